This is an optimization exercise on Yosys and OpenROAD, whose aim is small area and a short achievable clock period, not a production implementation.
At most, simulation tests tie the RTL to the original design; equivalence was not proved.
Order is by start time. A run may have started before the one above it ended, and the first run may already hold edits.
Some runs may be left out. An edit can pass the tests and still lose a function that they never use.
Function not checked in runs 26 and 27: the RTL went through the layout flow alone.

[design/flow/config.mk]
export PLATFORM = sky130hd
export DESIGN_NAME = APB_top
export DESIGN_NICKNAME = APB_top
export VERILOG_FILES = /design/flow/design.v
export SDC_FILE = /design/flow/constraint.sdc
export NUM_CORES = 4
export LEC_CHECK = 0
export CAP_MARGIN = 20
export CORE_MARGIN = 2
export CORE_UTILIZATION = 40
export PLACE_DENSITY = 0.6
export SLEW_MARGIN = 20
[design/flow/constraint.sdc]
create_clock -name core_clock -period 5.0 [get_ports {PCLK}]
set_input_delay 1.0000 -clock core_clock [delete_from_list [all_inputs] [get_ports {PCLK}]]
set_output_delay 1.0000 -clock core_clock [all_outputs]
set_load 0.01 [all_outputs]
[design/flow/design.v]
module APB_master(input Transfer,               
                  input Wr_Rd,                  
                  input [4:0] Address,          
                  input [31:0] write_data,      
                  output reg [31:0] read_data,  
                  input PCLK,                   
                  input PRESETn,                
                  input PREADY,                 
                  input [31:0] PRDATA,          
                  input PSLVERR,                
                  output [4:0] PADDR,           
                  output PSELx,                 
                  output PENABLE,               
                  output PWRITE,                
                  output [31:0] PWDATA);        
    parameter IDLE = 2'b00, SETUP = 2'b01, ACCESS = 2'b10;
    (* fsm_encoding = "none" *) reg [1:0] ps;
    reg [1:0] ns;
    reg [4:0]  paddr_q;
    reg        pwrite_q;
    reg [31:0] pwdata_q;
    wire setup_open = PRESETn && Transfer && (ps == SETUP);
    always @(posedge PCLK) begin
        if (!PRESETn)
            ps <= IDLE;
        else
            ps <= ns;
    end
    always @(*) begin
        if (!PRESETn  || !Transfer)
            ns = IDLE;
        else
        begin
            case (ps)
                IDLE:    ns = SETUP;
                SETUP:   ns = PSLVERR ? IDLE : ACCESS;
                ACCESS:  ns = PSLVERR ? IDLE : (PREADY ? SETUP : ACCESS);
                default: ns = IDLE;
            endcase
        end
    end
    assign PSELx   = (ps == SETUP) || (ps == ACCESS);
    assign PENABLE = (ps == ACCESS);
    always @(posedge PCLK) begin
        if (setup_open) begin
            paddr_q  <= Address;
            pwrite_q <= Wr_Rd;
            if (Wr_Rd)
                pwdata_q <= write_data;
        end
    end
    assign PADDR  = setup_open ? Address : paddr_q;
    assign PWRITE = setup_open ? Wr_Rd   : pwrite_q;
    assign PWDATA = (setup_open && Wr_Rd) ? write_data : pwdata_q;
    always @(posedge PCLK) begin
        if (PRESETn && PSELx && PENABLE && PREADY && !PSLVERR && !PWRITE)
            read_data <= PRDATA;
    end
endmodule
module APB_slave(input PCLK,                
                 input PRESETn,             
                 input [4:0] PADDR,         
                 input PSELx,               
                 input PENABLE,             
                 input PWRITE,              
                 input [31:0]PWDATA,        
                 output PREADY,             
                 output [31:0] PRDATA,      
                 output PSLVERR);           
    reg [31:0] mem [0:31];  
    assign PREADY  = PRESETn && PSELx && PENABLE;
    assign PSLVERR = 1'b0;
    always @(posedge PCLK) begin
        if (PRESETn && PSELx && PENABLE && PWRITE)
            mem[PADDR] <= PWDATA;
    end
    assign PRDATA = mem[PADDR];
endmodule
module APB_top(input PCLK,
               input PRESETn,
               input Transfer,
               input Wr_Rd,
               input [4:0] Address,
               input [31:0] write_data,
               output [31:0] read_data);
    wire [4:0] PADDR;
    wire [31:0] PWDATA,PRDATA;
    wire PSELx,PENABLE,PWRITE,PREADY,PSLVERR;
    APB_master Design_master(Transfer,Wr_Rd,Address,write_data,read_data,PCLK,PRESETn,PREADY,PRDATA,PSLVERR,PADDR,PSELx,PENABLE,PWRITE,PWDATA);
    APB_slave Design_slave(PCLK,PRESETn,PADDR,PSELx,PENABLE,PWRITE,PWDATA,PREADY,PRDATA,PSLVERR);
endmodule
[design/flow/run.sh]
#!/bin/bash
# synth_recipe.tcl (not shown) runs the flow's synth.tcl, then flattens the netlist and writes it again
# the make line also repeats each setting of config.mk as NAME=value (left out here)
make -C /OpenROAD-flow-scripts/flow DESIGN_CONFIG=/design/flow/config.mk WORK_HOME=/design/flow/orfs CLKGATE_MAP_FILE= SYNTH_SCRIPT=/design/flow/synth_recipe.tcl finish
==> results.sh, run 1 <==
export IMPL_crit_type="input pin to register"
export IMPL_synth_area_per_cell_um2=17.8
export IMPL_path_max_fanout=30
export IMPL_cts_clk_slew_worst_paths_ns=0.06
export IMPL_area_growth_pct=16.4
export IMPL_drv_cap=0
export IMPL_synth_compound_area_share_pct=5.00
export IMPL_grt_max_degree=158
export IMPL_final_nets=2537
export IMPL_port_buffers=72
export IMPL_drive_gt1_share_pct=19.0
export IMPL_cts_tree="yes"
export IMPL_rsz0062_at_grt="false"
export IMPL_grt_pass1_vias=22600
export IMPL_core_area_um2=103000
export IMPL_ant_nets=0
export IMPL_max_freq_mhz=259
export IMPL_dp_hpwl_mm=60.9
export IMPL_finalHoldViolations=0
export IMPL_wirelength_mm=109
export IMPL_ys_ff_latch=1096
export IMPL_crit_required_ns=5.39
export IMPL_end_kind="register"
export IMPL_cts_sinks=1096
export IMPL_ctsResizeCount=0
export IMPL_firstDrtPassIters=6
export IMPL_status="timing/DRC/antenna clean"
export IMPL_drt_iter0_drc=2558
export IMPL_dieHeight_um=327
export IMPL_antenna_found_initial=1
export IMPL_cts_buffers=109
export IMPL_fin_crit_sh_pct=77.2
export IMPL_synth_seq_area_share_pct=78.8
export IMPL_syn_area_um2=41700
export IMPL_wire_per_inst_um=27.4
export IMPL_skew_ns=0.0329
export IMPL_cts_setup_buffers=0
export IMPL_cts_root_buffer="clkbuf_16"
export IMPL_synthXorXnorAreaFrac_pct=0
export IMPL_avgViaCountPerCell=5.66
export IMPL_synth_top_family_by_area="multiplexers"
export IMPL_yosysWarnings=2
export IMPL_drc=0
export IMPL_post_route_min_period_ns=3.86
export IMPL_ioPinCount=73
export IMPL_synthSimpleGateAreaFrac_pct=5.82
export IMPL_worstSkewPairLatency_ns=0.70
export IMPL_grt_pass1_wl_mm=158
export IMPL_setup_violations=0
export IMPL_yosys_area_share_adder_pct=0
export IMPL_die_area_um2=107000
export IMPL_vias=22500
export IMPL_synthMuxAreaShare_pct=8.73
export IMPL_grt_overflow_total=0
export IMPL_synth_cell_types=24
export IMPL_arrival_ns=4.25
export IMPL_htreeDepth=3
export IMPL_tightestPinTransition_ns=1.09
export IMPL_min_path_type="register to register"
export IMPL_gp_congestion=0.810
export IMPL_die_width_um=327
export IMPL_start_util_pct=40.3
export IMPL_cts_hold_buf=0
export IMPL_slew_limit_headroom_pct=27.0
export IMPL_postSynthCellCount=2338
export IMPL_row_count=118
export IMPL_track_usage_pct=20.5
export IMPL_tns_ns=0
export IMPL_cts_buffer_depth=3
export IMPL_cp_start_kind="input pin"
export IMPL_final_max_slew_viol_count=0
export IMPL_syn_nets=2379
cells in the final DEF (no fill, tap or decap), types with 5 or more instances in the layout:
cell type | Yosys | final
clkbuf_1 | 46 | 23
nand3_1 | 121 | 117
clkbuf_16 | 0 | 110
a22oi_1 | 115 | 115
dfxtp_1 | 8 | 8
clkdlybuf4s50_1 | 0 | 72
nor3_2 | 0 | 5
bufinv_16 | 0 | 12
mux4_2 | 141 | 141
buf_4 | 12 | 82
nor2_4 | 0 | 32
clkinvlp_4 | 0 | 5
edfxtp_1 | 1088 | 1088
nand4_1 | 32 | 32
nor2b_1 | 6 | 6
clkinv_2 | 0 | 23
and2_1 | 8 | 8
clkinv_1 | 0 | 22
mux2_2 | 33 | 32
nand2_1 | 356 | 355
buf_12 | 0 | 27
a21oi_1 | 241 | 241
critical path, stage by stage:
cell             delay, ns
clkdlybuf4s50_1       0.58
nand4b_4              0.35
mux2i_4               0.56
buf_12                0.24
buf_12                0.23
mux4_2                0.53
a22oi_1               0.52
nand4_1               0.17
path summary, 6_finish.rpt:
| path | start | slack (ns) | to | depth (start not counted) |
|---|---|---|---|---|
| setup / recovery | PRESETn | 1.14 | Design_master.read_data[3]$_DFFE_PP_ | 8 |
| hold / removal | Design_master.pwrite_q$_DFF_P_ | 0.48 | Design_master.pwrite_q$_DFF_P_ | 2 |
| setup reg to reg | Design_master.ps[0]$_SDFF_PP0_ | 1.61 | Design_master.read_data[3]$_DFFE_PP_ | 7 |
| hold reg to reg | Design_master.pwrite_q$_DFF_P_ | 0.48 | Design_master.pwrite_q$_DFF_P_ | 2 |
sequential cells by signal, indices dropped and copies added (netlist names):
| name | cells |
|---|---|
| Design_master.paddr_q | 5 |
| Design_master.ps | 2 |
| Design_master.pwdata_q | 32 |
| Design_master.pwrite_q | 1 |
| Design_slave.mem | 1024 |
| Design_master.read_data | 32 |
per-layer routing:
metal / share of wire [%] / vias up / GRT usage, % / routed length (um)
li1: - / 9572 / - / -
met1: 40 / 11800 / 27.8 / 44000
met2: 48 / 919 / 32.5 / 52100
met3: 8.0 / 194 / 4.31 / 8670
met4: 3.5 / 4 / 7.74 / 3860
met5: 0.091 / - / 0.577 / 99
synth_stat cells (all sizes together):
master | n | area (um^2)
nand4b | 2 | 32.5
dfxtp | 8 | 160
nor2 | 34 | 128
a22oi | 115 | 863
a31oi | 2 | 12.5
nand4 | 32 | 200
mux4 | 141 | 3180
nand3 | 121 | 606
and2 | 8 | 50.1
nand2 | 356 | 1340
buf | 88 | 482
nor2b | 6 | 37.5
mux2 | 33 | 372
inv | 6 | 22.5
edfxtp | 1088 | 32700
clkbuf | 46 | 173
mux2i | 4 | 90.1
nor3 | 7 | 35.0
a21oi | 241 | 1210
cell families (layout without fill, tap and decap cells):
kind of cell | count (synthesis) | in the layout
flops | 1096 | 1096
simple gates | 566 | 566
mux | 178 | 178
other cells | 0 | 1
buf+inv | 140 | 388
compound gates | 358 | 358
final cells by class:
type | count | area, um^2
Antenna cell | 1 | 2.50
Clock buffer | 133 | 2840
Clock inverter | 68 | 723
Fill cell | 8741 | 54900
Inverter | 6 | 27.5
Multi-Input combinational cell | 1102 | 8450
Sequential cell | 1096 | 32800
Tap cell | 1380 | 1730
Timing Repair Buffer | 181 | 1880
per-stage QoR:
stage               worst slack [ns]  instances  util (%)  area (um^2)  hold slack, ns
floorplan                      0.866       2338         -        41700           0.436
global placement               0.511       3765      43.5        44900           0.460
detailed placement             0.430       3765      43.5        44900           0.483
CTS                             1.15       3966      46.9        48500           0.490
global route                   0.968       3966      46.9        48500           0.515
finish                          1.14       3967      46.9        48500           0.482
Power of run 1 is not shown: the default activity estimate is doubtful for this run.
==> run 2: changes to the inputs <==
==> design/flow/design.v (replaced) <==
module APB_master(input             PCLK,
                  input             PRESETn,
                  input             Transfer,
                  input             Wr_Rd,
                  input      [4:0]  Address,
                  input      [31:0] write_data,
                  output reg [31:0] read_data,
                  input      [31:0] PRDATA,    
                  output reg [31:0] PSEL_ROW,  
                  output reg [31:0] PWDATA,
                  output            PWEN,      
                  output            PACCESS);
    reg st_setup, st_access;
    reg pwrite_q;
    wire go = PRESETn & Transfer;
    always @(posedge PCLK) begin
        st_setup  <= go & ~st_setup;
        st_access <= go & st_setup;
    end
    always @(posedge PCLK) begin
        PSEL_ROW <= 32'd1 << Address;
        pwrite_q <= Wr_Rd;
        PWDATA   <= write_data;
    end
    assign PACCESS = st_access;
    assign PWEN    = PRESETn & st_access & pwrite_q;
    always @(posedge PCLK) begin
        if (PRESETn & st_access & ~pwrite_q)
            read_data <= PRDATA;
    end
endmodule
module APB_slave(input         PCLK,
                 input  [31:0] PSEL_ROW,
                 input  [31:0] PWDATA,
                 input         PWEN,
                 output [31:0] PRDATA);
    reg [31:0] mem [0:31];
    integer i;
    always @(posedge PCLK) begin
        for (i = 0; i < 32; i = i + 1)
            if (PWEN & PSEL_ROW[i])
                mem[i] <= PWDATA;
    end
    reg [31:0] rd;
    always @(*) begin
        rd = 32'd0;
        for (i = 0; i < 32; i = i + 1)
            rd = rd | (mem[i] & {32{PSEL_ROW[i]}});
    end
    assign PRDATA = rd;
endmodule
module APB_top(input PCLK,
               input PRESETn,
               input Transfer,
               input Wr_Rd,
               input [4:0] Address,
               input [31:0] write_data,
               output [31:0] read_data);
    wire [31:0] PSEL_ROW, PWDATA, PRDATA;
    wire        PWEN, PACCESS;
    APB_master Design_master(.PCLK(PCLK), .PRESETn(PRESETn), .Transfer(Transfer),
                             .Wr_Rd(Wr_Rd), .Address(Address), .write_data(write_data),
                             .read_data(read_data), .PRDATA(PRDATA), .PSEL_ROW(PSEL_ROW),
                             .PWDATA(PWDATA), .PWEN(PWEN), .PACCESS(PACCESS));
    APB_slave Design_slave(.PCLK(PCLK), .PSEL_ROW(PSEL_ROW), .PWDATA(PWDATA),
                           .PWEN(PWEN), .PRDATA(PRDATA));
endmodule
==> results.sh, run 2 <==
export IMPL_status="timing/DRC/antenna clean"
export IMPL_ys_ff_latch=1123
export IMPL_grt_max_degree=34
export IMPL_cts_tree="yes"
export IMPL_track_usage_pct=22.2
export IMPL_yosys_area_share_adder_pct=0
export IMPL_ctsResizeCount=0
export IMPL_final_max_slew_viol_count=0
export IMPL_grt_pass1_vias=19500
export IMPL_synth_top_area_share_pct=80.6
export IMPL_synth_area_per_cell_um2=19.6
export IMPL_dp_hpwl_mm=72.3
export IMPL_syn_nets=2053
export IMPL_ioPinCount=73
export IMPL_syn_area_um2=39300
export IMPL_row_count=115
export IMPL_nFillCells=8140
export IMPL_crit_chain="clkdlybuf4s50_1, and3_2, and2_2"
export IMPL_drv_cap=0
export IMPL_rsz0062_at_grt="false"
export IMPL_dieHeight_um=318
export IMPL_synth_top_family_by_area="compound AO/OA/AOI/OAI gates"
export IMPL_crit_type="input pin to register"
export IMPL_cts_buffers=110
export IMPL_cts_buffer_depth=3
export IMPL_start_util_pct=40.1
export IMPL_firstDrtPassIters=6
export IMPL_cts_sinks=1123
export IMPL_synthXorXnorAreaFrac_pct=0
export IMPL_slowest_stage="and3_2"
export IMPL_grtUsageMet1_pct=31.9
export IMPL_final_common_cell="edfxtp_1"
export IMPL_core_area_um2=98000
export IMPL_regArea_um2=33100
export IMPL_max_freq_mhz=326
export IMPL_fin_crit_sh_pct=61.3
export IMPL_setup_violations=0
export IMPL_postSynthCellCount=2012
export IMPL_vias=21100
export IMPL_tns_ns=0
export IMPL_area_growth_pct=12.9
export IMPL_yosys_top_cells_area="edfxtp_1 81%, a22oi_1 9.8%, dfxtp_1 3.4%"
export IMPL_crit_required_ns=5.28
export IMPL_wirelength_mm=115
export IMPL_synth_flop_cell="edfxtp_1"
export IMPL_port_buffers=72
export IMPL_grt_pass1_wl_mm=155
export IMPL_final_nets=2104
export IMPL_gp_congestion=0.922
export IMPL_grt_overflow_total=0
export IMPL_path_max_fanout=32
export IMPL_synthMuxAreaShare_pct=0
export IMPL_synthSimpleGateAreaFrac_pct=3.74
export IMPL_synth_top_cell_by_area="edfxtp_1"
export IMPL_slew_limit_headroom_pct=23.1
export IMPL_tightestPinTransition_ns=1.15
export IMPL_synth_cell_types=21
export IMPL_path_buf_inv=1
export IMPL_end_kind="register"
export IMPL_worstSkewPairLatency_ns=0.69
export IMPL_cpPeakStageDelay_ns=0.89
export IMPL_grt_busiest_layer="met2"
export IMPL_drt_iter0_drc=3288
export IMPL_cts_clk_slew_worst_paths_ns=0.06
export IMPL_drc=0
export IMPL_min_path_type="register to register"
export IMPL_yosysWarnings=3
export IMPL_wire_per_inst_um=33.2
export IMPL_drive_gt1_share_pct=12.2
export IMPL_synth_seq_area_share_pct=84.0
export IMPL_rrSetupSlack_ns=2.42
export IMPL_cts_root_buffer="clkbuf_16"
export IMPL_synth_most_common_cell="edfxtp_1"
export IMPL_path_delay_family="simple AND/OR/NAND/NOR gates"
export IMPL_synth_common_cells="1,056 x edfxtp_1, 512 x a22oi_1, 128 x nand4_1"
export IMPL_synth_edf_count=1056
export IMPL_post_route_min_period_ns=3.06
export IMPL_cts_setup_buffers=0
export IMPL_die_width_um=318
export IMPL_grtUsageMet3_pct=4.71
export IMPL_holdWs_ns=0.405
export IMPL_die_area_um2=101000
export IMPL_cts_hold_buf=0
export IMPL_mostFrequentLayoutCells="1,056 x edfxtp_1, 512 x a22oi_1, 128 x nand4_1, 115 x clkbuf_16, 72 x clkdlybuf4s50_1"
export IMPL_antenna_found_initial=15
export IMPL_skew_ns=0.0403
export IMPL_htreeDepth=3
export IMPL_async_flop_share_pct=0
export IMPL_synth_compound_area_share_pct=9.77
export IMPL_ant_nets=0
export IMPL_finalHoldViolations=0
export IMPL_avgViaCountPerCell=6.11
export IMPL_largest_register_ffs=1024
export IMPL_cp_start_kind="input pin"
export IMPL_grtUsageMet2_pct=33.2
export IMPL_regMostFlops="Design_slave.mem"
export IMPL_arrival_ns=3.34
export IMPL_multiInputGateArea_um2=5360
run 2: cell types whose count changed after synthesis, moves of 32 or more:
cell and change:
buf_6 +50, nand3_1 -120, a22oi_1 +397, or4_1 +32, a21oi_1 -241, nand4_1 +96, mux4_2 -141, buf_2 -36
mux2_2 -33, nand2_1 -352, edfxtp_1 -32, dfxtp_1 +59
run 2: worst paths after layout:
check | start | to | cells after the start
worst min register to register | Design_master.st_setup$_DFF_P_ | Design_master.st_setup$_DFF_P_ | 1
worst max register to register | Design_master.PSEL_ROW[21]$_SDFF_PN0_ | Design_master.read_data[24]$_DFFE_PP_ | 3
worst min-delay path | Design_master.st_setup$_DFF_P_ | Design_master.st_setup$_DFF_P_ | 1
worst max-delay path | PRESETn | Design_slave.mem[6][31]$_DFFE_PP_ | 3
run 2: per-layer routing:
metal	share of wire (%)	wire length, um
met4	4.1	4720
met5	0.039	45
met2	45	51500
met1	40	45500
met3	11	12900
run 2: stage by stage:
stage | setup slack (ns) | instance area (um^2) | utilization, % | instances
6_report | 1.94 | 44400 | 45.3 | 3449
5_1_grt | 1.93 | 44400 | 45.3 | 3445
2_1_floorplan | 2.17 | 39300 | - | 2012
4_1_cts | 2.00 | 44400 | 45.3 | 3445
3_3_place_gp | 1.29 | 40800 | 41.7 | 3238
3_5_place_dp | 1.29 | 40800 | 41.7 | 3238
run 2: logic make-up after synthesis:
logic type,count (synthesis)
AND/OR/NAND/NOR,243
flip-flops,1123
buffers and inverters,134
AO/OA/AOI/OAI,512
run 2: layout make-up:
cell class	count	area share (%)
repair buffers	73	1.64
multi-input cells	755	12.1
well taps	1287	3.62
clock inverters	55	1.04
diodes	4	0.0225
flip-flops and latches	1123	74.6
clock buffers	152	7.02
Power of run 2 is not shown: the default activity estimate is doubtful for this run.
==> run 3: changes to the inputs <==
--- a/design/flow/config.mk
+++ b/design/flow/config.mk
@@ -10,3 +10,4 @@
 export CORE_UTILIZATION = 40
 export PLACE_DENSITY = 0.6
+export SETUP_SLACK_MARGIN = 3.0
 export SLEW_MARGIN = 20
==> results.sh, run 3 <==
export IMPL_synth_seq_area_share_pct=84.0
export IMPL_dp_hpwl_mm=68.8
export IMPL_wirelength_mm=123
export IMPL_setup_worst_path_end="read_data[26]"
export IMPL_synth_most_common_cell="edfxtp_1"
export IMPL_tightestPinTransition_ns=1.07
export IMPL_r2r_cells=5
export IMPL_postSynthCellCount=2012
export IMPL_syn_area_um2=39300
export IMPL_nFillCells=7969
export IMPL_path_delay_family="flip-flops"
export IMPL_worstSkewPairLatency_ns=0.70
export IMPL_fin_util_pct=47.0
export IMPL_cpPeakStageDelay_ns=0.52
export IMPL_cts_hold_buf=0
export IMPL_finalHoldViolations=0
export IMPL_path_max_fanout=1
export IMPL_mostFrequentLayoutCells="1,056 x edfxtp_1, 420 x a22oi_1, 128 x nand4_1, 112 x clkbuf_16, 92 x a22oi_2"
export IMPL_largest_register_ffs=1024
export IMPL_synth_area_per_cell_um2=19.6
export IMPL_drc=0
export IMPL_crit_chain="buf_2"
export IMPL_syn_nets=2053
export IMPL_cp_depth=1
export IMPL_regMostFlops="Design_slave.mem"
export IMPL_arrival_ns=1.42
export IMPL_post_route_min_period_ns=2.42
export IMPL_path_buf_inv=1
export IMPL_r2r_start="Design_master.PSEL_ROW[3]$_SDFF_PP0_"
export IMPL_end_kind="output pin"
export IMPL_fin_crit_sh_pct=48.4
export IMPL_final_nets=2199
export IMPL_die_area_um2=101000
export IMPL_whs_path_depth=1
export IMPL_drv_cap=0
export IMPL_yosysWarnings=3
export IMPL_cts_buffers=111
export IMPL_slowest_stage="edfxtp_1"
export IMPL_ioPinCount=73
export IMPL_synth_edf_count=1056
export IMPL_drt_iter0_drc=3337
export IMPL_drive_gt1_share_pct=21.7
export IMPL_htreeDepth=3
export IMPL_row_count=115
export IMPL_holdWs_ns=0.406
export IMPL_start_util_pct=40.1
export IMPL_crit_required_ns=4.00
export IMPL_r2r_end="Design_master.read_data[15]$_DFFE_PP_"
export IMPL_final_common_cell="edfxtp_1"
export IMPL_setup_violations=0
export IMPL_firstDrtPassIters=5
export IMPL_status="timing/DRC/antenna clean"
export IMPL_crit_type="register to output pin"
export IMPL_cts_root_buffer="clkbuf_16"
export IMPL_min_path_type="register to register"
export IMPL_dieHeight_um=318
export IMPL_avgViaCountPerCell=6.06
export IMPL_area_growth_pct=17.1
export IMPL_skew_ns=0.0293
export IMPL_synth_common_cells="1,056 x edfxtp_1, 512 x a22oi_1, 128 x nand4_1"
export IMPL_rrSetupSlack_ns=2.88
export IMPL_rsz0062_at_grt="true"
export IMPL_slew_limit_headroom_pct=28.6
export IMPL_max_freq_mhz=414
export IMPL_synth_flop_cell="edfxtp_1"
export IMPL_grt_pass1_wl_mm=156
export IMPL_cts_sinks=1123
export IMPL_ys_ff_latch=1123
export IMPL_wire_per_inst_um=34.6
export IMPL_synth_top_area_share_pct=80.6
export IMPL_track_usage_pct=22.5
export IMPL_vias=21500
export IMPL_die_width_um=318
export IMPL_tns_ns=0
export IMPL_antenna_found_initial=17
export IMPL_grt_pass1_vias=20000
export IMPL_cts_buffer_depth=3
export IMPL_yosys_top_cells_area="edfxtp_1 81%, a22oi_1 9.8%, dfxtp_1 3.4%"
export IMPL_port_buffers=72
export IMPL_cp_start_kind="register"
export IMPL_crit_path_start="Design_master.read_data[26]$_DFFE_PP_"
export IMPL_grt_overflow_total=0
export IMPL_synth_cell_types=21
export IMPL_ant_nets=0
export IMPL_final_max_slew_viol_count=0
export IMPL_cts_clk_slew_worst_paths_ns=0.06
export IMPL_synth_top_cell_by_area="edfxtp_1"
export IMPL_grt_max_degree=35
export IMPL_cts_tree="yes"
export IMPL_gp_congestion=0.878
export IMPL_core_area_um2=98000
export IMPL_async_flop_share_pct=0
## run 3: cell count changes in the layout (fill, tap and decap cells not counted), moves of 8 or more
cell and delta:
buf_8 +8, buf_2 +24, dfxtp_4 +31, and2_4 +44, buf_4 +28, a22oi_1 -92, a22oi_2 +92, clkdlybuf4s50_1 -33
dfxtp_2 -29, buf_6 +17, buf_12 +20, and2_2 -22, diode_2 +9
## run 3: repair_timing
item                                     CTS  global route
endpoints found under the setup margin  1120           185
pin swaps                                 24            59
gates cloned                              18             7
setup buffers                              6            64
resized for setup                        257            69
endpoints found under the hold margin      0             0
## run 3: how the worst min path moves through the flow
stage	startpoint	to
after CTS	Design_master.st_setup$_DFF_P_	Design_master.st_setup$_DFF_P_
after floorplan	Design_master.st_setup$_DFF_P_	Design_master.st_setup$_DFF_P_
after detailed placement	Design_master.st_setup$_DFF_P_	Design_master.st_setup$_DFF_P_
after global placement	Design_master.st_setup$_DFF_P_	Design_master.st_setup$_DFF_P_
final	Design_master.st_setup$_DFF_P_	Design_master.st_setup$_DFF_P_
after global routing	Design_master.st_setup$_DFF_P_	Design_master.st_setup$_DFF_P_
## run 3: cells by family after synthesis
kind of cell | after synthesis | share of synthesized area (%)
buffers and inverters | 134 | 2.47
flip-flops | 1123 | 84.0
AO/OA/AOI/OAI | 512 | 9.77
AND/OR/NAND/NOR | 243 | 3.74
## run 3: layout make-up
cell class                      instances  area [um^2]  area share, %
Clock inverter                         70          599           1.30
Tap cell                             1287         1610           3.50
Multi-Input combinational cell        780         6110           13.3
Antenna cell                           13         32.5         0.0706
Timing Repair Buffer                  142         1560           3.39
Sequential cell                      1123        33200           72.1
Clock buffer                          138         2930           6.36
## run 3: stage by stage
step	area (um^2)	std cells	worst slack (ns)
2_1_floorplan	39400	2012	2.74
6_report	46100	3553	2.58
4_1_cts	44900	3469	2.53
3_3_place_gp	40800	3237	1.60
5_1_grt	46000	3540	2.54
3_5_place_dp	40800	3237	1.55
## run 3: metal layers
layer  track usage, %  share of wire (%)  vias to the layer above
met3             3.80                 10                      187
met4             6.67                3.2                        6
li1                 -                  -                     8809
met5                0              0.033                        -
met1             30.4                 38                    11300
met2             37.5                 48                     1259
## run 3: worst register-to-register path, stage by stage, from the launching register on
cell and delay [ns]:
dfxtp_4 0.37, buf_4 0.15, buf_16 0.16, a22oi_1 0.38, nand4_1 0.24, or4_1 0.57
Power of run 3 is not shown: the default activity estimate is doubtful for this run.
==> run 4: changes to the inputs <==
--- a/design/flow/config.mk
+++ b/design/flow/config.mk
@@ -10,4 +10,4 @@
 export CORE_UTILIZATION = 40
 export PLACE_DENSITY = 0.6
-export SETUP_SLACK_MARGIN = 3.0
+export SETUP_SLACK_MARGIN = 2.6
 export SLEW_MARGIN = 20
==> results.sh, run 4 <==
export IMPL_slew_limit_headroom_pct=32.1
export IMPL_die_area_um2=101000
export IMPL_yosys_top_cells_area="edfxtp_1 81%, a22oi_1 9.8%, dfxtp_1 3.4%"
export IMPL_synth_flop_cell="edfxtp_1"
export IMPL_grt_busiest_layer="met2"
export IMPL_gp_congestion=0.923
export IMPL_syn_nets=2053
export IMPL_r2r_cells=3
export IMPL_cts_buffer_depth=3
export IMPL_track_usage_pct=21.1
export IMPL_row_count=115
export IMPL_end_kind="register"
export IMPL_cts_sinks=1123
export IMPL_vias=20500
export IMPL_whs_path_depth=1
export IMPL_synth_common_cells="1,056 x edfxtp_1, 512 x a22oi_1, 128 x nand4_1"
export IMPL_regArea_um2=33100
export IMPL_setup_worst_path_end="Design_slave.mem[23][27]$_DFFE_PP_"
export IMPL_ioPinCount=73
export IMPL_setup_violations=0
export IMPL_crit_type="input pin to register"
export IMPL_cts_buffers=108
export IMPL_grtUsageMet3_pct=2.88
export IMPL_cts_hold_buf=0
export IMPL_fin_crit_sh_pct=50.7
export IMPL_max_freq_mhz=395
export IMPL_ys_ff_latch=1123
export IMPL_synth_top_area_share_pct=80.6
export IMPL_start_util_pct=40.1
export IMPL_rsz0062_at_grt="true"
export IMPL_grt_overflow_total=0
export IMPL_nFillCells=8133
export IMPL_area_growth_pct=13.2
export IMPL_status="timing/DRC/antenna clean"
export IMPL_skew_ns=0.0399
export IMPL_die_width_um=318
export IMPL_firstDrtPassIters=5
export IMPL_synth_most_common_cell="edfxtp_1"
export IMPL_synth_area_per_cell_um2=19.6
export IMPL_drc=0
export IMPL_antenna_found_initial=10
export IMPL_wirelength_mm=108
export IMPL_worstSkewPairLatency_ns=0.70
export IMPL_synth_edf_count=1056
export IMPL_min_path_type="register to register"
export IMPL_arrival_ns=2.84
export IMPL_cts_setup_buffers=0
export IMPL_r2r_start="Design_master.PSEL_ROW[0]$_SDFF_PP0_"
export IMPL_r2r_end="Design_master.read_data[6]$_DFFE_PP_"
export IMPL_avgViaCountPerCell=5.95
export IMPL_core_area_um2=98000
export IMPL_grt_max_degree=34
export IMPL_cts_clk_slew_worst_paths_ns=0.06
export IMPL_cts_tree="yes"
export IMPL_drv_cap=0
export IMPL_post_route_min_period_ns=2.53
export IMPL_dieHeight_um=318
export IMPL_final_common_cell="edfxtp_1"
export IMPL_htreeDepth=3
export IMPL_drt_iter0_drc=2618
export IMPL_wire_per_inst_um=31.3
export IMPL_grt_pass1_vias=19700
export IMPL_synth_top_cell_by_area="edfxtp_1"
export IMPL_mostFrequentLayoutCells="1,056 x edfxtp_1, 505 x a22oi_1, 128 x nand4_1, 110 x clkbuf_16, 64 x dfxtp_2"
export IMPL_ant_nets=0
export IMPL_grt_pass1_wl_mm=149
export IMPL_grtUsageMet1_pct=29.4
export IMPL_synth_seq_area_share_pct=84.0
export IMPL_grtUsageMet2_pct=34.2
export IMPL_tightestPinTransition_ns=1.02
export IMPL_drive_gt1_share_pct=13.5
export IMPL_placed_cells=3239
export IMPL_crit_required_ns=5.31
export IMPL_port_buffers=72
export IMPL_path_max_fanout=32
export IMPL_syn_area_um2=39300
export IMPL_cts_root_buffer="clkbuf_16"
export IMPL_largest_register_ffs=1024
export IMPL_dp_hpwl_mm=67.0
export IMPL_yosysWarnings=3
export IMPL_final_max_slew_viol_count=0
export IMPL_synth_cell_types=21
export IMPL_rrSetupSlack_ns=2.55
export IMPL_final_cell_count_no_fill=3452
export IMPL_tns_ns=0
export IMPL_cp_start_kind="input pin"
export IMPL_multiInputGateArea_um2=5440
export IMPL_postSynthCellCount=2012
export IMPL_finalHoldViolations=0
export IMPL_crit_path_start="PRESETn"
export IMPL_async_flop_share_pct=0
export IMPL_final_nets=2103
export IMPL_regMostFlops="Design_slave.mem"
==> run 4: cell types whose count changed in the layout (fill, tap and decap cells not counted), sizes merged, moves of 2 or more <==
cell and delta:
and3 -2, and2 -22, clkinv -12, inv -3
buf -91, bufinv +3, clkdlybuf4s15 +7, clkinvlp +7
dlygate4sd2 +14
==> run 4: area by class of cell <==
type,instances,area share [%]
flip-flops and latches,1123,74.4
repair buffers,74,1.52
multi-input cells,755,12.2
clock buffers,136,6.58
well taps,1287,3.62
clock inverters,65,1.61
diodes,12,0.0674
==> run 4: critical path, cell delays in order <==
cell and delay (ns):
clkdlybuf4s50_1 0.58, and3_1 0.21, buf_4 0.44, and2_4 0.56
==> run 4: logic make-up after synthesis <==
group | Yosys count | synth area share [%]
AOI/OAI and AO/OA | 512 | 9.77
and+or+nand+nor | 243 | 3.74
DFF | 1123 | 84.0
buffers and inverters | 134 | 2.47
==> run 4: worst min-delay path by stage <==
stage                                        start                              to
finish              Design_master.st_setup$_DFF_P_  Design_master.st_setup$_DFF_P_
global route        Design_master.st_setup$_DFF_P_  Design_master.st_setup$_DFF_P_
CTS                 Design_master.st_setup$_DFF_P_  Design_master.st_setup$_DFF_P_
detailed placement  Design_master.st_setup$_DFF_P_  Design_master.st_setup$_DFF_P_
global placement    Design_master.st_setup$_DFF_P_  Design_master.st_setup$_DFF_P_
floorplan           Design_master.st_setup$_DFF_P_  Design_master.st_setup$_DFF_P_
==> run 4: per-layer routing <==
| layer | up-vias | wire length (um) |
|---|---|---|
| met5 | - | 0 |
| met4 | 0 | 3890 |
| met3 | 178 | 8450 |
| met2 | 1029 | 51800 |
| met1 | 10800 | 44000 |
| li1 | 8580 | - |
==> run 4: stage by stage <==
stage          util, %  instance area, um^2  setup WS (ns)  hold WS (ns)
2_1_floorplan        -                39400           2.60         0.383
3_3_place_gp      41.7                40800           1.63         0.402
3_5_place_dp      41.7                40800           1.60         0.397
4_1_cts           45.4                44400           2.32         0.405
5_1_grt           45.4                44500           2.45         0.445
6_report          45.4                44500           2.47         0.407
==> run 4: what timing repair did <==
item,in CTS,in global routing
endpoints found under the setup margin,1060,1032
pin swaps,1,0
gates resized for setup,72,38
Power of run 4 is not shown: the default activity estimate is doubtful for this run.
==> run 5: changes to the inputs <==
--- a/design/flow/design.v
+++ b/design/flow/design.v
@@ -10,5 +10,6 @@
                   output reg [31:0] PWDATA,
                   output            PWEN,      
-                  output            PACCESS);
+                  output            PACCESS,
+                  output            PREAD);    
     reg st_setup, st_access;
     reg pwrite_q;
@@ -24,9 +25,9 @@
     end
     assign PACCESS = st_access;
+    assign PREAD   = st_access & ~pwrite_q;
     assign PWEN    = PRESETn & st_access & pwrite_q;
-    always @(posedge PCLK) begin
-        if (PRESETn & st_access & ~pwrite_q)
-            read_data <= PRDATA;
-    end
+    wire rd_hold = ~(PRESETn & st_access & ~pwrite_q);
+    always @(posedge PCLK)
+        read_data <= ({32{PRESETn}} & PRDATA) | ({32{rd_hold}} & read_data);
 endmodule
 module APB_slave(input         PCLK,
@@ -34,4 +35,5 @@
                  input  [31:0] PWDATA,
                  input         PWEN,
+                 input         PREAD,
                  output [31:0] PRDATA);
     reg [31:0] mem [0:31];
@@ -46,5 +48,5 @@
         rd = 32'd0;
         for (i = 0; i < 32; i = i + 1)
-            rd = rd | (mem[i] & {32{PSEL_ROW[i]}});
+            rd = rd | (mem[i] & {32{PSEL_ROW[i] & PREAD}});
     end
     assign PRDATA = rd;
@@ -58,10 +60,11 @@
                output [31:0] read_data);
     wire [31:0] PSEL_ROW, PWDATA, PRDATA;
-    wire        PWEN, PACCESS;
+    wire        PWEN, PACCESS, PREAD;
     APB_master Design_master(.PCLK(PCLK), .PRESETn(PRESETn), .Transfer(Transfer),
                              .Wr_Rd(Wr_Rd), .Address(Address), .write_data(write_data),
                              .read_data(read_data), .PRDATA(PRDATA), .PSEL_ROW(PSEL_ROW),
-                             .PWDATA(PWDATA), .PWEN(PWEN), .PACCESS(PACCESS));
+                             .PWDATA(PWDATA), .PWEN(PWEN), .PACCESS(PACCESS),
+                             .PREAD(PREAD));
     APB_slave Design_slave(.PCLK(PCLK), .PSEL_ROW(PSEL_ROW), .PWDATA(PWDATA),
-                           .PWEN(PWEN), .PRDATA(PRDATA));
+                           .PWEN(PWEN), .PREAD(PREAD), .PRDATA(PRDATA));
 endmodule
--- a/design/flow/config.mk
+++ b/design/flow/config.mk
@@ -10,4 +10,4 @@
 export CORE_UTILIZATION = 40
 export PLACE_DENSITY = 0.6
-export SETUP_SLACK_MARGIN = 2.6
+export SETUP_SLACK_MARGIN = 3.0
 export SLEW_MARGIN = 20
==> results.sh, run 5 <==
export IMPL_tightestPinTransition_ns=1.00
export IMPL_rsz0062_at_grt="true"
export IMPL_drt_iter0_drc=3339
export IMPL_grt_pass1_wl_mm=152
export IMPL_max_freq_mhz=466
export IMPL_grt_max_degree=45
export IMPL_ys_ff_latch=1123
export IMPL_fin_crit_sh_pct=42.9
export IMPL_htreeDepth=3
export IMPL_setup_violations=0
export IMPL_row_count=115
export IMPL_arrival_ns=1.15
export IMPL_cts_root_buffer="clkbuf_16"
export IMPL_drv_cap=0
export IMPL_wirelength_mm=112
export IMPL_avgViaCountPerCell=5.98
export IMPL_grt_overflow_total=0
export IMPL_cts_buffer_depth=3
export IMPL_end_kind="output pin"
export IMPL_skew_ns=0.0202
export IMPL_synth_common_cells="1,024 x edfxtp_1, 512 x a22oi_1, 128 x nand4_1"
export IMPL_slowest_stage="dfxtp_4"
export IMPL_vias=21500
export IMPL_grt_pass1_vias=20000
export IMPL_async_flop_share_pct=0
export IMPL_die_width_um=318
export IMPL_track_usage_pct=21.2
export IMPL_wire_per_inst_um=31.2
export IMPL_syn_area_um2=39300
export IMPL_crit_type="register to output pin"
export IMPL_syn_nets=2122
export IMPL_firstDrtPassIters=5
export IMPL_tns_ns=0
export IMPL_cts_sinks=1123
export IMPL_ioPinCount=73
export IMPL_final_common_cell="edfxtp_1"
export IMPL_regMostFlops="Design_slave.mem"
export IMPL_crit_chain="buf_6"
export IMPL_synth_top_cell_by_area="edfxtp_1"
export IMPL_path_max_fanout=2
export IMPL_largest_register_ffs=1024
export IMPL_core_area_um2=97800
export IMPL_drc=0
export IMPL_start_util_pct=40.2
export IMPL_synth_seq_area_share_pct=83.2
export IMPL_synth_flop_cell="edfxtp_1"
export IMPL_finalHoldViolations=0
export IMPL_port_buffers=72
export IMPL_worstSkewPairLatency_ns=0.66
export IMPL_dp_hpwl_mm=66.1
export IMPL_drive_gt1_share_pct=19.6
export IMPL_cts_hold_buf=0
export IMPL_min_path_type="register to register"
export IMPL_ant_nets=0
export IMPL_status="timing/DRC/antenna clean"
export IMPL_synth_top_area_share_pct=78.2
export IMPL_post_route_min_period_ns=2.15
export IMPL_path_delay_family="flip-flops"
export IMPL_cts_buffers=108
export IMPL_die_area_um2=101000
export IMPL_cpPeakStageDelay_ns=0.36
export IMPL_final_max_slew_viol_count=0
export IMPL_synth_most_common_cell="edfxtp_1"
export IMPL_synth_area_per_cell_um2=18.9
export IMPL_yosysWarnings=3
export IMPL_synth_cell_types=23
export IMPL_cts_tree="yes"
export IMPL_mostFrequentLayoutCells="1,024 x edfxtp_1, 475 x a22oi_1, 128 x nand4_1, 117 x clkbuf_16, 57 x dfxtp_2"
export IMPL_crit_required_ns=4.00
export IMPL_dieHeight_um=318
export IMPL_final_nets=2248
export IMPL_area_growth_pct=16.5
export IMPL_slew_limit_headroom_pct=33.4
export IMPL_gp_congestion=0.876
export IMPL_antenna_found_initial=3
export IMPL_cts_clk_slew_worst_paths_ns=0.06
export IMPL_yosys_top_cells_area="edfxtp_1 78%, a22oi_1 9.8%, dfxtp_1 5.0%"
export IMPL_cp_start_kind="register"
export IMPL_synth_edf_count=1024
export IMPL_postSynthCellCount=2081
export IMPL_path_buf_inv=1
-- run 5: cell count changes after synthesis, sizes merged --
cell    before   now
o21ai        0    32
edfxtp    1056  1024
nor4         0    32
or4         32     0
nand3b       3     4
buf         87   116
clkbuf      47    24
nand2        4    35
dfxtp       67    99
nor2        35    34
-- run 5: per-stage QoR --
step           setup WS (ns)  util, %  instances  hold slack, ns  area (um^2)
3_5_place_dp            1.57     41.9       3333           0.398        41000
2_1_floorplan           2.94        -       2081           0.383        39400
4_1_cts                 2.75     46.2       3556           0.406        45200
6_report                2.85     46.8       3588           0.401        45800
3_3_place_gp            1.68     41.9       3333           0.402        41000
5_1_grt                 2.84     46.8       3587           0.427        45800
-- run 5: metal layers --
layer,track usage (%),part of all wire (%)
met4,6.83,3.1
met3,4.57,11
met2,31.3,45
met1,31.5,42
met5,0,0.0089
-- run 5: cells by family (layout without fill, tap and decap cells) --
group	Yosys count	after routing	synth area share (%)
simple gates	274	301	3.94
other cells	0	2	0
flops	1123	1123	83.2
compound gates	544	544	10.2
buf+inv	140	331	2.64
-- run 5: layout make-up --
class                      count  area (um^2)
antenna                        2         5.00
clock buffer                 155         3140
clock inverter                47          453
fill                        8115        52000
multi-input combinational    845         6300
sequential                  1123        32900
tap                         1287         1610
timing repair buffer         129         1410
-- run 5: worst paths after layout --
kind,start,to,slack [ns],cells after the start
hold / removal,Design_master.st_setup$_DFF_P_,Design_master.st_setup$_DFF_P_,0.40,1
setup / recovery,Design_master.read_data[1]$_DFF_P_,read_data[1],2.85,1
hold reg to reg,Design_master.st_setup$_DFF_P_,Design_master.st_setup$_DFF_P_,0.40,1
setup reg to reg,Design_master.PSEL_ROW[3]$_SDFF_PP0_,Design_master.read_data[20]$_DFF_P_,2.98,5
-- run 5: timing repair --
action,in CTS,in global routing
buffers inserted,7,14
pin swaps,51,32
cloned,14,16
setup endpoints to repair,1088,406
gates resized for setup,278,78
Power of run 5 is not shown: the default activity estimate is doubtful for this run.
==> run 6: changes to the inputs <==
--- a/design/flow/config.mk
+++ b/design/flow/config.mk
@@ -8,6 +8,6 @@
 export CAP_MARGIN = 20
 export CORE_MARGIN = 2
-export CORE_UTILIZATION = 40
-export PLACE_DENSITY = 0.6
+export CORE_UTILIZATION = 65
+export PLACE_DENSITY = 0.75
 export SETUP_SLACK_MARGIN = 3.0
 export SLEW_MARGIN = 20
==> results.sh, run 6 <==
export IMPL_r2r_end="Design_master.read_data[23]$_DFF_P_"
export IMPL_cp_start_kind="register"
export IMPL_crit_type="register to output pin"
export IMPL_rrSetupSlack_ns=2.91
export IMPL_tns_ns=0
export IMPL_finalHoldViolations=0
export IMPL_synth_cell_types=23
export IMPL_cts_root_buffer="clkbuf_16"
export IMPL_slowest_stage="dfxtp_4"
export IMPL_cts_buffer_depth=3
export IMPL_yosys_top_cells_area="edfxtp_1 78%, a22oi_1 9.8%, dfxtp_1 5.0%"
export IMPL_antenna_found_initial=2
export IMPL_largest_register_ffs=1024
export IMPL_ioPinCount=73
export IMPL_setup_worst_path_end="read_data[1]"
export IMPL_track_usage_pct=33.5
export IMPL_final_max_slew_viol_count=0
export IMPL_firstDrtPassIters=6
export IMPL_max_freq_mhz=463
export IMPL_drc=0
export IMPL_cp_depth=1
export IMPL_port_buffers=72
export IMPL_synth_top_area_share_pct=78.2
export IMPL_avgViaCountPerCell=7.20
export IMPL_cts_clk_slew_worst_paths_ns=0.06
export IMPL_htreeDepth=3
export IMPL_wire_per_inst_um=34.2
export IMPL_slew_limit_headroom_pct=35.8
export IMPL_yosysWarnings=3
export IMPL_r2r_start="Design_master.PSEL_ROW[9]$_SDFF_PP0_"
export IMPL_insertedDiodeCount=0
export IMPL_area_growth_pct=15.2
export IMPL_grtUsageMet2_pct=48.2
export IMPL_start_util_pct=65.4
export IMPL_drive_gt1_share_pct=19.3
export IMPL_min_path_type="register to register"
export IMPL_tightestPinTransition_ns=0.962
export IMPL_final_common_cell="edfxtp_1"
export IMPL_syn_area_um2=39300
export IMPL_status="timing/DRC/antenna clean"
export IMPL_async_flop_share_pct=0
export IMPL_grt_pass1_wl_mm=146
export IMPL_arrival_ns=1.16
export IMPL_grt_pass1_vias=20700
export IMPL_synth_seq_area_share_pct=83.2
export IMPL_ys_ff_latch=1123
export IMPL_skew_ns=0.0211
export IMPL_cpPeakStageDelay_ns=0.39
export IMPL_drv_cap=0
export IMPL_row_count=90
export IMPL_rsz0062_at_grt="true"
export IMPL_die_area_um2=62500
export IMPL_cts_tree="yes"
export IMPL_syn_nets=2122
export IMPL_synth_edf_count=1024
export IMPL_core_area_um2=60100
export IMPL_whs_path_depth=1
export IMPL_mostFrequentLayoutCells="1,024 x edfxtp_1, 485 x a22oi_1, 128 x nand4_1, 119 x clkbuf_16, 59 x and2_4"
export IMPL_worstSkewPairLatency_ns=0.67
export IMPL_dieHeight_um=250
export IMPL_postSynthCellCount=2081
export IMPL_grtUsageMet1_pct=50.9
export IMPL_grt_max_degree=65
export IMPL_drt_iter0_drc=4332
export IMPL_synth_most_common_cell="edfxtp_1"
export IMPL_wirelength_mm=106
export IMPL_r2r_cells=6
export IMPL_end_kind="output pin"
export IMPL_vias=22300
export IMPL_grt_busiest_layer="met1"
export IMPL_post_route_min_period_ns=2.16
export IMPL_cts_buffers=105
export IMPL_crit_required_ns=4.00
export IMPL_dp_hpwl_mm=61.2
export IMPL_fin_crit_sh_pct=43.2
export IMPL_cts_sinks=1123
export IMPL_path_max_fanout=2
export IMPL_ant_nets=0
export IMPL_gp_congestion=0.917
export IMPL_die_width_um=250
export IMPL_path_buf_inv=1
export IMPL_crit_chain="buf_6"
export IMPL_synth_area_per_cell_um2=18.9
export IMPL_crit_path_start="Design_master.read_data[1]$_DFF_P_"
export IMPL_path_delay_family="flip-flops"
export IMPL_final_nets=2271
export IMPL_cts_hold_buf=0
export IMPL_regMostFlops="Design_slave.mem"
export IMPL_synth_flop_cell="edfxtp_1"
export IMPL_synth_common_cells="1,024 x edfxtp_1, 512 x a22oi_1, 128 x nand4_1"
export IMPL_grt_overflow_total=0
export IMPL_synth_top_cell_by_area="edfxtp_1"
export IMPL_setup_violations=0
export IMPL_grtUsageMet3_pct=8.72
run 6: cell count changes in the layout (fill, tap and decap cells not counted), sizes merged:
cell / change
buf: +16
clkbuf: -14
and2: +11
clkinv: +7
bufinv: +3
clkinvlp: -3
diode: -2
inv: +2
run 6: worst min path at each step:
stage / startpoint / endpoint / slack [ns]
5_1_grt: Design_master.st_setup$_DFF_P_ / Design_master.st_setup$_DFF_P_ / 0.47
4_1_cts: Design_master.st_setup$_DFF_P_ / Design_master.st_setup$_DFF_P_ / 0.44
6_report: Design_master.st_setup$_DFF_P_ / Design_master.st_setup$_DFF_P_ / 0.44
3_3_place_gp: Design_master.st_setup$_DFF_P_ / Design_master.st_setup$_DFF_P_ / 0.39
2_1_floorplan: Design_master.st_setup$_DFF_P_ / Design_master.st_setup$_DFF_P_ / 0.38
3_5_place_dp: Design_master.st_setup$_DFF_P_ / Design_master.st_setup$_DFF_P_ / 0.43
run 6: layer usage:
| metal | wire length [um] | vias up |
|---|---|---|
| met5 | 27 | - |
| met4 | 3540 | 4 |
| met3 | 16800 | 203 |
| met2 | 47300 | 1929 |
| met1 | 38600 | 11200 |
| li1 | - | 8989 |
run 6: through the flow:
| step | setup WS, ns | hold WS [ns] | cells | cell area (um^2) | utilization (%) |
|---|---|---|---|---|---|
| 2_1_floorplan | 2.94 | 0.383 | 2081 | 39400 | - |
| 3_3_place_gp | 1.79 | 0.391 | 2841 | 40400 | 67.2 |
| 3_5_place_dp | 1.72 | 0.430 | 2841 | 40400 | 67.2 |
| 4_1_cts | 2.66 | 0.438 | 3083 | 44800 | 74.5 |
| 5_1_grt | 2.84 | 0.466 | 3103 | 45300 | 75.3 |
| 6_report | 2.84 | 0.440 | 3103 | 45300 | 75.3 |
run 6: timing repair:
item | CTS | global route
gates resized for setup | 260 | 77
endpoints found under the hold margin | 0 | 0
pin swaps | 30 | 27
buffers inserted | 12 | 10
endpoints found under the setup margin | 1088 | 254
gates cloned | 32 | 10
run 6: cells by family (layout without fill, tap and decap cells):
family | count (synthesis) | count (layout) | synth area share (%)
compound gates | 544 | 544 | 10.2
buf+inv | 140 | 342 | 2.64
flops | 1123 | 1123 | 83.2
simple gates | 274 | 312 | 3.94
run 6: layout make-up:
cell class	count	area, um^2
Sequential cell	1123	32800
Fill cell	3220	14800
Multi-Input combinational cell	856	6310
Clock buffer	142	3050
Timing Repair Buffer	144	1540
Tap cell	782	978
Clock inverter	56	576
Power of run 6 is not shown: the default activity estimate is doubtful for this run.
==> run 7: changes to the inputs <==
--- a/design/flow/config.mk
+++ b/design/flow/config.mk
@@ -8,6 +8,8 @@
 export CAP_MARGIN = 20
 export CORE_MARGIN = 2
-export CORE_UTILIZATION = 65
-export PLACE_DENSITY = 0.75
-export SETUP_SLACK_MARGIN = 3.0
+export CORE_UTILIZATION = 40
+export CTS_CLUSTER_DIAMETER = 100
+export CTS_CLUSTER_SIZE = 30
+export PLACE_DENSITY = 0.6
+export SETUP_SLACK_MARGIN = 3.3
 export SLEW_MARGIN = 20
==> results.sh, run 7 <==
export IMPL_synth_cell_types=23
export IMPL_syn_nets=2122
export IMPL_hp_start="Design_master.st_setup$_DFF_P_"
export IMPL_fin_util_pct=46.9
export IMPL_r2r_end="Design_master.read_data[10]$_DFF_P_"
export IMPL_drv_cap=0
export IMPL_path_max_fanout=8
export IMPL_cts_tree="yes"
export IMPL_slew_limit_headroom_pct=19.1
export IMPL_final_nets=2319
export IMPL_synth_most_common_cell="edfxtp_1"
export IMPL_status="timing/DRC/antenna clean"
export IMPL_gp_congestion=0.890
export IMPL_tightestPinTransition_ns=1.21
export IMPL_mostFrequentLayoutCells="1,024 x edfxtp_1, 346 x a22oi_1, 166 x a22oi_2, 128 x nand4_1, 86 x and2_4"
export IMPL_regMostFlops="Design_slave.mem"
export IMPL_dieHeight_um=318
export IMPL_arrival_ns=2.73
export IMPL_port_buffers=72
export IMPL_final_max_slew_viol_count=0
export IMPL_grt_pass1_vias=20800
export IMPL_cts_buffer_depth=3
export IMPL_rrSetupSlack_ns=2.77
export IMPL_area_growth_pct=16.7
export IMPL_path_delay_family="simple AND/OR/NAND/NOR gates"
export IMPL_wirelength_mm=129
export IMPL_dpl_instance_area_um2=40900
export IMPL_crit_type="register to register"
export IMPL_skew_ns=0.0240
export IMPL_yosysWarnings=3
export IMPL_synth_top_cell_by_area="edfxtp_1"
export IMPL_synth_flop_cell="edfxtp_1"
export IMPL_stdcell_area_um2=45900
export IMPL_crit_required_ns=5.51
export IMPL_cp_depth=7
export IMPL_grt_overflow_total=0
export IMPL_vias=22700
export IMPL_synth_edf_count=1024
export IMPL_die_width_um=318
export IMPL_start_util_pct=40.2
export IMPL_end_kind="register"
export IMPL_postSynthCellCount=2081
export IMPL_cts_hold_buf=0
export IMPL_tns_ns=0
export IMPL_fin_crit_sh_pct=44.5
export IMPL_synth_seq_area_share_pct=83.2
export IMPL_crit_chain="buf_12, buf_8, buf_4, a22oi_2, nand4_1, nor4_4, o21ai_1"
export IMPL_synth_area_per_cell_um2=18.9
export IMPL_wire_per_inst_um=35.9
export IMPL_drt_iter0_drc=4079
export IMPL_synth_common_cells="1,024 x edfxtp_1, 512 x a22oi_1, 128 x nand4_1"
export IMPL_row_count=115
export IMPL_htreeDepth=2
export IMPL_worstSkewPairLatency_ns=0.64
export IMPL_async_flop_share_pct=0
export IMPL_yosys_top_cells_area="edfxtp_1 78%, a22oi_1 9.8%, dfxtp_1 5.0%"
export IMPL_dp_hpwl_mm=72.1
export IMPL_die_area_um2=101000
export IMPL_cts_sinks=1123
export IMPL_ant_nets=0
export IMPL_cts_clk_slew_worst_paths_ns=0.11
export IMPL_ioPinCount=73
export IMPL_grt_pass1_wl_mm=168
export IMPL_cpPeakStageDelay_ns=0.56
export IMPL_path_buf_inv=3
export IMPL_synth_top_area_share_pct=78.2
export IMPL_ys_ff_latch=1123
export IMPL_largest_register_ffs=1024
export IMPL_setup_violations=0
export IMPL_cp_start_kind="register"
export IMPL_min_path_type="register to register"
export IMPL_grt_max_degree=65
export IMPL_drc=0
export IMPL_post_route_min_period_ns=2.23
export IMPL_max_freq_mhz=449
export IMPL_drive_gt1_share_pct=27.2
export IMPL_cts_root_buffer="clkbuf_16"
export IMPL_finalHoldViolations=0
export IMPL_avgViaCountPerCell=6.31
export IMPL_crit_path_start="Design_master.PSEL_ROW[14]$_SDFF_PP0_"
export IMPL_whs_path_depth=1
export IMPL_syn_area_um2=39300
export IMPL_rsz0062_at_grt="true"
export IMPL_r2r_cells=7
export IMPL_hold_path_endpoint="Design_master.st_setup$_DFF_P_"
export IMPL_cts_buffers=44
export IMPL_final_common_cell="edfxtp_1"
export IMPL_slowest_stage="nand4_1"
export IMPL_track_usage_pct=24.1
export IMPL_firstDrtPassIters=5
export IMPL_antenna_found_initial=10
export IMPL_r2r_start="Design_master.PSEL_ROW[14]$_SDFF_PP0_"
export IMPL_core_area_um2=97800
[run 7: changes by cell type in the layout (fill, tap and decap cells not counted), moves of 27 or more]
| cell | before | now |
|---|---|---|
| a22oi_1 | 485 | 346 |
| a22oi_2 | 27 | 166 |
| clkbuf_16 | 119 | 52 |
| buf_4 | 46 | 81 |
| dfxtp_1 | 43 | 9 |
| and2_4 | 59 | 86 |
[run 7: how the worst max path moves through the flow]
stage,end
2_1_floorplan,Design_slave.mem[21][0]$_DFFE_PP_
3_3_place_gp,Design_slave.mem[11][12]$_DFFE_PP_
3_5_place_dp,Design_slave.mem[18][20]$_DFFE_PP_
4_1_cts,read_data[1]
5_1_grt,Design_master.read_data[4]$_DFF_P_
6_report,Design_master.read_data[10]$_DFF_P_
[run 7: layer usage]
layer  track usage, %  wire length [um]  vias to the layer above  share of wire (%)
met2             38.6             60100                     1586                 46
met5                0                88                        -              0.068
met3             5.11             15200                      247                 12
met1             32.5             47700                    11800                 37
li1                 -                 -                     9060                  -
met4             8.94              6310                       12                4.9
[run 7: metrics by stage]
step | cells | setup slack (ns) | hold slack, ns
floorplan | 2081 | 2.96 | 0.383
global placement | 3318 | 1.91 | 0.394
detailed placement | 3318 | 1.88 | 0.420
CTS | 3524 | 2.66 | 0.436
global route | 3599 | 2.80 | 0.462
finish | 3603 | 2.77 | 0.429
[run 7: kinds of logic (layout without fill, tap and decap cells)]
logic type | count (synthesis) | count (layout) | share of synthesized area (%)
simple gates | 274 | 334 | 3.94
other cells | 0 | 4 | 0
buf+inv | 140 | 311 | 2.64
compound gates | 544 | 544 | 10.2
flops | 1123 | 1123 | 83.2
[run 7: final cells by class]
class	count	area [um^2]
Tap cell	1287	1610
Clock buffer	74	1230
Sequential cell	1123	32900
Fill cell	8009	51900
Timing Repair Buffer	231	2730
Antenna cell	4	10.0
Clock inverter	6	82.6
Multi-Input combinational cell	878	7330
[run 7: timing repair]
action,in CTS,in global routing
gates cloned,41,36
pin swaps,150,91
buffers inserted,85,39
resized for setup,522,63
endpoints found under the setup margin,1090,513
Power of run 7 is not shown: the default activity estimate is doubtful for this run.
==> run 8: changes to the inputs <==
--- a/design/flow/config.mk
+++ b/design/flow/config.mk
@@ -9,6 +9,4 @@
 export CORE_MARGIN = 2
 export CORE_UTILIZATION = 40
-export CTS_CLUSTER_DIAMETER = 100
-export CTS_CLUSTER_SIZE = 30
 export PLACE_DENSITY = 0.6
 export SETUP_SLACK_MARGIN = 3.3
==> results.sh, run 8 <==
export IMPL_cts_buffer_depth=3
export IMPL_htreeDepth=3
export IMPL_dpl_instance_area_um2=40900
export IMPL_crit_type="register to register"
export IMPL_finalHoldViolations=0
export IMPL_arrival_ns=2.75
export IMPL_syn_nets=2122
export IMPL_synth_common_cells="1,024 x edfxtp_1, 512 x a22oi_1, 128 x nand4_1"
export IMPL_antenna_found_initial=5
export IMPL_dieHeight_um=318
export IMPL_final_max_slew_viol_count=0
export IMPL_die_width_um=318
export IMPL_tns_ns=0
export IMPL_synth_cell_types=23
export IMPL_status="timing/DRC/antenna clean"
export IMPL_grtUsageMet2_pct=39.4
export IMPL_grt_pass1_vias=21700
export IMPL_vias=22900
export IMPL_gp_congestion=0.890
export IMPL_grt_pass1_wl_mm=173
export IMPL_post_route_min_period_ns=2.20
export IMPL_cts_buffers=111
export IMPL_cts_hold_buf=0
export IMPL_yosysWarnings=3
export IMPL_tightestPinTransition_ns=1.19
export IMPL_synth_flop_cell="edfxtp_1"
export IMPL_grt_overflow_total=0
export IMPL_fin_crit_sh_pct=44.1
export IMPL_drv_cap=0
export IMPL_grt_busiest_layer="met2"
export IMPL_final_common_cell="edfxtp_1"
export IMPL_path_max_fanout=7
export IMPL_cts_sinks=1123
export IMPL_die_area_um2=101000
export IMPL_ant_nets=0
export IMPL_core_area_um2=97800
export IMPL_ys_ff_latch=1123
export IMPL_setup_violations=0
export IMPL_track_usage_pct=24.7
export IMPL_dp_hpwl_mm=72.1
export IMPL_cts_tree="yes"
export IMPL_grtUsageMet3_pct=5.78
export IMPL_grt_max_degree=65
export IMPL_wirelength_mm=128
export IMPL_firstDrtPassIters=5
export IMPL_largest_register_ffs=1024
export IMPL_wire_per_inst_um=34.5
export IMPL_cp_start_kind="register"
export IMPL_syn_area_um2=39300
export IMPL_slew_limit_headroom_pct=20.6
export IMPL_drive_gt1_share_pct=29.6
export IMPL_synth_edf_count=1024
export IMPL_regArea_um2=32900
export IMPL_dp_slack_ns=1.88
export IMPL_async_flop_share_pct=0
export IMPL_end_kind="register"
export IMPL_start_util_pct=40.2
export IMPL_yosys_top_cells_area="edfxtp_1 78%, a22oi_1 9.8%, dfxtp_1 5.0%"
export IMPL_crit_required_ns=5.55
export IMPL_area_growth_pct=22.0
export IMPL_nFillCells=7829
export IMPL_drt_iter0_drc=3615
export IMPL_synth_top_area_share_pct=78.2
export IMPL_grtUsageMet1_pct=32.8
export IMPL_final_nets=2354
export IMPL_synth_top_cell_by_area="edfxtp_1"
export IMPL_stdcell_area_um2=48000
export IMPL_synth_area_per_cell_um2=18.9
export IMPL_synth_most_common_cell="edfxtp_1"
export IMPL_worstSkewPairLatency_ns=0.69
export IMPL_drc=0
export IMPL_mostFrequentLayoutCells="1,024 x edfxtp_1, 337 x a22oi_1, 175 x a22oi_2, 128 x nand4_1, 114 x clkbuf_16"
export IMPL_setup_slack_ns=2.80
export IMPL_synth_seq_area_share_pct=83.2
export IMPL_fin_util_pct=49.0
export IMPL_cts_root_buffer="clkbuf_16"
export IMPL_avgViaCountPerCell=6.18
export IMPL_ioPinCount=73
export IMPL_multiInputGateArea_um2=7160
export IMPL_min_path_type="register to register"
export IMPL_row_count=115
export IMPL_regMostFlops="Design_slave.mem"
export IMPL_cts_clk_slew_worst_paths_ns=0.06
export IMPL_max_freq_mhz=454
export IMPL_skew_ns=0.0337
export IMPL_port_buffers=72
export IMPL_postSynthCellCount=2081
export IMPL_rsz0062_at_grt="true"
[run 8: cell counts after synthesis]
No cell type changed its count.
[run 8: routing by layer]
layer / up-vias / wire, um
met5: - / 40
met4: 6 / 6130
met3: 307 / 14700
met2: 1546 / 59800
met1: 11800 / 47200
li1: 9191 / -
[run 8: area by class of cell]
class                           instances  share of cell area, %
Clock inverter                         70                   1.39
Tap cell                             1287                   3.36
Sequential cell                      1123                   68.6
Clock buffer                          140                   6.23
Multi-Input combinational cell        854                   14.9
Antenna cell                            4                 0.0209
Timing Repair Buffer                  223                   5.46
[run 8: final timing paths]
path,start,to,slack (ns),cells after the start
setup / recovery,Design_master.PSEL_ROW[14]$_SDFF_PP0_,Design_master.read_data[10]$_DFF_P_,2.80,6
hold / removal,Design_master.st_setup$_DFF_P_,Design_master.st_setup$_DFF_P_,0.42,1
setup reg to reg,Design_master.PSEL_ROW[14]$_SDFF_PP0_,Design_master.read_data[10]$_DFF_P_,2.80,6
hold reg to reg,Design_master.st_setup$_DFF_P_,Design_master.st_setup$_DFF_P_,0.42,1
[run 8: worst max-delay path: stages, from the launching register on]
cell     delay (ns)
dfxtp_4        0.37
buf_12         0.15
buf_12         0.14
a22oi_2        0.30
nand4_1        0.61
nor4_4         0.40
o21ai_1        0.09
[run 8: metrics by stage]
step                hold slack [ns]  instances
floorplan                     0.383       2081
global placement              0.394       3318
CTS                           0.428       3649
global route                  0.453       3697
detailed placement            0.420       3318
finish                        0.421       3701
[run 8: logic make-up after synthesis]
logic type	after synthesis	share of synthesized area [%]
AO/OA/AOI/OAI	544	10.2
flip-flops	1123	83.2
buffers and inverters	140	2.64
AND/OR/NAND/NOR	274	3.94
[run 8: repair_timing]
item / in CTS / in global routing
resized for setup: 522 / 55
endpoints found under the setup margin: 1089 / 163
buffers inserted: 80 / 44
pin swaps: 158 / 76
cloned: 41 / 4
Power of run 8 is not shown: the default activity estimate is doubtful for this run.
==> run 9: changes to the inputs <==
--- a/design/flow/config.mk
+++ b/design/flow/config.mk
@@ -9,5 +9,6 @@
 export CORE_MARGIN = 2
 export CORE_UTILIZATION = 40
+export CTS_BUF_LIST = sky130_fd_sc_hd__clkbuf_8
 export PLACE_DENSITY = 0.6
-export SETUP_SLACK_MARGIN = 3.3
+export SETUP_SLACK_MARGIN = 3.0
 export SLEW_MARGIN = 20
==> results.sh, run 9 <==
export IMPL_status="timing/DRC/antenna clean"
export IMPL_yosysWarnings=3
export IMPL_setup_violations=0
export IMPL_synth_seq_area_share_pct=83.2
export IMPL_syn_nets=2122
export IMPL_cpPeakStageDelay_ns=0.36
export IMPL_post_route_min_period_ns=2.30
export IMPL_final_nets=2350
export IMPL_cts_tree="yes"
export IMPL_cts_sinks=1123
export IMPL_dp_slack_ns=1.57
export IMPL_cts_root_buffer="clkbuf_8"
export IMPL_ioPinCount=73
export IMPL_yosys_top_cells_area="edfxtp_1 78%, a22oi_1 9.8%, dfxtp_1 5.0%"
export IMPL_ys_ff_latch=1123
export IMPL_antenna_found_initial=2
export IMPL_path_delay_family="flip-flops"
export IMPL_slowest_stage="dfxtp_4"
export IMPL_cp_start_kind="register"
export IMPL_postSynthCellCount=2081
export IMPL_grt_max_degree=45
export IMPL_path_max_fanout=2
export IMPL_start_util_pct=40.2
export IMPL_arrival_ns=1.30
export IMPL_drc=0
export IMPL_track_usage_pct=21.9
export IMPL_synth_cell_types=23
export IMPL_crit_required_ns=4.00
export IMPL_ant_nets=0
export IMPL_synth_area_per_cell_um2=18.9
export IMPL_die_area_um2=101000
export IMPL_cts_buffer_depth=3
export IMPL_synth_top_area_share_pct=78.2
export IMPL_avgViaCountPerCell=5.94
export IMPL_nFillCells=8216
export IMPL_row_count=115
export IMPL_grt_overflow_total=0
export IMPL_port_buffers=72
export IMPL_vias=22200
export IMPL_syn_area_um2=39300
export IMPL_cts_buffers=175
export IMPL_crit_chain="buf_6"
export IMPL_final_common_cell="edfxtp_1"
export IMPL_worstSkewPairLatency_ns=0.83
export IMPL_slew_limit_headroom_pct=31.7
export IMPL_min_path_type="register to register"
export IMPL_max_freq_mhz=434
export IMPL_fin_crit_sh_pct=46.0
export IMPL_grt_pass1_wl_mm=155
export IMPL_synth_flop_cell="edfxtp_1"
export IMPL_drv_cap=0
export IMPL_largest_register_ffs=1024
export IMPL_async_flop_share_pct=0
export IMPL_wirelength_mm=115
export IMPL_dp_hpwl_mm=66.1
export IMPL_synth_edf_count=1024
export IMPL_core_area_um2=97800
export IMPL_setup_slack_ns=2.70
export IMPL_drt_iter0_drc=3182
export IMPL_cts_clk_slew_worst_paths_ns=0.06
export IMPL_firstDrtPassIters=7
export IMPL_rsz0062_at_grt="true"
export IMPL_synth_most_common_cell="edfxtp_1"
export IMPL_end_kind="output pin"
export IMPL_regMostFlops="Design_slave.mem"
export IMPL_final_max_slew_viol_count=0
export IMPL_finalHoldViolations=0
export IMPL_htreeDepth=4
export IMPL_wire_per_inst_um=30.9
export IMPL_drive_gt1_share_pct=22.2
export IMPL_area_growth_pct=16.7
export IMPL_mostFrequentLayoutCells="1,024 x edfxtp_1, 479 x a22oi_1, 192 x clkbuf_8, 128 x nand4_1, 75 x inv_1"
export IMPL_grt_pass1_vias=20800
export IMPL_tns_ns=0
export IMPL_synth_top_cell_by_area="edfxtp_1"
export IMPL_skew_ns=0.0323
export IMPL_synth_common_cells="1,024 x edfxtp_1, 512 x a22oi_1, 128 x nand4_1"
export IMPL_dieHeight_um=318
export IMPL_die_width_um=318
export IMPL_path_buf_inv=1
export IMPL_gp_congestion=0.876
export IMPL_crit_type="register to output pin"
export IMPL_tightestPinTransition_ns=1.02
run 9: cell counts after synthesis:
No cell type changed its count.
run 9: area by class of cell:
type	count	area (um^2)	area share, %
timing repair buffer	146	1650	3.59
tap	1287	1610	3.51
antenna	2	5.00	0.0109
clock inverter	120	654	1.43
clock buffer	191	2630	5.73
sequential	1123	32900	71.7
multi-input combinational	863	6460	14.1
run 9: timing repair:
action                     in CTS  in global routing
hold buffers                    0                  0
buffers inserted                9                 27
gates resized for setup       308                 67
cloned                         31                 19
pin swaps                      56                 44
setup endpoints to repair    1088                549
run 9: through the flow:
stage	utilization [%]	instances	hold slack, ns	area [um^2]
after global routing	46.9	3731	0.427	45900
after global placement	41.9	3333	0.402	41000
after detailed placement	41.9	3333	0.398	41000
after floorplan	-	2081	0.383	39400
after CTS	46.1	3684	0.406	45100
final	46.9	3732	0.400	45900
run 9: logic make-up (layout without fill, tap and decap cells):
kind of cell | Yosys count | in the layout | share of synthesized area, %
other | 0 | 2 | 0
buffers and inverters | 140 | 457 | 2.64
AND/OR/NAND/NOR | 274 | 319 | 3.94
flip-flops | 1123 | 1123 | 83.2
AO/OA/AOI/OAI | 544 | 544 | 10.2
run 9: metal layers:
| metal | vias up | global-route usage, % | part of all wire [%] |
|---|---|---|---|
| met4 | 2 | 7.40 | 2.7 |
| li1 | 9189 | - | - |
| met5 | - | 0 | 0.011 |
| met2 | 1301 | 32.1 | 45 |
| met1 | 11500 | 31.7 | 41 |
| met3 | 165 | 5.76 | 11 |
run 9: final timing paths:
check,startpoint,endpoint,slack [ns],depth (start not counted)
worst max-delay path,Design_master.read_data[1]$_DFF_P_,read_data[1],2.70,1
worst min register to register,Design_master.st_setup$_DFF_P_,Design_master.st_setup$_DFF_P_,0.40,1
worst min-delay path,Design_master.st_setup$_DFF_P_,Design_master.st_setup$_DFF_P_,0.40,1
worst max register to register,Design_master.PSEL_ROW[8]$_SDFF_PP0_,Design_master.read_data[3]$_DFF_P_,2.96,5
Power of run 9 is not shown: the default activity estimate is doubtful for this run.
==> run 10: changes to the inputs <==
--- a/design/flow/config.mk
+++ b/design/flow/config.mk
@@ -9,5 +9,5 @@
 export CORE_MARGIN = 2
 export CORE_UTILIZATION = 40
-export CTS_BUF_LIST = sky130_fd_sc_hd__clkbuf_8
+export CTS_BUF_LIST = sky130_fd_sc_hd__clkbuf_4
 export PLACE_DENSITY = 0.6
 export SETUP_SLACK_MARGIN = 3.0
==> results.sh, run 10 <==
export IMPL_status="timing/DRC/antenna clean"
export IMPL_die_width_um=318
export IMPL_drive_gt1_share_pct=29.4
export IMPL_wire_per_inst_um=29.7
export IMPL_regMostFlops="Design_slave.mem"
export IMPL_slew_limit_headroom_pct=31.0
export IMPL_rrSetupSlack_ns=2.94
export IMPL_syn_nets=2122
export IMPL_finalHoldViolations=0
export IMPL_grt_max_degree=45
export IMPL_synth_top_family_by_area="compound AO/OA/AOI/OAI gates"
export IMPL_largest_register_ffs=1024
export IMPL_yosys_area_share_adder_pct=0
export IMPL_worstSkewPairLatency_ns=1.17
export IMPL_yosys_top_cells_area="edfxtp_1 78%, a22oi_1 9.8%, dfxtp_1 5.0%"
export IMPL_ys_ff_latch=1123
export IMPL_skew_ns=0.0988
export IMPL_avgViaCountPerCell=5.87
export IMPL_synthXorXnorAreaFrac_pct=0
export IMPL_cts_sinks=1123
export IMPL_drc=0
export IMPL_path_delay_family="flip-flops"
export IMPL_grt_overflow_total=0
export IMPL_track_usage_pct=21.4
export IMPL_r2r_start="Design_master.pwrite_q$_DFF_P_"
export IMPL_max_freq_mhz=381
export IMPL_cts_buffers=297
export IMPL_whs_path_depth=1
export IMPL_mostFrequentLayoutCells="1,024 x edfxtp_1, 468 x a22oi_1, 446 x clkbuf_4, 128 x nand4_1, 56 x dfxtp_2"
export IMPL_end_kind="output pin"
export IMPL_grt_pass1_vias=21700
export IMPL_dieHeight_um=318
export IMPL_dp_slack_ns=1.57
export IMPL_yosysWarnings=3
export IMPL_crit_chain="buf_6"
export IMPL_cts_root_buffer="clkbuf_4"
export IMPL_final_common_cell="edfxtp_1"
export IMPL_path_buf_inv=1
export IMPL_cp_start_kind="register"
export IMPL_crit_type="register to output pin"
export IMPL_highest_signal_layer="met4"
export IMPL_synth_seq_area_share_pct=83.2
export IMPL_cts_tree="yes"
export IMPL_fin_crit_sh_pct=52.5
export IMPL_crit_required_ns=4.00
export IMPL_r2r_end="Design_slave.mem[15][26]$_DFFE_PP_"
export IMPL_synth_top_cell_by_area="edfxtp_1"
export IMPL_area_growth_pct=16.7
export IMPL_synthMuxAreaShare_pct=0
export IMPL_synth_area_per_cell_um2=18.9
export IMPL_hold_path_endpoint="Design_master.PWDATA[1]$_DFF_P_"
export IMPL_synth_cell_types=23
export IMPL_firstDrtPassIters=6
export IMPL_port_buffers=72
export IMPL_tns_ns=0
export IMPL_ioPinCount=73
export IMPL_cpPeakStageDelay_ns=0.36
export IMPL_synth_edf_count=1024
export IMPL_final_nets=2444
export IMPL_row_count=115
export IMPL_antenna_found_initial=4
export IMPL_slowest_stage="dfxtp_4"
export IMPL_met1_length_mm=47.7
export IMPL_synthSimpleGateAreaFrac_pct=3.94
export IMPL_synth_most_common_cell="edfxtp_1"
export IMPL_setup_violations=0
export IMPL_arrival_ns=1.63
export IMPL_gp_congestion=0.876
export IMPL_synth_flop_cell="edfxtp_1"
export IMPL_grt_pass1_wl_mm=153
export IMPL_rsz0062_at_grt="true"
export IMPL_met2WireLength_mm=52.4
export IMPL_setup_slack_ns=2.37
export IMPL_async_flop_share_pct=0
export IMPL_synth_top_area_share_pct=78.2
export IMPL_synth_compound_area_share_pct=10.2
export IMPL_dp_hpwl_mm=66.1
export IMPL_cts_clk_slew_worst_paths_ns=0.07
export IMPL_final_max_slew_viol_count=0
export IMPL_holdWs_ns=0.270
export IMPL_wirelength_mm=116
export IMPL_tightestPinTransition_ns=1.04
export IMPL_vias=22900
export IMPL_drt_iter0_drc=3082
export IMPL_core_area_um2=97800
export IMPL_cts_buffer_depth=4
export IMPL_syn_area_um2=39300
export IMPL_ant_nets=0
export IMPL_cts_hold_buf=0
export IMPL_hp_start="write_data[1]"
export IMPL_r2r_cells=2
export IMPL_die_area_um2=101000
export IMPL_path_max_fanout=2
export IMPL_htreeDepth=5
export IMPL_wl_met3_mm=12.4
export IMPL_start_util_pct=40.2
export IMPL_post_route_min_period_ns=2.63
export IMPL_postSynthCellCount=2081
export IMPL_synth_common_cells="1,024 x edfxtp_1, 512 x a22oi_1, 128 x nand4_1"
export IMPL_min_path_type="input pin to register"
export IMPL_drv_cap=0
run 10: cell counts after synthesis:
Identical to the previous run, type by type.
run 10: metal layers:
layer / vias up / global-route usage [%]
met3: 175 / 5.57
met1: 11700 / 31.1
met5: - / 0
met2: 1422 / 30.8
li1: 9549 / -
met4: 0 / 7.98
run 10: cell families (layout without fill, tap and decap cells):
kind of cell,after synthesis,after routing
other,0,8
flip-flops,1123,1123
buffers and inverters,140,632
AND/OR/NAND/NOR,274,306
AO/OA/AOI/OAI,544,544
run 10: final cells by class:
class / count / area, um^2
sequential: 1123 / 32900
antenna: 8 / 20.0
tap: 1287 / 1610
multi-input combinational: 850 / 6380
clock inverter: 55 / 270
fill: 8343 / 52000
clock buffer: 446 / 3350
timing repair buffer: 131 / 1380
run 10: how the worst max path moves through the flow:
stage | startpoint | end | slack [ns] | cells past startpoint
floorplan | PRESETn | Design_slave.mem[30][0]$_DFFE_PP_ | 2.94 | 2
global placement | PRESETn | Design_slave.mem[31][1]$_DFFE_PP_ | 1.68 | 3
detailed placement | PRESETn | Design_slave.mem[31][18]$_DFFE_PP_ | 1.57 | 3
CTS | Design_master.read_data[21]$_DFF_P_ | read_data[21] | 2.28 | 1
global route | Design_master.read_data[21]$_DFF_P_ | read_data[21] | 2.27 | 1
finish | Design_master.read_data[21]$_DFF_P_ | read_data[21] | 2.37 | 1
run 10: repair_timing:
item / in CTS / in global routing
pin swaps: 51 / 68
gates cloned: 1 / 34
setup endpoints to repair: 167 / 688
setup buffers: 11 / 12
gates resized for setup: 280 / 77
run 10: worst reg2reg max path: stages (launching register included):
cell and delay, ns:
dfxtp_1 0.59, and3_4 0.56, and2_2 0.55
run 10: metrics by stage:
| step | instances | utilization (%) | cell area (um^2) |
|---|---|---|---|
| finish | 3900 | 46.9 | 45900 |
| global route | 3898 | 46.9 | 45900 |
| CTS | 3846 | 46.2 | 45200 |
| detailed placement | 3333 | 41.9 | 41000 |
| global placement | 3333 | 41.9 | 41000 |
| floorplan | 2081 | - | 39400 |
Power of run 10 is not shown: the default activity estimate is doubtful for this run.
==> run 11: changes to the inputs <==
--- a/design/flow/config.mk
+++ b/design/flow/config.mk
@@ -8,7 +8,8 @@
 export CAP_MARGIN = 20
 export CORE_MARGIN = 2
-export CORE_UTILIZATION = 40
-export CTS_BUF_LIST = sky130_fd_sc_hd__clkbuf_4
-export PLACE_DENSITY = 0.6
-export SETUP_SLACK_MARGIN = 3.0
+export CORE_UTILIZATION = 65
+export CTS_CLUSTER_DIAMETER = 100
+export CTS_CLUSTER_SIZE = 25
+export PLACE_DENSITY = 0.75
+export SETUP_SLACK_MARGIN = 2.9
 export SLEW_MARGIN = 20
==> results.sh, run 11 <==
export IMPL_status="timing/DRC/antenna clean"
export IMPL_core_area_um2=60100
export IMPL_grt_overflow_total=0
export IMPL_synth_cell_types=23
export IMPL_drive_gt1_share_pct=16.9
export IMPL_synth_most_common_cell="edfxtp_1"
export IMPL_final_max_slew_viol_count=0
export IMPL_synth_seq_area_share_pct=83.2
export IMPL_cts_clk_slew_worst_paths_ns=0.10
export IMPL_nFillCells=3486
export IMPL_regMostFlops="Design_slave.mem"
export IMPL_crit_type="register to register"
export IMPL_crit_path_start="Design_master.PSEL_ROW[11]$_SDFF_PP0_"
export IMPL_cts_buffers=50
export IMPL_vias=22500
export IMPL_fin_crit_sh_pct=44.3
export IMPL_path_max_fanout=35
export IMPL_htreeDepth=2
export IMPL_finalHoldViolations=0
export IMPL_antenna_found_initial=7
export IMPL_arrival_ns=2.73
export IMPL_hold_path_endpoint="Design_master.st_setup$_DFF_P_"
export IMPL_slew_limit_headroom_pct=30.0
export IMPL_rsz0062_at_grt="true"
export IMPL_yosysWarnings=3
export IMPL_yosys_top_cells_area="edfxtp_1 78%, a22oi_1 9.8%, dfxtp_1 5.0%"
export IMPL_ys_ff_latch=1123
export IMPL_row_count=90
export IMPL_ant_nets=0
export IMPL_holdWs_ns=0.427
export IMPL_final_common_cell="edfxtp_1"
export IMPL_mostFrequentLayoutCells="1,024 x edfxtp_1, 491 x a22oi_1, 128 x nand4_1, 97 x and2_4, 60 x clkbuf_16"
export IMPL_synth_area_per_cell_um2=18.9
export IMPL_grt_max_degree=41
export IMPL_cts_sinks=1123
export IMPL_cpPeakStageDelay_ns=0.51
export IMPL_wire_per_inst_um=36.7
export IMPL_synth_flop_cell="edfxtp_1"
export IMPL_crit_chain="buf_4, a22oi_1, nand4_1, nor4_1, o21ai_1"
export IMPL_postSynthCellCount=2081
export IMPL_firstDrtPassIters=6
export IMPL_start_util_pct=65.4
export IMPL_dieHeight_um=250
export IMPL_path_delay_family="simple AND/OR/NAND/NOR gates"
export IMPL_r2r_start="Design_master.PSEL_ROW[11]$_SDFF_PP0_"
export IMPL_crit_required_ns=5.52
export IMPL_dp_slack_ns=1.67
export IMPL_ioPinCount=73
export IMPL_dp_hpwl_mm=62.7
export IMPL_cp_depth=5
export IMPL_post_route_min_period_ns=2.21
export IMPL_async_flop_share_pct=0
export IMPL_max_freq_mhz=452
export IMPL_largest_register_ffs=1024
export IMPL_cts_tree="yes"
export IMPL_gp_congestion=0.915
export IMPL_grt_pass1_vias=19900
export IMPL_avgViaCountPerCell=7.36
export IMPL_drc=0
export IMPL_final_nets=2264
export IMPL_skew_ns=0.0195
export IMPL_tightestPinTransition_ns=1.05
export IMPL_cts_hold_buf=0
export IMPL_path_buf_inv=1
export IMPL_worstSkewPairLatency_ns=0.65
export IMPL_port_buffers=72
export IMPL_end_kind="register"
export IMPL_die_area_um2=62500
export IMPL_setup_slack_ns=2.79
export IMPL_final_cell_count_no_fill=3054
export IMPL_cts_buffer_depth=3
export IMPL_cp_start_kind="register"
export IMPL_die_width_um=250
export IMPL_slowest_stage="nor4_1"
export IMPL_synth_top_area_share_pct=78.2
export IMPL_hp_start="Design_master.st_setup$_DFF_P_"
export IMPL_area_growth_pct=11.0
export IMPL_grt_pass1_wl_mm=148
export IMPL_track_usage_pct=34.2
export IMPL_r2r_cells=5
export IMPL_syn_nets=2122
export IMPL_wirelength_mm=112
export IMPL_synth_edf_count=1024
export IMPL_setup_violations=0
export IMPL_syn_area_um2=39300
export IMPL_synth_top_cell_by_area="edfxtp_1"
export IMPL_drv_cap=0
export IMPL_r2r_end="Design_master.read_data[3]$_DFF_P_"
export IMPL_tns_ns=0
export IMPL_cts_root_buffer="clkbuf_16"
export IMPL_synth_common_cells="1,024 x edfxtp_1, 512 x a22oi_1, 128 x nand4_1"
export IMPL_min_path_type="register to register"
export IMPL_drt_iter0_drc=4234
export IMPL_whs_path_depth=1
export IMPL_rrSetupSlack_ns=2.79
export IMPL_placed_cells=2833
## run 11: timing repair
action                      CTS  global route
resized for setup           248            97
pin swaps                    23            26
buffers inserted             17            13
gates cloned                 44            45
setup endpoints to repair  1088          1076
## run 11: final cells by class
type / count / area [um^2] / area share, %
Multi-Input combinational cell: 896 / 6550 / 15.0
Antenna cell: 7 / 17.5 / 0.0401
Tap cell: 782 / 978 / 2.24
Sequential cell: 1123 / 32800 / 75.2
Timing Repair Buffer: 152 / 1790 / 4.11
Clock buffer: 94 / 1490 / 3.41
## run 11: routing by layer
| layer | global-route usage, % | routed length [um] | vias up |
|---|---|---|---|
| li1 | - | - | 8980 |
| met1 | 48.5 | 37900 | 11200 |
| met2 | 50.9 | 50800 | 2046 |
| met3 | 9.41 | 17600 | 282 |
| met4 | 14.7 | 5830 | 8 |
| met5 | 0 | 55 | - |
## run 11: kinds of logic after synthesis
group	after synthesis	synth area share (%)
flip-flops	1123	83.2
AO/OA/AOI/OAI	544	10.2
AND/OR/NAND/NOR	274	3.94
buffers and inverters	140	2.64
## run 11: through the flow
stage / utilization, % / instance area [um^2]
finish: 72.6 / 43700
global route: 72.6 / 43600
CTS: 71.0 / 42700
detailed placement: 67.2 / 40400
global placement: 67.2 / 40400
floorplan: - / 39400
## run 11: worst reg2reg max path, cell delays in order, from the launching register on
cell and delay (ns):
dfxtp_1 0.31, buf_4 0.25, a22oi_1 0.51, nand4_1 0.40, nor4_1 0.51, o21ai_1 0.10
## run 11: worst max path at each step
stage / to / slack, ns
after floorplan: Design_slave.mem[0][0]$_DFFE_PP_ / 2.79
after global placement: Design_slave.mem[30][31]$_DFFE_PP_ / 1.69
after detailed placement: Design_slave.mem[30][0]$_DFFE_PP_ / 1.67
after CTS: Design_master.read_data[9]$_DFF_P_ / 2.58
after global routing: Design_master.read_data[8]$_DFF_P_ / 2.84
final: Design_master.read_data[3]$_DFF_P_ / 2.79
Power of run 11 is not shown: the default activity estimate is doubtful for this run.
==> run 12: changes to the inputs <==
--- a/design/flow/config.mk
+++ b/design/flow/config.mk
@@ -8,8 +8,8 @@
 export CAP_MARGIN = 20
 export CORE_MARGIN = 2
-export CORE_UTILIZATION = 65
+export CORE_UTILIZATION = 40
 export CTS_CLUSTER_DIAMETER = 100
 export CTS_CLUSTER_SIZE = 25
-export PLACE_DENSITY = 0.75
+export PLACE_DENSITY = 0.6
 export SETUP_SLACK_MARGIN = 2.9
 export SLEW_MARGIN = 20
==> results.sh, run 12 <==
export IMPL_cts_clk_slew_worst_paths_ns=0.10
export IMPL_crit_chain="buf_6"
export IMPL_crit_required_ns=4.00
export IMPL_yosysWarnings=3
export IMPL_async_flop_share_pct=0
export IMPL_die_width_um=318
export IMPL_drv_cap=0
export IMPL_drt_iter0_drc=3138
export IMPL_antenna_found_initial=9
export IMPL_drc=0
export IMPL_cts_buffers=51
export IMPL_final_cell_count_no_fill=3484
export IMPL_core_area_um2=97800
export IMPL_grt_pass1_wl_mm=155
export IMPL_cts_tree="yes"
export IMPL_r2r_cells=5
export IMPL_final_nets=2191
export IMPL_rsz0062_at_grt="true"
export IMPL_worstSkewPairLatency_ns=0.66
export IMPL_grtUsageMet2_pct=37.5
export IMPL_cts_buffer_depth=3
export IMPL_slew_limit_headroom_pct=26.5
export IMPL_wire_per_inst_um=33.2
export IMPL_tightestPinTransition_ns=1.10
export IMPL_synth_top_area_share_pct=78.2
export IMPL_start_util_pct=40.2
export IMPL_vias=21100
export IMPL_dp_hpwl_mm=68.0
export IMPL_die_area_um2=101000
export IMPL_arrival_ns=1.25
export IMPL_cts_hold_buf=0
export IMPL_yosys_top_cells_area="edfxtp_1 78%, a22oi_1 9.8%, dfxtp_1 5.0%"
export IMPL_skew_ns=0.0256
export IMPL_firstDrtPassIters=5
export IMPL_synth_area_per_cell_um2=18.9
export IMPL_synth_common_cells="1,024 x edfxtp_1, 512 x a22oi_1, 128 x nand4_1"
export IMPL_ioPinCount=73
export IMPL_grt_max_degree=65
export IMPL_cts_root_buffer="clkbuf_16"
export IMPL_wirelength_mm=116
export IMPL_ant_nets=0
export IMPL_grtUsageMet1_pct=28.0
export IMPL_area_growth_pct=11.0
export IMPL_fin_crit_sh_pct=45.0
export IMPL_htreeDepth=2
export IMPL_synth_cell_types=23
export IMPL_grtUsageMet3_pct=3.86
export IMPL_finalHoldViolations=0
export IMPL_crit_path_start="Design_master.read_data[4]$_DFF_P_"
export IMPL_end_kind="output pin"
export IMPL_tns_ns=0
export IMPL_port_buffers=72
export IMPL_synth_flop_cell="edfxtp_1"
export IMPL_post_route_min_period_ns=2.25
export IMPL_cts_sinks=1123
export IMPL_mostFrequentLayoutCells="1,024 x edfxtp_1, 482 x a22oi_1, 128 x nand4_1, 72 x and2_4, 71 x dfxtp_2"
export IMPL_final_common_cell="edfxtp_1"
export IMPL_drive_gt1_share_pct=16.1
export IMPL_whs_path_depth=1
export IMPL_max_freq_mhz=444
export IMPL_synth_most_common_cell="edfxtp_1"
export IMPL_syn_nets=2122
export IMPL_nFillCells=8340
export IMPL_grt_busiest_layer="met2"
export IMPL_largest_register_ffs=1024
export IMPL_avgViaCountPerCell=6.07
export IMPL_r2r_start="Design_master.PSEL_ROW[30]$_SDFF_PN0_"
export IMPL_gp_congestion=0.892
export IMPL_fin_util_pct=44.6
export IMPL_postSynthCellCount=2081
export IMPL_crit_type="register to output pin"
export IMPL_synth_seq_area_share_pct=83.2
export IMPL_min_path_type="register to register"
export IMPL_rrSetupSlack_ns=2.84
export IMPL_cp_start_kind="register"
export IMPL_placed_cells=3314
export IMPL_row_count=115
export IMPL_hp_start="Design_master.st_setup$_DFF_P_"
export IMPL_slowest_stage="dfxtp_4"
export IMPL_ys_ff_latch=1123
export IMPL_cp_depth=1
export IMPL_dp_slack_ns=1.74
export IMPL_grt_pass1_vias=19700
export IMPL_dieHeight_um=318
export IMPL_track_usage_pct=21.9
export IMPL_regMostFlops="Design_slave.mem"
export IMPL_path_buf_inv=1
export IMPL_cpPeakStageDelay_ns=0.46
export IMPL_syn_area_um2=39300
export IMPL_grt_overflow_total=0
export IMPL_final_max_slew_viol_count=0
export IMPL_synth_top_cell_by_area="edfxtp_1"
export IMPL_path_delay_family="flip-flops"
export IMPL_setup_violations=0
export IMPL_setup_slack_ns=2.75
export IMPL_path_max_fanout=2
export IMPL_status="timing/DRC/antenna clean"
export IMPL_synth_edf_count=1024
## run 12: cell counts after synthesis
Identical to the previous run, type by type.
## run 12: cell families after synthesis
group	after synthesis	synth area share (%)
flops	1123	83.2
buf+inv	140	2.64
simple gates	274	3.94
compound gates	544	10.2
## run 12: layer usage
| layer | part of all wire (%) | vias to the layer above |
|---|---|---|
| li1 | - | 8790 |
| met1 | 37 | 11000 |
| met2 | 50 | 1162 |
| met3 | 8.7 | 196 |
| met4 | 4.1 | 6 |
| met5 | 0.037 | - |
## run 12: area by class of cell
cell class                      instances  area (um^2)  share of cell area, %
Clock buffer                           91         1480                   3.39
Antenna cell                            5         12.5                 0.0287
Sequential cell                      1123        32900                   75.3
Clock inverter                          4         32.5                 0.0745
Timing Repair Buffer                  106         1220                   2.79
Multi-Input combinational cell        868         6420                   14.7
Tap cell                             1287         1610                   3.69
## run 12: timing repair
action	in CTS	in global routing
endpoints found under the setup margin	1080	565
hold endpoints to repair	0	0
cloned	34	22
buffers inserted	6	8
resized for setup	293	46
pin swaps	37	22
## run 12: through the flow
step	hold slack [ns]	instance area [um^2]
2_1_floorplan	0.383	39400
3_3_place_gp	0.390	40900
3_5_place_dp	0.398	40900
4_1_cts	0.411	43200
5_1_grt	0.428	43600
6_report	0.410	43700
## run 12: final timing paths
check | to
hold / removal | Design_master.st_setup$_DFF_P_
setup / recovery | read_data[4]
hold reg to reg | Design_master.st_setup$_DFF_P_
setup reg to reg | Design_master.read_data[16]$_DFF_P_
Power of run 12 is not shown: the default activity estimate is doubtful for this run.
==> run 13: changes to the inputs <==
--- a/design/flow/config.mk
+++ b/design/flow/config.mk
@@ -8,8 +8,8 @@
 export CAP_MARGIN = 20
 export CORE_MARGIN = 2
-export CORE_UTILIZATION = 40
+export CORE_UTILIZATION = 50
 export CTS_CLUSTER_DIAMETER = 100
 export CTS_CLUSTER_SIZE = 25
-export PLACE_DENSITY = 0.6
+export PLACE_DENSITY = 0.65
 export SETUP_SLACK_MARGIN = 2.9
 export SLEW_MARGIN = 20
==> results.sh, run 13 <==
export IMPL_status="timing/DRC/antenna clean"
export IMPL_drt_iter0_drc=3981
export IMPL_synth_top_area_share_pct=78.2
export IMPL_drv_cap=0
export IMPL_skew_ns=0.0137
export IMPL_tightestPinTransition_ns=0.958
export IMPL_cts_tree="yes"
export IMPL_cts_buffer_depth=3
export IMPL_min_path_type="register to register"
export IMPL_cts_root_buffer="clkbuf_16"
export IMPL_synth_top_cell_by_area="edfxtp_1"
export IMPL_cts_hold_buf=0
export IMPL_rsz0062_at_grt="true"
export IMPL_crit_type="register to register"
export IMPL_post_route_min_period_ns=2.20
export IMPL_crit_required_ns=5.49
export IMPL_yosysWarnings=3
export IMPL_die_width_um=284
export IMPL_drc=0
export IMPL_start_util_pct=50.7
export IMPL_mostFrequentLayoutCells="1,024 x edfxtp_1, 490 x a22oi_1, 128 x nand4_1, 104 x and2_4, 56 x clkbuf_16"
export IMPL_htreeDepth=2
export IMPL_end_kind="register"
export IMPL_synth_common_cells="1,024 x edfxtp_1, 512 x a22oi_1, 128 x nand4_1"
export IMPL_wire_per_inst_um=33.6
export IMPL_slew_limit_headroom_pct=36.1
export IMPL_placed_cells=3074
export IMPL_grt_overflow_total=0
export IMPL_cp_start_kind="register"
export IMPL_wirelength_mm=111
export IMPL_holdWs_ns=0.423
export IMPL_synth_most_common_cell="edfxtp_1"
export IMPL_cts_sinks=1123
export IMPL_final_cell_count_no_fill=3298
export IMPL_firstDrtPassIters=6
export IMPL_die_area_um2=80900
export IMPL_synth_area_per_cell_um2=18.9
export IMPL_synth_flop_cell="edfxtp_1"
export IMPL_finalHoldViolations=0
export IMPL_arrival_ns=2.69
export IMPL_dp_hpwl_mm=61.2
export IMPL_synth_seq_area_share_pct=83.2
export IMPL_cts_buffers=50
export IMPL_syn_nets=2122
export IMPL_setup_slack_ns=2.80
export IMPL_cts_clk_slew_worst_paths_ns=0.10
export IMPL_ant_nets=0
export IMPL_ys_ff_latch=1123
export IMPL_synth_edf_count=1024
export IMPL_r2r_end="Design_master.read_data[6]$_DFF_P_"
export IMPL_synth_cell_types=23
export IMPL_path_max_fanout=36
export IMPL_hp_start="Design_master.st_setup$_DFF_P_"
export IMPL_drive_gt1_share_pct=17.5
export IMPL_final_max_slew_viol_count=0
export IMPL_port_buffers=72
export IMPL_final_common_cell="edfxtp_1"
export IMPL_whs_path_depth=1
export IMPL_antenna_found_initial=5
export IMPL_area_growth_pct=12.3
export IMPL_max_freq_mhz=455
export IMPL_tns_ns=0
export IMPL_postSynthCellCount=2081
export IMPL_hold_path_endpoint="Design_master.st_setup$_DFF_P_"
export IMPL_final_nets=2255
export IMPL_setup_violations=0
export IMPL_regMostFlops="Design_slave.mem"
export IMPL_gp_congestion=0.878
export IMPL_crit_path_start="Design_master.PSEL_ROW[25]$_SDFF_PN0_"
export IMPL_ioPinCount=73
export IMPL_syn_area_um2=39300
export IMPL_row_count=102
export IMPL_r2r_start="Design_master.PSEL_ROW[25]$_SDFF_PN0_"
export IMPL_grt_pass1_wl_mm=149
export IMPL_grt_pass1_vias=19900
export IMPL_largest_register_ffs=1024
export IMPL_core_area_um2=77600
export IMPL_grt_max_degree=65
export IMPL_fin_crit_sh_pct=44.0
export IMPL_avgViaCountPerCell=6.54
export IMPL_dieHeight_um=284
export IMPL_worstSkewPairLatency_ns=0.64
export IMPL_yosys_top_cells_area="edfxtp_1 78%, a22oi_1 9.8%, dfxtp_1 5.0%"
export IMPL_async_flop_share_pct=0
export IMPL_rrSetupSlack_ns=2.80
export IMPL_track_usage_pct=26.4
export IMPL_vias=21600
export IMPL_r2r_cells=4
export IMPL_dp_slack_ns=1.67
-- run 13: stage by stage --
stage	cell area [um^2]	util (%)
after global routing	44100	56.9
after floorplan	39400	-
after detailed placement	40600	52.3
after CTS	43700	56.4
after global placement	40600	52.3
final	44100	56.9
-- run 13: what timing repair did --
| action | 4_1_cts | 5_1_grt |
|---|---|---|
| endpoints found under the setup margin | 1081 | 786 |
| pin swaps | 26 | 26 |
| buffers inserted | 35 | 7 |
| resized for setup | 308 | 52 |
| cloned | 81 | 5 |
-- run 13: cell type report --
cell class                      instances  area [um^2]
Antenna cell                            2         5.00
Clock buffer                           94         1490
Fill cell                            5807        33400
Multi-Input combinational cell        897         6680
Sequential cell                      1123        32900
Tap cell                             1040         1300
Timing Repair Buffer                  142         1780
-- run 13: per-layer routing --
metal	share of wire, %	GRT usage [%]	vias up	wire [um]
met5	0.017	0	-	19
met2	45	39.5	1426	49600
met4	3.6	8.67	4	4000
li1	-	-	8955	-
met3	14	6.79	164	15200
met1	38	38.2	11000	41900
-- run 13: worst max path at each step --
stage	endpoint
2_1_floorplan	Design_slave.mem[0][0]$_DFFE_PP_
3_3_place_gp	Design_slave.mem[30][21]$_DFFE_PP_
3_5_place_dp	Design_slave.mem[30][21]$_DFFE_PP_
4_1_cts	Design_master.read_data[25]$_DFF_P_
5_1_grt	Design_master.read_data[4]$_DFF_P_
6_report	Design_master.read_data[6]$_DFF_P_
-- run 13: cell families after synthesis --
group                  synth area share [%]
buffers and inverters                  2.64
and+or+nand+nor                        3.94
DFF                                    83.2
AOI/OAI and AO/OA                      10.2
-- run 13: critical path, stage by stage, from the launching register on --
cell     delay [ns]
dfxtp_2        0.56
a22oi_1        0.26
nand4_1        0.62
nor4_2         0.51
o21ai_1        0.09
Power of run 13 is not shown: the default activity estimate is doubtful for this run.
==> run 14: changes to the inputs <==
--- a/design/flow/config.mk
+++ b/design/flow/config.mk
@@ -8,8 +8,8 @@
 export CAP_MARGIN = 20
 export CORE_MARGIN = 2
-export CORE_UTILIZATION = 50
+export CORE_UTILIZATION = 40
 export CTS_CLUSTER_DIAMETER = 100
 export CTS_CLUSTER_SIZE = 25
-export PLACE_DENSITY = 0.65
-export SETUP_SLACK_MARGIN = 2.9
+export PLACE_DENSITY = 0.6
+export SETUP_SLACK_MARGIN = 3.0
 export SLEW_MARGIN = 20
==> results.sh, run 14 <==
export IMPL_crit_type="register to output pin"
export IMPL_synth_top_cell_by_area="edfxtp_1"
export IMPL_rsz0062_at_grt="true"
export IMPL_skew_ns=0.0268
export IMPL_htreeDepth=2
export IMPL_end_kind="output pin"
export IMPL_start_util_pct=40.2
export IMPL_final_nets=2220
export IMPL_final_max_slew_viol_count=0
export IMPL_slew_limit_headroom_pct=31.9
export IMPL_cp_start_kind="register"
export IMPL_die_width_um=318
export IMPL_dp_hpwl_mm=66.1
export IMPL_crit_chain="buf_6"
export IMPL_path_buf_inv=1
export IMPL_cts_root_buffer="clkbuf_16"
export IMPL_drv_cap=0
export IMPL_firstDrtPassIters=5
export IMPL_ant_nets=0
export IMPL_cts_tree="yes"
export IMPL_syn_nets=2122
export IMPL_cpPeakStageDelay_ns=0.38
export IMPL_path_max_fanout=2
export IMPL_slowest_stage="dfxtp_4"
export IMPL_drc=0
export IMPL_dieHeight_um=318
export IMPL_synth_flop_cell="edfxtp_1"
export IMPL_syn_area_um2=39300
export IMPL_rrSetupSlack_ns=2.90
export IMPL_post_route_min_period_ns=2.15
export IMPL_crit_required_ns=4.00
export IMPL_postSynthCellCount=2081
export IMPL_r2r_cells=6
export IMPL_wire_per_inst_um=32.1
export IMPL_mostFrequentLayoutCells="1,024 x edfxtp_1, 478 x a22oi_1, 128 x nand4_1, 58 x and2_4"
export IMPL_grt_pass1_vias=19700
export IMPL_crit_path_start="Design_master.read_data[1]$_DFF_P_"
export IMPL_min_path_type="register to register"
export IMPL_yosysWarnings=3
export IMPL_status="timing/DRC/antenna clean"
export IMPL_regMostFlops="Design_slave.mem"
export IMPL_path_delay_family="flip-flops"
export IMPL_fin_crit_sh_pct=42.9
export IMPL_port_buffers=72
export IMPL_worstSkewPairLatency_ns=0.65
export IMPL_row_count=115
export IMPL_async_flop_share_pct=0
export IMPL_r2r_end="Design_master.read_data[8]$_DFF_P_"
export IMPL_synth_cell_types=23
export IMPL_cts_buffers=50
export IMPL_synth_area_per_cell_um2=18.9
export IMPL_synth_edf_count=1024
export IMPL_nFillCells=8313
export IMPL_gp_congestion=0.876
export IMPL_max_freq_mhz=466
export IMPL_vias=21400
export IMPL_track_usage_pct=21.5
export IMPL_cts_clk_slew_worst_paths_ns=0.10
export IMPL_yosys_top_cells_area="edfxtp_1 78%, a22oi_1 9.8%, dfxtp_1 5.0%"
export IMPL_ioPinCount=73
export IMPL_grt_pass1_wl_mm=153
export IMPL_core_area_um2=97800
export IMPL_antenna_found_initial=1
export IMPL_r2r_start="Design_master.PSEL_ROW[8]$_SDFF_PP0_"
export IMPL_cp_depth=1
export IMPL_largest_register_ffs=1024
export IMPL_avgViaCountPerCell=6.09
export IMPL_grt_overflow_total=0
export IMPL_synth_top_area_share_pct=78.2
export IMPL_drive_gt1_share_pct=17.0
export IMPL_area_growth_pct=12.0
export IMPL_ys_ff_latch=1123
export IMPL_tns_ns=0
export IMPL_setup_worst_path_end="read_data[1]"
export IMPL_drt_iter0_drc=3305
export IMPL_die_area_um2=101000
export IMPL_synth_seq_area_share_pct=83.2
export IMPL_synth_most_common_cell="edfxtp_1"
export IMPL_arrival_ns=1.15
export IMPL_tightestPinTransition_ns=1.02
export IMPL_wirelength_mm=113
export IMPL_cts_sinks=1123
export IMPL_finalHoldViolations=0
export IMPL_final_common_cell="edfxtp_1"
export IMPL_synth_common_cells="1,024 x edfxtp_1, 512 x a22oi_1, 128 x nand4_1"
export IMPL_setup_violations=0
export IMPL_cts_buffer_depth=3
export IMPL_grt_max_degree=45
[run 14: worst min-delay path by stage]
stage | startpoint | to | slack, ns | cells after the start
final | Design_master.st_setup$_DFF_P_ | Design_master.st_setup$_DFF_P_ | 0.41 | 1
after floorplan | Design_master.st_setup$_DFF_P_ | Design_master.st_setup$_DFF_P_ | 0.38 | 1
after global placement | Design_master.st_setup$_DFF_P_ | Design_master.st_setup$_DFF_P_ | 0.40 | 1
after CTS | Design_master.st_setup$_DFF_P_ | Design_master.st_setup$_DFF_P_ | 0.41 | 1
after global routing | Design_master.st_setup$_DFF_P_ | Design_master.st_setup$_DFF_P_ | 0.43 | 1
after detailed placement | Design_master.st_setup$_DFF_P_ | Design_master.st_setup$_DFF_P_ | 0.40 | 1
[run 14: cell type report]
class / instances / area [um^2] / area share (%)
Sequential cell: 1123 / 32900 / 74.7
Multi-Input combinational cell: 853 / 6380 / 14.5
Timing Repair Buffer: 151 / 1670 / 3.80
Tap cell: 1287 / 1610 / 3.66
Clock buffer: 92 / 1480 / 3.37
Antenna cell: 2 / 5.00 / 0.0114
[run 14: metrics by stage]
step                instances  hold slack, ns  utilization (%)  setup slack (ns)  instance area [um^2]
finish                   3508           0.409             45.0              2.85                 44000
global route             3506           0.433             45.0              2.83                 44000
floorplan                2081           0.383                -              2.94                 39400
global placement         3333           0.402             41.9              1.68                 41000
detailed placement       3333           0.398             41.9              1.57                 41000
CTS                      3477           0.411             44.4              2.84                 43500
[run 14: layer usage]
| metal | routed length, um | global-route usage (%) | share of wire (%) |
|---|---|---|---|
| met2 | 50500 | 32.2 | 45 |
| met4 | 3450 | 5.97 | 3.1 |
| met3 | 11200 | 3.53 | 9.9 |
| met5 | 0 | 0 | 0 |
| met1 | 47500 | 32.4 | 42 |
[run 14: cells by family after synthesis]
kind of cell,Yosys count,synth area share (%)
AND/OR/NAND/NOR,274,3.94
flip-flops,1123,83.2
AO/OA/AOI/OAI,544,10.2
buffers and inverters,140,2.64
[run 14: timing repair]
action | 4_1_cts | 5_1_grt
resized for setup | 320 | 50
hold endpoints to repair | 0 | 0
hold buffers | 0 | 0
pin swaps | 66 | 35
setup endpoints to repair | 1088 | 60
gates cloned | 35 | 4
setup buffers | 17 | 25
Power of run 14 is not shown: the default activity estimate is doubtful for this run.
==> run 15: changes to the inputs <==
--- a/design/flow/config.mk
+++ b/design/flow/config.mk
@@ -11,5 +11,5 @@
 export CTS_CLUSTER_DIAMETER = 100
 export CTS_CLUSTER_SIZE = 25
-export PLACE_DENSITY = 0.6
+export PLACE_DENSITY = 0.7
 export SETUP_SLACK_MARGIN = 3.0
 export SLEW_MARGIN = 20
==> results.sh, run 15 <==
export IMPL_status="timing/DRC/antenna clean"
export IMPL_die_area_um2=101000
export IMPL_yosysWarnings=3
export IMPL_skew_ns=0.0251
export IMPL_htreeDepth=2
export IMPL_drv_cap=0
export IMPL_synth_common_cells="1,024 x edfxtp_1, 512 x a22oi_1, 128 x nand4_1"
export IMPL_vias=21200
export IMPL_cts_clk_slew_worst_paths_ns=0.10
export IMPL_cp_start_kind="register"
export IMPL_row_count=115
export IMPL_regArea_um2=32800
export IMPL_slew_limit_headroom_pct=34.8
export IMPL_syn_nets=2122
export IMPL_drive_gt1_share_pct=14.6
export IMPL_setup_violations=0
export IMPL_firstDrtPassIters=6
export IMPL_post_route_min_period_ns=2.16
export IMPL_wire_per_inst_um=30.0
export IMPL_area_growth_pct=10.6
export IMPL_synth_top_area_share_pct=78.2
export IMPL_yosys_top_cells_area="edfxtp_1 78%, a22oi_1 9.8%, dfxtp_1 5.0%"
export IMPL_synth_edf_count=1024
export IMPL_dieHeight_um=318
export IMPL_ioPinCount=73
export IMPL_r2r_start="Design_master.PSEL_ROW[17]$_SDFF_PN0_"
export IMPL_fin_crit_sh_pct=43.3
export IMPL_core_area_um2=97800
export IMPL_ys_ff_latch=1123
export IMPL_regMostFlops="Design_slave.mem"
export IMPL_rsz0062_at_grt="true"
export IMPL_path_max_fanout=2
export IMPL_finalHoldViolations=0
export IMPL_cts_root_buffer="clkbuf_16"
export IMPL_nFillCells=8150
export IMPL_grt_pass1_vias=19500
export IMPL_avgViaCountPerCell=6.09
export IMPL_synth_most_common_cell="edfxtp_1"
export IMPL_synth_area_per_cell_um2=18.9
export IMPL_grt_overflow_total=0
export IMPL_cts_buffers=51
export IMPL_worstSkewPairLatency_ns=0.65
export IMPL_crit_type="register to output pin"
export IMPL_start_util_pct=40.2
export IMPL_final_common_cell="edfxtp_1"
export IMPL_wirelength_mm=104
export IMPL_cts_sinks=1123
export IMPL_grt_max_degree=65
export IMPL_syn_area_um2=39300
export IMPL_slowest_stage="dfxtp_4"
export IMPL_ant_nets=0
export IMPL_multiInputGateArea_um2=6350
export IMPL_antenna_found_initial=2
export IMPL_holdWs_ns=0.418
export IMPL_mostFrequentLayoutCells="1,024 x edfxtp_1, 484 x a22oi_1, 128 x nand4_1, 64 x and2_4, 52 x clkbuf_16"
export IMPL_path_delay_family="flip-flops"
export IMPL_track_usage_pct=20.1
export IMPL_min_path_type="register to register"
export IMPL_synth_flop_cell="edfxtp_1"
export IMPL_cpPeakStageDelay_ns=0.40
export IMPL_largest_register_ffs=1024
export IMPL_grt_pass1_wl_mm=146
export IMPL_tns_ns=0
export IMPL_port_buffers=72
export IMPL_crit_required_ns=4.00
export IMPL_synth_seq_area_share_pct=83.2
export IMPL_cts_buffer_depth=3
export IMPL_arrival_ns=1.16
export IMPL_synth_cell_types=23
export IMPL_tightestPinTransition_ns=0.979
export IMPL_crit_path_start="Design_master.read_data[5]$_DFF_P_"
export IMPL_final_nets=2182
export IMPL_max_freq_mhz=462
export IMPL_crit_chain="buf_6"
export IMPL_drt_iter0_drc=3693
export IMPL_path_buf_inv=1
export IMPL_drc=0
export IMPL_end_kind="output pin"
export IMPL_die_width_um=318
export IMPL_hp_start="Design_master.st_setup$_DFF_P_"
export IMPL_synth_top_cell_by_area="edfxtp_1"
export IMPL_gp_congestion=0.911
export IMPL_final_max_slew_viol_count=0
export IMPL_async_flop_share_pct=0
export IMPL_postSynthCellCount=2081
export IMPL_cts_tree="yes"
export IMPL_dp_hpwl_mm=63.6
## run 15: cell counts after synthesis
No cell type changed its count.
## run 15: metal layers
metal / GRT usage, % / wire length (um) / share of wire [%] / vias up
met4: 6.78 / 4060 / 3.9 / 2
met3: 3.94 / 13100 / 13 / 171
met2: 30.4 / 46500 / 45 / 1546
met5: 0 / 15 / 0.014 / -
li1: - / - / - / 8763
met1: 29.4 / 40700 / 39 / 10700
## run 15: logic make-up (layout without fill, tap and decap cells)
| logic type | Yosys count | after routing | synth area share (%) |
|---|---|---|---|
| buffers and inverters | 140 | 208 | 2.64 |
| flip-flops | 1123 | 1123 | 83.2 |
| AO/OA/AOI/OAI | 544 | 544 | 10.2 |
| other | 0 | 3 | 0 |
| AND/OR/NAND/NOR | 274 | 309 | 3.94 |
## run 15: area by class of cell
class | count | area share, %
diodes | 3 | 0.0173
clock buffers | 91 | 3.33
clock inverters | 5 | 0.144
multi-input cells | 853 | 14.6
flip-flops and latches | 1123 | 75.5
well taps | 1287 | 3.70
repair buffers | 112 | 2.70
## run 15: what timing repair did
action | in CTS | in global routing
gates cloned | 34 | 1
gates resized for setup | 300 | 51
hold buffers | 0 | 0
buffers inserted | 4 | 0
pin swaps | 50 | 21
endpoints found under the setup margin | 1088 | 121
## run 15: worst paths after layout
| kind | endpoint | slack (ns) | cells past startpoint |
|---|---|---|---|
| setup reg to reg | Design_master.read_data[14]$_DFF_P_ | 2.97 | 5 |
| hold reg to reg | Design_master.st_setup$_DFF_P_ | 0.42 | 1 |
| hold / removal | Design_master.st_setup$_DFF_P_ | 0.42 | 1 |
| setup / recovery | read_data[5] | 2.84 | 1 |
## run 15: per-stage QoR
| stage | cell area [um^2] | utilization (%) | instances | worst slack [ns] |
|---|---|---|---|---|
| detailed placement | 41000 | 41.9 | 3336 | 1.70 |
| CTS | 43300 | 44.3 | 3470 | 2.66 |
| floorplan | 39400 | - | 2081 | 2.94 |
| global placement | 41000 | 41.9 | 3336 | 1.74 |
| finish | 43500 | 44.5 | 3474 | 2.84 |
| global route | 43500 | 44.5 | 3472 | 2.82 |
Power of run 15 is not shown: the default activity estimate is doubtful for this run.
==> run 16: changes to the inputs <==
--- a/design/flow/design.v
+++ b/design/flow/design.v
@@ -10,5 +10,4 @@
                   output reg [31:0] PWDATA,
                   output            PWEN,      
-                  output            PACCESS,
                   output            PREAD);    
     reg st_setup, st_access;
@@ -20,11 +19,10 @@
     end
     always @(posedge PCLK) begin
-        PSEL_ROW <= 32'd1 << Address;
+        PSEL_ROW <= (go & st_setup) ? (32'd1 << Address) : 32'd0;
         pwrite_q <= Wr_Rd;
         PWDATA   <= write_data;
     end
-    assign PACCESS = st_access;
-    assign PREAD   = st_access & ~pwrite_q;
-    assign PWEN    = PRESETn & st_access & pwrite_q;
+    assign PREAD   = ~pwrite_q;
+    assign PWEN    = PRESETn & pwrite_q;
     wire rd_hold = ~(PRESETn & st_access & ~pwrite_q);
     always @(posedge PCLK)
@@ -60,9 +58,9 @@
                output [31:0] read_data);
     wire [31:0] PSEL_ROW, PWDATA, PRDATA;
-    wire        PWEN, PACCESS, PREAD;
+    wire        PWEN, PREAD;
     APB_master Design_master(.PCLK(PCLK), .PRESETn(PRESETn), .Transfer(Transfer),
                              .Wr_Rd(Wr_Rd), .Address(Address), .write_data(write_data),
                              .read_data(read_data), .PRDATA(PRDATA), .PSEL_ROW(PSEL_ROW),
-                             .PWDATA(PWDATA), .PWEN(PWEN), .PACCESS(PACCESS),
+                             .PWDATA(PWDATA), .PWEN(PWEN),
                              .PREAD(PREAD));
     APB_slave Design_slave(.PCLK(PCLK), .PSEL_ROW(PSEL_ROW), .PWDATA(PWDATA),
==> results.sh, run 16 <==
export IMPL_cts_clk_slew_worst_paths_ns=0.10
export IMPL_die_area_um2=101000
export IMPL_area_growth_pct=9.66
export IMPL_postSynthCellCount=2088
export IMPL_regMostFlops="Design_slave.mem"
export IMPL_track_usage_pct=19.9
export IMPL_cts_buffer_depth=3
export IMPL_synth_cell_types=24
export IMPL_setup_violations=0
export IMPL_row_count=115
export IMPL_rrSetupSlack_ns=2.98
export IMPL_worstSkewPairLatency_ns=0.64
export IMPL_vias=21100
export IMPL_multiInputGateArea_um2=6100
export IMPL_arrival_ns=1.18
export IMPL_drive_gt1_share_pct=13.0
export IMPL_fin_util_pct=44.0
export IMPL_hp_start="Design_master.st_setup$_DFF_P_"
export IMPL_slew_limit_headroom_pct=31.3
export IMPL_finalHoldViolations=0
export IMPL_ant_nets=0
export IMPL_path_delay_family="flip-flops"
export IMPL_cp_start_kind="register"
export IMPL_wirelength_mm=103
export IMPL_slowest_stage="dfxtp_4"
export IMPL_final_common_cell="edfxtp_1"
export IMPL_port_buffers=72
export IMPL_synth_common_cells="1,024 x edfxtp_1, 512 x a22oi_1, 128 x nand4_1"
export IMPL_synth_top_cell_by_area="edfxtp_1"
export IMPL_dp_hpwl_mm=66.1
export IMPL_crit_required_ns=4.00
export IMPL_cts_sinks=1123
export IMPL_min_path_type="register to register"
export IMPL_tightestPinTransition_ns=1.03
export IMPL_synth_top_area_share_pct=78.2
export IMPL_ioPinCount=73
export IMPL_start_util_pct=40.2
export IMPL_drt_iter0_drc=3028
export IMPL_avgViaCountPerCell=6.10
export IMPL_syn_nets=2129
export IMPL_fin_crit_sh_pct=43.5
export IMPL_grt_max_degree=35
export IMPL_status="timing/DRC/antenna clean"
export IMPL_synth_flop_cell="edfxtp_1"
export IMPL_synth_edf_count=1024
export IMPL_drv_cap=0
export IMPL_firstDrtPassIters=6
export IMPL_yosysWarnings=3
export IMPL_r2r_end="Design_master.read_data[4]$_DFF_P_"
export IMPL_htreeDepth=2
export IMPL_cts_buffers=50
export IMPL_grt_pass1_vias=19300
export IMPL_grt_overflow_total=0
export IMPL_async_flop_share_pct=0
export IMPL_regArea_um2=32900
export IMPL_synth_area_per_cell_um2=18.8
export IMPL_core_area_um2=98000
export IMPL_die_width_um=318
export IMPL_holdWs_ns=0.418
export IMPL_final_max_slew_viol_count=0
export IMPL_dieHeight_um=318
export IMPL_crit_type="register to output pin"
export IMPL_final_nets=2169
export IMPL_rsz0062_at_grt="true"
export IMPL_end_kind="output pin"
export IMPL_path_buf_inv=1
export IMPL_drc=0
export IMPL_synth_most_common_cell="edfxtp_1"
export IMPL_grt_pass1_wl_mm=145
export IMPL_antenna_found_initial=3
export IMPL_tns_ns=0
export IMPL_ys_ff_latch=1123
export IMPL_stdcell_area_um2=43100
export IMPL_path_max_fanout=2
export IMPL_skew_ns=0.0352
export IMPL_yosys_top_cells_area="edfxtp_1 78%, a22oi_1 9.8%, dfxtp_1 5.0%"
export IMPL_mostFrequentLayoutCells="1,024 x edfxtp_1, 487 x a22oi_1, 128 x nand4_1, 51 x clkbuf_16, 45 x buf_4"
export IMPL_cts_hold_buf=0
export IMPL_nFillCells=8131
export IMPL_hold_path_endpoint="Design_master.st_setup$_DFF_P_"
export IMPL_cts_root_buffer="clkbuf_16"
export IMPL_post_route_min_period_ns=2.18
export IMPL_cts_tree="yes"
export IMPL_crit_chain="buf_6"
export IMPL_wire_per_inst_um=29.7
export IMPL_synth_seq_area_share_pct=83.2
export IMPL_dpl_instance_area_um2=41100
export IMPL_max_freq_mhz=459
export IMPL_syn_area_um2=39300
export IMPL_whs_path_depth=1
export IMPL_cpPeakStageDelay_ns=0.42
export IMPL_r2r_cells=5
export IMPL_largest_register_ffs=1024
export IMPL_gp_congestion=0.888
export IMPL_r2r_start="Design_master.PSEL_ROW[17]$_SDFF_PN0_"
==> run 16: cell types whose count changed in the layout (fill, tap and decap cells not counted), sizes merged, moves of 2 or more <==
| cell | change |
|---|---|
| clkinv | -3 |
| buf | +8 |
| and3 | +41 |
| nor2b | +2 |
| and2 | -64 |
| or3b | -2 |
| nand3b | -3 |
| nand2 | +5 |
==> run 16: worst register-to-register path, delay by kind of cell, from the launching register on <==
kind / cells / cell delay [ns]
buffers and inverters: 1 / 0.24
AO/OA/AOI/OAI: 2 / 0.38
flip-flops: 1 / 0.32
AND/OR/NAND/NOR: 2 / 0.97
==> run 16: worst max path at each step <==
| stage | depth (start not counted) | slack (ns) | end | startpoint |
|---|---|---|---|---|
| after global placement | 2 | 1.73 | Design_slave.mem[30][12]$_DFFE_PP_ | PRESETn |
| after floorplan | 2 | 3.08 | Design_slave.mem[15][0]$_DFFE_PP_ | PRESETn |
| after CTS | 1 | 2.82 | read_data[17] | Design_master.read_data[17]$_DFF_P_ |
| after global routing | 1 | 2.79 | read_data[11] | Design_master.read_data[11]$_DFF_P_ |
| after detailed placement | 2 | 1.70 | Design_slave.mem[30][13]$_DFFE_PP_ | PRESETn |
| final | 1 | 2.82 | read_data[17] | Design_master.read_data[17]$_DFF_P_ |
==> run 16: cells by family (layout without fill, tap and decap cells) <==
family,after synthesis,in the layout,share of synthesized area (%)
simple gates,278,290,3.95
other cells,0,3,0
buf+inv,143,212,2.68
compound gates,544,544,10.2
flops,1123,1123,83.2
==> run 16: layer usage <==
metal  vias up  share of wire, %  global-route usage, %  routed length (um)
li1       8758                 -                      -                   -
met1     10900                40                   29.7               41400
met2      1356                45                   29.4               45800
met3       125                12                   3.66               11900
met4         0               3.6                   6.49                3710
met5         -                 0                      0                   0
==> run 16: layout make-up <==
cell class / count / area share, %
clock inverter: 2 / 0.0290
tap: 1287 / 3.73
clock buffer: 91 / 3.31
antenna: 3 / 0.0174
sequential: 1123 / 76.2
multi-input combinational: 834 / 14.1
timing repair buffer: 119 / 2.59
==> run 16: per-stage QoR <==
step | std cells | worst slack, ns
final | 3459 | 2.82
after global routing | 3456 | 2.79
after CTS | 3455 | 2.82
after detailed placement | 3343 | 1.70
after global placement | 3343 | 1.73
after floorplan | 2088 | 3.08
==> run 16: what timing repair did <==
item                                    4_1_cts  5_1_grt
endpoints found under the setup margin     1121       82
pin swaps                                    25       21
gates cloned                                 12        0
setup buffers                                 7        1
resized for setup                           265       32
Power of run 16 is not shown: the default activity estimate is doubtful for this run.
==> run 17: changes to the inputs <==
--- a/design/flow/config.mk
+++ b/design/flow/config.mk
@@ -11,5 +11,5 @@
 export CTS_CLUSTER_DIAMETER = 100
 export CTS_CLUSTER_SIZE = 25
-export PLACE_DENSITY = 0.7
+export PLACE_DENSITY = 0.6
 export SETUP_SLACK_MARGIN = 3.0
 export SLEW_MARGIN = 20
==> results.sh, run 17 <==
export IMPL_dieHeight_um=318
export IMPL_crit_type="register to output pin"
export IMPL_htreeDepth=2
export IMPL_slew_limit_headroom_pct=35.2
export IMPL_status="timing/DRC/antenna clean"
export IMPL_final_cell_count_no_fill=3428
export IMPL_synth_most_common_cell="edfxtp_1"
export IMPL_synth_cell_types=24
export IMPL_synth_seq_area_share_pct=83.2
export IMPL_fin_crit_sh_pct=43.7
export IMPL_track_usage_pct=20.9
export IMPL_placed_cells=3311
export IMPL_syn_nets=2129
export IMPL_cts_root_buffer="clkbuf_16"
export IMPL_cp_start_kind="register"
export IMPL_drv_cap=0
export IMPL_arrival_ns=1.18
export IMPL_cts_tree="yes"
export IMPL_core_area_um2=98000
export IMPL_min_path_type="register to register"
export IMPL_postSynthCellCount=2088
export IMPL_path_buf_inv=1
export IMPL_yosys_top_cells_area="edfxtp_1 78%, a22oi_1 9.8%, dfxtp_1 5.0%"
export IMPL_grt_pass1_vias=19600
export IMPL_cts_buffers=50
export IMPL_post_route_min_period_ns=2.18
export IMPL_final_nets=2140
export IMPL_syn_area_um2=39300
export IMPL_gp_congestion=0.903
export IMPL_firstDrtPassIters=5
export IMPL_ys_ff_latch=1123
export IMPL_r2r_end="Design_master.read_data[28]$_DFF_P_"
export IMPL_start_util_pct=40.2
export IMPL_rsz0062_at_grt="true"
export IMPL_holdWs_ns=0.428
export IMPL_synth_flop_cell="edfxtp_1"
export IMPL_antenna_found_initial=0
export IMPL_whs_path_depth=1
export IMPL_max_freq_mhz=458
export IMPL_skew_ns=0.0330
export IMPL_rrSetupSlack_ns=2.95
export IMPL_synth_top_area_share_pct=78.2
export IMPL_setup_violations=0
export IMPL_crit_chain="buf_6"
export IMPL_drt_iter0_drc=3305
export IMPL_synth_area_per_cell_um2=18.8
export IMPL_mostFrequentLayoutCells="1,024 x edfxtp_1, 481 x a22oi_1, 128 x nand4_1, 56 x dfxtp_2, 50 x clkbuf_16"
export IMPL_dp_hpwl_mm=68.4
export IMPL_slowest_stage="dfxtp_4"
export IMPL_regMostFlops="Design_slave.mem"
export IMPL_cpPeakStageDelay_ns=0.41
export IMPL_wire_per_inst_um=31.6
export IMPL_row_count=115
export IMPL_yosysWarnings=3
export IMPL_vias=20800
export IMPL_drive_gt1_share_pct=13.5
export IMPL_die_area_um2=101000
export IMPL_path_max_fanout=2
export IMPL_grt_overflow_total=0
export IMPL_port_buffers=72
export IMPL_final_max_slew_viol_count=0
export IMPL_drc=0
export IMPL_final_common_cell="edfxtp_1"
export IMPL_grt_max_degree=52
export IMPL_largest_register_ffs=1024
export IMPL_crit_required_ns=4.00
export IMPL_tns_ns=0
export IMPL_ioPinCount=73
export IMPL_area_growth_pct=9.24
export IMPL_hold_path_endpoint="Design_master.st_setup$_DFF_P_"
export IMPL_r2r_cells=4
export IMPL_synth_common_cells="1,024 x edfxtp_1, 512 x a22oi_1, 128 x nand4_1"
export IMPL_worstSkewPairLatency_ns=0.66
export IMPL_synth_top_cell_by_area="edfxtp_1"
export IMPL_die_width_um=318
export IMPL_wirelength_mm=108
export IMPL_avgViaCountPerCell=6.07
export IMPL_grt_pass1_wl_mm=150
export IMPL_cts_buffer_depth=3
export IMPL_ant_nets=0
export IMPL_async_flop_share_pct=0
export IMPL_finalHoldViolations=0
export IMPL_end_kind="output pin"
export IMPL_cts_sinks=1123
export IMPL_hp_start="Design_master.st_setup$_DFF_P_"
export IMPL_tightestPinTransition_ns=0.972
export IMPL_path_delay_family="flip-flops"
export IMPL_cts_clk_slew_worst_paths_ns=0.10
export IMPL_r2r_start="Design_master.PSEL_ROW[9]$_SDFF_PP0_"
export IMPL_synth_edf_count=1024
[run 17: cell count changes in the layout (fill, tap and decap cells not counted), moves of 2 or more]
| cell | delta |
|---|---|
| nor4_4 | -2 |
| buf_6 | -2 |
| nor4_1 | +2 |
| buf_4 | -32 |
| dfxtp_2 | +17 |
| dfxtp_4 | +13 |
| a22oi_1 | -6 |
| dfxtp_1 | -30 |
| and3_2 | +6 |
| a22oi_2 | +6 |
[run 17: per-stage QoR]
step	setup slack (ns)	instance area, um^2	utilization, %
after floorplan	3.08	39500	-
after global placement	1.64	40900	41.7
after detailed placement	1.60	40900	41.7
after CTS	2.79	42800	43.7
after global routing	2.78	43000	43.9
final	2.82	43000	43.9
[run 17: logic make-up (layout without fill, tap and decap cells)]
group / after synthesis / in the layout / synth area share [%]
flops: 1123 / 1123 / 83.2
simple gates: 278 / 295 / 3.95
other cells: 0 / 2 / 0
buf+inv: 143 / 177 / 2.68
compound gates: 544 / 544 / 10.2
[run 17: metal layers]
| metal | vias up | track usage, % | wire length [um] |
|---|---|---|---|
| li1 | 8714 | - | - |
| met1 | 11000 | 31.9 | 47300 |
| met2 | 993 | 30.8 | 47800 |
| met3 | 106 | 3.86 | 10000 |
| met4 | 0 | 5.49 | 3200 |
| met5 | - | 0 | 0 |
[run 17: worst max-delay path by stage]
stage,start,end,cells past startpoint
final,Design_master.read_data[21]$_DFF_P_,read_data[21],1
after global routing,Design_master.read_data[0]$_DFF_P_,read_data[0],1
after CTS,Design_master.read_data[0]$_DFF_P_,read_data[0],1
after detailed placement,PRESETn,Design_master.read_data[1]$_DFF_P_,5
after global placement,PRESETn,Design_master.read_data[0]$_DFF_P_,5
after floorplan,PRESETn,Design_slave.mem[15][0]$_DFFE_PP_,2
[run 17: what timing repair did]
| action | 4_1_cts | 5_1_grt |
|---|---|---|
| hold buffers | 0 | 0 |
| pin swaps | 20 | 19 |
| setup endpoints to repair | 1120 | 53 |
| gates cloned | 17 | 0 |
| gates resized for setup | 275 | 32 |
| buffers inserted | 6 | 0 |
[run 17: cell type report]
cell class	count	area [um^2]
repair buffers	85	856
clock inverters	3	33.8
flip-flops and latches	1123	32900
fillers	8324	55000
diodes	2	5.00
well taps	1287	1610
clock buffers	89	1400
multi-input cells	839	6130
Power of run 17 is not shown: the default activity estimate is doubtful for this run.
==> run 18: changes to the inputs <==
--- a/design/flow/config.mk
+++ b/design/flow/config.mk
@@ -8,8 +8,8 @@
 export CAP_MARGIN = 20
 export CORE_MARGIN = 2
-export CORE_UTILIZATION = 40
+export CORE_UTILIZATION = 50
 export CTS_CLUSTER_DIAMETER = 100
 export CTS_CLUSTER_SIZE = 25
-export PLACE_DENSITY = 0.6
+export PLACE_DENSITY = 0.65
 export SETUP_SLACK_MARGIN = 3.0
 export SLEW_MARGIN = 20
==> results.sh, run 18 <==
export IMPL_slowest_stage="dfxtp_4"
export IMPL_synth_top_area_share_pct=78.2
export IMPL_synth_top_cell_by_area="edfxtp_1"
export IMPL_drv_cap=0
export IMPL_final_max_slew_viol_count=0
export IMPL_syn_nets=2129
export IMPL_r2r_cells=5
export IMPL_cts_buffer_depth=3
export IMPL_cts_clk_slew_worst_paths_ns=0.10
export IMPL_rrSetupSlack_ns=2.98
export IMPL_met1_length_mm=41.8
export IMPL_synth_common_cells="1,024 x edfxtp_1, 512 x a22oi_1, 128 x nand4_1"
export IMPL_tns_ns=0
export IMPL_ys_ff_latch=1123
export IMPL_r2r_end="Design_master.read_data[5]$_DFF_P_"
export IMPL_crit_chain="buf_6"
export IMPL_rsz0062_at_grt="true"
export IMPL_r2r_start="Design_master.PSEL_ROW[13]$_SDFF_PP0_"
export IMPL_crit_path_start="Design_master.read_data[12]$_DFF_P_"
export IMPL_firstDrtPassIters=7
export IMPL_track_usage_pct=26.6
export IMPL_cts_sinks=1123
export IMPL_final_nets=2244
export IMPL_die_area_um2=80900
export IMPL_fin_crit_sh_pct=43.2
export IMPL_synth_edf_count=1024
export IMPL_min_path_type="register to register"
export IMPL_drc=0
export IMPL_cts_tree="yes"
export IMPL_setup_slack_ns=2.84
export IMPL_yosysWarnings=3
export IMPL_crit_required_ns=4.00
export IMPL_slew_limit_headroom_pct=34.6
export IMPL_wire_per_inst_um=33.4
export IMPL_synth_cell_types=24
export IMPL_die_width_um=285
export IMPL_largest_register_ffs=1024
export IMPL_path_max_fanout=2
export IMPL_status="timing/DRC/antenna clean"
export IMPL_vias=21700
export IMPL_finalHoldViolations=0
export IMPL_ant_nets=0
export IMPL_yosys_top_cells_area="edfxtp_1 78%, a22oi_1 9.8%, dfxtp_1 5.0%"
export IMPL_cp_start_kind="register"
export IMPL_area_growth_pct=12.2
export IMPL_start_util_pct=50.6
export IMPL_synth_flop_cell="edfxtp_1"
export IMPL_wl_met3_mm=11.9
export IMPL_worstSkewPairLatency_ns=0.64
export IMPL_nFillCells=5747
export IMPL_grt_pass1_vias=20400
export IMPL_grt_max_degree=67
export IMPL_async_flop_share_pct=0
export IMPL_syn_area_um2=39300
export IMPL_wirelength_mm=110
export IMPL_port_buffers=72
export IMPL_final_common_cell="edfxtp_1"
export IMPL_ioPinCount=73
export IMPL_htreeDepth=2
export IMPL_cp_depth=1
export IMPL_synth_most_common_cell="edfxtp_1"
export IMPL_post_route_min_period_ns=2.16
export IMPL_row_count=102
export IMPL_dp_hpwl_mm=62.4
export IMPL_synth_seq_area_share_pct=83.2
export IMPL_skew_ns=0.0272
export IMPL_arrival_ns=1.16
export IMPL_path_delay_family="flip-flops"
export IMPL_highest_signal_layer="met5"
export IMPL_dieHeight_um=285
export IMPL_max_freq_mhz=463
export IMPL_synth_area_per_cell_um2=18.8
export IMPL_path_buf_inv=1
export IMPL_crit_type="register to output pin"
export IMPL_mostFrequentLayoutCells="1,024 x edfxtp_1, 497 x a22oi_1, 128 x nand4_1, 64 x and3_4, 54 x clkbuf_16"
export IMPL_gp_congestion=0.908
export IMPL_setup_worst_path_end="read_data[12]"
export IMPL_cpPeakStageDelay_ns=0.41
export IMPL_drt_iter0_drc=3357
export IMPL_setup_violations=0
export IMPL_fin_util_pct=56.8
export IMPL_drive_gt1_share_pct=15.9
export IMPL_end_kind="output pin"
export IMPL_avgViaCountPerCell=6.59
export IMPL_regMostFlops="Design_slave.mem"
export IMPL_grt_overflow_total=0
export IMPL_postSynthCellCount=2088
export IMPL_cts_hold_buf=0
export IMPL_grt_pass1_wl_mm=153
export IMPL_tightestPinTransition_ns=0.980
export IMPL_cts_buffers=51
export IMPL_cts_root_buffer="clkbuf_16"
export IMPL_met2WireLength_mm=51.5
export IMPL_dp_slack_ns=1.80
export IMPL_core_area_um2=77700
export IMPL_antenna_found_initial=6
-- run 18: cell types whose count changed in the layout (fill, tap and decap cells not counted), sizes merged --
cell and delta:
inv -1, bufbuf +1, clkdlybuf4s15 +1, buf +86, and3 +15, clkbuf +4
diode +2
-- run 18: worst min path at each step --
stage                                    from                        endpoint  slack, ns  cells past startpoint
2_1_floorplan  Design_master.st_setup$_DFF_P_  Design_master.st_setup$_DFF_P_       0.38                      1
3_3_place_gp   Design_master.st_setup$_DFF_P_  Design_master.st_setup$_DFF_P_       0.40                      1
3_5_place_dp   Design_master.st_setup$_DFF_P_  Design_master.st_setup$_DFF_P_       0.40                      1
4_1_cts        Design_master.st_setup$_DFF_P_  Design_master.st_setup$_DFF_P_       0.41                      1
5_1_grt        Design_master.st_setup$_DFF_P_  Design_master.st_setup$_DFF_P_       0.44                      1
6_report       Design_master.st_setup$_DFF_P_  Design_master.st_setup$_DFF_P_       0.41                      1
-- run 18: timing repair --
action,4_1_cts,5_1_grt
buffers inserted,47,8
pin swaps,58,30
gates resized for setup,292,58
gates cloned,33,1
endpoints found under the setup margin,1113,56
-- run 18: through the flow --
step | instance area (um^2) | cells | hold slack, ns
3_3_place_gp | 40800 | 3101 | 0.395
2_1_floorplan | 39500 | 2088 | 0.383
3_5_place_dp | 40800 | 3101 | 0.402
5_1_grt | 44100 | 3285 | 0.437
4_1_cts | 43800 | 3276 | 0.414
6_report | 44100 | 3289 | 0.413
-- run 18: area by class of cell --
type | instances | area [um^2] | area share [%]
Multi-Input combinational cell | 854 | 6340 | 14.4
Clock inverter | 2 | 32.5 | 0.0737
Timing Repair Buffer | 173 | 2090 | 4.75
Sequential cell | 1123 | 32900 | 74.5
Clock buffer | 93 | 1480 | 3.34
Antenna cell | 4 | 10.0 | 0.0227
Tap cell | 1040 | 1300 | 2.95
-- run 18: kinds of logic after synthesis --
| kind of cell | Yosys count | share of synthesized area [%] |
|---|---|---|
| AOI/OAI and AO/OA | 544 | 10.2 |
| DFF | 1123 | 83.2 |
| buffers and inverters | 143 | 2.68 |
| and+or+nand+nor | 278 | 3.95 |
-- run 18: metal layers --
metal | vias up | global-route usage, %
met2 | 1319 | 41.5
li1 | 8944 | -
met1 | 11200 | 37.4
met3 | 178 | 5.51
met5 | - | 0
met4 | 4 | 9.79
Power of run 18 is not shown: the default activity estimate is doubtful for this run.
==> run 19: changes to the inputs <==
--- a/design/flow/config.mk
+++ b/design/flow/config.mk
@@ -8,8 +8,8 @@
 export CAP_MARGIN = 20
 export CORE_MARGIN = 2
-export CORE_UTILIZATION = 50
+export CORE_UTILIZATION = 40
 export CTS_CLUSTER_DIAMETER = 100
 export CTS_CLUSTER_SIZE = 25
-export PLACE_DENSITY = 0.65
-export SETUP_SLACK_MARGIN = 3.0
+export PLACE_DENSITY = 0.6
+export SETUP_SLACK_MARGIN = 3.1
 export SLEW_MARGIN = 20
==> results.sh, run 19 <==
export IMPL_status="timing/DRC/antenna clean"
export IMPL_firstDrtPassIters=6
export IMPL_wire_per_inst_um=31.9
export IMPL_r2r_cells=6
export IMPL_synth_common_cells="1,024 x edfxtp_1, 512 x a22oi_1, 128 x nand4_1"
export IMPL_ioPinCount=73
export IMPL_r2r_start="Design_master.PSEL_ROW[22]$_SDFF_PN0_"
export IMPL_final_nets=2191
export IMPL_max_freq_mhz=459
export IMPL_cp_depth=1
export IMPL_final_common_cell="edfxtp_1"
export IMPL_slew_limit_headroom_pct=32.5
export IMPL_synth_flop_cell="edfxtp_1"
export IMPL_start_util_pct=40.2
export IMPL_port_buffers=72
export IMPL_syn_nets=2129
export IMPL_track_usage_pct=20.7
export IMPL_grt_overflow_total=0
export IMPL_multiInputGateArea_um2=6680
export IMPL_arrival_ns=1.18
export IMPL_synth_edf_count=1024
export IMPL_drc=0
export IMPL_regArea_um2=32900
export IMPL_min_path_type="register to register"
export IMPL_gp_congestion=0.887
export IMPL_grt_pass1_wl_mm=148
export IMPL_cts_tree="yes"
export IMPL_ant_nets=0
export IMPL_post_route_min_period_ns=2.18
export IMPL_tightestPinTransition_ns=1.01
export IMPL_die_width_um=318
export IMPL_wirelength_mm=111
export IMPL_cts_root_buffer="clkbuf_16"
export IMPL_r2r_end="Design_master.read_data[23]$_DFF_P_"
export IMPL_drv_cap=0
export IMPL_path_delay_family="flip-flops"
export IMPL_antenna_found_initial=0
export IMPL_row_count=115
export IMPL_worstSkewPairLatency_ns=0.66
export IMPL_finalHoldViolations=0
export IMPL_hold_path_endpoint="Design_master.st_setup$_DFF_P_"
export IMPL_die_area_um2=101000
export IMPL_regMostFlops="Design_slave.mem"
export IMPL_skew_ns=0.0471
export IMPL_whs_path_depth=1
export IMPL_rsz0062_at_grt="true"
export IMPL_synth_area_per_cell_um2=18.8
export IMPL_cts_hold_buf=0
export IMPL_slowest_stage="dfxtp_4"
export IMPL_dieHeight_um=318
export IMPL_cts_buffers=51
export IMPL_synth_top_cell_by_area="edfxtp_1"
export IMPL_rrSetupSlack_ns=3.00
export IMPL_grt_pass1_vias=19500
export IMPL_crit_required_ns=4.00
export IMPL_largest_register_ffs=1024
export IMPL_vias=21400
export IMPL_path_max_fanout=2
export IMPL_core_area_um2=98000
export IMPL_grt_max_degree=35
export IMPL_avgViaCountPerCell=6.16
export IMPL_drive_gt1_share_pct=18.8
export IMPL_postSynthCellCount=2088
export IMPL_drt_iter0_drc=3210
export IMPL_mostFrequentLayoutCells="1,024 x edfxtp_1, 416 x a22oi_1, 128 x nand4_1, 96 x a22oi_2, 55 x clkbuf_16"
export IMPL_cpPeakStageDelay_ns=0.41
export IMPL_yosys_top_cells_area="edfxtp_1 78%, a22oi_1 9.8%, dfxtp_1 5.0%"
export IMPL_cts_clk_slew_worst_paths_ns=0.10
export IMPL_dp_hpwl_mm=67.4
export IMPL_yosysWarnings=3
export IMPL_area_growth_pct=12.6
export IMPL_synth_cell_types=24
export IMPL_ys_ff_latch=1123
export IMPL_cp_start_kind="register"
export IMPL_fin_crit_sh_pct=43.6
export IMPL_synth_seq_area_share_pct=83.2
export IMPL_crit_type="register to output pin"
export IMPL_final_max_slew_viol_count=0
export IMPL_synth_top_area_share_pct=78.2
export IMPL_setup_violations=0
export IMPL_async_flop_share_pct=0
export IMPL_htreeDepth=2
export IMPL_cts_buffer_depth=3
export IMPL_synth_most_common_cell="edfxtp_1"
export IMPL_cts_sinks=1123
export IMPL_path_buf_inv=1
export IMPL_hp_start="Design_master.st_setup$_DFF_P_"
export IMPL_tns_ns=0
export IMPL_crit_chain="buf_6"
export IMPL_insertedDiodeCount=0
export IMPL_end_kind="output pin"
export IMPL_nFillCells=8181
export IMPL_syn_area_um2=39300
-- run 19: cell type report --
type                       instances  area share (%)
tap                             1287            3.64
sequential                      1123            74.3
multi-input combinational        840            15.1
clock buffer                      90            3.31
timing repair buffer             134            3.56
clock inverter                     4           0.116
-- run 19: kinds of logic after synthesis --
kind of cell	Yosys count	share of synthesized area (%)
AOI/OAI and AO/OA	544	10.2
buffers and inverters	143	2.68
DFF	1123	83.2
and+or+nand+nor	278	3.95
-- run 19: what timing repair did --
action                      CTS  global route
pin swaps                    95            59
cloned                        4            20
setup buffers                20             9
setup endpoints to repair  1120           850
resized for setup           376            72
-- run 19: stage by stage --
stage / setup WS, ns / util, % / cells / cell area [um^2] / hold WS [ns]
floorplan: 3.10 / - / 2088 / 39500 / 0.383
finish: 2.82 / 45.2 / 3478 / 44300 / 0.419
detailed placement: 1.55 / 41.9 / 3331 / 41000 / 0.405
CTS: 2.80 / 44.6 / 3449 / 43700 / 0.418
global placement: 1.61 / 41.9 / 3331 / 41000 / 0.398
global route: 2.78 / 45.2 / 3478 / 44300 / 0.425
-- run 19: routing by layer --
layer  part of all wire (%)  global-route usage (%)
met1                     43                    31.4
met2                     46                    31.4
met4                    2.4                    4.97
met3                    9.0                    3.02
met5                      0                       0
-- run 19: worst max path at each step --
stage	from	end	slack (ns)
final	Design_master.read_data[16]$_DFF_P_	read_data[16]	2.82
after detailed placement	PRESETn	Design_slave.mem[9][13]$_DFFE_PP_	1.55
after global placement	PRESETn	Design_slave.mem[9][12]$_DFFE_PP_	1.61
after floorplan	PRESETn	Design_slave.mem[16][0]$_DFFE_PP_	3.10
after global routing	Design_master.read_data[21]$_DFF_P_	read_data[21]	2.78
after CTS	Design_master.read_data[25]$_DFF_P_	read_data[25]	2.80
Power of run 19 is not shown: the default activity estimate is doubtful for this run.
==> run 20: changes to the inputs <==
--- a/design/flow/config.mk
+++ b/design/flow/config.mk
@@ -8,8 +8,8 @@
 export CAP_MARGIN = 20
 export CORE_MARGIN = 2
-export CORE_UTILIZATION = 40
+export CORE_UTILIZATION = 45
 export CTS_CLUSTER_DIAMETER = 100
 export CTS_CLUSTER_SIZE = 25
 export PLACE_DENSITY = 0.6
-export SETUP_SLACK_MARGIN = 3.1
+export SETUP_SLACK_MARGIN = 3.0
 export SLEW_MARGIN = 20
==> results.sh, run 20 <==
export IMPL_skew_ns=0.0323
export IMPL_drt_iter0_drc=2563
export IMPL_max_freq_mhz=459
export IMPL_port_buffers=72
export IMPL_path_buf_inv=1
export IMPL_fin_util_pct=49.8
export IMPL_final_nets=2177
export IMPL_finalHoldViolations=0
export IMPL_largest_register_ffs=1024
export IMPL_wire_per_inst_um=33.3
export IMPL_slew_limit_headroom_pct=32.0
export IMPL_slowest_stage="dfxtp_4"
export IMPL_yosysWarnings=3
export IMPL_grt_pass1_vias=19900
export IMPL_crit_chain="buf_6"
export IMPL_path_max_fanout=2
export IMPL_cts_clk_slew_worst_paths_ns=0.10
export IMPL_synth_most_common_cell="edfxtp_1"
export IMPL_mostFrequentLayoutCells="1,024 x edfxtp_1, 494 x a22oi_1, 128 x nand4_1, 52 x clkbuf_16, 49 x and3_4"
export IMPL_crit_required_ns=4.00
export IMPL_postSynthCellCount=2088
export IMPL_cpPeakStageDelay_ns=0.41
export IMPL_arrival_ns=1.18
export IMPL_dieHeight_um=300
export IMPL_setup_violations=0
export IMPL_die_area_um2=89800
export IMPL_cp_start_kind="register"
export IMPL_cts_sinks=1123
export IMPL_cts_buffers=51
export IMPL_avgViaCountPerCell=6.28
export IMPL_synth_area_per_cell_um2=18.8
export IMPL_grt_max_degree=51
export IMPL_area_growth_pct=9.79
export IMPL_row_count=108
export IMPL_syn_area_um2=39300
export IMPL_syn_nets=2129
export IMPL_synth_top_area_share_pct=78.2
export IMPL_synth_common_cells="1,024 x edfxtp_1, 512 x a22oi_1, 128 x nand4_1"
export IMPL_die_width_um=300
export IMPL_final_common_cell="edfxtp_1"
export IMPL_cts_buffer_depth=3
export IMPL_async_flop_share_pct=0
export IMPL_post_route_min_period_ns=2.18
export IMPL_wirelength_mm=111
export IMPL_crit_type="register to output pin"
export IMPL_grt_pass1_wl_mm=153
export IMPL_tns_ns=0
export IMPL_firstDrtPassIters=7
export IMPL_grt_overflow_total=0
export IMPL_yosys_top_cells_area="edfxtp_1 78%, a22oi_1 9.8%, dfxtp_1 5.0%"
export IMPL_rsz0062_at_grt="true"
export IMPL_min_path_type="register to register"
export IMPL_synth_seq_area_share_pct=83.2
export IMPL_htreeDepth=2
export IMPL_vias=20900
export IMPL_ioPinCount=73
export IMPL_ant_nets=0
export IMPL_drive_gt1_share_pct=13.3
export IMPL_final_max_slew_viol_count=0
export IMPL_synth_top_cell_by_area="edfxtp_1"
export IMPL_dp_hpwl_mm=65.4
export IMPL_start_util_pct=45.4
export IMPL_end_kind="output pin"
export IMPL_cts_root_buffer="clkbuf_16"
export IMPL_drc=0
export IMPL_ys_ff_latch=1123
export IMPL_synth_edf_count=1024
export IMPL_worstSkewPairLatency_ns=0.67
export IMPL_tightestPinTransition_ns=1.02
export IMPL_status="timing/DRC/antenna clean"
export IMPL_synth_flop_cell="edfxtp_1"
export IMPL_path_delay_family="flip-flops"
export IMPL_gp_congestion=0.856
export IMPL_drv_cap=0
export IMPL_core_area_um2=86800
export IMPL_synth_cell_types=24
export IMPL_fin_crit_sh_pct=43.6
export IMPL_track_usage_pct=24.1
export IMPL_regMostFlops="Design_slave.mem"
export IMPL_antenna_found_initial=5
export IMPL_cts_tree="yes"
export IMPL_nFillCells=7087
-- run 20: cell count changes in the layout (fill, tap and decap cells not counted), sizes merged --
cell / before / now
buf: 92 / 78
and3: 51 / 54
clkbuf: 93 / 91
diode: 0 / 2
inv: 3 / 4
-- run 20: cell type report --
type	instances	area, um^2	share of cell area (%)
diodes	2	5.00	0.0116
clock buffers	91	1460	3.37
clock inverters	5	53.8	0.125
multi-input cells	843	6150	14.2
flip-flops and latches	1123	32900	76.2
well taps	1155	1450	3.35
repair buffers	117	1180	2.73
-- run 20: path summary, 6_finish.rpt --
path	slack (ns)	endpoint	cells past startpoint	start
max	2.82	read_data[10]	1	Design_master.read_data[10]$_DFF_P_
min reg2reg	0.42	Design_master.st_setup$_DFF_P_	1	Design_master.st_setup$_DFF_P_
max reg2reg	2.97	Design_master.read_data[13]$_DFF_P_	4	Design_master.PSEL_ROW[11]$_SDFF_PP0_
min	0.42	Design_master.st_setup$_DFF_P_	1	Design_master.st_setup$_DFF_P_
-- run 20: layer usage --
metal | part of all wire, % | up-vias | global-route usage, % | routed length [um]
met3 | 7.8 | 161 | 4.39 | 8600
met1 | 40 | 11100 | 32.6 | 44200
met2 | 49 | 919 | 40.2 | 54600
li1 | - | 8788 | - | -
met5 | 0.035 | - | 0 | 39
met4 | 3.3 | 6 | 7.08 | 3610
-- run 20: logic make-up (layout without fill, tap and decap cells) --
kind of cell	count (synthesis)	count (layout)	synth area share [%]
AO/OA/AOI/OAI	544	544	10.2
buffers and inverters	143	213	2.68
flip-flops	1123	1123	83.2
other	0	2	0
AND/OR/NAND/NOR	278	299	3.95
-- run 20: through the flow --
stage	setup WS [ns]	std cells	hold slack, ns	cell area, um^2
2_1_floorplan	3.08	2088	0.383	39500
3_3_place_gp	1.34	3205	0.397	40900
3_5_place_dp	1.29	3205	0.404	40900
4_1_cts	2.80	3321	0.417	43000
5_1_grt	2.80	3334	0.449	43200
6_report	2.82	3336	0.420	43200
-- run 20: repair_timing --
action / CTS / global route
resized for setup: 276 / 25
setup endpoints to repair: 1120 / 474
gates cloned: 16 / 5
hold buffers: 0 / 0
setup buffers: 4 / 8
pin swaps: 22 / 31
Power of run 20 is not shown: the default activity estimate is doubtful for this run.
==> run 21: changes to the inputs <==
--- a/design/flow/config.mk
+++ b/design/flow/config.mk
@@ -8,7 +8,7 @@
 export CAP_MARGIN = 20
 export CORE_MARGIN = 2
-export CORE_UTILIZATION = 45
-export CTS_CLUSTER_DIAMETER = 100
-export CTS_CLUSTER_SIZE = 25
+export CORE_UTILIZATION = 40
+export CTS_CLUSTER_DIAMETER = 120
+export CTS_CLUSTER_SIZE = 30
 export PLACE_DENSITY = 0.6
 export SETUP_SLACK_MARGIN = 3.0
==> results.sh, run 21 <==
export IMPL_status="timing/DRC/antenna clean"
export IMPL_vias=20900
export IMPL_syn_area_um2=39300
export IMPL_yosysWarnings=3
export IMPL_cpPeakStageDelay_ns=0.41
export IMPL_cts_root_buffer="clkbuf_16"
export IMPL_final_common_cell="edfxtp_1"
export IMPL_postSynthCellCount=2088
export IMPL_cts_buffer_depth=3
export IMPL_synth_most_common_cell="edfxtp_1"
export IMPL_rsz0062_at_grt="true"
export IMPL_grt_pass1_vias=19400
export IMPL_area_growth_pct=8.86
export IMPL_gp_congestion=0.903
export IMPL_tightestPinTransition_ns=0.996
export IMPL_avgViaCountPerCell=6.12
export IMPL_track_usage_pct=20.9
export IMPL_synth_common_cells="1,024 x edfxtp_1, 512 x a22oi_1, 128 x nand4_1"
export IMPL_finalHoldViolations=0
export IMPL_max_freq_mhz=463
export IMPL_regMostFlops="Design_slave.mem"
export IMPL_setup_violations=0
export IMPL_wirelength_mm=109
export IMPL_mostFrequentLayoutCells="1,024 x edfxtp_1, 488 x a22oi_1, 128 x nand4_1, 55 x dfxtp_2, 45 x clkbuf_16"
export IMPL_synth_top_cell_by_area="edfxtp_1"
export IMPL_synth_seq_area_share_pct=83.2
export IMPL_die_area_um2=101000
export IMPL_grt_max_degree=51
export IMPL_slowest_stage="dfxtp_4"
export IMPL_syn_nets=2129
export IMPL_start_util_pct=40.2
export IMPL_crit_type="register to output pin"
export IMPL_synth_cell_types=24
export IMPL_yosys_top_cells_area="edfxtp_1 78%, a22oi_1 9.8%, dfxtp_1 5.0%"
export IMPL_crit_chain="buf_6"
export IMPL_antenna_found_initial=0
export IMPL_skew_ns=0.0305
export IMPL_cts_sinks=1123
export IMPL_htreeDepth=2
export IMPL_drive_gt1_share_pct=12.9
export IMPL_cts_clk_slew_worst_paths_ns=0.12
export IMPL_ys_ff_latch=1123
export IMPL_drv_cap=0
export IMPL_dp_hpwl_mm=68.4
export IMPL_drc=0
export IMPL_worstSkewPairLatency_ns=0.63
export IMPL_tns_ns=0
export IMPL_path_buf_inv=1
export IMPL_grt_overflow_total=0
export IMPL_arrival_ns=1.16
export IMPL_largest_register_ffs=1024
export IMPL_slew_limit_headroom_pct=33.6
export IMPL_die_width_um=318
export IMPL_path_delay_family="flip-flops"
export IMPL_ant_nets=0
export IMPL_cts_tree="yes"
export IMPL_path_max_fanout=2
export IMPL_end_kind="output pin"
export IMPL_ioPinCount=73
export IMPL_post_route_min_period_ns=2.16
export IMPL_crit_required_ns=4.00
export IMPL_final_max_slew_viol_count=0
export IMPL_row_count=115
export IMPL_cts_buffers=43
export IMPL_final_nets=2134
export IMPL_synth_area_per_cell_um2=18.8
export IMPL_synth_top_area_share_pct=78.2
export IMPL_cts_hold_buf=0
export IMPL_min_path_type="register to register"
export IMPL_synth_flop_cell="edfxtp_1"
export IMPL_firstDrtPassIters=7
export IMPL_dieHeight_um=318
export IMPL_synth_edf_count=1024
export IMPL_cp_start_kind="register"
export IMPL_async_flop_share_pct=0
export IMPL_fin_crit_sh_pct=43.2
export IMPL_wire_per_inst_um=31.9
export IMPL_core_area_um2=98000
export IMPL_grt_pass1_wl_mm=150
export IMPL_drt_iter0_drc=3511
export IMPL_port_buffers=72
[run 21: cell counts after synthesis]
No cell type changed its count.
[run 21: area by class of cell]
| cell class | instances | area (um^2) |
|---|---|---|
| flip-flops and latches | 1123 | 32900 |
| repair buffers | 86 | 903 |
| multi-input cells | 839 | 6090 |
| well taps | 1287 | 1610 |
| clock inverters | 1 | 16.3 |
| clock buffers | 77 | 1250 |
| diodes | 6 | 15.0 |
| fillers | 8321 | 55200 |
[run 21: per-layer routing]
layer | vias to the layer above | global-route usage [%] | share of wire, %
met5 | - | 0 | 0
met4 | 0 | 3.99 | 2.9
met3 | 94 | 3.41 | 9.6
met2 | 1058 | 31.4 | 44
met1 | 11100 | 32.3 | 43
li1 | 8691 | - | -
[run 21: final timing paths]
path,startpoint,to,slack (ns),cells past startpoint
hold reg to reg,Design_master.st_setup$_DFF_P_,Design_master.st_setup$_DFF_P_,0.44,1
hold / removal,Design_master.st_setup$_DFF_P_,Design_master.st_setup$_DFF_P_,0.44,1
setup / recovery,Design_master.read_data[0]$_DFF_P_,read_data[0],2.84,1
setup reg to reg,Design_master.PSEL_ROW[3]$_SDFF_PP0_,Design_master.read_data[8]$_DFF_P_,2.92,4
[run 21: worst reg2reg max path, delay by kind of cell (launching register included)]
| family | cells | cell delay (ns) |
|---|---|---|
| AND/OR/NAND/NOR | 2 | 0.77 |
| AO/OA/AOI/OAI | 2 | 0.63 |
| flip-flops | 1 | 0.56 |
[run 21: logic make-up (layout without fill, tap and decap cells)]
kind of cell	Yosys count	after routing	synth area share [%]
AO/OA/AOI/OAI	544	544	10.2
buffers and inverters	143	164	2.68
flip-flops	1123	1123	83.2
other	0	6	0
AND/OR/NAND/NOR	278	295	3.95
[run 21: timing repair]
action | 4_1_cts | 5_1_grt
endpoints found under the setup margin | 1120 | 87
resized for setup | 275 | 26
cloned | 16 | 1
setup buffers | 5 | 2
pin swaps | 14 | 17
[run 21: through the flow]
step	area [um^2]	hold WS [ns]	util (%)	worst slack (ns)	cells
6_report	42800	0.440	43.7	2.84	3419
5_1_grt	42800	0.440	43.7	2.81	3413
4_1_cts	42600	0.420	43.5	2.83	3410
3_5_place_dp	40900	0.404	41.7	1.60	3311
3_3_place_gp	40900	0.399	41.7	1.64	3311
2_1_floorplan	39500	0.383	-	3.08	2088
Power of run 21 is not shown: the default activity estimate is doubtful for this run.
==> run 22: changes to the inputs <==
--- a/design/flow/config.mk
+++ b/design/flow/config.mk
@@ -11,5 +11,5 @@
 export CTS_CLUSTER_DIAMETER = 120
 export CTS_CLUSTER_SIZE = 30
-export PLACE_DENSITY = 0.6
+export PLACE_DENSITY = 0.65
 export SETUP_SLACK_MARGIN = 3.0
 export SLEW_MARGIN = 20
==> results.sh, run 22 <==
export IMPL_crit_required_ns=4.00
export IMPL_regArea_um2=32900
export IMPL_synth_edf_count=1024
export IMPL_ant_nets=0
export IMPL_fin_crit_sh_pct=43.6
export IMPL_synth_cell_types=24
export IMPL_regMostFlops="Design_slave.mem"
export IMPL_mostFrequentLayoutCells="1,024 x edfxtp_1, 454 x a22oi_1, 128 x nand4_1, 58 x a22oi_2, 53 x dfxtp_2"
export IMPL_tns_ns=0
export IMPL_ys_ff_latch=1123
export IMPL_area_growth_pct=10.9
export IMPL_cts_sinks=1123
export IMPL_row_count=115
export IMPL_synth_flop_cell="edfxtp_1"
export IMPL_setup_violations=0
export IMPL_synth_most_common_cell="edfxtp_1"
export IMPL_end_kind="output pin"
export IMPL_post_route_min_period_ns=2.18
export IMPL_track_usage_pct=21.4
export IMPL_slew_limit_headroom_pct=29.9
export IMPL_grt_pass1_wl_mm=153
export IMPL_yosys_top_cells_area="edfxtp_1 78%, a22oi_1 9.8%, dfxtp_1 5.0%"
export IMPL_synth_top_cell_by_area="edfxtp_1"
export IMPL_drive_gt1_share_pct=16.3
export IMPL_dpl_instance_area_um2=41100
export IMPL_final_common_cell="edfxtp_1"
export IMPL_yosysWarnings=3
export IMPL_multiInputGateArea_um2=6410
export IMPL_synth_top_area_share_pct=78.2
export IMPL_avgViaCountPerCell=6.18
export IMPL_antenna_found_initial=3
export IMPL_path_buf_inv=1
export IMPL_syn_area_um2=39300
export IMPL_slowest_stage="dfxtp_4"
export IMPL_grt_pass1_vias=19700
export IMPL_wire_per_inst_um=32.2
export IMPL_cts_buffer_depth=3
export IMPL_ioPinCount=73
export IMPL_dieHeight_um=318
export IMPL_die_area_um2=101000
export IMPL_yosys_area_share_adder_pct=0
export IMPL_cts_hold_buf=0
export IMPL_grt_overflow_total=0
export IMPL_firstDrtPassIters=6
export IMPL_synthXorXnorAreaFrac_pct=0
export IMPL_status="timing/DRC/antenna clean"
export IMPL_die_width_um=318
export IMPL_rsz0062_at_grt="true"
export IMPL_cts_clk_slew_worst_paths_ns=0.11
export IMPL_final_nets=2184
export IMPL_skew_ns=0.0199
export IMPL_tightestPinTransition_ns=1.05
export IMPL_nFillCells=8178
export IMPL_cts_buffers=43
export IMPL_gp_congestion=0.914
export IMPL_arrival_ns=1.18
export IMPL_syn_nets=2129
export IMPL_wirelength_mm=112
export IMPL_largest_register_ffs=1024
export IMPL_synth_area_per_cell_um2=18.8
export IMPL_vias=21400
export IMPL_crit_type="register to output pin"
export IMPL_min_path_type="register to register"
export IMPL_finalHoldViolations=0
export IMPL_synth_seq_area_share_pct=83.2
export IMPL_drv_cap=0
export IMPL_cp_start_kind="register"
export IMPL_final_max_slew_viol_count=0
export IMPL_synth_compound_area_share_pct=10.2
export IMPL_cpPeakStageDelay_ns=0.43
export IMPL_worstSkewPairLatency_ns=0.63
export IMPL_synth_top_family_by_area="compound AO/OA/AOI/OAI gates"
export IMPL_crit_chain="buf_6"
export IMPL_synth_common_cells="1,024 x edfxtp_1, 512 x a22oi_1, 128 x nand4_1"
export IMPL_port_buffers=72
export IMPL_drc=0
export IMPL_synthSimpleGateAreaFrac_pct=3.95
export IMPL_dp_hpwl_mm=69.5
export IMPL_drt_iter0_drc=3707
export IMPL_core_area_um2=98000
export IMPL_synthMuxAreaShare_pct=0
export IMPL_cts_root_buffer="clkbuf_16"
export IMPL_path_max_fanout=2
export IMPL_async_flop_share_pct=0
export IMPL_cts_tree="yes"
export IMPL_postSynthCellCount=2088
export IMPL_start_util_pct=40.2
export IMPL_stdcell_area_um2=43600
export IMPL_max_freq_mhz=459
export IMPL_htreeDepth=2
export IMPL_path_delay_family="flip-flops"
export IMPL_grt_max_degree=53
## run 22: cell counts after synthesis
Identical to the previous run, type by type.
## run 22: worst reg2reg max path, cell delays in order (launching register included)
cell	delay, ns
dfxtp_4	0.40
buf_12	0.14
buf_4	0.15
a22oi_2	0.19
nand4_1	0.57
nor4_4	0.48
o21ai_1	0.08
## run 22: cells by family after synthesis
family,after synthesis
simple gates,278
flops,1123
buf+inv,143
compound gates,544
## run 22: layer usage
layer	track usage, %	share of wire [%]
met1	30.9	39
met2	32.9	46
met3	4.22	11
met4	6.35	3.2
met5	0	0.015
## run 22: repair_timing
item,CTS,global route
buffers inserted,9,15
pin swaps,44,42
cloned,20,2
gates resized for setup,334,56
endpoints found under the setup margin,1120,59
## run 22: worst paths after layout
path / endpoint / cells past startpoint / start / slack (ns)
min reg2reg: Design_master.st_setup$_DFF_P_ / 1 / Design_master.st_setup$_DFF_P_ / 0.43
max: read_data[11] / 1 / Design_master.read_data[11]$_DFF_P_ / 2.82
min: Design_master.st_setup$_DFF_P_ / 1 / Design_master.st_setup$_DFF_P_ / 0.43
max reg2reg: Design_master.read_data[9]$_DFF_P_ / 6 / Design_master.PSEL_ROW[10]$_SDFF_PP0_ / 2.86
## run 22: final cells by class
cell class / instances / share of cell area, %
diodes: 3 / 0.0172
repair buffers: 135 / 3.29
clock inverters: 1 / 0.0459
clock buffers: 77 / 2.86
well taps: 1287 / 3.69
multi-input cells: 840 / 14.7
flip-flops and latches: 1123 / 75.4
## run 22: stage by stage
stage / utilization [%] / instances / setup WS [ns] / hold WS [ns]
3_3_place_gp: 41.9 / 3339 / 1.66 / 0.396
6_report: 44.5 / 3466 / 2.82 / 0.427
3_5_place_dp: 41.9 / 3339 / 1.60 / 0.408
2_1_floorplan: - / 2088 / 3.08 / 0.383
4_1_cts: 44.1 / 3446 / 2.81 / 0.424
5_1_grt: 44.5 / 3463 / 2.80 / 0.449
Power of run 22 is not shown: the default activity estimate is doubtful for this run.
==> run 23: changes to the inputs <==
--- a/design/flow/config.mk
+++ b/design/flow/config.mk
@@ -8,8 +8,8 @@
 export CAP_MARGIN = 20
 export CORE_MARGIN = 2
-export CORE_UTILIZATION = 40
-export CTS_CLUSTER_DIAMETER = 120
-export CTS_CLUSTER_SIZE = 30
-export PLACE_DENSITY = 0.65
+export CORE_UTILIZATION = 35
+export CTS_CLUSTER_DIAMETER = 100
+export CTS_CLUSTER_SIZE = 25
+export PLACE_DENSITY = 0.6
 export SETUP_SLACK_MARGIN = 3.0
 export SLEW_MARGIN = 20
==> results.sh, run 23 <==
export IMPL_setup_violations=0
export IMPL_synth_seq_area_share_pct=83.2
export IMPL_cts_clk_slew_worst_paths_ns=0.10
export IMPL_start_util_pct=35.1
export IMPL_regMostFlops="Design_slave.mem"
export IMPL_worstSkewPairLatency_ns=0.65
export IMPL_slew_limit_headroom_pct=24.2
export IMPL_wirelength_mm=117
export IMPL_cts_root_buffer="clkbuf_16"
export IMPL_final_nets=2137
export IMPL_synth_common_cells="1,024 x edfxtp_1, 512 x a22oi_1, 128 x nand4_1"
export IMPL_cts_sinks=1123
export IMPL_dp_hpwl_mm=72.9
export IMPL_syn_area_um2=39300
export IMPL_row_count=123
export IMPL_tns_ns=0
export IMPL_yosys_top_cells_area="edfxtp_1 78%, a22oi_1 9.8%, dfxtp_1 5.0%"
export IMPL_crit_chain="buf_6"
export IMPL_postSynthCellCount=2088
export IMPL_area_growth_pct=10.6
export IMPL_path_buf_inv=1
export IMPL_synth_most_common_cell="edfxtp_1"
export IMPL_fin_crit_sh_pct=43.5
export IMPL_antenna_found_initial=4
export IMPL_wire_per_inst_um=32.0
export IMPL_firstDrtPassIters=5
export IMPL_cts_tree="yes"
export IMPL_syn_nets=2129
export IMPL_drv_cap=0
export IMPL_avgViaCountPerCell=5.85
export IMPL_async_flop_share_pct=0
export IMPL_synth_area_per_cell_um2=18.8
export IMPL_end_kind="output pin"
export IMPL_cpPeakStageDelay_ns=0.41
export IMPL_stdcell_area_um2=43500
export IMPL_min_path_type="register to register"
export IMPL_setup_worst_path_end="read_data[21]"
export IMPL_synth_top_area_share_pct=78.2
export IMPL_arrival_ns=1.17
export IMPL_rrSetupSlack_ns=2.94
export IMPL_r2r_start="Design_master.PSEL_ROW[16]$_SDFF_PN0_"
export IMPL_path_max_fanout=2
export IMPL_synth_flop_cell="edfxtp_1"
export IMPL_grt_max_degree=38
export IMPL_synth_edf_count=1024
export IMPL_die_width_um=339
export IMPL_ioPinCount=73
export IMPL_status="timing/DRC/antenna clean"
export IMPL_port_buffers=72
export IMPL_cp_start_kind="register"
export IMPL_ys_ff_latch=1123
export IMPL_track_usage_pct=19.2
export IMPL_holdWs_ns=0.417
export IMPL_crit_type="register to output pin"
export IMPL_path_delay_family="flip-flops"
export IMPL_slowest_stage="dfxtp_4"
export IMPL_mostFrequentLayoutCells="1,024 x edfxtp_1, 465 x a22oi_1, 128 x nand4_1, 60 x dfxtp_2, 56 x clkbuf_16"
export IMPL_ant_nets=0
export IMPL_r2r_cells=4
export IMPL_grt_overflow_total=0
export IMPL_r2r_end="Design_master.read_data[12]$_DFF_P_"
export IMPL_grt_pass1_wl_mm=156
export IMPL_final_max_slew_viol_count=0
export IMPL_dieHeight_um=339
export IMPL_largest_register_ffs=1024
export IMPL_drt_iter0_drc=3522
export IMPL_cts_buffer_depth=3
export IMPL_core_area_um2=112000
export IMPL_final_common_cell="edfxtp_1"
export IMPL_drive_gt1_share_pct=14.5
export IMPL_skew_ns=0.0319
export IMPL_gp_congestion=0.917
export IMPL_cp_depth=1
export IMPL_vias=21300
export IMPL_finalHoldViolations=0
export IMPL_yosysWarnings=3
export IMPL_crit_path_start="Design_master.read_data[21]$_DFF_P_"
export IMPL_grt_pass1_vias=19500
export IMPL_crit_required_ns=4.00
export IMPL_tightestPinTransition_ns=1.14
export IMPL_rsz0062_at_grt="true"
export IMPL_synth_top_cell_by_area="edfxtp_1"
export IMPL_post_route_min_period_ns=2.17
export IMPL_dpl_instance_area_um2=41200
export IMPL_synth_cell_types=24
export IMPL_htreeDepth=2
export IMPL_max_freq_mhz=460
export IMPL_cts_buffers=51
export IMPL_die_area_um2=115000
export IMPL_drc=0
run 23: cell counts after synthesis:
Identical to the previous run, type by type.
run 23: how the worst min path moves through the flow:
stage,depth (start not counted),end,slack [ns],start
final,1,Design_master.st_setup$_DFF_P_,0.42,Design_master.st_setup$_DFF_P_
after global routing,1,Design_master.st_setup$_DFF_P_,0.43,Design_master.st_setup$_DFF_P_
after CTS,1,Design_master.st_setup$_DFF_P_,0.41,Design_master.st_setup$_DFF_P_
after detailed placement,1,Design_master.st_setup$_DFF_P_,0.40,Design_master.st_setup$_DFF_P_
after global placement,1,Design_master.st_setup$_DFF_P_,0.39,Design_master.st_setup$_DFF_P_
after floorplan,1,Design_master.st_setup$_DFF_P_,0.38,Design_master.st_setup$_DFF_P_
run 23: logic make-up after synthesis:
group                  share of synthesized area [%]
and+or+nand+nor                                 3.95
DFF                                             83.2
AOI/OAI and AO/OA                               10.2
buffers and inverters                           2.68
run 23: area by class of cell:
cell class | instances | area [um^2]
Timing Repair Buffer | 88 | 972
Tap cell | 1500 | 1880
Fill cell | 10100 | 68500
Clock inverter | 3 | 37.5
Antenna cell | 3 | 7.51
Sequential cell | 1123 | 32900
Clock buffer | 92 | 1470
Multi-Input combinational cell | 832 | 6200
run 23: repair_timing:
item / 4_1_cts / 5_1_grt
setup buffers: 3 / 8
hold buffers: 0 / 0
resized for setup: 293 / 41
endpoints found under the setup margin: 1120 / 683
gates cloned: 3 / 7
pin swaps: 30 / 20
run 23: through the flow:
stage / setup WS (ns) / instances / util (%)
2_1_floorplan: 3.08 / 2088 / -
3_3_place_gp: 1.75 / 3522 / 36.7
3_5_place_dp: 1.71 / 3522 / 36.7
4_1_cts: 2.80 / 3623 / 38.5
5_1_grt: 2.79 / 3638 / 38.8
6_report: 2.83 / 3641 / 38.8
run 23: per-layer routing:
metal	share of wire [%]	track usage (%)	vias up
li1	-	-	8685
met1	40	27.0	11200
met2	45	29.3	1232
met3	11	4.20	159
met4	4.1	7.37	6
met5	0.029	0	-
Power of run 23 is not shown: the default activity estimate is doubtful for this run.
==> run 24: changes to the inputs <==
--- a/design/flow/config.mk
+++ b/design/flow/config.mk
@@ -8,8 +8,9 @@
 export CAP_MARGIN = 20
 export CORE_MARGIN = 2
-export CORE_UTILIZATION = 35
-export CTS_CLUSTER_DIAMETER = 100
-export CTS_CLUSTER_SIZE = 25
+export CORE_UTILIZATION = 40
+export CTS_CLUSTER_DIAMETER = 120
+export CTS_CLUSTER_SIZE = 30
 export PLACE_DENSITY = 0.6
 export SETUP_SLACK_MARGIN = 3.0
 export SLEW_MARGIN = 20
+export TNS_END_PERCENT = 10
==> results.sh, run 24 <==
export IMPL_status="timing/DRC/antenna clean"
export IMPL_synth_edf_count=1024
export IMPL_async_flop_share_pct=0
export IMPL_yosys_top_cells_area="edfxtp_1 78%, a22oi_1 9.8%, dfxtp_1 5.0%"
export IMPL_tightestPinTransition_ns=1.21
export IMPL_drv_cap=0
export IMPL_synth_top_cell_by_area="edfxtp_1"
export IMPL_rsz0062_at_grt="true"
export IMPL_avgViaCountPerCell=6.29
export IMPL_area_growth_pct=8.60
export IMPL_dp_hpwl_mm=78.3
export IMPL_firstDrtPassIters=6
export IMPL_synth_area_per_cell_um2=18.8
export IMPL_synth_common_cells="1,024 x edfxtp_1, 512 x a22oi_1, 128 x nand4_1"
export IMPL_port_buffers=72
export IMPL_grt_pass1_wl_mm=166
export IMPL_ioPinCount=73
export IMPL_final_common_cell="edfxtp_1"
export IMPL_final_nets=2128
export IMPL_post_route_min_period_ns=2.20
export IMPL_die_area_um2=101000
export IMPL_arrival_ns=1.20
export IMPL_cts_tree="yes"
export IMPL_cpPeakStageDelay_ns=0.43
export IMPL_slew_limit_headroom_pct=19.6
export IMPL_syn_nets=2129
export IMPL_mostFrequentLayoutCells="1,024 x edfxtp_1, 468 x a22oi_1, 128 x nand4_1, 45 x dfxtp_2"
export IMPL_track_usage_pct=23.9
export IMPL_path_max_fanout=2
export IMPL_wire_per_inst_um=36.2
export IMPL_start_util_pct=40.2
export IMPL_crit_required_ns=4.00
export IMPL_regMostFlops="Design_slave.mem"
export IMPL_synth_cell_types=24
export IMPL_htreeDepth=2
export IMPL_postSynthCellCount=2088
export IMPL_grt_overflow_total=0
export IMPL_cts_clk_slew_worst_paths_ns=0.11
export IMPL_crit_chain="buf_6"
export IMPL_finalHoldViolations=0
export IMPL_drive_gt1_share_pct=13.1
export IMPL_core_area_um2=98000
export IMPL_cp_start_kind="register"
export IMPL_ys_ff_latch=1123
export IMPL_die_width_um=318
export IMPL_vias=21500
export IMPL_cts_hold_buf=0
export IMPL_drt_iter0_drc=3970
export IMPL_synth_seq_area_share_pct=83.2
export IMPL_row_count=115
export IMPL_antenna_found_initial=12
export IMPL_ant_nets=0
export IMPL_wirelength_mm=124
export IMPL_synth_most_common_cell="edfxtp_1"
export IMPL_setup_violations=0
export IMPL_largest_register_ffs=1024
export IMPL_holdWs_ns=0.413
export IMPL_fin_crit_sh_pct=43.9
export IMPL_grt_pass1_vias=19700
export IMPL_yosysWarnings=3
export IMPL_min_path_type="register to register"
export IMPL_cts_root_buffer="clkbuf_16"
export IMPL_crit_type="register to output pin"
export IMPL_worstSkewPairLatency_ns=0.65
export IMPL_cts_buffers=43
export IMPL_gp_congestion=0.931
export IMPL_dieHeight_um=318
export IMPL_drc=0
export IMPL_cts_buffer_depth=3
export IMPL_synth_flop_cell="edfxtp_1"
export IMPL_cts_sinks=1123
export IMPL_grt_max_degree=37
export IMPL_path_buf_inv=1
export IMPL_slowest_stage="dfxtp_4"
export IMPL_tns_ns=0
export IMPL_path_delay_family="flip-flops"
export IMPL_max_freq_mhz=455
export IMPL_end_kind="output pin"
export IMPL_syn_area_um2=39300
export IMPL_skew_ns=0.0268
export IMPL_final_max_slew_viol_count=0
export IMPL_synth_top_area_share_pct=78.2
-- run 24: cell counts after synthesis --
Identical to the previous run, type by type.
-- run 24: cell type report --
cell class / instances / area, um^2
sequential: 1123 / 32900
clock inverter: 4 / 45.0
fill: 8343 / 55300
clock buffer: 75 / 1220
antenna: 6 / 15.0
tap: 1287 / 1610
multi-input combinational: 822 / 5930
timing repair buffer: 97 / 962
-- run 24: per-stage QoR --
| step | instances | instance area [um^2] | util [%] | worst slack, ns |
|---|---|---|---|---|
| 2_1_floorplan | 2088 | 39400 | - | 2.78 |
| 3_3_place_gp | 3326 | 40900 | 41.7 | 1.92 |
| 3_5_place_dp | 3326 | 40900 | 41.7 | 1.87 |
| 4_1_cts | 3408 | 42500 | 43.4 | 2.78 |
| 5_1_grt | 3408 | 42700 | 43.6 | 2.78 |
| 6_report | 3414 | 42700 | 43.6 | 2.80 |
-- run 24: timing repair --
action / in CTS / in global routing
buffers inserted: 3 / 0
setup endpoints to repair: 1101 / 637
gates cloned: 0 / 0
pin swaps: 7 / 19
gates resized for setup: 264 / 52
-- run 24: cell families after synthesis --
logic type / synth area share, %
DFF: 83.2
AOI/OAI and AO/OA: 10.2
and+or+nand+nor: 3.95
buffers and inverters: 2.68
-- run 24: path summary, 6_finish.rpt --
check | from | endpoint | slack [ns] | cells past startpoint
worst min register to register | Design_master.st_setup$_DFF_P_ | Design_master.st_setup$_DFF_P_ | 0.41 | 1
worst max-delay path | Design_master.read_data[30]$_DFF_P_ | read_data[30] | 2.80 | 1
worst max register to register | Design_master.PSEL_ROW[20]$_SDFF_PN0_ | Design_master.read_data[16]$_DFF_P_ | 2.89 | 4
worst min-delay path | Design_master.st_setup$_DFF_P_ | Design_master.st_setup$_DFF_P_ | 0.41 | 1
-- run 24: metal layers --
metal  track usage [%]  wire [um]  part of all wire (%)
met1              32.5      46800                    38
met2              39.0      58700                    47
met3              4.25      12900                    10
met4              8.50       5270                   4.3
met5                 0         22                 0.018
Power of run 24 is not shown: the default activity estimate is doubtful for this run.
==> run 25: changes to the inputs <==
--- a/design/flow/config.mk
+++ b/design/flow/config.mk
@@ -11,6 +11,6 @@
 export CTS_CLUSTER_DIAMETER = 120
 export CTS_CLUSTER_SIZE = 30
+export GPL_TIMING_DRIVEN = 0
 export PLACE_DENSITY = 0.6
 export SETUP_SLACK_MARGIN = 3.0
 export SLEW_MARGIN = 20
-export TNS_END_PERCENT = 10
==> results.sh, run 25 <==
export IMPL_area_growth_pct=17.3
export IMPL_max_freq_mhz=463
export IMPL_tns_ns=0
export IMPL_path_delay_family="flip-flops"
export IMPL_synth_top_area_share_pct=78.2
export IMPL_grtUsageMet3_pct=4.55
export IMPL_min_path_type="register to register"
export IMPL_worstSkewPairLatency_ns=0.65
export IMPL_row_count=115
export IMPL_hold_path_endpoint="Design_master.st_setup$_DFF_P_"
export IMPL_dp_slack_ns=1.82
export IMPL_rrSetupSlack_ns=3.00
export IMPL_async_flop_share_pct=0
export IMPL_yosysWarnings=3
export IMPL_finalHoldViolations=0
export IMPL_start_util_pct=40.2
export IMPL_vias=22400
export IMPL_synth_top_cell_by_area="edfxtp_1"
export IMPL_skew_ns=0.0587
export IMPL_cp_start_kind="register"
export IMPL_syn_nets=2129
export IMPL_r2r_cells=2
export IMPL_cts_buffers=43
export IMPL_synth_edf_count=1024
export IMPL_htreeDepth=2
export IMPL_drt_iter0_drc=3408
export IMPL_slew_limit_headroom_pct=28.7
export IMPL_crit_required_ns=4.00
export IMPL_setup_violations=0
export IMPL_cts_sinks=1123
export IMPL_end_kind="output pin"
export IMPL_cts_clk_slew_worst_paths_ns=0.12
export IMPL_grt_pass1_vias=21700
export IMPL_cts_root_buffer="clkbuf_16"
export IMPL_fin_util_pct=47.1
export IMPL_avgViaCountPerCell=6.07
export IMPL_path_buf_inv=1
export IMPL_track_usage_pct=22.7
export IMPL_hp_start="Design_master.st_setup$_DFF_P_"
export IMPL_post_route_min_period_ns=2.16
export IMPL_grt_busiest_layer="met2"
export IMPL_grtUsageMet2_pct=36.8
export IMPL_wire_per_inst_um=32.0
export IMPL_synth_area_per_cell_um2=18.8
export IMPL_ioPinCount=73
export IMPL_status="timing/DRC/antenna clean"
export IMPL_cts_buffer_depth=3
export IMPL_synth_cell_types=24
export IMPL_arrival_ns=1.16
export IMPL_dieHeight_um=318
export IMPL_dp_hpwl_mm=59.5
export IMPL_synth_most_common_cell="edfxtp_1"
export IMPL_ys_ff_latch=1123
export IMPL_final_common_cell="edfxtp_1"
export IMPL_whs_path_depth=1
export IMPL_cts_tree="yes"
export IMPL_setup_slack_ns=2.84
export IMPL_final_max_slew_viol_count=0
export IMPL_rsz0062_at_grt="true"
export IMPL_die_area_um2=101000
export IMPL_die_width_um=318
export IMPL_drv_cap=0
export IMPL_grtUsageMet1_pct=29.7
export IMPL_firstDrtPassIters=5
export IMPL_synth_common_cells="1,024 x edfxtp_1, 512 x a22oi_1, 128 x nand4_1"
export IMPL_ant_nets=0
export IMPL_holdWs_ns=0.432
export IMPL_grt_max_degree=33
export IMPL_wirelength_mm=118
export IMPL_crit_type="register to output pin"
export IMPL_r2r_end="Design_slave.mem[29][17]$_DFFE_PP_"
export IMPL_fin_crit_sh_pct=43.2
export IMPL_gp_congestion=0.789
export IMPL_largest_register_ffs=1024
export IMPL_port_buffers=72
export IMPL_core_area_um2=98000
export IMPL_cts_hold_buf=0
export IMPL_synth_flop_cell="edfxtp_1"
export IMPL_postSynthCellCount=2088
export IMPL_tightestPinTransition_ns=1.07
export IMPL_yosys_top_cells_area="edfxtp_1 78%, a22oi_1 9.8%, dfxtp_1 5.0%"
export IMPL_antenna_found_initial=4
export IMPL_path_max_fanout=2
export IMPL_synth_seq_area_share_pct=83.2
export IMPL_grt_pass1_wl_mm=162
export IMPL_r2r_start="Design_master.pwrite_q$_DFF_P_"
export IMPL_cpPeakStageDelay_ns=0.39
export IMPL_final_nets=2406
export IMPL_grt_overflow_total=0
export IMPL_drive_gt1_share_pct=20.5
export IMPL_regMostFlops="Design_slave.mem"
export IMPL_crit_chain="buf_6"
export IMPL_mostFrequentLayoutCells="1,024 x edfxtp_1, 508 x a22oi_1, 128 x nand4_1, 103 x buf_12, 84 x buf_6"
export IMPL_syn_area_um2=39300
export IMPL_drc=0
export IMPL_slowest_stage="dfxtp_2"
run 25: repair_timing:
| action | CTS | global route |
|---|---|---|
| setup buffers | 121 | 6 |
| setup endpoints to repair | 1090 | 219 |
| gates resized for setup | 282 | 58 |
| pin swaps | 57 | 8 |
| cloned | 32 | 0 |
run 25: cell families after synthesis:
kind of cell	Yosys count	synth area share [%]
compound gates	544	10.2
buf+inv	143	2.68
flops	1123	83.2
simple gates	278	3.95
run 25: cell type report:
| type | instances | area, um^2 |
|---|---|---|
| flip-flops and latches | 1123 | 32800 |
| well taps | 1287 | 1610 |
| repair buffers | 200 | 3010 |
| clock inverters | 4 | 71.3 |
| plain buffers | 143 | 1160 |
| clock buffers | 75 | 1220 |
| diodes | 1 | 2.50 |
| fillers | 8025 | 51800 |
| multi-input cells | 854 | 6240 |
run 25: metal layers:
layer / wire, um / part of all wire, %
met1: 43900 / 37
met2: 55600 / 47
met3: 12200 / 10
met4: 6110 / 5.2
met5: 34 / 0.029
run 25: how the worst max path moves through the flow:
stage	from	end	cells past startpoint
after detailed placement	PRESETn	Design_slave.mem[29][14]$_DFFE_PP_	2
final	Design_master.read_data[21]$_DFF_P_	read_data[21]	1
after CTS	Design_master.read_data[21]$_DFF_P_	read_data[21]	1
after global routing	Design_master.read_data[11]$_DFF_P_	read_data[11]	1
after global placement	PRESETn	Design_slave.mem[29][17]$_DFFE_PP_	2
after floorplan	PRESETn	Design_slave.mem[15][0]$_DFFE_PP_	2
run 25: through the flow:
stage               cells  cell area (um^2)
detailed placement   3448             41900
global placement     3447             41800
finish               3687             46100
global route         3686             46100
floorplan            2088             39500
CTS                  3680             45900
Power of run 25 is not shown: the default activity estimate is doubtful for this run.
==> run 26: changes to the inputs <==
--- a/design/flow/design.v
+++ b/design/flow/design.v
@@ -25,7 +25,11 @@
     assign PREAD   = ~pwrite_q;
     assign PWEN    = PRESETn & pwrite_q;
-    wire rd_hold = ~(PRESETn & st_access & ~pwrite_q);
-    always @(posedge PCLK)
-        read_data <= ({32{PRESETn}} & PRDATA) | ({32{rd_hold}} & read_data);
+    reg  [31:0] rd_q;
+    wire        rd_load = PRESETn & st_access & ~pwrite_q;
+    always @(posedge PCLK) begin
+        if (rd_load)
+            rd_q <= PRDATA;
+        read_data <= ({32{PRESETn}} & PRDATA) | ({32{~rd_load}} & rd_q);
+    end
 endmodule
 module APB_slave(input         PCLK,
--- a/design/flow/config.mk
+++ b/design/flow/config.mk
@@ -11,5 +11,4 @@
 export CTS_CLUSTER_DIAMETER = 120
 export CTS_CLUSTER_SIZE = 30
-export GPL_TIMING_DRIVEN = 0
 export PLACE_DENSITY = 0.6
 export SETUP_SLACK_MARGIN = 3.0
==> results.sh, run 26 <==
export IMPL_path_delay_family="simple AND/OR/NAND/NOR gates"
export IMPL_cpPeakStageDelay_ns=0.65
export IMPL_wire_per_inst_um=34.9
export IMPL_finalHoldViolations=0
export IMPL_grt_overflow_total=0
export IMPL_start_util_pct=40.4
export IMPL_yosysWarnings=3
export IMPL_avgViaCountPerCell=6.25
export IMPL_track_usage_pct=24.2
export IMPL_vias=23000
export IMPL_end_kind="register"
export IMPL_wirelength_mm=128
export IMPL_regMostFlops="Design_slave.mem"
export IMPL_synth_top_area_share_pct=78.2
export IMPL_synth_edf_count=1056
export IMPL_cts_buffer_depth=3
export IMPL_final_nets=2323
export IMPL_synth_most_common_cell="edfxtp_1"
export IMPL_antenna_found_initial=12
export IMPL_ys_ff_latch=1155
export IMPL_crit_chain="buf_12, buf_4, a22oi_1, nand4_1, or4_4, nor2b_1"
export IMPL_crit_path_start="Design_master.PSEL_ROW[10]$_SDFF_PP0_"
export IMPL_drive_gt1_share_pct=24.9
export IMPL_drc=0
export IMPL_tightestPinTransition_ns=1.03
export IMPL_dp_hpwl_mm=65.7
export IMPL_cts_root_buffer="clkbuf_16"
export IMPL_area_growth_pct=17.1
export IMPL_synth_cell_types=24
export IMPL_gp_congestion=0.939
export IMPL_largest_register_ffs=1024
export IMPL_grt_pass1_vias=21600
export IMPL_cts_clk_slew_worst_paths_ns=0.12
export IMPL_path_buf_inv=2
export IMPL_grt_pass1_wl_mm=174
export IMPL_syn_nets=2168
export IMPL_fin_crit_sh_pct=48.8
export IMPL_postSynthCellCount=2127
export IMPL_synth_flop_cell="edfxtp_1"
export IMPL_syn_area_um2=40500
export IMPL_tns_ns=0
export IMPL_slew_limit_headroom_pct=31.1
export IMPL_synth_seq_area_share_pct=83.1
export IMPL_dieHeight_um=322
export IMPL_htreeDepth=2
export IMPL_status="timing/DRC/antenna clean"
export IMPL_firstDrtPassIters=6
export IMPL_final_max_slew_viol_count=0
export IMPL_drt_iter0_drc=3607
export IMPL_synth_common_cells="1,056 x edfxtp_1, 388 x a22oi_1, 115 x clkbuf_1"
export IMPL_nFillCells=8213
export IMPL_ioPinCount=73
export IMPL_setup_violations=0
export IMPL_crit_type="register to register"
export IMPL_skew_ns=0.0303
export IMPL_placed_cells=3430
export IMPL_rsz0062_at_grt="true"
export IMPL_hp_start="Design_master.st_setup$_DFF_P_"
export IMPL_synth_area_per_cell_um2=19.1
export IMPL_cts_buffers=44
export IMPL_ant_nets=0
export IMPL_min_path_type="register to register"
export IMPL_path_max_fanout=5
export IMPL_die_area_um2=104000
export IMPL_slowest_stage="or4_4"
export IMPL_die_width_um=322
export IMPL_synth_top_cell_by_area="edfxtp_1"
export IMPL_r2r_start="Design_master.PSEL_ROW[10]$_SDFF_PP0_"
export IMPL_cp_start_kind="register"
export IMPL_yosys_top_cells_area="edfxtp_1 78%, a22oi_1 7.2%, dfxtp_1 4.9%"
export IMPL_cts_tree="yes"
export IMPL_post_route_min_period_ns=2.44
export IMPL_cts_hold_buf=0
export IMPL_max_freq_mhz=410
export IMPL_drv_cap=0
export IMPL_crit_required_ns=5.40
export IMPL_grt_max_degree=50
export IMPL_mostFrequentLayoutCells="1,056 x edfxtp_1, 328 x a22oi_1, 91 x a22o_1, 66 x nand4_1, 64 x and3_4"
export IMPL_async_flop_share_pct=0
export IMPL_worstSkewPairLatency_ns=0.66
export IMPL_port_buffers=72
export IMPL_final_cell_count_no_fill=3686
export IMPL_arrival_ns=2.84
export IMPL_row_count=116
export IMPL_core_area_um2=100000
export IMPL_final_common_cell="edfxtp_1"
export IMPL_cts_sinks=1155
==> run 26: cell count changes in the layout (fill, tap and decap cells not counted), sizes merged, moves of 10 or more <==
cell	delta
o21ai	-31
nand3	+62
or4	+31
diode	+10
nand4	-62
nand2	-30
a22oi	-124
a221oi	+62
nor2b	+33
edfxtp	+32
buf	-112
nor4	-31
a22o	+93
==> run 26: cell type report <==
cell class,count,area (um^2),share of cell area (%)
diodes,11,27.5,0.0580
clock inverters,2,32.5,0.0686
clock buffers,80,1280,2.69
flip-flops and latches,1155,33900,71.4
well taps,1357,1700,3.58
multi-input cells,855,7600,16.0
repair buffers,223,2890,6.09
repair inverters,1,7.51,0.0158
inverters,2,11.3,0.0237
==> run 26: path summary, 6_finish.rpt <==
check | endpoint | slack [ns] | cells past startpoint
hold / removal | Design_master.st_setup$_DFF_P_ | 0.42 | 1
setup / recovery | Design_master.rd_q[11]$_DFFE_PP_ | 2.56 | 6
setup reg to reg | Design_master.rd_q[11]$_DFFE_PP_ | 2.56 | 6
hold reg to reg | Design_master.st_setup$_DFF_P_ | 0.42 | 1
==> run 26: routing by layer <==
| metal | vias to the layer above | wire length (um) | GRT usage, % |
|---|---|---|---|
| met2 | 1521 | 58800 | 37.6 |
| li1 | 9230 | - | - |
| met3 | 243 | 15100 | 5.78 |
| met4 | 12 | 5760 | 9.07 |
| met5 | - | 77 | 0 |
| met1 | 12000 | 48800 | 33.1 |
==> run 26: cell families after synthesis <==
group | after synthesis | share of synthesized area [%]
buffers and inverters | 149 | 1.72
AO/OA/AOI/OAI | 544 | 11.2
AND/OR/NAND/NOR | 279 | 3.93
flip-flops | 1155 | 83.1
==> run 26: what timing repair did <==
| item | 4_1_cts | 5_1_grt |
|---|---|---|
| gates resized for setup | 422 | 92 |
| endpoints found under the setup margin | 1171 | 912 |
| pin swaps | 86 | 53 |
| setup buffers | 92 | 25 |
| gates cloned | 41 | 5 |
==> run 26: per-stage QoR <==
step	setup WS [ns]	hold slack (ns)	instance area [um^2]	utilization, %
2_1_floorplan	2.68	0.383	40700	-
3_3_place_gp	1.56	0.397	42600	42.5
3_5_place_dp	1.52	0.411	42600	42.5
4_1_cts	2.54	0.426	46700	46.5
5_1_grt	2.52	0.438	47400	47.3
6_report	2.56	0.420	47500	47.3
Power of run 26 is not shown: the default activity estimate is doubtful for this run.
==> run 27: changes to the inputs <==
--- a/design/flow/config.mk
+++ b/design/flow/config.mk
@@ -9,6 +9,6 @@
 export CORE_MARGIN = 2
 export CORE_UTILIZATION = 40
-export CTS_CLUSTER_DIAMETER = 120
-export CTS_CLUSTER_SIZE = 30
+export CTS_CLUSTER_DIAMETER = 100
+export CTS_CLUSTER_SIZE = 25
 export PLACE_DENSITY = 0.6
 export SETUP_SLACK_MARGIN = 3.0
==> results.sh, run 27 <==
export IMPL_status="timing/DRC/antenna clean"
export IMPL_drt_iter0_drc=3246
export IMPL_ioPinCount=73
export IMPL_cts_tree="yes"
export IMPL_port_buffers=72
export IMPL_drc=0
export IMPL_multiInputGateArea_um2=7660
export IMPL_cp_start_kind="register"
export IMPL_whs_path_depth=1
export IMPL_grt_max_degree=50
export IMPL_crit_top_cell="buf_6"
export IMPL_core_area_um2=100000
export IMPL_mostFrequentLayoutCells="1,056 x edfxtp_1, 306 x a22oi_1, 92 x a22o_1, 84 x buf_4, 82 x a22oi_2"
export IMPL_wirelength_mm=128
export IMPL_yosysWarnings=3
export IMPL_tns_ns=0
export IMPL_synth_flop_cell="edfxtp_1"
export IMPL_avgViaCountPerCell=6.16
export IMPL_finalHoldViolations=0
export IMPL_path_buf_inv=3
export IMPL_largest_register_ffs=1024
export IMPL_r2r_cells=7
export IMPL_final_max_slew_viol_count=0
export IMPL_synth_common_cells="1,056 x edfxtp_1, 388 x a22oi_1, 115 x clkbuf_1"
export IMPL_cts_clk_slew_worst_paths_ns=0.10
export IMPL_syn_nets=2168
export IMPL_setup_violations=0
export IMPL_gp_congestion=0.939
export IMPL_worstSkewPairLatency_ns=0.66
export IMPL_ys_ff_latch=1155
export IMPL_cts_buffers=52
export IMPL_ant_nets=0
export IMPL_fin_crit_sh_pct=49.4
export IMPL_post_route_min_period_ns=2.47
export IMPL_rsz0062_at_grt="true"
export IMPL_area_growth_pct=18.3
export IMPL_min_path_type="register to register"
export IMPL_regArea_um2=33900
export IMPL_synth_edf_count=1056
export IMPL_yosys_top_cells_area="edfxtp_1 78%, a22oi_1 7.2%, dfxtp_1 4.9%"
export IMPL_vias=23000
export IMPL_cpPeakStageDelay_ns=0.63
export IMPL_synth_seq_area_share_pct=83.1
export IMPL_tightestPinTransition_ns=1.02
export IMPL_synth_top_area_share_pct=78.2
export IMPL_grt_pass1_vias=22000
export IMPL_final_nets=2362
export IMPL_wire_per_inst_um=34.4
export IMPL_firstDrtPassIters=8
export IMPL_syn_area_um2=40500
export IMPL_crit_chain="buf_12, buf_6, buf_6, a22oi_2, nand4_1, or4_4, nor2b_4"
export IMPL_grt_overflow_total=0
export IMPL_crit_type="register to register"
export IMPL_synth_cell_types=24
export IMPL_synth_area_per_cell_um2=19.1
export IMPL_slew_limit_headroom_pct=32.1
export IMPL_start_util_pct=40.4
export IMPL_cts_root_buffer="clkbuf_16"
export IMPL_grt_pass1_wl_mm=175
export IMPL_dieHeight_um=322
export IMPL_drive_gt1_share_pct=26.8
export IMPL_path_max_fanout=6
export IMPL_track_usage_pct=24.3
export IMPL_skew_ns=0.0293
export IMPL_postSynthCellCount=2127
export IMPL_crit_required_ns=5.40
export IMPL_drv_cap=0
export IMPL_path_delay_family="simple AND/OR/NAND/NOR gates"
export IMPL_regMostFlops="Design_slave.mem"
export IMPL_antenna_found_initial=11
export IMPL_final_common_cell="edfxtp_1"
export IMPL_end_kind="register"
export IMPL_arrival_ns=2.87
export IMPL_nFillCells=8167
export IMPL_cp_depth=7
export IMPL_die_width_um=322
export IMPL_slowest_stage="or4_4"
export IMPL_dp_hpwl_mm=65.7
export IMPL_die_area_um2=104000
export IMPL_row_count=116
export IMPL_async_flop_share_pct=0
export IMPL_cts_buffer_depth=3
export IMPL_max_freq_mhz=405
export IMPL_htreeDepth=2
export IMPL_synth_most_common_cell="edfxtp_1"
export IMPL_cts_sinks=1155
export IMPL_synth_top_cell_by_area="edfxtp_1"
run 27: changes by cell type in the layout (fill, tap and decap cells not counted), moves of 6 or more:
cell	previous run	this run
a22oi_2	60	82
buf_4	62	84
a221oi_2	44	51
clkbuf_1	34	42
a22oi_1	328	306
buf_12	32	38
run 27: final cells by class:
cell class | count | area share [%]
inverters | 2 | 0.0235
clock inverters | 3 | 0.0939
repair buffers | 254 | 6.57
multi-input cells | 855 | 16.0
flip-flops and latches | 1155 | 70.7
repair inverters | 1 | 0.0157
diodes | 9 | 0.0470
clock buffers | 94 | 3.04
well taps | 1357 | 3.54
run 27: through the flow:
step           setup WS, ns  instances  area (um^2)  hold slack [ns]  utilization, %
2_1_floorplan          2.68       2127        40700            0.383               -
3_3_place_gp           1.56       3430        42600            0.397            42.5
3_5_place_dp           1.52       3430        42600            0.411            42.5
4_1_cts                2.55       3700        47400            0.425            47.2
5_1_grt                2.52       3722        47900            0.436            47.8
6_report               2.53       3730        48000            0.419            47.8
run 27: repair_timing:
item / 4_1_cts / 5_1_grt
setup buffers: 133 / 21
cloned: 40 / 0
endpoints found under the setup margin: 1171 / 866
pin swaps: 105 / 61
hold buffers: 0 / 0
gates resized for setup: 453 / 86
run 27: logic make-up after synthesis:
logic type | Yosys count | share of synthesized area [%]
simple gates | 279 | 3.93
compound gates | 544 | 11.2
buf+inv | 149 | 1.72
flops | 1155 | 83.1
run 27: per-layer routing:
metal | vias up | routed length [um] | part of all wire, % | GRT usage [%]
li1 | 9306 | - | - | -
met1 | 12000 | 48900 | 38 | 32.9
met2 | 1389 | 59100 | 46 | 37.8
met3 | 253 | 14200 | 11 | 5.61
met4 | 8 | 5940 | 4.6 | 10.5
met5 | - | 55 | 0.043 | 0
run 27: path summary, 6_finish.rpt:
kind | slack (ns) | to | from
setup reg to reg | 2.53 | Design_master.rd_q[16]$_DFFE_PP_ | Design_master.PSEL_ROW[10]$_SDFF_PP0_
hold / removal | 0.42 | Design_master.st_setup$_DFF_P_ | Design_master.st_setup$_DFF_P_
setup / recovery | 2.53 | Design_master.rd_q[16]$_DFFE_PP_ | Design_master.PSEL_ROW[10]$_SDFF_PP0_
hold reg to reg | 0.42 | Design_master.st_setup$_DFF_P_ | Design_master.st_setup$_DFF_P_
Power of run 27 is not shown: the default activity estimate is doubtful for this run.
==> run 28: changes to the inputs <==
--- a/design/flow/design.v
+++ b/design/flow/design.v
@@ -25,11 +25,7 @@
     assign PREAD   = ~pwrite_q;
     assign PWEN    = PRESETn & pwrite_q;
-    reg  [31:0] rd_q;
-    wire        rd_load = PRESETn & st_access & ~pwrite_q;
-    always @(posedge PCLK) begin
-        if (rd_load)
-            rd_q <= PRDATA;
-        read_data <= ({32{PRESETn}} & PRDATA) | ({32{~rd_load}} & rd_q);
-    end
+    wire rd_hold = ~(PRESETn & st_access & ~pwrite_q);
+    always @(posedge PCLK)
+        read_data <= ({32{PRESETn}} & PRDATA) | ({32{rd_hold}} & read_data);
 endmodule
 module APB_slave(input         PCLK,
==> design/flow/config.mk (replaced) <==
export PLATFORM = sky130hd
export DESIGN_NAME = APB_top
export DESIGN_NICKNAME = APB_top
export VERILOG_FILES = /design/flow/design.v
export SDC_FILE = /design/flow/constraint.sdc
export NUM_CORES = 4
export LEC_CHECK = 0
export CAP_MARGIN = 0
export CORE_MARGIN = 2
export CORE_UTILIZATION = 40
export CTS_CLUSTER_DIAMETER = 120
export CTS_CLUSTER_SIZE = 30
export PLACE_DENSITY = 0.6
export SETUP_SLACK_MARGIN = 3.0
export SLEW_MARGIN = 0
==> results.sh, run 28 <==
export IMPL_status="timing/DRC/antenna clean"
export IMPL_slowest_stage="dfxtp_4"
export IMPL_row_count=115
export IMPL_path_max_fanout=2
export IMPL_yosys_top_cells_area="edfxtp_1 78%, a22oi_1 9.8%, dfxtp_1 5.0%"
export IMPL_final_common_cell="edfxtp_1"
export IMPL_rsz0062_at_grt="true"
export IMPL_tightestPinTransition_ns=0.996
export IMPL_die_width_um=318
export IMPL_synth_common_cells="1,024 x edfxtp_1, 512 x a22oi_1, 128 x nand4_1"
export IMPL_async_flop_share_pct=0
export IMPL_synth_most_common_cell="edfxtp_1"
export IMPL_fin_util_pct=43.7
export IMPL_cts_clk_slew_worst_paths_ns=0.12
export IMPL_finalHoldViolations=0
export IMPL_syn_area_um2=39300
export IMPL_regMostFlops="Design_slave.mem"
export IMPL_yosysWarnings=3
export IMPL_worstSkewPairLatency_ns=0.63
export IMPL_grt_pass1_vias=19400
export IMPL_end_kind="output pin"
export IMPL_firstDrtPassIters=7
export IMPL_drt_iter0_drc=3511
export IMPL_gp_congestion=0.903
export IMPL_core_area_um2=98000
export IMPL_ioPinCount=73
export IMPL_grt_overflow_total=0
export IMPL_path_delay_family="flip-flops"
export IMPL_arrival_ns=1.16
export IMPL_cts_buffer_depth=3
export IMPL_drive_gt1_share_pct=12.9
export IMPL_largest_register_ffs=1024
export IMPL_ys_ff_latch=1123
export IMPL_syn_nets=2129
export IMPL_crit_required_ns=4.00
export IMPL_crit_type="register to output pin"
export IMPL_track_usage_pct=20.9
export IMPL_synth_top_cell_by_area="edfxtp_1"
export IMPL_grt_pass1_wl_mm=150
export IMPL_drv_cap=0
export IMPL_crit_chain="buf_6"
export IMPL_cts_tree="yes"
export IMPL_antenna_found_initial=0
export IMPL_final_max_slew_viol_count=0
export IMPL_mostFrequentLayoutCells="1,024 x edfxtp_1, 488 x a22oi_1, 128 x nand4_1, 55 x dfxtp_2, 45 x clkbuf_16"
export IMPL_fin_crit_sh_pct=43.2
export IMPL_r2r_start="Design_master.PSEL_ROW[3]$_SDFF_PP0_"
export IMPL_synth_top_area_share_pct=78.2
export IMPL_dp_hpwl_mm=68.4
export IMPL_synth_edf_count=1024
export IMPL_cts_buffers=43
export IMPL_cp_start_kind="register"
export IMPL_hp_start="Design_master.st_setup$_DFF_P_"
export IMPL_cts_sinks=1123
export IMPL_synth_flop_cell="edfxtp_1"
export IMPL_rrSetupSlack_ns=2.92
export IMPL_crit_path_start="Design_master.read_data[0]$_DFF_P_"
export IMPL_wire_per_inst_um=31.9
export IMPL_dieHeight_um=318
export IMPL_synth_seq_area_share_pct=83.2
export IMPL_postSynthCellCount=2088
export IMPL_htreeDepth=2
export IMPL_cpPeakStageDelay_ns=0.41
export IMPL_vias=20900
export IMPL_skew_ns=0.0305
export IMPL_path_buf_inv=1
export IMPL_avgViaCountPerCell=6.12
export IMPL_cts_hold_buf=0
export IMPL_tns_ns=0
export IMPL_wirelength_mm=109
export IMPL_post_route_min_period_ns=2.16
export IMPL_cts_root_buffer="clkbuf_16"
export IMPL_final_nets=2134
export IMPL_slew_limit_headroom_pct=33.6
export IMPL_setup_violations=0
export IMPL_grt_max_degree=51
export IMPL_die_area_um2=101000
export IMPL_holdWs_ns=0.440
export IMPL_max_freq_mhz=463
export IMPL_min_path_type="register to register"
export IMPL_ant_nets=0
export IMPL_start_util_pct=40.2
export IMPL_area_growth_pct=8.86
export IMPL_synth_cell_types=24
export IMPL_drc=0
export IMPL_synth_area_per_cell_um2=18.8
export IMPL_port_buffers=72
## run 28: changes by cell type in the layout (fill, tap and decap cells not counted), moves of 38 or more
cell and change:
a22oi_2 -58, a221oi_2 -51, nand4_1 +62, a22o_1 -92
buf_12 -38, buf_4 -72, a22oi_1 +182
## run 28: cells by family (layout without fill, tap and decap cells)
group / after synthesis / in the layout / synth area share, %
DFF: 1123 / 1123 / 83.2
AOI/OAI and AO/OA: 544 / 544 / 10.2
and+or+nand+nor: 278 / 295 / 3.95
buffers and inverters: 143 / 164 / 2.68
other: 0 / 6 / 0
## run 28: final cells by class
class / count / area (um^2)
clock inverter: 1 / 16.3
multi-input combinational: 839 / 6090
tap: 1287 / 1610
antenna: 6 / 15.0
clock buffer: 77 / 1250
fill: 8321 / 55200
timing repair buffer: 86 / 903
sequential: 1123 / 32900
## run 28: metal layers
| layer | track usage [%] | vias to the layer above | routed length, um |
|---|---|---|---|
| met5 | 0 | - | 0 |
| met4 | 3.99 | 0 | 3140 |
| met3 | 3.41 | 94 | 10400 |
| met2 | 31.4 | 1058 | 48100 |
| met1 | 32.3 | 11100 | 47200 |
| li1 | - | 8691 | - |
## run 28: path summary, 6_finish.rpt
kind	to	depth (start not counted)
worst max-delay path	read_data[0]	1
worst min-delay path	Design_master.st_setup$_DFF_P_	1
worst max register to register	Design_master.read_data[8]$_DFF_P_	4
worst min register to register	Design_master.st_setup$_DFF_P_	1
## run 28: per-stage QoR
stage	cells	setup WS, ns	area, um^2
global placement	3311	1.64	40900
detailed placement	3311	1.60	40900
floorplan	2088	3.08	39500
finish	3419	2.84	42800
global route	3413	2.81	42800
CTS	3410	2.83	42600
## run 28: what timing repair did
item | 4_1_cts | 5_1_grt
hold endpoints to repair | 0 | 0
buffers inserted | 5 | 2
endpoints found under the setup margin | 1120 | 87
resized for setup | 275 | 26
pin swaps | 14 | 17
cloned | 16 | 1
Power of run 28 is not shown: the default activity estimate is doubtful for this run.
==> run 29: changes to the inputs <==
--- a/design/flow/config.mk
+++ b/design/flow/config.mk
@@ -6,5 +6,6 @@
 export NUM_CORES = 4
 export LEC_CHECK = 0
-export CAP_MARGIN = 0
+export ABC_CLOCK_PERIOD_IN_PS = 2000
+export CAP_MARGIN = 20
 export CORE_MARGIN = 2
 export CORE_UTILIZATION = 40
@@ -13,3 +14,3 @@
 export PLACE_DENSITY = 0.6
 export SETUP_SLACK_MARGIN = 3.0
-export SLEW_MARGIN = 0
+export SLEW_MARGIN = 20
==> results.sh, run 29 <==
export IMPL_final_max_slew_viol_count=0
export IMPL_met2WireLength_mm=48.1
export IMPL_synth_compound_area_share_pct=10.2
export IMPL_post_route_min_period_ns=2.16
export IMPL_worstSkewPairLatency_ns=0.63
export IMPL_firstDrtPassIters=7
export IMPL_arrival_ns=1.16
export IMPL_r2r_cells=4
export IMPL_final_nets=2134
export IMPL_end_kind="output pin"
export IMPL_setup_slack_ns=2.84
export IMPL_crit_type="register to output pin"
export IMPL_slew_limit_headroom_pct=33.6
export IMPL_cts_root_buffer="clkbuf_16"
export IMPL_cts_buffer_depth=3
export IMPL_postSynthCellCount=2088
export IMPL_synth_seq_area_share_pct=83.2
export IMPL_wl_met3_mm=10.4
export IMPL_wirelength_mm=109
export IMPL_setup_violations=0
export IMPL_track_usage_pct=20.9
export IMPL_slowest_stage="dfxtp_4"
export IMPL_yosys_top_cells_area="edfxtp_1 78%, a22oi_1 9.8%, dfxtp_1 5.0%"
export IMPL_die_width_um=318
export IMPL_antenna_found_initial=0
export IMPL_synth_common_cells="1,024 x edfxtp_1, 512 x a22oi_1, 128 x nand4_1"
export IMPL_cp_start_kind="register"
export IMPL_cts_clk_slew_worst_paths_ns=0.12
export IMPL_avgViaCountPerCell=6.12
export IMPL_tns_ns=0
export IMPL_grt_pass1_vias=19400
export IMPL_crit_required_ns=4.00
export IMPL_grt_max_degree=51
export IMPL_ant_nets=0
export IMPL_synthSimpleGateAreaFrac_pct=3.95
export IMPL_r2r_start="Design_master.PSEL_ROW[3]$_SDFF_PP0_"
export IMPL_gp_congestion=0.903
export IMPL_syn_nets=2129
export IMPL_cpPeakStageDelay_ns=0.41
export IMPL_synth_top_area_share_pct=78.2
export IMPL_htreeDepth=2
export IMPL_highest_signal_layer="met4"
export IMPL_drive_gt1_share_pct=12.9
export IMPL_cts_sinks=1123
export IMPL_placed_cells=3311
export IMPL_skew_ns=0.0305
export IMPL_start_util_pct=40.2
export IMPL_synth_top_cell_by_area="edfxtp_1"
export IMPL_synth_most_common_cell="edfxtp_1"
export IMPL_dieHeight_um=318
export IMPL_synth_flop_cell="edfxtp_1"
export IMPL_dp_hpwl_mm=68.4
export IMPL_row_count=115
export IMPL_die_area_um2=101000
export IMPL_yosys_area_share_adder_pct=0
export IMPL_hp_start="Design_master.st_setup$_DFF_P_"
export IMPL_synth_edf_count=1024
export IMPL_path_max_fanout=2
export IMPL_grt_overflow_total=0
export IMPL_syn_area_um2=39300
export IMPL_regMostFlops="Design_slave.mem"
export IMPL_min_path_type="register to register"
export IMPL_synth_top_family_by_area="compound AO/OA/AOI/OAI gates"
export IMPL_core_area_um2=98000
export IMPL_whs_path_depth=1
export IMPL_synth_area_per_cell_um2=18.8
export IMPL_drv_cap=0
export IMPL_dp_slack_ns=1.60
export IMPL_ys_ff_latch=1123
export IMPL_yosysWarnings=3
export IMPL_area_growth_pct=8.86
export IMPL_synthXorXnorAreaFrac_pct=0
export IMPL_hold_path_endpoint="Design_master.st_setup$_DFF_P_"
export IMPL_synthMuxAreaShare_pct=0
export IMPL_max_freq_mhz=463
export IMPL_drc=0
export IMPL_cts_hold_buf=0
export IMPL_mostFrequentLayoutCells="1,024 x edfxtp_1, 488 x a22oi_1, 128 x nand4_1, 55 x dfxtp_2, 45 x clkbuf_16"
export IMPL_ioPinCount=73
export IMPL_port_buffers=72
export IMPL_crit_chain="buf_6"
export IMPL_path_buf_inv=1
export IMPL_status="timing/DRC/antenna clean"
export IMPL_synth_cell_types=24
export IMPL_drt_iter0_drc=3511
export IMPL_final_common_cell="edfxtp_1"
export IMPL_met1_length_mm=47.2
export IMPL_largest_register_ffs=1024
export IMPL_async_flop_share_pct=0
export IMPL_tightestPinTransition_ns=0.996
export IMPL_rrSetupSlack_ns=2.92
export IMPL_vias=20900
export IMPL_final_cell_count_no_fill=3419
export IMPL_finalHoldViolations=0
export IMPL_wire_per_inst_um=31.9
export IMPL_cts_tree="yes"
export IMPL_cts_buffers=43
export IMPL_r2r_end="Design_master.read_data[8]$_DFF_P_"
export IMPL_fin_crit_sh_pct=43.2
export IMPL_grt_pass1_wl_mm=150
export IMPL_rsz0062_at_grt="true"
export IMPL_path_delay_family="flip-flops"
==> run 29: final cells by class <==
class | count | area (um^2)
Antenna cell | 6 | 15.0
Clock buffer | 77 | 1250
Clock inverter | 1 | 16.3
Fill cell | 8321 | 55200
Multi-Input combinational cell | 839 | 6090
Sequential cell | 1123 | 32900
Tap cell | 1287 | 1610
Timing Repair Buffer | 86 | 903
==> run 29: per-stage QoR <==
step	area [um^2]	hold slack (ns)	utilization, %
after floorplan	39500	0.383	-
after global placement	40900	0.399	41.7
after detailed placement	40900	0.404	41.7
after CTS	42600	0.420	43.5
after global routing	42800	0.440	43.7
final	42800	0.440	43.7
==> run 29: cells by family after synthesis <==
family,after synthesis
AO/OA/AOI/OAI,544
buffers and inverters,143
flip-flops,1123
AND/OR/NAND/NOR,278
==> run 29: worst max path at each step <==
stage / start / endpoint / slack [ns] / cells after the start
3_5_place_dp: PRESETn / Design_master.read_data[1]$_DFF_P_ / 1.60 / 5
5_1_grt: Design_master.read_data[11]$_DFF_P_ / read_data[11] / 2.81 / 1
2_1_floorplan: PRESETn / Design_slave.mem[15][0]$_DFFE_PP_ / 3.08 / 2
4_1_cts: Design_master.read_data[11]$_DFF_P_ / read_data[11] / 2.83 / 1
3_3_place_gp: PRESETn / Design_master.read_data[0]$_DFF_P_ / 1.64 / 5
6_report: Design_master.read_data[0]$_DFF_P_ / read_data[0] / 2.84 / 1
==> run 29: what timing repair did <==
item / 4_1_cts / 5_1_grt
setup buffers: 5 / 2
setup endpoints to repair: 1120 / 87
cloned: 16 / 1
pin swaps: 14 / 17
gates resized for setup: 275 / 26
==> run 29: metal layers <==
metal	global-route usage, %	up-vias
met2	31.4	1058
li1	-	8691
met5	0	-
met3	3.41	94
met1	32.3	11100
met4	3.99	0
==> run 29: worst reg2reg max path, stage by stage, from the launching register on <==
cell	delay, ns
dfxtp_2	0.56
a22oi_1	0.54
nand4_1	0.46
nor4_2	0.31
o21ai_1	0.09
Power of run 29 is not shown: the default activity estimate is doubtful for this run.

-- static timing again, ports no longer ideal --
No port has a modelled driver above. Below, the same layouts with a new extraction and two added sets of constraints.
Step 1 (the two cells are an assumption about what drives the block):
set clk [get_ports {PCLK}]
set_driving_cell -lib_cell sky130_fd_sc_hd__clkbuf_16 $clk
set_driving_cell -lib_cell sky130_fd_sc_hd__buf_2 [delete_from_list [all_inputs] $clk]
Step 2 times the ports against the registers' clock, not the clock port: input delays grow and output delays shrink by t, the midpoint of the rising clock arrivals with the driver on.
Three values: no drivers, after step 1, after step 2; two values: the first two.
run	t, ns	setup slack, ns	worst setup path at the end	latest minus earliest clock arrival (ns)
run 1	0.749	1.142 / 1.174 / 0.425	input to register	0.034 / 0.034
run 2	0.736	1.936 / 1.978 / 1.242	input to register	0.047 / 0.046
run 3	0.756	2.582 / 2.515 / 2.272	input to register	0.033 / 0.033
run 4	0.744	2.467 / 2.490 / 1.761	input to register	0.044 / 0.044
run 5	0.724	2.855 / 2.786 / 2.270	input to register	0.021 / 0.022
run 6	0.716	2.840 / 2.778 / 2.350	input to register	0.025 / 0.025
run 7	0.691	2.773 / 2.770 / 2.593	input to register	0.028 / 0.028
run 8	0.743	2.796 / 2.777 / 2.573	input to register	0.038 / 0.038
run 9	0.876	2.698 / 2.635 / 2.312	input to register	0.042 / 0.042
run 10	1.177	2.374 / 2.315 / 1.692	input to register	0.102 / 0.101
run 11	0.700	2.786 / 2.786 / 2.386	input to register	0.023 / 0.023
run 12	0.708	2.748 / 2.685 / 2.467	input to register	0.028 / 0.029
run 13	0.693	2.801 / 2.801 / 2.512	input to register	0.015 / 0.016
run 14	0.706	2.853 / 2.784 / 2.315	input to register	0.029 / 0.029
run 15	0.710	2.837 / 2.770 / 2.300	input to register	0.027 / 0.027
run 16	0.688	2.823 / 2.759 / 2.417	input to register	0.038 / 0.038
run 17	0.710	2.817 / 2.749 / 2.467	input to register	0.036 / 0.035
run 18	0.692	2.841 / 2.780 / 2.390	input to register	0.029 / 0.029
run 19	0.699	2.820 / 2.755 / 2.445	input to register	0.051 / 0.051
run 20	0.715	2.821 / 2.757 / 2.322	input to register	0.038 / 0.038
run 21	0.685	2.842 / 2.773 / 2.480	input to register	0.033 / 0.034
run 22	0.689	2.820 / 2.753 / 2.354	input to register	0.023 / 0.022
run 23	0.701	2.826 / 2.758 / 2.375	input to register	0.036 / 0.035
run 24	0.707	2.804 / 2.733 / 2.229	input to register	0.030 / 0.030
run 25	0.692	2.842 / 2.776 / 2.339	input to register	0.060 / 0.060
run 26	0.720	2.562 / 2.562 / 2.363	input to register	0.032 / 0.033
run 27	0.717	2.530 / 2.530 / 2.367	input to register	0.032 / 0.032
run 28	0.685	2.842 / 2.773 / 2.480	input to register	0.033 / 0.034
run 29	0.685	2.842 / 2.773 / 2.480	input to register	0.033 / 0.034
After both steps setup and hold are still met in every run listed. The setup slack of run 1, which loses most, moves by +0.032 ns with the drivers and by -0.717 ns with both steps.
